What follows belongs to an exercise in optimizing a design on an open flow for small area and a short achievable clock period; a production flow would make more cautious choices.
Where RTL was checked, it was by simulation tests only, not by an equivalence proof against the original.
Runs are listed by start time; runs that overlapped did not see each other's results, and the first one shown may already differ from the original design.
Some runs may be left out. An edit can pass the tests and still lose a function that they never use.
No functional check of the RTL was part of run 2.
In runs 4 to 16 the design's own scripts or RTL, not TritonCTS, make the clock network.
The flow treats the clock pin as an ideal source. Dropping or thinning the clock tree relies on that and would not hold on a real chip.
No activity file was given, so power comes from the tool's default toggle rates.

==> flow/design.v <==
`timescale 1ns / 1ps
module fifo_priority #(
    parameter DATA_WIDTH = 32,
    parameter DEPTH = 16,
    parameter ADDR_WIDTH = 4    
)(
    input wire clk,
    input wire rst,
    input wire hp_wr_en,
    input wire [DATA_WIDTH-1:0] hp_din,
    input wire lp_wr_en,
    input wire [DATA_WIDTH-1:0] lp_din,
    input wire rd_en,
    output reg [DATA_WIDTH-1:0] dout,
    output wire hp_empty,
    output wire lp_empty,
    output wire hp_full,
    output wire lp_full
);
reg [DATA_WIDTH-1:0] hp_mem [0:DEPTH-1];
reg [DATA_WIDTH-1:0] lp_mem [0:DEPTH-1];
reg [ADDR_WIDTH:0] hp_wr_ptr;
reg [ADDR_WIDTH:0] hp_rd_ptr;
reg [ADDR_WIDTH:0] lp_wr_ptr;
reg [ADDR_WIDTH:0] lp_rd_ptr;
always @(posedge clk) begin
    if (rst) begin
        hp_wr_ptr <= 0;
    end else if (hp_wr_en && !hp_full) begin
        hp_mem[hp_wr_ptr[ADDR_WIDTH-1:0]] <= hp_din;
        hp_wr_ptr <= hp_wr_ptr + 1;
    end
end
always @(posedge clk) begin
    if (rst) begin
        lp_wr_ptr <= 0;
    end else if (lp_wr_en && !lp_full) begin
        lp_mem[lp_wr_ptr[ADDR_WIDTH-1:0]] <= lp_din;
        lp_wr_ptr <= lp_wr_ptr + 1;
    end
end
always @(posedge clk) begin
    if (rst) begin
        dout <= 0;
        hp_rd_ptr <= 0;
        lp_rd_ptr <= 0;
    end else if (rd_en) begin
        if (!hp_empty) begin
            dout <= hp_mem[hp_rd_ptr[ADDR_WIDTH-1:0]];
            hp_rd_ptr <= hp_rd_ptr + 1;
        end else if (!lp_empty) begin
            dout <= lp_mem[lp_rd_ptr[ADDR_WIDTH-1:0]];
            lp_rd_ptr <= lp_rd_ptr + 1;
        end
    end
end
assign hp_empty = (hp_wr_ptr == hp_rd_ptr);
assign lp_empty = (lp_wr_ptr == lp_rd_ptr);
assign hp_full = (hp_wr_ptr[ADDR_WIDTH] != hp_rd_ptr[ADDR_WIDTH]) && 
                 (hp_wr_ptr[ADDR_WIDTH-1:0] == hp_rd_ptr[ADDR_WIDTH-1:0]);
assign lp_full = (lp_wr_ptr[ADDR_WIDTH] != lp_rd_ptr[ADDR_WIDTH]) && 
                 (lp_wr_ptr[ADDR_WIDTH-1:0] == lp_rd_ptr[ADDR_WIDTH-1:0]);
endmodule
==> flow/run.sh <==
#!/bin/bash
# synth_recipe.tcl (not shown) runs the flow's synth.tcl, then flattens the netlist and writes it again
# the make line also repeats each setting of config.mk as NAME=value (left out here)
make -C /OpenROAD-flow-scripts/flow DESIGN_CONFIG=/design/flow/config.mk WORK_HOME=/design/flow/orfs CLKGATE_MAP_FILE= SYNTH_SCRIPT=/design/flow/synth_recipe.tcl finish
==> flow/config.mk <==
export PLATFORM = sky130hd
export DESIGN_NAME = fifo_priority
export DESIGN_NICKNAME = fifo_priority
export VERILOG_FILES = /design/flow/design.v
export SDC_FILE = /design/flow/constraint.sdc
export NUM_CORES = 4
export LEC_CHECK = 0
export CAP_MARGIN = 20
export CORE_MARGIN = 2
export CORE_UTILIZATION = 40
export SETUP_SLACK_MARGIN = 0.5
export SLEW_MARGIN = 20
==> flow/constraint.sdc <==
create_clock -name core_clock -period 2.5 [get_ports {clk}]
set_input_delay 0.5000 -clock core_clock [delete_from_list [all_inputs] [get_ports {clk}]]
set_output_delay 0.5000 -clock core_clock [all_outputs]
set_load 0.01 [all_outputs]
==> results of run 1 <==
## placed cells by master (no fill, tap or decap), types with 6 or more instances in the layout
cell type                         count
sky130_fd_sc_hd__nand2_1              9
sky130_fd_sc_hd__nor2b_1              8
sky130_fd_sc_hd__a22oi_2             15
sky130_fd_sc_hd__dfxtp_1             32
sky130_fd_sc_hd__buf_16              25
sky130_fd_sc_hd__nor4_4               9
sky130_fd_sc_hd__inv_1               11
sky130_fd_sc_hd__mux2i_1             26
sky130_fd_sc_hd__nor2_1              23
sky130_fd_sc_hd__nand2b_1            10
sky130_fd_sc_hd__buf_12             109
sky130_fd_sc_hd__clkinv_1            16
sky130_fd_sc_hd__clkbuf_8            10
sky130_fd_sc_hd__clkbuf_16          159
sky130_fd_sc_hd__o211ai_1             6
sky130_fd_sc_hd__nor3_4               8
sky130_fd_sc_hd__bufinv_16           13
sky130_fd_sc_hd__a22oi_1             48
sky130_fd_sc_hd__dfxtp_4             14
sky130_fd_sc_hd__a21oi_1             33
sky130_fd_sc_hd__a221o_1             30
sky130_fd_sc_hd__buf_8                8
sky130_fd_sc_hd__buf_4              111
sky130_fd_sc_hd__ha_1                10
sky130_fd_sc_hd__nor2_4              20
sky130_fd_sc_hd__clkinv_2            22
sky130_fd_sc_hd__a21oi_2             12
sky130_fd_sc_hd__edfxtp_1          1024
sky130_fd_sc_hd__a221oi_1             8
sky130_fd_sc_hd__clkdlybuf4s50_1     68
sky130_fd_sc_hd__buf_6               51
sky130_fd_sc_hd__xnor2_2              9
sky130_fd_sc_hd__clkbuf_1            19
sky130_fd_sc_hd__mux4_2             264
sky130_fd_sc_hd__dlymetal6s2s_1      28
sky130_fd_sc_hd__dfxtp_2             14
## cell type report
class	instances	share of cell area [%]
Inverter	12	0.0842
Multi-Input combinational cell	635	17.6
Tap cell	1368	3.20
Clock buffer	140	5.58
Sequential cell	1084	59.9
Clock inverter	55	1.19
Timing Repair Buffer	452	12.5
## state kept, by name (all words and copies together) (netlist names), named ones only
| signal | cells |
|---|---|
| hp_rd_ptr | 5 |
| lp_wr_ptr | 5 |
| lp_rd_ptr | 5 |
| hp_wr_ptr | 5 |
| lp_mem | 512 |
| dout | 32 |
| hp_mem | 512 |
## worst register-to-register path, delay by kind of cell, from the launching register on
kind            cells  cell delay [ns]
compound gates      1             0.19
xor+xnor            1             0.20
buf+inv             8             1.13
flops               1             0.34
simple gates        2             0.19
## cells in the mapped netlist, types with 4 or more instances
library cell               number  area share (%)
sky130_fd_sc_hd__o211ai_1       6            0.11
sky130_fd_sc_hd__dfxtp_1       60             2.9
sky130_fd_sc_hd__nor3_1        10            0.12
sky130_fd_sc_hd__a211oi_1       6            0.11
sky130_fd_sc_hd__a21oi_1       47            0.57
sky130_fd_sc_hd__inv_1         11            0.10
sky130_fd_sc_hd__nand2_1       12            0.11
sky130_fd_sc_hd__buf_4         11            0.20
sky130_fd_sc_hd__nand2b_1      10            0.15
sky130_fd_sc_hd__xnor2_1       13            0.28
sky130_fd_sc_hd__buf_2         37            0.45
sky130_fd_sc_hd__a221o_1       30            0.73
sky130_fd_sc_hd__edfxtp_1    1024              75
sky130_fd_sc_hd__mux4_1         4            0.26
sky130_fd_sc_hd__o21ai_0        7           0.085
sky130_fd_sc_hd__buf_1          8           0.073
sky130_fd_sc_hd__nor2_1        46            0.42
sky130_fd_sc_hd__ha_1          10            0.30
sky130_fd_sc_hd__mux2i_1       32            0.78
sky130_fd_sc_hd__buf_6          4            0.11
sky130_fd_sc_hd__a22oi_1       63             1.2
sky130_fd_sc_hd__xor2_1         7            0.15
sky130_fd_sc_hd__or3_1          5           0.076
sky130_fd_sc_hd__a221oi_1      10            0.21
sky130_fd_sc_hd__clkbuf_1      38            0.35
sky130_fd_sc_hd__mux4_2       263              14
sky130_fd_sc_hd__nor4_1        10            0.15
sky130_fd_sc_hd__nor2b_1       11            0.17
## power by group through the flow
stage / logic, W / clock network, W / registers (W)
after CTS: 0.00525 / 0.0167 / 0.0204
after detailed placement: 0.00434 / 0 / 0.0208
final: 0.00551 / 0.0165 / 0.0204
after floorplan: 0.00253 / 0 / 0.0207
after global routing: 0.00580 / 0.0174 / 0.0204
after global placement: 0.00428 / 0 / 0.0208
## logic make-up after synthesis
kind of cell	share of synthesized area, %
AO/OA/AOI/OAI	3.33
XOR/XNOR	0.426
adder cells (fa/ha/maj)	0.305
buffers and inverters	1.29
flip-flops	77.8
multiplexers	15.5
AND/OR/NAND/NOR	1.44
## per-stage QoR
step / TNS (ns) / std cells
global placement: -3.04 / 3367
CTS: 0 / 3633
floorplan: -11.25 / 1829
global route: 0 / 3746
detailed placement: -2.40 / 3367
finish: 0 / 3746
## worst max-delay path by stage
stage / from / slack (ns) / endpoint / cells after the start
floorplan: lp_wr_ptr[2] / -0.09 / lp_mem[0][0] / 5
global placement: flop / -0.14 / dout[16] / 6
detailed placement: flop / -0.11 / dout[16] / 6
CTS: flop / 0.24 / dout[25] / 5
global route: hp_wr_ptr[3] / 0.13 / hp_mem[12][10] / 12
finish: hp_wr_ptr[3] / 0.20 / hp_mem[12][21] / 12
## layer usage
layer	part of all wire, %	routed length [um]
met1	40	45600
met2	51	58700
met3	6.6	7620
met4	2.6	3020
met5	0.081	93
## repair_timing
action / in CTS / in global routing
pin swaps: 25 / 40
cloned: 16 / 62
setup endpoints to repair: 683 / 1081
resized for setup: 166 / 152
setup buffers: 55 / 51
hold buffers: 0 / 0
endpoints found under the hold margin: 0 / 0
==> impl_table.tex, run 1 <==
\begin{tabular}{lr}
\hline
Metric & Value \\
\hline
\multicolumn{2}{l}{\textbf{Status}} \\
\quad Outcome & timing/DRC/antenna clean \\
\multicolumn{2}{l}{\textbf{Placement}} \\
\quad Setup WS pre-CTS & -0.112 ns \\
\quad Count of port buffers added during placement & approximately 100 \\
\quad HPWL reported at the end of detailed placement & a little over 60000 um \\
\quad Post-detailed-placement cell area & 0.0459 mm\^{}2 \\
\quad Routability-driven placement congestion ratio & around 0.77 \\
\multicolumn{2}{l}{\textbf{Setup path}} \\
\quad Number of cell instances on the worst register-to-register path & 12 \\
\quad Cell chain of the critical path & xnor2\_2, nand4\_1, buf\_6, buf\_6, buf\_6, buf\_6, o2111ai\_4, buf\_6, buf\_6, nor2\_4, buf\_12, clkbuf\_16 \\
\quad Kind of cell with the highest combined delay on the critical path & buffers and inverters \\
\quad Delay of the slowest cell on the worst path & between 0.3 and 0.4 ns \\
\quad Kind of end point of the critical path & flop \\
\quad Worst setup path class & flop to flop \\
\quad Crit path DAT & $\sim$2.7 ns \\
\quad Reg2reg setup slack & 0.20 ns \\
\quad Required time of the critical path & between 2 and 3 ns \\
\quad Beginning of the worst register-to-register path & hp\_wr\_ptr[3] \\
\quad Number of buffer and inverter instances along the worst setup path & 8 \\
\quad Crit-path slowest cell & sky130\_fd\_sc\_hd\_\_dfxtp\_2 \\
\quad Max FO, Critical Path & 8 \\
\quad Worst reg2reg endpoint & hp\_mem[12][21] \\
\quad Kind of start point of the critical path & flop \\
\quad Cell mode on critical path & sky130\_fd\_sc\_hd\_\_buf\_6 \\
\multicolumn{2}{l}{\textbf{Pwr}} \\
\quad Cell internal power dissipation & $\sim$0.033 W \\
\quad Reported leakage power & 17.3 nW \\
\quad Switching component of the power & 0.00953 W \\
\quad Power share of the sequential group & 48.2\% \\
\quad Maximum resistive drop on vdd & 0.000744 V \\
\quad Clock network power share & 38.8\% \\
\quad Fraction of power spent switching nets & between 20\% and 30\% \\
\quad PD cells & approximately 790 mW/mm\^{}2 \\
\quad Comb power frac & a little over an eighth \\
\quad Total power & about 0.042 W \\
\multicolumn{2}{l}{\textbf{Cells and area}} \\
\quad Post-route cell area & 0.0535 mm\^{}2 \\
\quad Area overhead of the layout relative to synthesis & 30.2\% \\
\quad Layout cells sized above 1 & about two fifths \\
\quad Area occupied by multi-input gates & 0.00943 mm\^{}2 \\
\quad FF/Latch Area & $\sim$0.032 mm\^{}2 \\
\quad Utilization after layout & $\sim$53\% \\
\quad Filler instances & just under 8000 \\
\quad Post-layout net count & about 2400 \\
\quad ANT cells & 0 \\
\multicolumn{2}{l}{\textbf{CTS}} \\
\quad Clock buffers created by TritonCTS & between 100 and 150 \\
\quad Clock Latency Late Sink & roughly 0.69 ns \\
\quad CTS tree & done \\
\quad Clock-pin slew on the worst setup and hold paths & 0.07 ns \\
\quad Number of clock sinks seen by CTS & around 1100 \\
\quad Max Buffers Root-to-Sink & 3 \\
\quad Root buffer cell & sky130\_fd\_sc\_hd\_\_clkbuf\_16 \\
\quad CTS HTree Levels & 3 \\
\multicolumn{2}{l}{\textbf{Logic synthesis}} \\
\quad Number of nets in the synthesized netlist & about 1900 \\
\quad Number of distinct standard cells referenced by the synthesized netlist & 46 \\
\quad Portion of the post-synthesis area used by sequential elements & between 70 and 80\% \\
\quad Async set-or-reset flop fraction in the synthesized netlist & 0\% \\
\quad Post-synthesis register bit count & roughly 1100 \\
\quad EDFF count, synth & 1024 \\
\quad Most used flip-flop cell after synthesis & sky130\_fd\_sc\_hd\_\_edfxtp\_1 \\
\quad Synth Cell Area & 0.0411 mm\^{}2 \\
\quad Post-synthesis average cell area & $\sim$22 um\^{}2 \\
\quad Count of warnings emitted by yosys & 1 \\
\quad Synthesized netlist cell count & approximately 1800 \\
\multicolumn{2}{l}{\textbf{Die}} \\
\quad Initial Utilization & $\sim$40\% \\
\quad I/O pin cnt & about 110 \\
\quad Floorplan die width & between 300 and 400 um \\
\quad Total Die Area & around 0.11 mm\^{}2 \\
\quad Total number of placement rows & approximately 120 \\
\quad Height of the die & around 320 um \\
\quad Placeable Area & 0.102 mm\^{}2 \\
\multicolumn{2}{l}{\textbf{Routing}} \\
\quad Final routed DRC violation total & 0 \\
\quad Wire length after detailed routing & about 120000 um \\
\quad Number of vias in the routed layout & between 20000 and 25000 \\
\quad Antenna-violating nets left & 0 \\
\quad Total iterations of the first detailed-routing run & 5 \\
\quad Via density per instance & around 5.7 \\
\quad 1st-iter DRT viols & about 2700 \\
\quad Per-cell routed wire length & 30.7 um \\
\multicolumn{2}{l}{\textbf{Global route}} \\
\quad GR Layer Usage met1 & 26.0\% \\
\quad Initial antenna violation count & 10 \\
\quad Met3 capacity usage during global routing & 3.19\% \\
\quad Maximum number of pins on one net before global-route repair & 45 \\
\quad Global route total overflow & 0 \\
\quad Met2 Track Usage GR & around a third \\
\quad First-pass GRT wire length & between 100000 and 150000 um \\
\quad Vias in the first global route & roughly 21000 \\
\quad Total GRT Usage & between 10\% and 20\% \\
\quad Highest-utilization routing layer at the global route stage & met2 \\
\multicolumn{2}{l}{\textbf{STA}} \\
\quad Share of the clock period used by the worst path after layout & between 90\% and 100\% \\
\quad Worst setup skew after layout & between 0.03 and 0.04 ns \\
\quad Slew at the pin with the worst max-slew slack & slightly below 0.7 ns \\
\quad Pins Over Slew Limit & 0 \\
\quad Post-route worst hold slack & 0.471 ns \\
\quad Count of final hold-check violations & 0 \\
\quad Final worst slack & between 0.15 and 0.2 ns \\
\quad Total of endpoints with negative setup slack in the final report & 0 \\
\quad Final Critical Period & around 2.3 ns \\
\quad FMAX & 434 MHz \\
\quad Max-slew headroom at the worst pin & between 50 and 60\% \\
\quad Unrepaired setup endpoints after global routing & true \\
\multicolumn{2}{l}{\textbf{Run}} \\
\quad Number of max-cap violations & 0 \\
\multicolumn{2}{l}{\textbf{Min path}} \\
\quad Class of the most critical hold timing path & flop to flop \\
\quad Depth of the worst hold-timing path & 2 \\
\quad Launch point of the worst hold path & dout[6] \\
\quad Worst hold endpoint & dout[6] \\
\hline
\end{tabular}
==> run 2, diff against run 1 <==
==> flow/design.v (replaced) <==
`timescale 1ns / 1ps
module fifo_queue16 (
    input  wire        clk,
    input  wire        rst,
    input  wire        wr_en,
    input  wire [31:0] din,
    input  wire        pop,
    output wire [31:0] head,
    output reg         empty,
    output reg         full
);
reg [31:0] mem [0:15];
reg [15:0] wsel;
reg [15:0] rsel;
reg [3:0]  cnt;
wire push = wr_en & ~full;
integer i;
always @(posedge clk) begin
    for (i = 0; i < 16; i = i + 1)
        if (wsel[i]) mem[i] <= din;
end
always @(posedge clk) begin
    if (rst) begin
        wsel  <= 16'h0001;
        rsel  <= 16'h0000;
        cnt   <= 4'd0;
        empty <= 1'b1;
        full  <= 1'b0;
    end else begin
        if (full)
            wsel <= pop ? rsel : 16'h0000;
        else if (push)
            wsel <= (cnt == 4'd15 && !pop) ? 16'h0000 : {wsel[14:0], wsel[15]};
        if (empty)
            rsel <= push ? wsel : 16'h0000;
        else if (pop)
            rsel <= (cnt == 4'd1 && !push) ? 16'h0000 : {rsel[14:0], rsel[15]};
        cnt   <= cnt + {3'd0, push} - {3'd0, pop};
        empty <= (empty & ~push) | (cnt == 4'd1 & pop & ~push);
        full  <= (full & ~pop) | (cnt == 4'd15 & push & ~pop);
    end
end
reg [31:0] h;
integer k;
always @(*) begin
    h = 32'd0;
    for (k = 0; k < 16; k = k + 1)
        h = h | ({32{rsel[k]}} & mem[k]);
end
assign head = h;
endmodule
module fifo_priority #(
    parameter DATA_WIDTH = 32,
    parameter DEPTH = 16,
    parameter ADDR_WIDTH = 4    
)(
    input wire clk,
    input wire rst,
    input wire hp_wr_en,
    input wire [DATA_WIDTH-1:0] hp_din,
    input wire lp_wr_en,
    input wire [DATA_WIDTH-1:0] lp_din,
    input wire rd_en,
    output reg [DATA_WIDTH-1:0] dout,
    output wire hp_empty,
    output wire lp_empty,
    output wire hp_full,
    output wire lp_full
);
wire [31:0] hp_head, lp_head;
wire hp_pop = rd_en & ~hp_empty;
wire lp_pop = rd_en & hp_empty & ~lp_empty;
fifo_queue16 hpq (
    .clk(clk), .rst(rst), .wr_en(hp_wr_en), .din(hp_din), .pop(hp_pop),
    .head(hp_head), .empty(hp_empty), .full(hp_full)
);
fifo_queue16 lpq (
    .clk(clk), .rst(rst), .wr_en(lp_wr_en), .din(lp_din), .pop(lp_pop),
    .head(lp_head), .empty(lp_empty), .full(lp_full)
);
always @(posedge clk) begin
    if (rst)
        dout <= 32'd0;
    else if (rd_en & ~(hp_empty & lp_empty))
        dout <= hp_head | (lp_head & {32{hp_empty}});
end
endmodule
==> run 2 against run 1 <==
Compared with the run above:
- still clean on timing, DRC and antenna
- clock power decreased by 3%
- global-route usage up 2.6 points
- routed wire length is 0.92% higher
- final area decreased by 9.9%
- sequential share of layout area increased by 8.7 points
- worst hold slack worse by 0.097 ns
- area after synthesis fell by 0.98%
- sequential power increased by 3%
- utilization down 4.5 points
- first-iteration DRC count increased by 16%
- die area is 0.97% lower
- clock skew is 0.012 ns lower
- largest cell class unchanged
==> impl_table.tex, run 2 <==
\begin{tabular}{lr}
\hline
Metric & Value \\
\hline
\multicolumn{2}{l}{\textbf{Status}} \\
\quad Outcome & timing/DRC/antenna clean (unchanged) \\
\multicolumn{2}{l}{\textbf{STA}} \\
\quad Final worst slack & 0.492 ns (was 0.198 ns) \\
\quad Unrepaired setup endpoints after global routing & true (unchanged) \\
\quad Slew at the pin with the worst max-slew slack & 0.954 ns (was 0.681 ns) \\
\quad Pins Over Slew Limit & 0 (unchanged) \\
\quad Total of endpoints with negative setup slack in the final report & 0 (unchanged) \\
\quad Max-slew headroom at the worst pin & 36.4\% (was 54.5\%) \\
\quad FMAX & 498 MHz (was 434 MHz) \\
\quad Count of final hold-check violations & 0 (unchanged) \\
\quad Worst setup skew after layout & 0.0232 ns (was 0.0356 ns) \\
\quad Final Critical Period & 2.01 ns (was 2.30 ns) \\
\quad Post-route worst hold slack & 0.373 ns (was 0.471 ns) \\
\quad Share of the clock period used by the worst path after layout & 80.3\% (was 92.1\%) \\
\multicolumn{2}{l}{\textbf{Logic synthesis}} \\
\quad Number of distinct standard cells referenced by the synthesized netlist & 35 (was 46) \\
\quad EDFF count, synth & 1024 (unchanged) \\
\quad Post-synthesis register bit count & 1132 (was 1084) \\
\quad Synth top cells by count & 1024 x sky130\_fd\_sc\_hd\_\_edfxtp\_1, 194 x sky130\_fd\_sc\_hd\_\_a221oi\_1, 192 x sky130\_fd\_sc\_hd\_\_a22o\_1 (was 1024 x sky130\_fd\_sc\_hd\_\_edfxtp\_1, 263 x sky130\_fd\_sc\_hd\_\_mux4\_2, 63 x sky130\_fd\_sc\_hd\_\_a22oi\_1) \\
\quad Most used flip-flop cell after synthesis & sky130\_fd\_sc\_hd\_\_edfxtp\_1 (unchanged) \\
\quad Number of nets in the synthesized netlist & 2294 (was 1908) \\
\quad Portion of the post-synthesis area used by sequential elements & 80.9\% (was 77.8\%) \\
\quad Post-synthesis average cell area & 18.4 um\^{}2 (was 22.5 um\^{}2) \\
\quad Most frequent cell after synthesis & sky130\_fd\_sc\_hd\_\_edfxtp\_1 (unchanged) \\
\quad Top area cells in the synthesized netlist & sky130\_fd\_sc\_hd\_\_edfxtp\_1 76\%, sky130\_fd\_sc\_hd\_\_dfxtp\_1 5.3\%, sky130\_fd\_sc\_hd\_\_a221oi\_1 4.2\% (was sky130\_fd\_sc\_hd\_\_edfxtp\_1 75\%, sky130\_fd\_sc\_hd\_\_mux4\_2 14\%, sky130\_fd\_sc\_hd\_\_dfxtp\_1 2.9\%) \\
\quad Synthesized netlist cell count & 2211 (was 1829) \\
\quad Async set-or-reset flop fraction in the synthesized netlist & 0\% (unchanged) \\
\quad Count of warnings emitted by yosys & 3 (was 1) \\
\quad Area share of the largest cell type after synthesis & 75.6\% (was 74.8\%) \\
\quad Synth Cell Area & 0.0407 mm\^{}2 (was 0.0411 mm\^{}2) \\
\quad Library cell occupying the most area in the post-synthesis netlist & sky130\_fd\_sc\_hd\_\_edfxtp\_1 (unchanged) \\
\multicolumn{2}{l}{\textbf{Cells and area}} \\
\quad Layout cells sized above 1 & 19.0\% (was 38.5\%) \\
\quad Most common cell after layout, fill and taps aside & sky130\_fd\_sc\_hd\_\_edfxtp\_1 (unchanged) \\
\quad Filler instances & 8317 (was 7844) \\
\quad Area overhead of the layout relative to synthesis & 18.5\% (was 30.2\%) \\
\quad Post-route insts no fill & 3880 (was 3746) \\
\quad FF/Latch Area & 0.0330 mm\^{}2 (was 0.0320 mm\^{}2) \\
\quad Most frequent cells in the layout & 1024 x sky130\_fd\_sc\_hd\_\_edfxtp\_1, 192 x sky130\_fd\_sc\_hd\_\_a22o\_1, 159 x sky130\_fd\_sc\_hd\_\_a221oi\_1 (was 1024 x sky130\_fd\_sc\_hd\_\_edfxtp\_1, 264 x sky130\_fd\_sc\_hd\_\_mux4\_2, 159 x sky130\_fd\_sc\_hd\_\_clkbuf\_16) \\
\quad Area occupied by multi-input gates & 0.00714 mm\^{}2 (was 0.00943 mm\^{}2) \\
\quad Post-layout net count & 2509 (was 2370) \\
\multicolumn{2}{l}{\textbf{Routing}} \\
\quad Wire length after detailed routing & 116000 um (was 115000 um) \\
\quad Total iterations of the first detailed-routing run & 9 (was 5) \\
\quad Via density per instance & 6.05 (was 5.71) \\
\quad 1st-iter DRT viols & 3186 (was 2741) \\
\quad Final routed DRC violation total & 0 (unchanged) \\
\quad Number of vias in the routed layout & 23500 (was 21400) \\
\quad Antenna-violating nets left & 0 (unchanged) \\
\quad Per-cell routed wire length & 29.9 um (was 30.7 um) \\
\multicolumn{2}{l}{\textbf{Setup path}} \\
\quad Max FO, Critical Path & 14 (was 8) \\
\quad Kind of end point of the critical path & flop (unchanged) \\
\quad Kind of start point of the critical path & flop (unchanged) \\
\quad Crit path DAT & 2.56 ns (was 2.73 ns) \\
\quad Reg2reg setup slack & 0.49 ns (was 0.20 ns) \\
\quad Required time of the critical path & 3.05 ns (was 2.93 ns) \\
\quad Worst setup path class & flop to flop (unchanged) \\
\multicolumn{2}{l}{\textbf{Die}} \\
\quad Total number of placement rows & 116 (was 117) \\
\quad Total Die Area & 0.104 mm\^{}2 (was 0.105 mm\^{}2) \\
\quad I/O pin cnt & 105 (unchanged) \\
\quad Height of the die & 323 um (was 325 um) \\
\quad Initial Utilization & 40.5\% (was 40.3\%) \\
\quad Placeable Area & 0.100 mm\^{}2 (was 0.102 mm\^{}2) \\
\quad Floorplan die width & 323 um (was 325 um) \\
\multicolumn{2}{l}{\textbf{Placement}} \\
\quad Placed insts & 3649 (was 3367) \\
\quad HPWL reported at the end of detailed placement & 66900 um (was 60300 um) \\
\quad Routability-driven placement congestion ratio & 0.800 (was 0.775) \\
\quad Setup WS pre-CTS & -0.175 ns (was -0.112 ns) \\
\quad Count of port buffers added during placement & 104 (unchanged) \\
\multicolumn{2}{l}{\textbf{Global route}} \\
\quad Maximum number of pins on one net before global-route repair & 61 (was 45) \\
\quad Initial antenna violation count & 8 (was 10) \\
\quad Vias in the first global route & 23300 (was 21300) \\
\quad Global route total overflow & 0 (unchanged) \\
\quad First-pass GRT wire length & 165000 um (was 149000 um) \\
\quad Total GRT Usage & 21.9\% (was 19.3\%) \\
\multicolumn{2}{l}{\textbf{CTS}} \\
\quad Max Buffers Root-to-Sink & 3 (unchanged) \\
\quad Root buffer cell & sky130\_fd\_sc\_hd\_\_clkbuf\_16 (unchanged) \\
\quad Clock Latency Late Sink & 0.69 ns (about the same) \\
\quad Clock buffers created by TritonCTS & 110 (was 106) \\
\quad Clock-pin slew on the worst setup and hold paths & 0.06 ns (was 0.07 ns) \\
\quad Post-cts hold buffer count & 0 (unchanged) \\
\quad Number of clock sinks seen by CTS & 1132 (was 1084) \\
\quad CTS tree & done (unchanged) \\
\quad CTS HTree Levels & 3 (unchanged) \\
\multicolumn{2}{l}{\textbf{Pwr}} \\
\quad Reported leakage power & 15.5 nW (was 17.3 nW) \\
\quad PD cells & 802 mW/mm\^{}2 (was 792 mW/mm\^{}2) \\
\quad Maximum resistive drop on vdd & 0.000572 V (was 0.000744 V) \\
\multicolumn{2}{l}{\textbf{Run}} \\
\quad Number of max-cap violations & 0 (unchanged) \\
\multicolumn{2}{l}{\textbf{Min path}} \\
\quad Class of the most critical hold timing path & input port to flop (was flop to flop) \\
\hline
\end{tabular}
## run 2: changes by cell type after synthesis, sizes merged, moves of 44 or more
cell and delta:
nand4 +62, a22o +192, mux4 -267, buf +44, a222oi +62, a221oi +184
nor2 +57, a22oi +65, dfxtp +48
## run 2: cells by family after synthesis
kind of cell	count (synthesis)	synth area share (%)
compound gates	624	13.0
buf+inv	185	2.51
xor+xnor	4	0.0861
flops	1132	80.9
simple gates	252	3.01
fa+ha+maj	14	0.467
## run 2: critical path: stages, from the launching register on
cell and delay, ns:
sky130_fd_sc_hd__dfxtp_4 0.39, sky130_fd_sc_hd__buf_6 0.17, sky130_fd_sc_hd__a22o_1 0.22, sky130_fd_sc_hd__a221oi_2 0.26
sky130_fd_sc_hd__nand4_1 0.37, sky130_fd_sc_hd__a211oi_2 0.36, sky130_fd_sc_hd__nor3_1 0.08
## run 2: per-stage QoR
| step | power [W] | setup TNS (ns) | utilization, % | instance area [um^2] |
|---|---|---|---|---|
| 5_1_grt | 0.0398 | 0 | 48.0 | 48200 |
| 4_1_cts | 0.0388 | 0 | 47.6 | 47800 |
| 3_5_place_dp | 0.0230 | -0.379 | 43.8 | 43900 |
| 3_3_place_gp | 0.0229 | -0.279 | 43.8 | 43900 |
| 2_1_floorplan | 0.0221 | 0 | - | 40700 |
| 6_report | 0.0387 | 0 | 48.0 | 48200 |
## run 2: path summary, 6_finish.rpt
check | from | cells after the start | endpoint
max reg2reg | lpq.rsel[0] | 6 | dout[23]
max | lpq.rsel[0] | 6 | dout[23]
min | rst | 2 | lpq.cnt[3]
min reg2reg | dout[27] | 2 | dout[27]
## run 2: metal layers
metal,wire (um),GRT usage [%]
met5,69,0
met4,2650,5.84
met3,9090,3.38
met2,57700,37.1
met1,46600,29.6
## run 2: cell type report
class | instances | share of cell area [%]
clock buffer | 148 | 6.30
multi-input combinational | 894 | 14.8
antenna | 1 | 0.00519
inverter | 18 | 0.140
sequential | 1132 | 68.6
tap | 1357 | 3.52
timing repair buffer | 270 | 5.65
clock inverter | 60 | 1.02
## run 2: timing repair
item	4_1_cts	5_1_grt
setup buffers	1	18
pin swaps	29	31
resized for setup	112	49
setup endpoints to repair	69	34
cloned	2	1
## run 2: power by group
part | internal [W] | leakage (nW) | switching (W)
registers | 0.0209 | 10.2 | 0.000196
logic | 0.000559 | 3.55 | 0.000968
clock network | 0.00906 | 1.73 | 0.00697
==> run 3, diff against run 2 <==
==> flow/design.v (replaced) <==
`timescale 1ns / 1ps
module fifo_queue16 (
    input  wire         clk,
    input  wire         rst,
    input  wire         wr_en,
    input  wire [31:0]  din,
    input  wire         pop,
    output reg  [15:0]  rsel,
    output wire [511:0] mem_q,    
    output reg          empty,
    output reg          full
);
reg [31:0] mem [0:15];
reg [15:0] wsel;
reg [7:0]  jc;      
wire one     = jc[0] & ~jc[1];    
wire fifteen = jc[7] & ~jc[6];    
wire push    = wr_en & ~full;
integer i;
always @(posedge clk) begin
    for (i = 0; i < 16; i = i + 1)
        if (wsel[i]) mem[i] <= din;
end
genvar g;
generate
    for (g = 0; g < 16; g = g + 1) begin : q
        assign mem_q[32*g +: 32] = mem[g];
    end
endgenerate
always @(posedge clk) begin
    if (rst) begin
        wsel  <= 16'h0001;
        rsel  <= 16'h0000;
        jc    <= 8'd0;
        empty <= 1'b1;
        full  <= 1'b0;
    end else begin
        if (full)
            wsel <= pop ? rsel : 16'h0000;
        else if (push)
            wsel <= (fifteen & ~pop) ? 16'h0000 : {wsel[14:0], wsel[15]};
        if (empty)
            rsel <= push ? wsel : 16'h0000;
        else if (pop)
            rsel <= (one & ~push) ? 16'h0000 : {rsel[14:0], rsel[15]};
        if (push & ~pop)
            jc <= {jc[6:0], ~jc[7]};
        else if (pop & ~push)
            jc <= {~jc[0], jc[7:1]};
        empty <= (empty & ~push) | (one & pop & ~push);
        full  <= (full & ~pop) | (fifteen & push & ~pop);
    end
end
endmodule
module fifo_aor8 (
    input  wire [7:0] s,
    input  wire [7:0] d,
    output wire       y
);
assign y = |(s & d);
endmodule
module fifo_dout_next (
    input  wire [3:0] p,
    input  wire       hload,
    input  wire       lload,
    input  wire       hold,
    input  wire       q,
    output wire       y
);
assign y = (hload & (p[0] | p[1])) | (lload & (p[2] | p[3])) | (hold & q);
endmodule
module fifo_priority #(
    parameter DATA_WIDTH = 32,
    parameter DEPTH = 16,
    parameter ADDR_WIDTH = 4    
)(
    input wire clk,
    input wire rst,
    input wire hp_wr_en,
    input wire [DATA_WIDTH-1:0] hp_din,
    input wire lp_wr_en,
    input wire [DATA_WIDTH-1:0] lp_din,
    input wire rd_en,
    output reg [DATA_WIDTH-1:0] dout,
    output wire hp_empty,
    output wire lp_empty,
    output wire hp_full,
    output wire lp_full
);
wire [15:0]  hp_rsel, lp_rsel;
wire [511:0] hp_mem, lp_mem;
wire hp_pop = rd_en & ~hp_empty;
wire lp_pop = rd_en & hp_empty & ~lp_empty;
fifo_queue16 hpq (
    .clk(clk), .rst(rst), .wr_en(hp_wr_en), .din(hp_din), .pop(hp_pop),
    .rsel(hp_rsel), .mem_q(hp_mem), .empty(hp_empty), .full(hp_full)
);
fifo_queue16 lpq (
    .clk(clk), .rst(rst), .wr_en(lp_wr_en), .din(lp_din), .pop(lp_pop),
    .rsel(lp_rsel), .mem_q(lp_mem), .empty(lp_empty), .full(lp_full)
);
wire fire  = rd_en & ~(hp_empty & lp_empty);
wire hload = rd_en & ~hp_empty & ~rst;
wire lload = rd_en & hp_empty & ~rst;
wire hold  = ~fire & ~rst;
wire [31:0] dout_d;
genvar b, e;
generate
    for (b = 0; b < 32; b = b + 1) begin : bit_
        wire [7:0] hd0, hd1, ld0, ld1;
        for (e = 0; e < 8; e = e + 1) begin : ent
            assign hd0[e] = hp_mem[32*e + b];
            assign hd1[e] = hp_mem[32*(e+8) + b];
            assign ld0[e] = lp_mem[32*e + b];
            assign ld1[e] = lp_mem[32*(e+8) + b];
        end
        wire [3:0] p;
        fifo_aor8 h0 (.s(hp_rsel[7:0]),  .d(hd0), .y(p[0]));
        fifo_aor8 h1 (.s(hp_rsel[15:8]), .d(hd1), .y(p[1]));
        fifo_aor8 l0 (.s(lp_rsel[7:0]),    .d(ld0), .y(p[2]));
        fifo_aor8 l1 (.s(lp_rsel[15:8]),  .d(ld1), .y(p[3]));
        fifo_dout_next n (.p(p), .hload(hload), .lload(lload), .hold(hold), .q(dout[b]), .y(dout_d[b]));
    end
endgenerate
always @(posedge clk)
    dout <= dout_d;
endmodule
--- a/flow/config.mk
+++ b/flow/config.mk
@@ -9,4 +9,8 @@
 export CORE_MARGIN = 2
-export CORE_UTILIZATION = 40
-export SETUP_SLACK_MARGIN = 0.5
+export CORE_UTILIZATION = 60
+export CTS_CLUSTER_DIAMETER = 100
+export CTS_CLUSTER_SIZE = 30
+export SETUP_SLACK_MARGIN = 0.8
 export SLEW_MARGIN = 20
+export SYNTH_HIERARCHICAL = 1
+export SYNTH_MINIMUM_KEEP_SIZE = 0
==> run 3 against run 2 <==
Compared with the run above:
- clock power down 45%
- final area down 5.3%
- combinational power down 36%
- routed wire length down 7.4%
- maximum frequency up 18%
- power down 20%
- sequential share of layout area up 4.4 points
- clock-buffer cell count down 71
- largest power group unchanged
==> impl_table.tex, run 3 <==
\begin{tabular}{lr}
\hline
Metric & Value \\
\hline
\multicolumn{2}{l}{\textbf{Cells and area}} \\
\quad Area overhead of the layout relative to synthesis & 11.4\% (was 18.5\%) \\
\quad Most common cell after layout, fill and taps aside & sky130\_fd\_sc\_hd\_\_edfxtp\_1 (unchanged) \\
\quad Post-layout net count & 2595 (was 2509) \\
\quad Layout cells sized above 1 & 15.2\% (was 19.0\%) \\
\quad Utilization after layout & 67.7\% (was 48.0\%) \\
\quad Filler instances & 4572 (was 8317) \\
\quad Most frequent cells in the layout & 1024 x sky130\_fd\_sc\_hd\_\_edfxtp\_1, 544 x sky130\_fd\_sc\_hd\_\_a22oi\_1, 128 x sky130\_fd\_sc\_hd\_\_nand4\_1 (was 1024 x sky130\_fd\_sc\_hd\_\_edfxtp\_1, 192 x sky130\_fd\_sc\_hd\_\_a22o\_1, 159 x sky130\_fd\_sc\_hd\_\_a221oi\_1) \\
\quad Post-route cell area & 0.0456 mm\^{}2 (was 0.0482 mm\^{}2) \\
\multicolumn{2}{l}{\textbf{Logic synthesis}} \\
\quad Post-synthesis average cell area & 17.7 um\^{}2 (was 18.4 um\^{}2) \\
\quad Synth Cell Area & 0.0409 mm\^{}2 (was 0.0407 mm\^{}2) \\
\quad Top area cells in the synthesized netlist & sky130\_fd\_sc\_hd\_\_edfxtp\_1 75\%, sky130\_fd\_sc\_hd\_\_a22oi\_1 10\%, sky130\_fd\_sc\_hd\_\_dfxtp\_1 5.7\% (was sky130\_fd\_sc\_hd\_\_edfxtp\_1 76\%, sky130\_fd\_sc\_hd\_\_dfxtp\_1 5.3\%, sky130\_fd\_sc\_hd\_\_a221oi\_1 4.2\%) \\
\quad Area share of the largest cell type after synthesis & 75.1\% (was 75.6\%) \\
\quad Post-synthesis register bit count & 1140 (was 1132) \\
\quad Async set-or-reset flop fraction in the synthesized netlist & 0\% (unchanged) \\
\quad Count of warnings emitted by yosys & 9 (was 3) \\
\quad Synth top cells by count & 1024 x sky130\_fd\_sc\_hd\_\_edfxtp\_1, 544 x sky130\_fd\_sc\_hd\_\_a22oi\_1, 128 x sky130\_fd\_sc\_hd\_\_nand4\_1 (was 1024 x sky130\_fd\_sc\_hd\_\_edfxtp\_1, 194 x sky130\_fd\_sc\_hd\_\_a221oi\_1, 192 x sky130\_fd\_sc\_hd\_\_a22o\_1) \\
\quad Portion of the post-synthesis area used by sequential elements & 80.8\% (was 80.9\%) \\
\quad Number of distinct standard cells referenced by the synthesized netlist & 34 (was 35) \\
\quad Most used flip-flop cell after synthesis & sky130\_fd\_sc\_hd\_\_edfxtp\_1 (unchanged) \\
\quad EDFF count, synth & 1024 (unchanged) \\
\quad Library cell occupying the most area in the post-synthesis netlist & sky130\_fd\_sc\_hd\_\_edfxtp\_1 (unchanged) \\
\quad Number of nets in the synthesized netlist & 2376 (was 2294) \\
\quad Most frequent cell after synthesis & sky130\_fd\_sc\_hd\_\_edfxtp\_1 (unchanged) \\
\quad Synthesized netlist cell count & 2307 (was 2211) \\
\multicolumn{2}{l}{\textbf{STA}} \\
\quad Final Critical Period & 1.69 ns (was 2.01 ns) \\
\quad Count of final hold-check violations & 0 (unchanged) \\
\quad Share of the clock period used by the worst path after layout & 67.8\% (was 80.3\%) \\
\quad Unrepaired setup endpoints after global routing & false (was true) \\
\quad Total of endpoints with negative setup slack in the final report & 0 (unchanged) \\
\quad Post-route worst hold slack & 0.234 ns (was 0.373 ns) \\
\quad FMAX & 590 MHz (was 498 MHz) \\
\quad Worst setup skew after layout & 0.0323 ns (was 0.0232 ns) \\
\quad Slew at the pin with the worst max-slew slack & 0.792 ns (was 0.954 ns) \\
\quad Pins Over Slew Limit & 0 (unchanged) \\
\quad Final-layout setup total negative slack & 0 ns (unchanged) \\
\quad Max-slew headroom at the worst pin & 47.2\% (was 36.4\%) \\
\multicolumn{2}{l}{\textbf{CTS}} \\
\quad Max Buffers Root-to-Sink & 3 (unchanged) \\
\quad CTS HTree Levels & 2 (was 3) \\
\quad Clock buffers created by TritonCTS & 43 (was 110) \\
\quad Root buffer cell & sky130\_fd\_sc\_hd\_\_clkbuf\_16 (unchanged) \\
\quad Post-cts hold buffer count & 0 (unchanged) \\
\quad Number of clock sinks seen by CTS & 1140 (was 1132) \\
\quad Clock Latency Late Sink & 0.64 ns (was 0.69 ns) \\
\quad CTS tree & done (unchanged) \\
\quad Clock-pin slew on the worst setup and hold paths & 0.12 ns (was 0.06 ns) \\
\multicolumn{2}{l}{\textbf{Die}} \\
\quad Height of the die & 265 um (was 323 um) \\
\quad Total Die Area & 0.0703 mm\^{}2 (was 0.104 mm\^{}2) \\
\quad Total number of placement rows & 95 (was 116) \\
\quad I/O pin cnt & 105 (unchanged) \\
\quad Initial Utilization & 60.8\% (was 40.5\%) \\
\quad Placeable Area & 0.0674 mm\^{}2 (was 0.100 mm\^{}2) \\
\quad Floorplan die width & 265 um (was 323 um) \\
\multicolumn{2}{l}{\textbf{Routing}} \\
\quad 1st-iter DRT viols & 2969 (was 3186) \\
\quad Number of vias in the routed layout & 23600 (was 23500) \\
\quad Per-cell routed wire length & 31.3 um (was 29.9 um) \\
\quad Wire length after detailed routing & 108000 um (was 116000 um) \\
\quad Via density per instance & 6.87 (was 6.05) \\
\quad Final routed DRC violation total & 0 (unchanged) \\
\quad Total iterations of the first detailed-routing run & 6 (was 9) \\
\quad Antenna-violating nets left & 0 (unchanged) \\
\multicolumn{2}{l}{\textbf{Placement}} \\
\quad HPWL reported at the end of detailed placement & 61000 um (was 66900 um) \\
\quad Count of port buffers added during placement & 104 (unchanged) \\
\quad Post-detailed-placement cell area & 0.0440 mm\^{}2 (was 0.0439 mm\^{}2) \\
\quad Routability-driven placement congestion ratio & 0.791 (was 0.800) \\
\multicolumn{2}{l}{\textbf{Global route}} \\
\quad Highest-utilization routing layer at the global route stage & met2 (unchanged) \\
\quad GR Layer Usage met1 & 42.0\% (was 29.6\%) \\
\quad Maximum number of pins on one net before global-route repair & 43 (was 61) \\
\quad Global route total overflow & 0 (unchanged) \\
\quad Total GRT Usage & 30.1\% (was 21.9\%) \\
\quad Met2 Track Usage GR & 50.5\% (was 37.1\%) \\
\quad Vias in the first global route & 23000 (was 23300) \\
\quad Initial antenna violation count & 7 (was 8) \\
\quad First-pass GRT wire length & 154000 um (was 165000 um) \\
\quad Met3 capacity usage during global routing & 4.40\% (was 3.38\%) \\
\multicolumn{2}{l}{\textbf{Pwr}} \\
\quad Reported leakage power & 13.8 nW (was 15.5 nW) \\
\quad PD cells & 676 mW/mm\^{}2 (was 802 mW/mm\^{}2) \\
\quad Total power & 0.0308 W (was 0.0387 W) \\
\quad Maximum resistive drop on vdd & 0.000694 V (was 0.000572 V) \\
\multicolumn{2}{l}{\textbf{Setup path}} \\
\quad Worst setup path class & flop to flop (unchanged) \\
\quad Max FO, Critical Path & 23 (was 14) \\
\quad Kind of end point of the critical path & flop (unchanged) \\
\quad Required time of the critical path & 3.00 ns (was 3.05 ns) \\
\quad Kind of start point of the critical path & flop (unchanged) \\
\quad Crit path DAT & 2.20 ns (was 2.56 ns) \\
\multicolumn{2}{l}{\textbf{Min path}} \\
\quad Class of the most critical hold timing path & input port to flop (unchanged) \\
\multicolumn{2}{l}{\textbf{Run}} \\
\quad Number of max-cap violations & 0 (unchanged) \\
\multicolumn{2}{l}{\textbf{Status}} \\
\quad Outcome & timing/DRC/antenna clean (unchanged) \\
\hline
\end{tabular}
[run 3: cell count changes after synthesis, sizes merged, moves of 33 or more]
cell / delta
nor3b: +33
o21ai: +96
nor2: -98
a22o: -192
a31oi: +33
nand4: +64
a21oi: +69
a222oi: -62
clkbuf: -43
buf: -66
a22oi: +416
a221oi: -194
[run 3: layout make-up]
type	instances	area (um^2)	share of cell area, %
multi-input combinational	1104	7700	16.9
antenna	3	7.51	0.0165
inverter	6	22.5	0.0494
clock buffer	77	1200	2.64
timing repair buffer	231	2290	5.03
clock inverter	3	26.3	0.0576
tap	873	1090	2.39
sequential	1140	33300	72.9
[run 3: worst paths after layout]
kind / startpoint / endpoint / slack (ns) / cells past startpoint
max: hpq.rsel[7] / dout[23] / 0.81 / 5
max reg2reg: hpq.rsel[7] / dout[23] / 0.81 / 5
min reg2reg: dout[0] / dout[0] / 0.47 / 2
min: rst / lpq.rsel[6] / 0.23 / 2
[run 3: metrics by stage]
stage                     std cells  setup slack (ns)
after floorplan                2307             0.808
after global placement         3330             0.151
final                          3437             0.805
after global routing           3435             0.801
after CTS                      3421             0.690
after detailed placement       3330             0.135
[run 3: cell families (layout without fill, tap and decap cells)]
family / Yosys count / after routing / share of synthesized area [%]
buffers and inverters: 64 / 317 / 0.892
AOI/OAI and AO/OA: 789 / 789 / 13.6
DFF: 1140 / 1140 / 80.8
other: 0 / 3 / 0
and+or+nand+nor: 314 / 315 / 4.77
[run 3: worst max-delay path: stages, from the launching register on]
cell                      delay [ns]
sky130_fd_sc_hd__dfxtp_2        0.45
sky130_fd_sc_hd__buf_12         0.23
sky130_fd_sc_hd__a22oi_1        0.19
sky130_fd_sc_hd__nand4_1        0.12
sky130_fd_sc_hd__o21ai_1        0.41
sky130_fd_sc_hd__nand3_1        0.13
[run 3: repair_timing]
action	in CTS	in global routing
resized for setup	222	38
buffers inserted	10	13
endpoints found under the setup margin	110	81
gates cloned	1	0
pin swaps	1	4
[run 3: per-layer routing]
| metal | vias up | share of wire [%] |
|---|---|---|
| met2 | 1058 | 50 |
| met5 | - | 0.064 |
| li1 | 10200 | - |
| met3 | 172 | 8.1 |
| met1 | 12100 | 40 |
| met4 | 10 | 2.5 |
[run 3: power breakdown]
group          leakage [nW]  internal (W)  switching [W]
sequential             10.3        0.0209       0.000166
clock                 0.584       0.00335        0.00541
combinational          2.95      0.000300       0.000672
[run 3: per-module statistics from Yosys (local to each module, per instance)]
module | cells inside | flops+latches | times used | area, um^2
fifo_queue16 | 750 | 554 | 2 | 17500
fifo_priority | 39 | 32 | 1 | 683
fifo_aor8 | 5 | 0 | 128 | 36.3
fifo_dout_next | 4 | 0 | 32 | 18.8
==> run 4, diff against run 3 <==
--- a/flow/design.v
+++ b/flow/design.v
@@ -9,5 +9,8 @@
     output wire [511:0] mem_q,    
-    output reg          empty,
-    output reg          full
+    output reg          empty,      
+    output reg          full,
+    output reg          ne,         
+    output wire         empty_n     
 );
+reg nf;                             
 reg [31:0] mem [0:15];
@@ -17,3 +20,3 @@
 wire fifteen = jc[7] & ~jc[6];    
-wire push    = wr_en & ~full;
+wire push    = wr_en & nf;
 integer i;
@@ -29,26 +32,59 @@
 endgenerate
+wire ns    = ~rst;
+wire w_r   = ns & ~nf & pop;
+wire w_s   = ns & nf & wr_en & ~(fifteen & ~pop);
+wire w_h   = ns & nf & ~wr_en;
+wire r_w   = ns & ~ne & wr_en;
+wire r_s   = ns & ne & pop & ~(one & ~push);
+wire r_h   = ns & ne & ~pop;
+wire inc   = push & ~pop;
+wire dec   = pop & ~push;
+wire j_u   = ns & inc;
+wire j_d   = ns & dec;
+wire j_h   = ns & ~inc & ~dec;
+assign empty_n = rst | (~ne & ~push) | (one & pop & ~push);
+wire   full_n  = ns & ((~nf & ~pop) | (fifteen & push & ~pop));
+wire [15:0] wsel_n, rsel_n;
+wire [7:0]  jc_n;
+wire [15:0] wsel_rot = {wsel[14:0], wsel[15]};
+wire [15:0] rsel_rot = {rsel[14:0], rsel[15]};
+wire [7:0]  jc_up    = {jc[6:0], ~jc[7]};
+wire [7:0]  jc_dn    = {~jc[0], jc[7:1]};
+genvar k;
+generate
+    for (k = 0; k < 16; k = k + 1) begin : ptr
+        fifo_sel3 ws (.a(rsel[k]), .sa(w_r), .b(wsel_rot[k]), .sb(w_s), .c(wsel[k]), .sc(w_h), .y(wsel_n[k]));
+        fifo_sel3 rs (.a(wsel[k]), .sa(r_w), .b(rsel_rot[k]), .sb(r_s), .c(rsel[k]), .sc(r_h), .y(rsel_n[k]));
+    end
+    for (k = 0; k < 8; k = k + 1) begin : cnt
+        fifo_sel3 js (.a(jc_up[k]), .sa(j_u), .b(jc_dn[k]), .sb(j_d), .c(jc[k]), .sc(j_h), .y(jc_n[k]));
+    end
+endgenerate
 always @(posedge clk) begin
-    if (rst) begin
-        wsel  <= 16'h0001;
-        rsel  <= 16'h0000;
-        jc    <= 8'd0;
-        empty <= 1'b1;
-        full  <= 1'b0;
-    end else begin
-        if (full)
-            wsel <= pop ? rsel : 16'h0000;
-        else if (push)
-            wsel <= (fifteen & ~pop) ? 16'h0000 : {wsel[14:0], wsel[15]};
-        if (empty)
-            rsel <= push ? wsel : 16'h0000;
-        else if (pop)
-            rsel <= (one & ~push) ? 16'h0000 : {rsel[14:0], rsel[15]};
-        if (push & ~pop)
-            jc <= {jc[6:0], ~jc[7]};
-        else if (pop & ~push)
-            jc <= {~jc[0], jc[7:1]};
-        empty <= (empty & ~push) | (one & pop & ~push);
-        full  <= (full & ~pop) | (fifteen & push & ~pop);
-    end
+    wsel  <= {wsel_n[15:1], wsel_n[0] | rst};
+    rsel  <= rsel_n;
+    jc    <= jc_n;
+    empty <= empty_n;
+    ne    <= ~empty_n;
+    full  <= full_n;
+    nf    <= ~full_n;
 end
+endmodule
+module fifo_sel3 (
+    input  wire a, sa,
+    input  wire b, sb,
+    input  wire c, sc,
+    output wire y
+);
+wire na, nb, nc;
+fifo_nand2 ga (.a(sa), .b(a), .y(na));
+fifo_nand2 gb (.a(sb), .b(b), .y(nb));
+fifo_nand2 gc (.a(sc), .b(c), .y(nc));
+fifo_nand3 gy (.a(na), .b(nb), .c(nc), .y(y));
+endmodule
+module fifo_nand2 (input wire a, b, output wire y);
+assign y = ~(a & b);
+endmodule
+module fifo_nand3 (input wire a, b, c, output wire y);
+assign y = ~(a & b & c);
 endmodule
@@ -91,7 +127,12 @@
 wire [511:0] hp_mem, lp_mem;
-wire hp_pop = rd_en & ~hp_empty;
-wire lp_pop = rd_en & hp_empty & ~lp_empty;
+wire hp_pop = rd_en & hp_ne;
+wire hp_empty_n, lp_empty_n;
+wire hp_ne, lp_ne;
+reg  lp_ok;
+always @(posedge clk)
+    lp_ok <= hp_empty_n & ~lp_empty_n;
+wire lp_pop = rd_en & lp_ok;
 fifo_queue16 hpq (
     .clk(clk), .rst(rst), .wr_en(hp_wr_en), .din(hp_din), .pop(hp_pop),
-    .rsel(hp_rsel), .mem_q(hp_mem), .empty(hp_empty), .full(hp_full)
+    .rsel(hp_rsel), .mem_q(hp_mem), .empty(hp_empty), .full(hp_full), .ne(hp_ne), .empty_n(hp_empty_n)
 );
@@ -99,7 +140,7 @@
     .clk(clk), .rst(rst), .wr_en(lp_wr_en), .din(lp_din), .pop(lp_pop),
-    .rsel(lp_rsel), .mem_q(lp_mem), .empty(lp_empty), .full(lp_full)
+    .rsel(lp_rsel), .mem_q(lp_mem), .empty(lp_empty), .full(lp_full), .ne(lp_ne), .empty_n(lp_empty_n)
 );
-wire fire  = rd_en & ~(hp_empty & lp_empty);
-wire hload = rd_en & ~hp_empty & ~rst;
-wire lload = rd_en & hp_empty & ~rst;
+wire fire  = rd_en & (hp_ne | lp_ok);
+wire hload = rd_en & hp_ne & ~rst;
+wire lload = rd_en & lp_ok & ~rst;
 wire hold  = ~fire & ~rst;
==> flow/flow/run.sh (new file) <==
#!/bin/bash
# Standard ORFS layout (standard.sh), except that the clock tree is
# built by flow/cts_tree.tcl (a PRE_CTS_TCL hook) instead of ORFS's CTS.
set -euo pipefail
work=$(pwd)
bash standard.sh PRE_CTS_TCL="$work/flow/cts_tree.tcl" finish > "$work/standard_flow.log" 2>&1
==> flow/flow/cts_tree.tcl (new file) <==
proc build_tree {leafsize nroot} {
  set block [ord::get_db_block]
  set db [ord::get_db]
  set master [$db findMaster sky130_fd_sc_hd__clkbuf_16]
  set clk [$block findNet clk]
  set sinks {}
  foreach it [$clk getITerms] {
    set inst [$it getInst]
    set b [$inst getBBox]
    lappend sinks [list $it [expr {([$b xMin]+[$b xMax])/2}] [expr {([$b yMin]+[$b yMax])/2}]]
  }
  set n [llength $sinks]
  set nleaf [expr {int(ceil(double($n)/$leafsize))}]
  # bands: nb bands by y, each split by x
  set nb [expr {int(round(sqrt($nleaf)))}]
  set sinks [lsort -real -index 2 $sinks]
  set per_band [expr {int(ceil(double($n)/$nb))}]
  set leaves {}
  set li 0
  for {set bi 0} {$bi < $nb} {incr bi} {
    set band [lrange $sinks [expr {$bi*$per_band}] [expr {($bi+1)*$per_band-1}]]
    if {[llength $band] == 0} continue
    set band [lsort -real -index 1 $band]
    set nc [expr {int(ceil(double([llength $band])/$leafsize))}]
    set per [expr {int(ceil(double([llength $band])/$nc))}]
    for {set ci 0} {$ci < $nc} {incr ci} {
      set cl [lrange $band [expr {$ci*$per}] [expr {($ci+1)*$per-1}]]
      if {[llength $cl] == 0} continue
      set sx 0; set sy 0
      foreach s $cl { set sx [expr {$sx+[lindex $s 1]}]; set sy [expr {$sy+[lindex $s 2]}] }
      set cx [expr {int($sx/[llength $cl])}]; set cy [expr {int($sy/[llength $cl])}]
      set inst [odb::dbInst_create $block $master "ckleaf_$li"]
      $inst setLocation $cx $cy
      $inst setPlacementStatus PLACED
      set net [odb::dbNet_create $block "cknet_leaf_$li"]
      $net setSigType CLOCK
      foreach s $cl { set it [lindex $s 0]; $it disconnect; $it connect $net }
      [$inst findITerm X] connect $net
      lappend leaves [list $inst $cx $cy]
      incr li
    }
  }
  # roots: split leaves by x into nroot groups
  set leaves [lsort -real -index 1 $leaves]
  set per [expr {int(ceil(double([llength $leaves])/$nroot))}]
  for {set r 0} {$r < $nroot} {incr r} {
    set gl [lrange $leaves [expr {$r*$per}] [expr {($r+1)*$per-1}]]
    if {[llength $gl] == 0} continue
    set sx 0; set sy 0
    foreach s $gl { set sx [expr {$sx+[lindex $s 1]}]; set sy [expr {$sy+[lindex $s 2]}] }
    set cx [expr {int($sx/[llength $gl])}]; set cy [expr {int($sy/[llength $gl])}]
    set inst [odb::dbInst_create $block $master "ckroot_$r"]
    $inst setLocation $cx $cy
    $inst setPlacementStatus PLACED
    set net [odb::dbNet_create $block "cknet_root_$r"]
    $net setSigType CLOCK
    foreach s $gl { [[lindex $s 0] findITerm A] connect $net }
    [$inst findITerm X] connect $net
    [$inst findITerm A] connect $clk
  }
  puts "tree: $n sinks, [llength $leaves] leaves, $nroot roots"
}

set leaf_size 28
set nroot 4
if {[info exists ::env(TREE_LEAF_SIZE)]} { set leaf_size $::env(TREE_LEAF_SIZE) }
if {[info exists ::env(TREE_NROOT)]} { set nroot $::env(TREE_NROOT) }
build_tree $leaf_size $nroot
set_propagated_clock [all_clocks]

rename clock_tree_synthesis orfs_clock_tree_synthesis
proc clock_tree_synthesis {args} {
  puts "clock_tree_synthesis skipped: clock tree built by the PRE_CTS_TCL hook"
}
==> flow/standard.sh (new file) <==
#!/bin/bash
# synth_recipe.tcl (not shown) runs the flow's synth.tcl, then flattens the netlist and writes it again
# the make line also repeats each setting of config.mk as NAME=value (left out here)
make -C /OpenROAD-flow-scripts/flow DESIGN_CONFIG=/design/flow/config.mk WORK_HOME=/design/flow/orfs CLKGATE_MAP_FILE= SYNTH_SCRIPT=/design/flow/synth_recipe.tcl "${@:-finish}"
--- a/flow/config.mk
+++ b/flow/config.mk
@@ -9,6 +9,4 @@
 export CORE_MARGIN = 2
-export CORE_UTILIZATION = 60
-export CTS_CLUSTER_DIAMETER = 100
-export CTS_CLUSTER_SIZE = 30
-export SETUP_SLACK_MARGIN = 0.8
+export CORE_UTILIZATION = 70
+export SETUP_SLACK_MARGIN = 0.95
 export SLEW_MARGIN = 20
removed: flow/run.sh
==> run 4 against run 3 <==
Compared with the run above:
- still clean on timing, DRC and antenna
- sequential share of layout area decreased by 0.38 points
- worst setup slack improved by 0.11 ns
- area after synthesis decreased by 1.8%
- register-to-register slack improved by 0.11 ns
- sequential cell count increased by 5
- final cell count decreased by 1.3%
- clock skew increased by 0.021 ns
- critical path type unchanged
- largest power group unchanged
==> impl_table.tex, run 4 <==
\begin{tabular}{lr}
\hline
Metric & Value \\
\hline
\multicolumn{2}{l}{\textbf{STA}} \\
\quad Slew at the pin with the worst max-slew slack & 0.795 ns (was 0.792 ns) \\
\quad Unrepaired setup endpoints after global routing & true (was false) \\
\quad Pins Over Slew Limit & 0 (unchanged) \\
\quad Total of endpoints with negative setup slack in the final report & 0 (unchanged) \\
\quad FMAX & 629 MHz (was 590 MHz) \\
\quad Max-slew headroom at the worst pin & 47.0\% (was 47.2\%) \\
\quad Worst setup skew after layout & 0.0537 ns (was 0.0323 ns) \\
\quad Count of final hold-check violations & 0 (unchanged) \\
\quad Final-layout setup total negative slack & 0 ns (unchanged) \\
\quad Share of the clock period used by the worst path after layout & 63.6\% (was 67.8\%) \\
\quad Final Critical Period & 1.59 ns (was 1.69 ns) \\
\multicolumn{2}{l}{\textbf{Logic synthesis}} \\
\quad Most used flip-flop cell after synthesis & sky130\_fd\_sc\_hd\_\_edfxtp\_1 (unchanged) \\
\quad Synth Cell Area & 0.0402 mm\^{}2 (was 0.0409 mm\^{}2) \\
\quad Fraction of synthesized cell area in xor and xnor cells & 0\% (unchanged) \\
\quad Number of distinct standard cells referenced by the synthesized netlist & 29 (was 34) \\
\quad Post-synthesis average cell area & 17.5 um\^{}2 (was 17.7 um\^{}2) \\
\quad Async set-or-reset flop fraction in the synthesized netlist & 0\% (unchanged) \\
\quad Compound-cell area share of the yosys netlist & 10.7\% (was 13.6\%) \\
\quad Synthesized netlist cell count & 2298 (was 2307) \\
\quad Adder and majority gate portion of the synthesized area & 0\% (unchanged) \\
\quad Post-synthesis register bit count & 1145 (was 1140) \\
\quad EDFF count, synth & 1024 (unchanged) \\
\quad Synth top cells by count & 1024 x sky130\_fd\_sc\_hd\_\_edfxtp\_1, 512 x sky130\_fd\_sc\_hd\_\_a22oi\_1, 272 x sky130\_fd\_sc\_hd\_\_nand2\_1 (was 1024 x sky130\_fd\_sc\_hd\_\_edfxtp\_1, 544 x sky130\_fd\_sc\_hd\_\_a22oi\_1, 128 x sky130\_fd\_sc\_hd\_\_nand4\_1) \\
\quad Area share of the largest cell type after synthesis & 76.5\% (was 75.1\%) \\
\quad Count of warnings emitted by yosys & 9 (unchanged) \\
\quad Most frequent cell after synthesis & sky130\_fd\_sc\_hd\_\_edfxtp\_1 (unchanged) \\
\quad Multiplexer fraction of the synthesized cell area & 0\% (unchanged) \\
\quad Number of nets in the synthesized netlist & 2367 (was 2376) \\
\quad Simple-gate area share of the yosys netlist & 6.54\% (was 4.77\%) \\
\quad Largest family of logic cells by synthesized area & compound AO/OA/AOI/OAI gates (unchanged) \\
\quad Top area cells in the synthesized netlist & sky130\_fd\_sc\_hd\_\_edfxtp\_1 76\%, sky130\_fd\_sc\_hd\_\_a22oi\_1 9.6\%, sky130\_fd\_sc\_hd\_\_dfxtp\_1 6.0\% (was sky130\_fd\_sc\_hd\_\_edfxtp\_1 75\%, sky130\_fd\_sc\_hd\_\_a22oi\_1 10\%, sky130\_fd\_sc\_hd\_\_dfxtp\_1 5.7\%) \\
\quad Library cell occupying the most area in the post-synthesis netlist & sky130\_fd\_sc\_hd\_\_edfxtp\_1 (unchanged) \\
\quad Portion of the post-synthesis area used by sequential elements & 82.5\% (was 80.8\%) \\
\multicolumn{2}{l}{\textbf{Die}} \\
\quad Height of the die & 244 um (was 265 um) \\
\quad Placeable Area & 0.0566 mm\^{}2 (was 0.0674 mm\^{}2) \\
\quad Total number of placement rows & 87 (was 95) \\
\quad Total Die Area & 0.0594 mm\^{}2 (was 0.0703 mm\^{}2) \\
\quad Initial Utilization & 71.0\% (was 60.8\%) \\
\quad Floorplan die width & 244 um (was 265 um) \\
\quad I/O pin cnt & 105 (unchanged) \\
\multicolumn{2}{l}{\textbf{Setup path}} \\
\quad Max FO, Critical Path & 10 (was 23) \\
\quad Crit path DAT & 1.92 ns (was 2.20 ns) \\
\quad Delay of the slowest cell on the worst path & 0.42 ns (was 0.45 ns) \\
\quad Worst reg2reg endpoint & dout[24] (was dout[23]) \\
\quad Reg2reg setup slack & 0.91 ns (was 0.81 ns) \\
\quad Crit-path slowest cell & sky130\_fd\_sc\_hd\_\_dfxtp\_4 (was sky130\_fd\_sc\_hd\_\_dfxtp\_2) \\
\quad Worst setup path class & flop to flop (unchanged) \\
\quad Required time of the critical path & 2.83 ns (was 3.00 ns) \\
\quad Beginning of the worst register-to-register path & lpq.rsel[0] (was hpq.rsel[7]) \\
\quad Number of cell instances on the worst register-to-register path & 5 (unchanged) \\
\quad Kind of start point of the critical path & flop (unchanged) \\
\quad Cell chain of the critical path & buf\_6, a22oi\_1, nand4\_1, o21ai\_2, nand3\_1 (was buf\_12, a22oi\_1, nand4\_1, o21ai\_1, nand3\_1) \\
\quad Kind of end point of the critical path & flop (unchanged) \\
\multicolumn{2}{l}{\textbf{Run}} \\
\quad Number of max-cap violations & 0 (unchanged) \\
\multicolumn{2}{l}{\textbf{Min path}} \\
\quad Launch point of the worst hold path & rst (unchanged) \\
\quad Class of the most critical hold timing path & input port to flop (unchanged) \\
\quad Worst hold endpoint & hpq.ne (was lpq.rsel[6]) \\
\quad Depth of the worst hold-timing path & 2 (unchanged) \\
\multicolumn{2}{l}{\textbf{Pwr}} \\
\quad Total power & 0.0306 W (was 0.0308 W) \\
\quad PD cells & 664 mW/mm\^{}2 (was 676 mW/mm\^{}2) \\
\quad Reported leakage power & 14.6 nW (was 13.8 nW) \\
\quad Maximum resistive drop on vdd & 0.000908 V (was 0.000694 V) \\
\multicolumn{2}{l}{\textbf{Routing}} \\
\quad Number of vias in the routed layout & 24500 (was 23600) \\
\quad 1st-iter DRT viols & 3606 (was 2969) \\
\quad Final routed DRC violation total & 0 (unchanged) \\
\quad Via density per instance & 7.23 (was 6.87) \\
\quad Wire length after detailed routing & 111000 um (was 108000 um) \\
\quad Per-cell routed wire length & 32.8 um (was 31.3 um) \\
\quad Total iterations of the first detailed-routing run & 7 (was 6) \\
\quad Antenna-violating nets left & 0 (unchanged) \\
\multicolumn{2}{l}{\textbf{Cells and area}} \\
\quad Area overhead of the layout relative to synthesis & 14.5\% (was 11.4\%) \\
\quad Layout cells sized above 1 & 16.9\% (was 15.2\%) \\
\quad Most common cell after layout, fill and taps aside & sky130\_fd\_sc\_hd\_\_edfxtp\_1 (unchanged) \\
\quad Utilization after layout & 81.3\% (was 67.7\%) \\
\quad Post-layout net count & 2706 (was 2595) \\
\quad Post-route cell area & 0.0460 mm\^{}2 (was 0.0456 mm\^{}2) \\
\quad Post-route insts no fill & 3392 (was 3437) \\
\quad Most frequent cells in the layout & 1024 x sky130\_fd\_sc\_hd\_\_edfxtp\_1, 499 x sky130\_fd\_sc\_hd\_\_a22oi\_1, 272 x sky130\_fd\_sc\_hd\_\_nand2\_1 (was 1024 x sky130\_fd\_sc\_hd\_\_edfxtp\_1, 544 x sky130\_fd\_sc\_hd\_\_a22oi\_1, 128 x sky130\_fd\_sc\_hd\_\_nand4\_1) \\
\multicolumn{2}{l}{\textbf{CTS}} \\
\quad Clock-pin slew on the worst setup and hold paths & 0.11 ns (was 0.12 ns) \\
\quad Clock Latency Late Sink & 0.44 ns (was 0.64 ns) \\
\multicolumn{2}{l}{\textbf{Placement}} \\
\quad Placed insts & 3254 (was 3330) \\
\quad Post-detailed-placement cell area & 0.0434 mm\^{}2 (was 0.0440 mm\^{}2) \\
\quad Count of port buffers added during placement & 104 (unchanged) \\
\quad Routability-driven placement congestion ratio & 0.822 (was 0.791) \\
\quad HPWL reported at the end of detailed placement & 60900 um (was 61000 um) \\
\multicolumn{2}{l}{\textbf{Global route}} \\
\quad Initial antenna violation count & 7 (unchanged) \\
\quad Global route total overflow & 0 (unchanged) \\
\quad First-pass GRT wire length & 156000 um (was 154000 um) \\
\quad Total GRT Usage & 36.1\% (was 30.1\%) \\
\quad Vias in the first global route & 23700 (was 23000) \\
\quad Maximum number of pins on one net before global-route repair & 36 (was 43) \\
\multicolumn{2}{l}{\textbf{Status}} \\
\quad Outcome & timing/DRC/antenna clean (unchanged) \\
\hline
\end{tabular}
run 4: changes by cell type after synthesis, sizes merged, moves of 14 or more:
cell / change
a31oi: -34
clkbuf: -20
buf: -30
o21ai: -32
a22oi: -32
a21oi: -73
nand3: +50
and2: -14
nor3b: -27
o2111ai: -32
nand2: +238
run 4: per-layer routing:
metal	global-route usage, %	vias up	share of wire [%]
met3	5.02	317	12
met4	13.2	14	4.4
met5	0	-	0.085
met2	59.9	1914	49
met1	50.0	12100	34
li1	-	10100	-
run 4: where the power goes:
group | switching, W | leakage (nW) | internal [W]
logic | 0.000644 | 3.71 | 0.000299
registers | 0.000139 | 10.3 | 0.0210
clock network | 0.00516 | 0.567 | 0.00331
total | 0.00595 | 14.6 | 0.0246
run 4: metrics by stage:
stage	hold WS, ns	worst slack [ns]
after floorplan	0.448	0.937
after global placement	0.447	0.336
after detailed placement	0.453	0.257
after CTS	0.476	0.859
after global routing	0.401	0.867
final	0.385	0.910
run 4: repair_timing:
item,4_1_cts,5_1_grt
gates cloned,4,1
hold buffers,0,0
setup endpoints to repair,149,70
pin swaps,17,42
setup buffers,31,55
resized for setup,204,55
run 4: how the worst max path moves through the flow:
| stage | from | to | slack [ns] | depth (start not counted) |
|---|---|---|---|---|
| 4_1_cts | dout[3] | dout[3] | 0.86 | 1 |
| 6_report | lpq.rsel[0] | dout[24] | 0.91 | 5 |
| 3_3_place_gp | rd_en | dout[3] | 0.34 | 6 |
| 5_1_grt | lpq.rsel[5] | dout[24] | 0.87 | 5 |
| 2_1_floorplan | rd_en | hpq.rsel[11] | 0.94 | 6 |
| 3_5_place_dp | hp_wr_en | hpq.jc[7] | 0.26 | 5 |
run 4: cells by family (layout without fill, tap and decap cells):
family                 Yosys count  count (layout)
buffers and inverters           14             350
and+or+nand+nor                544             545
other                            0               1
DFF                           1145            1145
AOI/OAI and AO/OA              595             595
run 4: per-module statistics from Yosys (local to each module, per instance), excerpt:
module	cell area (um^2)	flip-flops and latches	cells
fifo_aor8	36.3	0	5
fifo_dout_next	18.8	0	4
fifo_nand2	3.75	0	1
fifo_nand3	5.00	0	1
fifo_priority	723	33	40
fifo_queue16	16500	556	585
run 4: critical path: cells and delay by family, from the launching register on:
kind / cells / cell delay, ns
AOI/OAI and AO/OA: 2 / 0.47
and+or+nand+nor: 2 / 0.40
buffers and inverters: 1 / 0.19
DFF: 1 / 0.42
run 4: layout make-up:
class	instances	area, um^2
tap	756	946
antenna	1	2.50
sequential	1145	33400
inverter	6	22.5
timing repair buffer	298	3180
multi-input combinational	1140	7330
fill	2875	10600
buffer	46	1150
==> run 5, diff against run 4 <==
==> flow/flow/run.sh (replaced) <==
#!/bin/bash
# Standard ORFS layout (standard.sh), except that:
#  - the clock tree is built by flow/cts_tree.tcl (a PRE_CTS_TCL hook)
#    instead of ORFS's CTS;
#  - the port buffers are buf_2 cells (ORFS's default pick is a delay cell).
set -euo pipefail
work=$(pwd)
bash standard.sh PRE_CTS_TCL="$work/flow/cts_tree.tcl" \
    "BUFFER_PORTS_ARGS=-inputs -outputs -buffer_cell sky130_fd_sc_hd__buf_2" \
    finish > "$work/standard_flow.log" 2>&1
--- a/flow/config.mk
+++ b/flow/config.mk
@@ -9,3 +9,3 @@
 export CORE_MARGIN = 2
-export CORE_UTILIZATION = 70
+export CORE_UTILIZATION = 78
 export SETUP_SLACK_MARGIN = 0.95
==> run 5 against run 4 <==
Compared with the run above:
- still clean on timing, DRC and antenna
- combinational power is 3.9% lower
- die area fell by 10%
- final area shrank 1.4%
- global-route usage rose by 5.2 points
- area after synthesis is the same
- final cell count down 2.6%
- worst hold slack gained 0.021 ns
- routed wire length increased by 7.3%
- utilization up 7.5 points
- worst setup slack worse by 0.064 ns
==> impl_table.tex, run 5 <==
\begin{tabular}{lr}
\hline
Metric & Value \\
\hline
\multicolumn{2}{l}{\textbf{Setup path}} \\
\quad Crit-path slowest cell & sky130\_fd\_sc\_hd\_\_dfxtp\_4 (unchanged) \\
\quad Beginning of the worst register-to-register path & lpq.rsel[3] (was lpq.rsel[0]) \\
\quad Number of cell instances on the worst register-to-register path & 5 (unchanged) \\
\quad Kind of cell with the highest combined delay on the critical path & flip-flops (was compound AO/OA/AOI/OAI gates) \\
\quad Worst reg2reg endpoint & dout[1] (was dout[24]) \\
\quad Kind of end point of the critical path & flop (unchanged) \\
\quad Required time of the critical path & 2.86 ns (was 2.83 ns) \\
\quad Reg2reg setup slack & 0.85 ns (was 0.91 ns) \\
\quad Delay of the slowest cell on the worst path & 0.48 ns (was 0.42 ns) \\
\quad Crit path DAT & 2.01 ns (was 1.92 ns) \\
\quad Kind of start point of the critical path & flop (unchanged) \\
\quad Cell chain of the critical path & buf\_16, a22oi\_1, nand4\_1, o21ai\_1, nand3\_1 (was buf\_6, a22oi\_1, nand4\_1, o21ai\_2, nand3\_1) \\
\quad Worst setup path class & flop to flop (unchanged) \\
\quad Max FO, Critical Path & 19 (was 10) \\
\quad Number of buffer and inverter instances along the worst setup path & 1 (unchanged) \\
\multicolumn{2}{l}{\textbf{Logic synthesis}} \\
\quad Post-synthesis register bit count & 1145 (unchanged) \\
\quad Number of nets in the synthesized netlist & 2367 (unchanged) \\
\quad Most frequent cell after synthesis & sky130\_fd\_sc\_hd\_\_edfxtp\_1 (unchanged) \\
\quad Synth top cells by count & 1024 x sky130\_fd\_sc\_hd\_\_edfxtp\_1, 512 x sky130\_fd\_sc\_hd\_\_a22oi\_1, 272 x sky130\_fd\_sc\_hd\_\_nand2\_1 (unchanged) \\
\quad EDFF count, synth & 1024 (unchanged) \\
\quad Async set-or-reset flop fraction in the synthesized netlist & 0\% (unchanged) \\
\quad Top area cells in the synthesized netlist & sky130\_fd\_sc\_hd\_\_edfxtp\_1 76\%, sky130\_fd\_sc\_hd\_\_a22oi\_1 9.6\%, sky130\_fd\_sc\_hd\_\_dfxtp\_1 6.0\% (unchanged) \\
\quad Count of warnings emitted by yosys & 9 (unchanged) \\
\quad Library cell occupying the most area in the post-synthesis netlist & sky130\_fd\_sc\_hd\_\_edfxtp\_1 (unchanged) \\
\quad Post-synthesis average cell area & 17.5 um\^{}2 (unchanged) \\
\quad Portion of the post-synthesis area used by sequential elements & 82.5\% (unchanged) \\
\quad Most used flip-flop cell after synthesis & sky130\_fd\_sc\_hd\_\_edfxtp\_1 (unchanged) \\
\quad Synth Cell Area & 0.0402 mm\^{}2 (unchanged) \\
\quad Synthesized netlist cell count & 2298 (unchanged) \\
\quad Area share of the largest cell type after synthesis & 76.5\% (unchanged) \\
\quad Number of distinct standard cells referenced by the synthesized netlist & 29 (unchanged) \\
\multicolumn{2}{l}{\textbf{Routing}} \\
\quad Total iterations of the first detailed-routing run & 8 (was 7) \\
\quad Antenna-violating nets left & 0 (unchanged) \\
\quad Per-cell routed wire length & 36.1 um (was 32.8 um) \\
\quad Number of vias in the routed layout & 26100 (was 24500) \\
\quad 1st-iter DRT viols & 5034 (was 3606) \\
\quad Final routed DRC violation total & 0 (unchanged) \\
\quad Wire length after detailed routing & 119000 um (was 111000 um) \\
\quad Via density per instance & 7.90 (was 7.23) \\
\multicolumn{2}{l}{\textbf{Cells and area}} \\
\quad Most common cell after layout, fill and taps aside & sky130\_fd\_sc\_hd\_\_edfxtp\_1 (unchanged) \\
\quad Post-layout net count & 2691 (was 2706) \\
\quad Layout cells sized above 1 & 18.9\% (was 16.9\%) \\
\quad Most frequent cells in the layout & 1024 x sky130\_fd\_sc\_hd\_\_edfxtp\_1, 483 x sky130\_fd\_sc\_hd\_\_a22oi\_1, 272 x sky130\_fd\_sc\_hd\_\_nand2\_1 (was 1024 x sky130\_fd\_sc\_hd\_\_edfxtp\_1, 499 x sky130\_fd\_sc\_hd\_\_a22oi\_1, 272 x sky130\_fd\_sc\_hd\_\_nand2\_1) \\
\quad Post-route cell area & 0.0454 mm\^{}2 (was 0.0460 mm\^{}2) \\
\quad Area overhead of the layout relative to synthesis & 12.9\% (was 14.5\%) \\
\quad Post-route insts no fill & 3305 (was 3392) \\
\multicolumn{2}{l}{\textbf{STA}} \\
\quad Worst setup skew after layout & 0.0644 ns (was 0.0537 ns) \\
\quad Share of the clock period used by the worst path after layout & 66.1\% (was 63.6\%) \\
\quad Pins Over Slew Limit & 0 (unchanged) \\
\quad Max-slew headroom at the worst pin & 47.7\% (was 47.0\%) \\
\quad Final-layout setup total negative slack & 0 ns (unchanged) \\
\quad Count of final hold-check violations & 0 (unchanged) \\
\quad Post-route worst hold slack & 0.406 ns (was 0.385 ns) \\
\quad Unrepaired setup endpoints after global routing & true (unchanged) \\
\quad FMAX & 605 MHz (was 629 MHz) \\
\quad Total of endpoints with negative setup slack in the final report & 0 (unchanged) \\
\quad Slew at the pin with the worst max-slew slack & 0.783 ns (was 0.795 ns) \\
\quad Final Critical Period & 1.65 ns (was 1.59 ns) \\
\multicolumn{2}{l}{\textbf{Global route}} \\
\quad Vias in the first global route & 24400 (was 23700) \\
\quad Maximum number of pins on one net before global-route repair & 36 (unchanged) \\
\quad Total GRT Usage & 41.3\% (was 36.1\%) \\
\quad Global route total overflow & 0 (unchanged) \\
\quad First-pass GRT wire length & 158000 um (was 156000 um) \\
\quad Initial antenna violation count & 9 (was 7) \\
\multicolumn{2}{l}{\textbf{Die}} \\
\quad Total number of placement rows & 83 (was 87) \\
\quad Total Die Area & 0.0534 mm\^{}2 (was 0.0594 mm\^{}2) \\
\quad Floorplan die width & 231 um (was 244 um) \\
\quad Height of the die & 231 um (was 244 um) \\
\quad Placeable Area & 0.0511 mm\^{}2 (was 0.0566 mm\^{}2) \\
\quad I/O pin cnt & 105 (unchanged) \\
\quad Initial Utilization & 78.7\% (was 71.0\%) \\
\multicolumn{2}{l}{\textbf{Placement}} \\
\quad Routability-driven placement congestion ratio & 0.845 (was 0.822) \\
\quad Placed insts & 3160 (was 3254) \\
\quad Count of port buffers added during placement & 104 (unchanged) \\
\quad HPWL reported at the end of detailed placement & 61900 um (was 60900 um) \\
\quad Post-detailed-placement cell area & 0.0426 mm\^{}2 (was 0.0434 mm\^{}2) \\
\multicolumn{2}{l}{\textbf{CTS}} \\
\quad Post-cts hold buffer count & 0 (unchanged) \\
\quad Clock-pin slew on the worst setup and hold paths & 0.11 ns (about the same) \\
\quad Clock Latency Late Sink & 0.47 ns (was 0.44 ns) \\
\multicolumn{2}{l}{\textbf{Run}} \\
\quad Number of max-cap violations & 0 (unchanged) \\
\multicolumn{2}{l}{\textbf{Min path}} \\
\quad Depth of the worst hold-timing path & 1 (was 2) \\
\quad Launch point of the worst hold path & hp\_din[25] (was rst) \\
\quad Class of the most critical hold timing path & input port to flop (unchanged) \\
\quad Worst hold endpoint & hpq.mem[5][25] (was hpq.ne) \\
\multicolumn{2}{l}{\textbf{Pwr}} \\
\quad Total power & 0.0306 W (about the same) \\
\quad PD cells & 673 mW/mm\^{}2 (was 664 mW/mm\^{}2) \\
\quad Reported leakage power & 14.5 nW (was 14.6 nW) \\
\quad Maximum resistive drop on vdd & 0.000627 V (was 0.000908 V) \\
\multicolumn{2}{l}{\textbf{Status}} \\
\quad Outcome & timing/DRC/antenna clean (unchanged) \\
\hline
\end{tabular}
[run 5: cell counts after synthesis]
No cell type changed its count.
[run 5: repair_timing]
item | in CTS | in global routing
gates cloned | 3 | 1
setup buffers | 16 | 74
pin swaps | 13 | 55
setup endpoints to repair | 91 | 90
resized for setup | 70 | 64
[run 5: metal layers]
| metal | vias to the layer above | GRT usage, % | wire length, um |
|---|---|---|---|
| met3 | 644 | 7.22 | 16600 |
| met2 | 2751 | 68.2 | 57500 |
| li1 | 10100 | - | - |
| met5 | - | 0 | 57 |
| met1 | 12600 | 53.9 | 35900 |
| met4 | 10 | 21.3 | 9120 |
[run 5: per-module statistics from Yosys, one instance, submodules excluded, a selection]
| module | flops+latches | cell area, um^2 | times used | cells |
|---|---|---|---|---|
| fifo_aor8 | 0 | 36.3 | 128 | 5 |
| fifo_dout_next | 0 | 18.8 | 32 | 4 |
| fifo_nand2 | 0 | 3.75 | 240 | 1 |
| fifo_nand3 | 0 | 5.00 | 80 | 1 |
| fifo_priority | 33 | 723 | 1 | 40 |
| fifo_queue16 | 556 | 16500 | 2 | 585 |
[run 5: through the flow]
step                setup slack, ns  util (%)
global route                  0.847      88.8
floorplan                     0.937         -
detailed placement            0.403      83.4
CTS                           0.853      86.6
global placement              0.560      83.4
finish                        0.847      88.9
[run 5: how the worst max path moves through the flow]
stage / to / cells after the start / from
after detailed placement: lpq.rsel[12] / 5 / rst
final: dout[1] / 5 / lpq.rsel[3]
after floorplan: hpq.rsel[11] / 6 / rd_en
after CTS: dout[23] / 5 / lpq.rsel[10]
after global placement: hpq.rsel[13] / 5 / rst
after global routing: dout[1] / 5 / lpq.rsel[0]
[run 5: kinds of logic (layout without fill, tap and decap cells)]
kind of cell,count (synthesis),after routing,share of synthesized area [%]
buf+inv,14,334,0.230
other cells,0,5,0
flops,1145,1145,82.5
compound gates,595,595,10.7
simple gates,544,546,6.54
[run 5: layout make-up]
type,count,area [um^2]
timing repair buffer,282,2530
inverter,6,22.5
tap,680,851
buffer,46,1150
multi-input combinational,1141,7490
antenna,5,12.5
sequential,1145,33300
fill,1886,5690
[run 5: power by group]
part	switching, W	leakage (nW)	internal, W
logic	0.000666	3.65	0.000240
clock network	0.00520	0.567	0.00332
registers	0.000158	10.3	0.0210
total	0.00602	14.5	0.0245
==> run 6, diff against run 5 <==
==> flow/flow/run.sh (replaced) <==
#!/bin/bash
# Standard ORFS layout (standard.sh), except that:
#  - the clock tree is built by flow/cts_tree.tcl (a PRE_CTS_TCL hook)
#    instead of ORFS's CTS;
#  - the port buffers are buf_1 cells (ORFS's default pick is a delay cell).
set -euo pipefail
work=$(pwd)
bash standard.sh PRE_CTS_TCL="$work/flow/cts_tree.tcl" \
    "BUFFER_PORTS_ARGS=-inputs -outputs -buffer_cell sky130_fd_sc_hd__buf_1" \
    finish > "$work/standard_flow.log" 2>&1
--- a/flow/config.mk
+++ b/flow/config.mk
@@ -9,3 +9,3 @@
 export CORE_MARGIN = 2
-export CORE_UTILIZATION = 78
+export CORE_UTILIZATION = 74
 export SETUP_SLACK_MARGIN = 0.95
==> run 6 against run 5 <==
Compared with the run above:
- still clean on timing, DRC and antenna
- via count is 4.2% lower
- area after synthesis stayed put
- register-to-register slack hardly changed
- power is 0.24% lower
- final cell count is 0.70% higher
- final area hardly changed
- utilization is 4.5 points lower
- sequential power hardly changed
- die area is 5.3% higher
- critical path type unchanged
- critical endpoint is now dout[27]
- highest routed layer unchanged
==> impl_table.tex, run 6 <==
\begin{tabular}{lr}
\hline
Metric & Value \\
\hline
\multicolumn{2}{l}{\textbf{Cells and area}} \\
\quad Layout cells sized above 1 & 15.9\% (was 18.9\%) \\
\quad Most common cell after layout, fill and taps aside & sky130\_fd\_sc\_hd\_\_edfxtp\_1 (unchanged) \\
\quad Filler instances & 2470 (was 1886) \\
\quad Most frequent cells in the layout & 1024 x sky130\_fd\_sc\_hd\_\_edfxtp\_1, 459 x sky130\_fd\_sc\_hd\_\_a22oi\_1, 272 x sky130\_fd\_sc\_hd\_\_nand2\_1 (was 1024 x sky130\_fd\_sc\_hd\_\_edfxtp\_1, 483 x sky130\_fd\_sc\_hd\_\_a22oi\_1, 272 x sky130\_fd\_sc\_hd\_\_nand2\_1) \\
\quad Post-layout net count & 2698 (was 2691) \\
\quad Post-route insts no fill & 3328 (was 3305) \\
\quad Post-route cell area & 0.0454 mm\^{}2 (about the same) \\
\quad Area overhead of the layout relative to synthesis & 13.0\% (was 12.9\%) \\
\quad Utilization after layout & 84.4\% (was 88.9\%) \\
\multicolumn{2}{l}{\textbf{Die}} \\
\quad Floorplan die width & 237 um (was 231 um) \\
\quad Height of the die & 237 um (was 231 um) \\
\quad Initial Utilization & 74.7\% (was 78.7\%) \\
\quad I/O pin cnt & 105 (unchanged) \\
\quad Total number of placement rows & 85 (was 83) \\
\quad Placeable Area & 0.0538 mm\^{}2 (was 0.0511 mm\^{}2) \\
\quad Total Die Area & 0.0562 mm\^{}2 (was 0.0534 mm\^{}2) \\
\multicolumn{2}{l}{\textbf{Status}} \\
\quad Outcome & timing/DRC/antenna clean (unchanged) \\
\multicolumn{2}{l}{\textbf{Routing}} \\
\quad Per-cell routed wire length & 33.8 um (was 36.1 um) \\
\quad Antenna-violating nets left & 0 (unchanged) \\
\quad Wire length after detailed routing & 112000 um (was 119000 um) \\
\quad Total iterations of the first detailed-routing run & 6 (was 8) \\
\quad Via density per instance & 7.51 (was 7.90) \\
\quad Number of vias in the routed layout & 25000 (was 26100) \\
\quad Final routed DRC violation total & 0 (unchanged) \\
\quad 1st-iter DRT viols & 4260 (was 5034) \\
\multicolumn{2}{l}{\textbf{Placement}} \\
\quad Count of port buffers added during placement & 104 (unchanged) \\
\quad Placed insts & 3182 (was 3160) \\
\quad HPWL reported at the end of detailed placement & 61000 um (was 61900 um) \\
\quad Routability-driven placement congestion ratio & 0.846 (was 0.845) \\
\quad Setup WS pre-CTS & 0.447 ns (was 0.403 ns) \\
\quad Post-detailed-placement cell area & 0.0425 mm\^{}2 (was 0.0426 mm\^{}2) \\
\multicolumn{2}{l}{\textbf{Logic synthesis}} \\
\quad Number of nets in the synthesized netlist & 2367 (unchanged) \\
\quad Synth Cell Area & 0.0402 mm\^{}2 (unchanged) \\
\quad Portion of the post-synthesis area used by sequential elements & 82.5\% (unchanged) \\
\quad Count of warnings emitted by yosys & 9 (unchanged) \\
\quad Synthesized netlist cell count & 2298 (unchanged) \\
\quad Multiplexer fraction of the synthesized cell area & 0\% (unchanged) \\
\quad Most used flip-flop cell after synthesis & sky130\_fd\_sc\_hd\_\_edfxtp\_1 (unchanged) \\
\quad EDFF count, synth & 1024 (unchanged) \\
\quad Area share of the largest cell type after synthesis & 76.5\% (unchanged) \\
\quad Adder and majority gate portion of the synthesized area & 0\% (unchanged) \\
\quad Top area cells in the synthesized netlist & sky130\_fd\_sc\_hd\_\_edfxtp\_1 76\%, sky130\_fd\_sc\_hd\_\_a22oi\_1 9.6\%, sky130\_fd\_sc\_hd\_\_dfxtp\_1 6.0\% (unchanged) \\
\quad Synth top cells by count & 1024 x sky130\_fd\_sc\_hd\_\_edfxtp\_1, 512 x sky130\_fd\_sc\_hd\_\_a22oi\_1, 272 x sky130\_fd\_sc\_hd\_\_nand2\_1 (unchanged) \\
\quad Fraction of synthesized cell area in xor and xnor cells & 0\% (unchanged) \\
\quad Number of distinct standard cells referenced by the synthesized netlist & 29 (unchanged) \\
\quad Post-synthesis average cell area & 17.5 um\^{}2 (unchanged) \\
\quad Simple-gate area share of the yosys netlist & 6.54\% (unchanged) \\
\quad Most frequent cell after synthesis & sky130\_fd\_sc\_hd\_\_edfxtp\_1 (unchanged) \\
\quad Largest family of logic cells by synthesized area & compound AO/OA/AOI/OAI gates (unchanged) \\
\quad Async set-or-reset flop fraction in the synthesized netlist & 0\% (unchanged) \\
\quad Library cell occupying the most area in the post-synthesis netlist & sky130\_fd\_sc\_hd\_\_edfxtp\_1 (unchanged) \\
\quad Post-synthesis register bit count & 1145 (unchanged) \\
\quad Compound-cell area share of the yosys netlist & 10.7\% (unchanged) \\
\multicolumn{2}{l}{\textbf{Global route}} \\
\quad Total GRT Usage & 37.8\% (was 41.3\%) \\
\quad Vias in the first global route & 23500 (was 24400) \\
\quad Maximum number of pins on one net before global-route repair & 36 (unchanged) \\
\quad Global route total overflow & 0 (unchanged) \\
\quad First-pass GRT wire length & 154000 um (was 158000 um) \\
\quad Initial antenna violation count & 10 (was 9) \\
\multicolumn{2}{l}{\textbf{STA}} \\
\quad Worst setup skew after layout & 0.0579 ns (was 0.0644 ns) \\
\quad Final worst slack & 0.843 ns (was 0.847 ns) \\
\quad Final-layout setup total negative slack & 0 ns (unchanged) \\
\quad Pins Over Slew Limit & 0 (unchanged) \\
\quad FMAX & 603 MHz (was 605 MHz) \\
\quad Final Critical Period & 1.66 ns (was 1.65 ns) \\
\quad Share of the clock period used by the worst path after layout & 66.3\% (was 66.1\%) \\
\quad Slew at the pin with the worst max-slew slack & 0.796 ns (was 0.783 ns) \\
\quad Count of final hold-check violations & 0 (unchanged) \\
\quad Total of endpoints with negative setup slack in the final report & 0 (unchanged) \\
\quad Max-slew headroom at the worst pin & 47.0\% (was 47.7\%) \\
\quad Unrepaired setup endpoints after global routing & true (unchanged) \\
\multicolumn{2}{l}{\textbf{Setup path}} \\
\quad Kind of end point of the critical path & flop (unchanged) \\
\quad Worst setup path class & flop to flop (unchanged) \\
\quad Kind of start point of the critical path & flop (unchanged) \\
\quad Required time of the critical path & 2.81 ns (was 2.86 ns) \\
\quad Max FO, Critical Path & 11 (was 19) \\
\quad Crit path DAT & 1.97 ns (was 2.01 ns) \\
\quad Number of buffer and inverter instances along the worst setup path & 1 (unchanged) \\
\quad Kind of cell with the highest combined delay on the critical path & compound AO/OA/AOI/OAI gates (was flip-flops) \\
\quad Crit-path slowest cell & sky130\_fd\_sc\_hd\_\_dfxtp\_4 (unchanged) \\
\quad Delay of the slowest cell on the worst path & 0.41 ns (was 0.48 ns) \\
\quad Cell chain of the critical path & buf\_4, a22oi\_2, nand4\_1, o21ai\_2, nand3\_1 (was buf\_16, a22oi\_1, nand4\_1, o21ai\_1, nand3\_1) \\
\multicolumn{2}{l}{\textbf{CTS}} \\
\quad Clock-pin slew on the worst setup and hold paths & 0.11 ns (about the same) \\
\quad Clock Latency Late Sink & 0.45 ns (was 0.47 ns) \\
\quad Post-cts hold buffer count & 0 (unchanged) \\
\multicolumn{2}{l}{\textbf{Pwr}} \\
\quad PD cells & 671 mW/mm\^{}2 (was 673 mW/mm\^{}2) \\
\quad Maximum resistive drop on vdd & 0.000646 V (was 0.000627 V) \\
\quad Reported leakage power & 14.2 nW (was 14.5 nW) \\
\multicolumn{2}{l}{\textbf{Min path}} \\
\quad Class of the most critical hold timing path & flop to flop (was input port to flop) \\
\multicolumn{2}{l}{\textbf{Run}} \\
\quad Number of max-cap violations & 0 (unchanged) \\
\hline
\end{tabular}
[run 6: cell types whose count changed in the layout (fill, tap and decap cells not counted), sizes merged]
cell and change:
nor2b +1, clkbuf +5, and2 +1
[run 6: cells by family (layout without fill, tap and decap cells)]
| kind of cell | after synthesis | count (layout) |
|---|---|---|
| compound gates | 595 | 595 |
| buf+inv | 14 | 339 |
| flops | 1145 | 1145 |
| other cells | 0 | 5 |
| simple gates | 544 | 548 |
[run 6: repair_timing]
action | 4_1_cts | 5_1_grt
setup buffers | 39 | 49
endpoints found under the hold margin | 0 | 0
setup endpoints to repair | 108 | 95
gates resized for setup | 65 | 102
pin swaps | 26 | 82
gates cloned | 2 | 5
[run 6: metrics by stage]
step,total power [W],hold slack [ns]
finish,0.0305,0.481
global route,0.0310,0.499
CTS,0.0303,0.489
detailed placement,0.0223,0.460
global placement,0.0223,0.444
floorplan,0.0218,0.448
[run 6: report_power, final]
part | total (W) | leakage, nW | switching, W | internal [W]
clock network | 0.00847 | 0.567 | 0.00516 | 0.00331
logic | 0.000894 | 3.37 | 0.000669 | 0.000225
registers | 0.0211 | 10.3 | 0.000130 | 0.0210
[run 6: area by class of cell]
type	count	area, um^2	share of cell area, %
diodes	5	12.5	0.0275
plain buffers	46	1150	2.53
inverters	6	22.5	0.0496
multi-input cells	1143	7510	16.5
flip-flops and latches	1145	33300	73.4
well taps	696	871	1.92
repair buffers	287	2500	5.51
[run 6: per-layer routing]
layer	global-route usage, %	up-vias	wire, um
li1	-	10100	-
met1	52.3	12300	37400
met2	61.3	2208	53900
met3	6.26	397	15000
met4	16.1	6	6030
met5	0	-	34
[run 6: per-module statistics from Yosys, one instance, submodules excluded, excerpt]
module,cells,area (um^2),copies in the design,flops+latches
fifo_aor8,5,36.3,128,0
fifo_queue16,585,16500,2,556
fifo_nand2,1,3.75,240,0
fifo_dout_next,4,18.8,32,0
fifo_nand3,1,5.00,80,0
fifo_priority,40,723,1,33
[run 6: final timing paths]
path | from | end | slack (ns) | depth (start not counted)
worst min register to register | hpq.jc[3] | hpq.jc[2] | 0.48 | 2
worst max register to register | hpq.rsel[10] | dout[27] | 0.84 | 5
worst min-delay path | hpq.jc[3] | hpq.jc[2] | 0.48 | 2
worst max-delay path | hpq.rsel[10] | dout[27] | 0.84 | 5
[run 6: worst min-delay path, cell delays in order, from the launching register on]
cell,delay [ns]
sky130_fd_sc_hd__dfxtp_1,0.34
sky130_fd_sc_hd__nand2_1,0.06
sky130_fd_sc_hd__nand3_1,0.06
==> run 7, diff against run 6 <==
--- a/flow/config.mk
+++ b/flow/config.mk
@@ -14 +14,2 @@
 export SYNTH_MINIMUM_KEEP_SIZE = 0
+export TNS_END_PERCENT = 20
==> run 7 against run 6 <==
Compared with the run above:
- still clean
- register-to-register slack gained 0.03 ns
- combinational power shrank about 10%
- sequential cell count is the same
- critical path type unchanged
- largest cell class unchanged
- largest power group unchanged
==> impl_table.tex, run 7 <==
\begin{tabular}{lr}
\hline
Metric & Value \\
\hline
\multicolumn{2}{l}{\textbf{Logic synthesis}} \\
\quad Number of nets in the synthesized netlist & 2367 (unchanged) \\
\quad Synth top cells by count & 1024 x sky130\_fd\_sc\_hd\_\_edfxtp\_1, 512 x sky130\_fd\_sc\_hd\_\_a22oi\_1, 272 x sky130\_fd\_sc\_hd\_\_nand2\_1 (unchanged) \\
\quad Top area cells in the synthesized netlist & sky130\_fd\_sc\_hd\_\_edfxtp\_1 76\%, sky130\_fd\_sc\_hd\_\_a22oi\_1 9.6\%, sky130\_fd\_sc\_hd\_\_dfxtp\_1 6.0\% (unchanged) \\
\quad Post-synthesis register bit count & 1145 (unchanged) \\
\quad Number of distinct standard cells referenced by the synthesized netlist & 29 (unchanged) \\
\quad Most frequent cell after synthesis & sky130\_fd\_sc\_hd\_\_edfxtp\_1 (unchanged) \\
\quad EDFF count, synth & 1024 (unchanged) \\
\quad Most used flip-flop cell after synthesis & sky130\_fd\_sc\_hd\_\_edfxtp\_1 (unchanged) \\
\quad Largest family of logic cells by synthesized area & compound AO/OA/AOI/OAI gates (unchanged) \\
\quad Simple-gate area share of the yosys netlist & 6.54\% (unchanged) \\
\quad Library cell occupying the most area in the post-synthesis netlist & sky130\_fd\_sc\_hd\_\_edfxtp\_1 (unchanged) \\
\quad Synthesized netlist cell count & 2298 (unchanged) \\
\quad Count of warnings emitted by yosys & 9 (unchanged) \\
\quad Synth Cell Area & 0.0402 mm\^{}2 (unchanged) \\
\quad Multiplexer fraction of the synthesized cell area & 0\% (unchanged) \\
\quad Post-synthesis average cell area & 17.5 um\^{}2 (unchanged) \\
\quad Adder and majority gate portion of the synthesized area & 0\% (unchanged) \\
\quad Fraction of synthesized cell area in xor and xnor cells & 0\% (unchanged) \\
\quad Area share of the largest cell type after synthesis & 76.5\% (unchanged) \\
\quad Portion of the post-synthesis area used by sequential elements & 82.5\% (unchanged) \\
\quad Compound-cell area share of the yosys netlist & 10.7\% (unchanged) \\
\quad Async set-or-reset flop fraction in the synthesized netlist & 0\% (unchanged) \\
\multicolumn{2}{l}{\textbf{Setup path}} \\
\quad Cell chain of the critical path & buf\_4, buf\_6, a22oi\_2, nand4\_1, o21ai\_1, nand3\_1 (was buf\_4, a22oi\_2, nand4\_1, o21ai\_2, nand3\_1) \\
\quad Crit-path slowest cell & sky130\_fd\_sc\_hd\_\_dfxtp\_4 (unchanged) \\
\quad Worst setup path class & flop to flop (unchanged) \\
\quad Worst setup path start & lpq.rsel[4] (was hpq.rsel[10]) \\
\quad Max FO, Critical Path & 12 (was 11) \\
\quad Beginning of the worst register-to-register path & lpq.rsel[4] (was hpq.rsel[10]) \\
\quad Kind of cell with the highest combined delay on the critical path & flip-flops (was compound AO/OA/AOI/OAI gates) \\
\quad Crit path DAT & 1.96 ns (was 1.97 ns) \\
\quad Kind of start point of the critical path & flop (unchanged) \\
\quad Number of buffer and inverter instances along the worst setup path & 2 (was 1) \\
\quad Kind of end point of the critical path & flop (unchanged) \\
\quad Required time of the critical path & 2.84 ns (was 2.81 ns) \\
\quad Delay of the slowest cell on the worst path & 0.41 ns (about the same) \\
\multicolumn{2}{l}{\textbf{Pwr}} \\
\quad Total power & 0.0304 W (was 0.0305 W) \\
\quad Cell internal power dissipation & 0.0245 W (about the same) \\
\quad Comb power frac & 2.6\% (was 2.9\%) \\
\quad Fraction of power spent switching nets & 19.4\% (was 19.5\%) \\
\quad Maximum resistive drop on vdd & 0.000743 V (was 0.000646 V) \\
\quad Switching component of the power & 0.00590 W (was 0.00596 W) \\
\quad Clock network power share & 27.8\% (about the same) \\
\quad PD cells & 682 mW/mm\^{}2 (was 671 mW/mm\^{}2) \\
\quad Reported leakage power & 13.9 nW (was 14.2 nW) \\
\quad Power share of the sequential group & 69.6\% (was 69.3\%) \\
\multicolumn{2}{l}{\textbf{Placement}} \\
\quad Routability-driven placement congestion ratio & 0.847 (was 0.846) \\
\quad Count of port buffers added during placement & 104 (unchanged) \\
\quad HPWL reported at the end of detailed placement & 60800 um (was 61000 um) \\
\quad Post-detailed-placement cell area & 0.0426 mm\^{}2 (was 0.0425 mm\^{}2) \\
\multicolumn{2}{l}{\textbf{Global route}} \\
\quad Met2 Track Usage GR & 61.8\% (was 61.3\%) \\
\quad Highest-utilization routing layer at the global route stage & met2 (unchanged) \\
\quad Met3 capacity usage during global routing & 5.49\% (was 6.26\%) \\
\quad Initial antenna violation count & 8 (was 10) \\
\quad First-pass GRT wire length & 150000 um (was 154000 um) \\
\quad Maximum number of pins on one net before global-route repair & 36 (unchanged) \\
\quad Global route total overflow & 0 (unchanged) \\
\quad Vias in the first global route & 23300 (was 23500) \\
\quad GR Layer Usage met1 & 49.7\% (was 52.3\%) \\
\quad Total GRT Usage & 36.8\% (was 37.8\%) \\
\multicolumn{2}{l}{\textbf{Routing}} \\
\quad Total iterations of the first detailed-routing run & 9 (was 6) \\
\quad Wire length after detailed routing & 107000 um (was 112000 um) \\
\quad Antenna-violating nets left & 0 (unchanged) \\
\quad Via density per instance & 7.37 (was 7.51) \\
\quad Per-cell routed wire length & 32.6 um (was 33.8 um) \\
\quad Number of vias in the routed layout & 24200 (was 25000) \\
\quad 1st-iter DRT viols & 3851 (was 4260) \\
\quad Final routed DRC violation total & 0 (unchanged) \\
\multicolumn{2}{l}{\textbf{STA}} \\
\quad Final-layout setup total negative slack & 0 ns (unchanged) \\
\quad Post-route worst hold slack & 0.483 ns (was 0.481 ns) \\
\quad Max-slew headroom at the worst pin & 44.0\% (was 47.0\%) \\
\quad Worst setup skew after layout & 0.0602 ns (was 0.0579 ns) \\
\quad FMAX & 616 MHz (was 603 MHz) \\
\quad Share of the clock period used by the worst path after layout & 64.9\% (was 66.3\%) \\
\quad Slew at the pin with the worst max-slew slack & 0.840 ns (was 0.796 ns) \\
\quad Unrepaired setup endpoints after global routing & true (unchanged) \\
\quad Final Critical Period & 1.62 ns (was 1.66 ns) \\
\quad Total of endpoints with negative setup slack in the final report & 0 (unchanged) \\
\quad Pins Over Slew Limit & 0 (unchanged) \\
\quad Count of final hold-check violations & 0 (unchanged) \\
\multicolumn{2}{l}{\textbf{Min path}} \\
\quad Class of the most critical hold timing path & flop to flop (unchanged) \\
\quad Launch point of the worst hold path & lpq.wsel[2] (was hpq.jc[3]) \\
\multicolumn{2}{l}{\textbf{Cells and area}} \\
\quad Most common cell after layout, fill and taps aside & sky130\_fd\_sc\_hd\_\_edfxtp\_1 (unchanged) \\
\quad Layout cells sized above 1 & 12.4\% (was 15.9\%) \\
\quad FF/Latch Area & 0.0333 mm\^{}2 (about the same) \\
\quad Post-route cell area & 0.0446 mm\^{}2 (was 0.0454 mm\^{}2) \\
\quad Most frequent cells in the layout & 1024 x sky130\_fd\_sc\_hd\_\_edfxtp\_1, 508 x sky130\_fd\_sc\_hd\_\_a22oi\_1, 272 x sky130\_fd\_sc\_hd\_\_nand2\_1 (was 1024 x sky130\_fd\_sc\_hd\_\_edfxtp\_1, 459 x sky130\_fd\_sc\_hd\_\_a22oi\_1, 272 x sky130\_fd\_sc\_hd\_\_nand2\_1) \\
\quad Area overhead of the layout relative to synthesis & 11.0\% (was 13.0\%) \\
\quad Utilization after layout & 82.9\% (was 84.4\%) \\
\quad Filler instances & 2605 (was 2470) \\
\quad Post-layout net count & 2657 (was 2698) \\
\quad Area occupied by multi-input gates & 0.00721 mm\^{}2 (was 0.00751 mm\^{}2) \\
\multicolumn{2}{l}{\textbf{Die}} \\
\quad Floorplan die width & 237 um (unchanged) \\
\quad I/O pin cnt & 105 (unchanged) \\
\quad Placeable Area & 0.0538 mm\^{}2 (unchanged) \\
\quad Initial Utilization & 74.7\% (unchanged) \\
\quad Total Die Area & 0.0562 mm\^{}2 (unchanged) \\
\quad Total number of placement rows & 85 (unchanged) \\
\quad Height of the die & 237 um (unchanged) \\
\multicolumn{2}{l}{\textbf{Status}} \\
\quad Outcome & timing/DRC/antenna clean (unchanged) \\
\multicolumn{2}{l}{\textbf{Run}} \\
\quad Number of max-cap violations & 0 (unchanged) \\
\multicolumn{2}{l}{\textbf{CTS}} \\
\quad Clock-pin slew on the worst setup and hold paths & 0.11 ns (about the same) \\
\quad Post-cts hold buffer count & 0 (unchanged) \\
\quad Clock Latency Late Sink & 0.45 ns (about the same) \\
\hline
\end{tabular}
[run 7: cell counts after synthesis]
No cell type changed its count.
[run 7: final cells by class]
cell class / count / area share (%)
flip-flops and latches: 1145 / 74.7
multi-input cells: 1140 / 16.2
repair buffers: 249 / 4.51
plain buffers: 46 / 2.58
well taps: 696 / 1.95
inverters: 6 / 0.0505
diodes: 6 / 0.0337
[run 7: final timing paths]
check,end,slack [ns],cells after the start
hold reg to reg,lpq.wsel[3],0.48,2
setup reg to reg,dout[19],0.88,6
hold / removal,lpq.wsel[3],0.48,2
setup / recovery,dout[19],0.88,6
[run 7: per-layer routing]
| metal | share of wire [%] | wire length, um | up-vias |
|---|---|---|---|
| met5 | 0.025 | 27 | - |
| met4 | 5.0 | 5350 | 4 |
| met3 | 12 | 12400 | 353 |
| met2 | 49 | 52800 | 1832 |
| met1 | 34 | 36500 | 12000 |
| li1 | - | - | 10000 |
[run 7: per-module statistics from Yosys (local to each module, per instance), a selection]
module,cells,copies in the design
fifo_nand3,1,80
fifo_nand2,1,240
fifo_aor8,5,128
fifo_priority,40,1
fifo_queue16,585,2
fifo_dout_next,4,32
[run 7: repair_timing]
item                                    CTS  global route
endpoints found under the setup margin  100           101
setup buffers                            21            27
cloned                                    1             1
gates resized for setup                  50            33
pin swaps                                 8            15
[run 7: logic make-up (layout without fill, tap and decap cells)]
group | Yosys count | in the layout
DFF | 1145 | 1145
AOI/OAI and AO/OA | 595 | 595
buffers and inverters | 14 | 301
and+or+nand+nor | 544 | 545
other | 0 | 6
[run 7: metrics by stage]
stage                     std cells  worst slack [ns]
after floorplan                2298             0.767
after global placement         3186             0.520
final                          3288             0.877
after detailed placement       3186             0.472
after CTS                      3254             0.838
after global routing           3287             0.865
[run 7: worst register-to-register path, cell delays in order, from the launching register on]
cell and delay, ns:
sky130_fd_sc_hd__dfxtp_4 0.41, sky130_fd_sc_hd__buf_4 0.21, sky130_fd_sc_hd__buf_6 0.19, sky130_fd_sc_hd__a22oi_2 0.17
sky130_fd_sc_hd__nand4_1 0.23, sky130_fd_sc_hd__o21ai_1 0.23, sky130_fd_sc_hd__nand3_1 0.09
[run 7: power by group through the flow]
| stage | combinational [W] | clock, W | sequential (W) |
|---|---|---|---|
| after floorplan | 0.000218 | 0 | 0.0216 |
| after global placement | 0.000668 | 0 | 0.0216 |
| after detailed placement | 0.000701 | 0 | 0.0216 |
| after CTS | 0.000733 | 0.00842 | 0.0211 |
| after global routing | 0.000845 | 0.00891 | 0.0212 |
| final | 0.000805 | 0.00845 | 0.0211 |
==> run 8, diff against run 7 <==
==> flow/flow/run.sh (replaced) <==
#!/bin/bash
# Standard ORFS layout (standard.sh), except that:
#  - the clock tree is built by flow/cts_tree.tcl (a PRE_CTS_TCL hook)
#    instead of ORFS's CTS;
#  - the port buffers are buf_2 cells (ORFS's default pick is a delay cell).
set -euo pipefail
work=$(pwd)
bash standard.sh PRE_CTS_TCL="$work/flow/cts_tree.tcl" \
    "BUFFER_PORTS_ARGS=-inputs -outputs -buffer_cell sky130_fd_sc_hd__buf_2" \
    finish > "$work/standard_flow.log" 2>&1
--- a/flow/flow/cts_tree.tcl
+++ b/flow/flow/cts_tree.tcl
@@ -1,5 +1,7 @@
-proc build_tree {leafsize nroot} {
+
+proc build_tree {leafsize nroot {leafcell sky130_fd_sc_hd__clkbuf_16} {rootcell sky130_fd_sc_hd__clkbuf_16}} {
   set block [ord::get_db_block]
   set db [ord::get_db]
-  set master [$db findMaster sky130_fd_sc_hd__clkbuf_16]
+  set master [$db findMaster $rootcell]
+  set lmaster [$db findMaster $leafcell]
   set clk [$block findNet clk]
@@ -31,3 +33,3 @@
       set cx [expr {int($sx/[llength $cl])}]; set cy [expr {int($sy/[llength $cl])}]
-      set inst [odb::dbInst_create $block $master "ckleaf_$li"]
+      set inst [odb::dbInst_create $block $lmaster "ckleaf_$li"]
       $inst setLocation $cx $cy
@@ -37,3 +39,3 @@
       foreach s $cl { set it [lindex $s 0]; $it disconnect; $it connect $net }
-      [$inst findITerm X] connect $net
+      [$inst findITerm $::OUTPIN] connect $net
       lappend leaves [list $inst $cx $cy]
@@ -42,7 +44,18 @@
   }
-  # roots: split leaves by x into nroot groups
+  # roots: leaves split by x into two halves, each half by y into nroot/2
+  # groups (quadrants for 4 roots); one root buffer per group
   set leaves [lsort -real -index 1 $leaves]
-  set per [expr {int(ceil(double([llength $leaves])/$nroot))}]
-  for {set r 0} {$r < $nroot} {incr r} {
-    set gl [lrange $leaves [expr {$r*$per}] [expr {($r+1)*$per-1}]]
+  set nl [llength $leaves]
+  set half [expr {int(ceil($nl/2.0))}]
+  set groups {}
+  foreach hl [list [lrange $leaves 0 [expr {$half-1}]] [lrange $leaves $half end]] {
+    set hl [lsort -real -index 2 $hl]
+    set ng [expr {$nroot/2}]
+    set per [expr {int(ceil(double([llength $hl])/$ng))}]
+    for {set g 0} {$g < $ng} {incr g} {
+      lappend groups [lrange $hl [expr {$g*$per}] [expr {($g+1)*$per-1}]]
+    }
+  }
+  set r 0
+  foreach gl $groups {
     if {[llength $gl] == 0} continue
@@ -56,5 +69,6 @@
     $net setSigType CLOCK
-    foreach s $gl { [[lindex $s 0] findITerm A] connect $net }
-    [$inst findITerm X] connect $net
-    [$inst findITerm A] connect $clk
+    foreach s $gl { [[lindex $s 0] findITerm $::INPIN] connect $net }
+    [$inst findITerm $::OUTPIN] connect $net
+    [$inst findITerm $::INPIN] connect $clk
+    incr r
   }
@@ -63,9 +77,13 @@
 
-set leaf_size 28
+set ::OUTPIN Y
+set ::INPIN A
+set leaf_size 24
 set nroot 4
-if {[info exists ::env(TREE_LEAF_SIZE)]} { set leaf_size $::env(TREE_LEAF_SIZE) }
-if {[info exists ::env(TREE_NROOT)]} { set nroot $::env(TREE_NROOT) }
-build_tree $leaf_size $nroot
+build_tree $leaf_size $nroot sky130_fd_sc_hd__clkinv_8 sky130_fd_sc_hd__clkinv_16
 set_propagated_clock [all_clocks]
 
+rename repair_clock_inverters orfs_repair_clock_inverters
+proc repair_clock_inverters {args} {
+  puts "repair_clock_inverters skipped: clock tree built by the PRE_CTS_TCL hook"
+}
 rename clock_tree_synthesis orfs_clock_tree_synthesis
==> run 8 against run 7 <==
Compared with the run above:
- routed wire length decreased by 3.4%
- area after synthesis unchanged
- clock skew decreased by 0.022 ns
- power decreased by 5.1%
- largest cell class unchanged
- final area decreased by 1.0%
- critical path type unchanged
- die area unchanged
- sequential share of layout area increased by 0.75 points
==> impl_table.tex, run 8 <==
\begin{tabular}{lr}
\hline
Metric & Value \\
\hline
\multicolumn{2}{l}{\textbf{Status}} \\
\quad Outcome & timing/DRC/antenna clean (unchanged) \\
\multicolumn{2}{l}{\textbf{Setup path}} \\
\quad Kind of start point of the critical path & flop (unchanged) \\
\quad Kind of end point of the critical path & flop (unchanged) \\
\quad Number of cell instances on the worst register-to-register path & 5 (was 6) \\
\quad Beginning of the worst register-to-register path & hpq.rsel[13] (was lpq.rsel[4]) \\
\quad Kind of cell with the highest combined delay on the critical path & flip-flops (unchanged) \\
\quad Worst reg2reg endpoint & dout[1] (was dout[19]) \\
\quad Crit-path slowest cell & sky130\_fd\_sc\_hd\_\_dfxtp\_4 (unchanged) \\
\quad Worst setup path class & flop to flop (unchanged) \\
\quad Path length in cells of the critical path & 5 (was 6) \\
\quad Number of buffer and inverter instances along the worst setup path & 1 (was 2) \\
\quad Crit path DAT & 1.85 ns (was 1.96 ns) \\
\quad Cell chain of the critical path & buf\_16, a22oi\_1, nand4\_1, o21ai\_2, nand3\_1 (was buf\_4, buf\_6, a22oi\_2, nand4\_1, o21ai\_1, nand3\_1) \\
\quad Reg2reg setup slack & 0.86 ns (was 0.88 ns) \\
\quad Required time of the critical path & 2.70 ns (was 2.84 ns) \\
\quad Max FO, Critical Path & 15 (was 12) \\
\quad Delay of the slowest cell on the worst path & 0.47 ns (was 0.41 ns) \\
\multicolumn{2}{l}{\textbf{Placement}} \\
\quad Routability-driven placement congestion ratio & 0.849 (was 0.847) \\
\quad Count of port buffers added during placement & 104 (unchanged) \\
\quad Post-detailed-placement cell area & 0.0424 mm\^{}2 (was 0.0426 mm\^{}2) \\
\quad Placed insts & 3164 (was 3186) \\
\quad HPWL reported at the end of detailed placement & 57800 um (was 60800 um) \\
\multicolumn{2}{l}{\textbf{Global route}} \\
\quad Total GRT Usage & 36.5\% (was 36.8\%) \\
\quad Vias in the first global route & 23400 (was 23300) \\
\quad Initial antenna violation count & 4 (was 8) \\
\quad Maximum number of pins on one net before global-route repair & 36 (unchanged) \\
\quad Global route total overflow & 0 (unchanged) \\
\quad First-pass GRT wire length & 149000 um (was 150000 um) \\
\multicolumn{2}{l}{\textbf{STA}} \\
\quad Total of endpoints with negative setup slack in the final report & 0 (unchanged) \\
\quad Pins Over Slew Limit & 0 (unchanged) \\
\quad Worst setup skew after layout & 0.0382 ns (was 0.0602 ns) \\
\quad Post-route worst hold slack & 0.474 ns (was 0.483 ns) \\
\quad Max-slew headroom at the worst pin & 48.0\% (was 44.0\%) \\
\quad Final Critical Period & 1.64 ns (was 1.62 ns) \\
\quad FMAX & 608 MHz (was 616 MHz) \\
\quad Count of final hold-check violations & 0 (unchanged) \\
\quad Slew at the pin with the worst max-slew slack & 0.781 ns (was 0.840 ns) \\
\quad Share of the clock period used by the worst path after layout & 65.8\% (was 64.9\%) \\
\quad Unrepaired setup endpoints after global routing & true (unchanged) \\
\multicolumn{2}{l}{\textbf{Die}} \\
\quad Total number of placement rows & 85 (unchanged) \\
\quad Placeable Area & 0.0538 mm\^{}2 (unchanged) \\
\quad I/O pin cnt & 105 (unchanged) \\
\quad Height of the die & 237 um (unchanged) \\
\quad Floorplan die width & 237 um (unchanged) \\
\quad Initial Utilization & 74.7\% (unchanged) \\
\quad Total Die Area & 0.0562 mm\^{}2 (unchanged) \\
\multicolumn{2}{l}{\textbf{CTS}} \\
\quad Clock-pin slew on the worst setup and hold paths & 0.10 ns (was 0.11 ns) \\
\quad Clock Latency Late Sink & 0.34 ns (was 0.45 ns) \\
\multicolumn{2}{l}{\textbf{Cells and area}} \\
\quad Post-route insts no fill & 3260 (was 3288) \\
\quad Layout cells sized above 1 & 15.2\% (was 12.4\%) \\
\quad Post-route cell area & 0.0442 mm\^{}2 (was 0.0446 mm\^{}2) \\
\quad Utilization after layout & 82.1\% (was 82.9\%) \\
\quad Area overhead of the layout relative to synthesis & 9.85\% (was 11.0\%) \\
\quad Most frequent cells in the layout & 1024 x sky130\_fd\_sc\_hd\_\_edfxtp\_1, 511 x sky130\_fd\_sc\_hd\_\_a22oi\_1, 272 x sky130\_fd\_sc\_hd\_\_nand2\_1 (was 1024 x sky130\_fd\_sc\_hd\_\_edfxtp\_1, 508 x sky130\_fd\_sc\_hd\_\_a22oi\_1, 272 x sky130\_fd\_sc\_hd\_\_nand2\_1) \\
\quad Post-layout net count & 2633 (was 2657) \\
\quad Most common cell after layout, fill and taps aside & sky130\_fd\_sc\_hd\_\_edfxtp\_1 (unchanged) \\
\multicolumn{2}{l}{\textbf{Logic synthesis}} \\
\quad Async set-or-reset flop fraction in the synthesized netlist & 0\% (unchanged) \\
\quad Top area cells in the synthesized netlist & sky130\_fd\_sc\_hd\_\_edfxtp\_1 76\%, sky130\_fd\_sc\_hd\_\_a22oi\_1 9.6\%, sky130\_fd\_sc\_hd\_\_dfxtp\_1 6.0\% (unchanged) \\
\quad Number of distinct standard cells referenced by the synthesized netlist & 29 (unchanged) \\
\quad EDFF count, synth & 1024 (unchanged) \\
\quad Portion of the post-synthesis area used by sequential elements & 82.5\% (unchanged) \\
\quad Count of warnings emitted by yosys & 9 (unchanged) \\
\quad Most used flip-flop cell after synthesis & sky130\_fd\_sc\_hd\_\_edfxtp\_1 (unchanged) \\
\quad Synth Cell Area & 0.0402 mm\^{}2 (unchanged) \\
\quad Synth top cells by count & 1024 x sky130\_fd\_sc\_hd\_\_edfxtp\_1, 512 x sky130\_fd\_sc\_hd\_\_a22oi\_1, 272 x sky130\_fd\_sc\_hd\_\_nand2\_1 (unchanged) \\
\quad Post-synthesis register bit count & 1145 (unchanged) \\
\quad Area share of the largest cell type after synthesis & 76.5\% (unchanged) \\
\quad Most frequent cell after synthesis & sky130\_fd\_sc\_hd\_\_edfxtp\_1 (unchanged) \\
\quad Post-synthesis average cell area & 17.5 um\^{}2 (unchanged) \\
\quad Number of nets in the synthesized netlist & 2367 (unchanged) \\
\quad Library cell occupying the most area in the post-synthesis netlist & sky130\_fd\_sc\_hd\_\_edfxtp\_1 (unchanged) \\
\quad Synthesized netlist cell count & 2298 (unchanged) \\
\multicolumn{2}{l}{\textbf{Routing}} \\
\quad Number of vias in the routed layout & 24100 (was 24200) \\
\quad Per-cell routed wire length & 31.7 um (was 32.6 um) \\
\quad Antenna-violating nets left & 0 (unchanged) \\
\quad Total iterations of the first detailed-routing run & 8 (was 9) \\
\quad Via density per instance & 7.39 (was 7.37) \\
\quad Wire length after detailed routing & 103000 um (was 107000 um) \\
\quad 1st-iter DRT viols & 3760 (was 3851) \\
\quad Final routed DRC violation total & 0 (unchanged) \\
\multicolumn{2}{l}{\textbf{Pwr}} \\
\quad Reported leakage power & 13.9 nW (about the same) \\
\quad PD cells & 653 mW/mm\^{}2 (was 682 mW/mm\^{}2) \\
\quad Total power & 0.0289 W (was 0.0304 W) \\
\quad Maximum resistive drop on vdd & 0.000753 V (was 0.000743 V) \\
\multicolumn{2}{l}{\textbf{Run}} \\
\quad Number of max-cap violations & 0 (unchanged) \\
\multicolumn{2}{l}{\textbf{Min path}} \\
\quad Class of the most critical hold timing path & flop to flop (unchanged) \\
\quad Worst hold endpoint & dout[30] (was lpq.wsel[3]) \\
\quad Depth of the worst hold-timing path & 2 (unchanged) \\
\quad Launch point of the worst hold path & dout[30] (was lpq.wsel[2]) \\
\hline
\end{tabular}
[run 8: repair_timing]
action                                  CTS  global route
hold endpoints to repair                  0             0
gates resized for setup                  50            20
endpoints found under the setup margin  112           109
gates cloned                              3             0
hold buffers                              0             0
setup buffers                            23            15
pin swaps                                10             7
[run 8: logic make-up after synthesis]
logic type             count (synthesis)  share of synthesized area, %
flip-flops                          1145                          82.5
buffers and inverters                 14                         0.230
AO/OA/AOI/OAI                        595                          10.7
AND/OR/NAND/NOR                      544                          6.54
[run 8: cell type report]
cell class,instances,area (um^2)
Sequential cell,1145,33300
Fill cell,2700,9650
Multi-Input combinational cell,1142,7210
Timing Repair Buffer,216,1810
Inverter,59,940
Tap cell,696,871
Antenna cell,2,5.00
[run 8: worst min-delay path, delay by kind of cell (launching register included)]
kind             cells  cell delay (ns)
and+or+nand+nor      2             0.11
DFF                  1             0.32
[run 8: metal layers]
layer  GRT usage, %  wire [um]  up-vias
met3           6.07      12300      294
met1           48.6      35300    12000
met5              0         21        -
li1               -          -    10000
met4           14.1       4220        4
met2           61.6      51600     1837
[run 8: worst max path at each step]
| stage | startpoint | end | slack, ns |
|---|---|---|---|
| after floorplan | rd_en | lpq.wsel[0] | 0.77 |
| after global placement | rd_en | dout[4] | -0.03 |
| after detailed placement | rd_en | dout[4] | 0.005 |
| after CTS | hpq.ne | hpq.rsel[4] | 0.72 |
| after global routing | hpq.rsel[9] | dout[1] | 0.83 |
| final | hpq.rsel[13] | dout[1] | 0.86 |
[run 8: per-module statistics from Yosys, one instance, submodules excluded, a selection]
module	cell area (um^2)	cells	times used
fifo_queue16	16500	585	2
fifo_nand2	3.75	1	240
fifo_dout_next	18.8	4	32
fifo_nand3	5.00	1	80
fifo_aor8	36.3	5	128
fifo_priority	723	40	1
[run 8: where the power goes]
group / internal, W / total [W] / switching, W / leakage, nW
logic: 0.000207 / 0.000806 / 0.000599 / 3.20
registers: 0.0210 / 0.0211 / 0.000135 / 10.3
clock network: 0.000887 / 0.00692 / 0.00603 / 0.383
[run 8: per-stage QoR]
stage / setup TNS (ns) / setup WS, ns
6_report: 0 / 0.855
5_1_grt: 0 / 0.832
4_1_cts: 0 / 0.716
3_5_place_dp: 0 / 0.00518
3_3_place_gp: -0.0326 / -0.0253
2_1_floorplan: 0 / 0.767
==> run 9, diff against run 8 <==
--- a/flow/design.v
+++ b/flow/design.v
@@ -7,3 +7,4 @@
     input  wire         pop,
-    output reg  [15:0]  rsel,
+    output wire [15:0]  rsel,
+    output wire [15:0]  rsel_b,     
     output wire [511:0] mem_q,    
@@ -52,2 +53,4 @@
 wire [7:0]  jc_dn    = {~jc[0], jc[7:1]};
+fifo_reg16 ra (.clk(clk), .d(rsel_n), .q(rsel));
+fifo_reg16 rb (.clk(clk), .d(rsel_n), .q(rsel_b));
 genvar k;
@@ -64,3 +67,2 @@
     wsel  <= {wsel_n[15:1], wsel_n[0] | rst};
-    rsel  <= rsel_n;
     jc    <= jc_n;
@@ -71,2 +73,10 @@
 end
+endmodule
+module fifo_reg16 (
+    input  wire        clk,
+    input  wire [15:0] d,
+    output reg  [15:0] q
+);
+always @(posedge clk)
+    q <= d;
 endmodule
@@ -125,3 +135,3 @@
 );
-wire [15:0]  hp_rsel, lp_rsel;
+wire [15:0]  hp_rsel, lp_rsel, hp_rsel_b, lp_rsel_b;
 wire [511:0] hp_mem, lp_mem;
@@ -136,3 +146,3 @@
     .clk(clk), .rst(rst), .wr_en(hp_wr_en), .din(hp_din), .pop(hp_pop),
-    .rsel(hp_rsel), .mem_q(hp_mem), .empty(hp_empty), .full(hp_full), .ne(hp_ne), .empty_n(hp_empty_n)
+    .rsel(hp_rsel), .rsel_b(hp_rsel_b), .mem_q(hp_mem), .empty(hp_empty), .full(hp_full), .ne(hp_ne), .empty_n(hp_empty_n)
 );
@@ -140,3 +150,3 @@
     .clk(clk), .rst(rst), .wr_en(lp_wr_en), .din(lp_din), .pop(lp_pop),
-    .rsel(lp_rsel), .mem_q(lp_mem), .empty(lp_empty), .full(lp_full), .ne(lp_ne), .empty_n(lp_empty_n)
+    .rsel(lp_rsel), .rsel_b(lp_rsel_b), .mem_q(lp_mem), .empty(lp_empty), .full(lp_full), .ne(lp_ne), .empty_n(lp_empty_n)
 );
@@ -158,6 +168,8 @@
         wire [3:0] p;
-        fifo_aor8 h0 (.s(hp_rsel[7:0]),  .d(hd0), .y(p[0]));
-        fifo_aor8 h1 (.s(hp_rsel[15:8]), .d(hd1), .y(p[1]));
-        fifo_aor8 l0 (.s(lp_rsel[7:0]),    .d(ld0), .y(p[2]));
-        fifo_aor8 l1 (.s(lp_rsel[15:8]),  .d(ld1), .y(p[3]));
+        wire [15:0] hs = (b < 16) ? hp_rsel : hp_rsel_b;
+        wire [15:0] ls = (b < 16) ? lp_rsel : lp_rsel_b;
+        fifo_aor8 h0 (.s(hs[7:0]),  .d(hd0), .y(p[0]));
+        fifo_aor8 h1 (.s(hs[15:8]), .d(hd1), .y(p[1]));
+        fifo_aor8 l0 (.s(ls[7:0]),  .d(ld0), .y(p[2]));
+        fifo_aor8 l1 (.s(ls[15:8]), .d(ld1), .y(p[3]));
         fifo_dout_next n (.p(p), .hload(hload), .lload(lload), .hold(hold), .q(dout[b]), .y(dout_d[b]));
==> run 9 against run 8 <==
Compared with the run above:
- first-iteration DRC count is 7.3% lower
- sequential cell count increased by 32
- combinational power down 8.8%
- global-route usage is 2.1 points lower
- power increased by 3.1%
- area after synthesis grew 1.6%
- critical path type unchanged
==> impl_table.tex, run 9 <==
\begin{tabular}{lr}
\hline
Metric & Value \\
\hline
\multicolumn{2}{l}{\textbf{Routing}} \\
\quad M1 wire length & 35100 um (was 35300 um) \\
\quad 1st-iter DRT viols & 3484 (was 3760) \\
\quad Total iterations of the first detailed-routing run & 6 (was 8) \\
\quad Via density per instance & 7.19 (was 7.39) \\
\quad Length of routed met2 wiring & 49600 um (was 51600 um) \\
\quad Wire length after detailed routing & 98600 um (was 103000 um) \\
\quad Final routed DRC violation total & 0 (unchanged) \\
\quad Number of vias in the routed layout & 23500 (was 24100) \\
\quad Antenna-violating nets left & 0 (unchanged) \\
\quad DR WL met3 & 10100 um (was 12300 um) \\
\quad Per-cell routed wire length & 30.1 um (was 31.7 um) \\
\quad Highest routed metal layer & met5 (unchanged) \\
\multicolumn{2}{l}{\textbf{STA}} \\
\quad Final-layout setup total negative slack & 0 ns (unchanged) \\
\quad Count of final hold-check violations & 0 (unchanged) \\
\quad Total of endpoints with negative setup slack in the final report & 0 (unchanged) \\
\quad FMAX & 613 MHz (was 608 MHz) \\
\quad Pins Over Slew Limit & 0 (unchanged) \\
\quad Max-slew headroom at the worst pin & 39.1\% (was 48.0\%) \\
\quad Worst setup skew after layout & 0.0600 ns (was 0.0382 ns) \\
\quad Unrepaired setup endpoints after global routing & true (unchanged) \\
\quad Final worst slack & 0.870 ns (was 0.855 ns) \\
\quad Share of the clock period used by the worst path after layout & 65.2\% (was 65.8\%) \\
\quad Final Critical Period & 1.63 ns (was 1.64 ns) \\
\quad Slew at the pin with the worst max-slew slack & 0.913 ns (was 0.781 ns) \\
\multicolumn{2}{l}{\textbf{CTS}} \\
\quad Clock-pin slew on the worst setup and hold paths & 0.10 ns (about the same) \\
\quad Clock Latency Late Sink & 0.36 ns (was 0.34 ns) \\
\multicolumn{2}{l}{\textbf{Logic synthesis}} \\
\quad Top area cells in the synthesized netlist & sky130\_fd\_sc\_hd\_\_edfxtp\_1 75\%, sky130\_fd\_sc\_hd\_\_a22oi\_1 9.4\%, sky130\_fd\_sc\_hd\_\_dfxtp\_1 7.5\% (was sky130\_fd\_sc\_hd\_\_edfxtp\_1 76\%, sky130\_fd\_sc\_hd\_\_a22oi\_1 9.6\%, sky130\_fd\_sc\_hd\_\_dfxtp\_1 6.0\%) \\
\quad Post-synthesis average cell area & 17.5 um\^{}2 (about the same) \\
\quad Synth top cells by count & 1024 x sky130\_fd\_sc\_hd\_\_edfxtp\_1, 512 x sky130\_fd\_sc\_hd\_\_a22oi\_1, 272 x sky130\_fd\_sc\_hd\_\_nand2\_1 (unchanged) \\
\quad Library cell occupying the most area in the post-synthesis netlist & sky130\_fd\_sc\_hd\_\_edfxtp\_1 (unchanged) \\
\quad Synthesized netlist cell count & 2330 (was 2298) \\
\quad Synth Cell Area & 0.0408 mm\^{}2 (was 0.0402 mm\^{}2) \\
\quad Post-synthesis register bit count & 1177 (was 1145) \\
\quad Most frequent cell after synthesis & sky130\_fd\_sc\_hd\_\_edfxtp\_1 (unchanged) \\
\quad Async set-or-reset flop fraction in the synthesized netlist & 0\% (unchanged) \\
\quad Count of warnings emitted by yosys & 10 (was 9) \\
\quad Area share of the largest cell type after synthesis & 75.3\% (was 76.5\%) \\
\quad EDFF count, synth & 1024 (unchanged) \\
\quad Number of distinct standard cells referenced by the synthesized netlist & 29 (unchanged) \\
\quad Portion of the post-synthesis area used by sequential elements & 82.8\% (was 82.5\%) \\
\quad Number of nets in the synthesized netlist & 2399 (was 2367) \\
\quad Most used flip-flop cell after synthesis & sky130\_fd\_sc\_hd\_\_edfxtp\_1 (unchanged) \\
\multicolumn{2}{l}{\textbf{Global route}} \\
\quad Maximum number of pins on one net before global-route repair & 36 (unchanged) \\
\quad Vias in the first global route & 23300 (was 23400) \\
\quad First-pass GRT wire length & 143000 um (was 149000 um) \\
\quad Initial antenna violation count & 9 (was 4) \\
\quad Total GRT Usage & 34.4\% (was 36.5\%) \\
\quad Global route total overflow & 0 (unchanged) \\
\multicolumn{2}{l}{\textbf{Die}} \\
\quad I/O pin cnt & 105 (unchanged) \\
\quad Placeable Area & 0.0549 mm\^{}2 (was 0.0538 mm\^{}2) \\
\quad Initial Utilization & 74.4\% (was 74.7\%) \\
\quad Total Die Area & 0.0571 mm\^{}2 (was 0.0562 mm\^{}2) \\
\quad Floorplan die width & 239 um (was 237 um) \\
\quad Height of the die & 239 um (was 237 um) \\
\quad Total number of placement rows & 86 (was 85) \\
\multicolumn{2}{l}{\textbf{Placement}} \\
\quad Post-detailed-placement cell area & 0.0430 mm\^{}2 (was 0.0424 mm\^{}2) \\
\quad Setup WS pre-CTS & 0.365 ns (was 0.00518 ns) \\
\quad Count of port buffers added during placement & 104 (unchanged) \\
\quad Routability-driven placement congestion ratio & 0.837 (was 0.849) \\
\quad HPWL reported at the end of detailed placement & 58500 um (was 57800 um) \\
\multicolumn{2}{l}{\textbf{Run}} \\
\quad Number of max-cap violations & 0 (unchanged) \\
\multicolumn{2}{l}{\textbf{Cells and area}} \\
\quad Most common cell after layout, fill and taps aside & sky130\_fd\_sc\_hd\_\_edfxtp\_1 (unchanged) \\
\quad Most frequent cells in the layout & 1024 x sky130\_fd\_sc\_hd\_\_edfxtp\_1, 512 x sky130\_fd\_sc\_hd\_\_a22oi\_1, 272 x sky130\_fd\_sc\_hd\_\_nand2\_1 (was 1024 x sky130\_fd\_sc\_hd\_\_edfxtp\_1, 511 x sky130\_fd\_sc\_hd\_\_a22oi\_1, 272 x sky130\_fd\_sc\_hd\_\_nand2\_1) \\
\quad Post-layout net count & 2629 (was 2633) \\
\quad Filler instances & 2865 (was 2700) \\
\quad Layout cells sized above 1 & 14.3\% (was 15.2\%) \\
\quad Post-route cell area & 0.0443 mm\^{}2 (was 0.0442 mm\^{}2) \\
\quad Area overhead of the layout relative to synthesis & 8.54\% (was 9.85\%) \\
\multicolumn{2}{l}{\textbf{Setup path}} \\
\quad Max FO, Critical Path & 16 (was 15) \\
\quad Kind of start point of the critical path & flop (unchanged) \\
\quad Kind of end point of the critical path & flop (unchanged) \\
\quad Worst setup path class & flop to flop (unchanged) \\
\quad Number of cell instances on the worst register-to-register path & 5 (unchanged) \\
\quad Required time of the critical path & 2.73 ns (was 2.70 ns) \\
\quad Crit path DAT & 1.86 ns (was 1.85 ns) \\
\multicolumn{2}{l}{\textbf{Min path}} \\
\quad Depth of the worst hold-timing path & 2 (unchanged) \\
\quad Class of the most critical hold timing path & flop to flop (unchanged) \\
\multicolumn{2}{l}{\textbf{Pwr}} \\
\quad Maximum resistive drop on vdd & 0.000845 V (was 0.000753 V) \\
\quad Total power & 0.0297 W (was 0.0289 W) \\
\quad PD cells & 671 mW/mm\^{}2 (was 653 mW/mm\^{}2) \\
\quad Reported leakage power & 13.9 nW (about the same) \\
\multicolumn{2}{l}{\textbf{Status}} \\
\quad Outcome & timing/DRC/antenna clean (unchanged) \\
\hline
\end{tabular}
run 9: path summary, 6_finish.rpt:
| kind | to | slack (ns) | start |
|---|---|---|---|
| max | dout[0] | 0.87 | lpq.ra.q[0] |
| min | lpq.wsel[5] | 0.47 | lpq.wsel[4] |
| max reg2reg | dout[0] | 0.87 | lpq.ra.q[0] |
| min reg2reg | lpq.wsel[5] | 0.47 | lpq.wsel[4] |
run 9: routing by layer:
layer / vias up / track usage [%]
met5: - / 0
li1: 10000 / -
met1: 11800 / 46.2
met4: 4 / 13.2
met2: 1455 / 57.7
met3: 255 / 5.43
run 9: critical path, stage by stage (launching register included):
cell and delay [ns]:
sky130_fd_sc_hd__dfxtp_1 0.37, sky130_fd_sc_hd__buf_4 0.26, sky130_fd_sc_hd__a22oi_1 0.23, sky130_fd_sc_hd__nand4_1 0.14, sky130_fd_sc_hd__o21ai_1 0.39, sky130_fd_sc_hd__nand3_1 0.11
run 9: cell families (layout without fill, tap and decap cells):
logic type      count (synthesis)  after routing  synth area share [%]
buf+inv                        14            241                 0.227
simple gates                  544            545                  6.44
flops                        1177           1177                  82.8
compound gates                595            595                  10.6
other cells                     0              8                     0
run 9: Yosys stat by module, one instance, submodules excluded, excerpt:
module / copies in the design / cells / flops+latches
fifo_queue16: 2 / 569 / 540
fifo_priority: 1 / 40 / 33
fifo_reg16: 4 / 16 / 16
fifo_aor8: 128 / 5 / 0
fifo_dout_next: 32 / 4 / 0
fifo_nand3: 80 / 1 / 0
fifo_nand2: 240 / 1 / 0
run 9: cell type report:
class                      count  area [um^2]  share of cell area (%)
tap                          704          881                    1.99
inverter                      65         1040                    2.34
antenna                        8         20.0                  0.0452
sequential                  1177        33900                    76.5
multi-input combinational   1140         7120                    16.1
timing repair buffer         176         1350                    3.04
run 9: repair_timing:
action / in CTS / in global routing
endpoints found under the setup margin: 106 / 129
endpoints found under the hold margin: 0 / 0
pin swaps: 3 / 5
buffers inserted: 4 / 5
hold buffers: 0 / 0
gates resized for setup: 63 / 29
cloned: 0 / 2
run 9: power by group:
part	total, W	switching (W)	internal, W
Clock	0.00730	0.00634	0.000964
Sequential	0.0217	0.000166	0.0215
Combinational	0.000735	0.000538	0.000197
run 9: metrics by stage:
| step | instances | util, % | hold slack (ns) |
|---|---|---|---|
| 2_1_floorplan | 2330 | - | 0.448 |
| 3_3_place_gp | 3192 | 78.4 | 0.443 |
| 3_5_place_dp | 3192 | 78.4 | 0.448 |
| 4_1_cts | 3255 | 80.5 | 0.471 |
| 5_1_grt | 3267 | 80.8 | 0.486 |
| 6_report | 3270 | 80.8 | 0.474 |
==> run 10, diff against run 9 <==
--- a/flow/config.mk
+++ b/flow/config.mk
@@ -10,3 +10,3 @@
 export CORE_UTILIZATION = 74
-export SETUP_SLACK_MARGIN = 0.95
+export SETUP_SLACK_MARGIN = 1.05
 export SLEW_MARGIN = 20
==> run 10 against run 9 <==
Compared with the run above:
- synthesized cell count unchanged
- sequential power about the same
- register-to-register slack improved by 0.08 ns
- via count increased by 0.83%
- clock skew decreased by 0.014 ns
- worst setup slack improved by 0.077 ns
- clock power about the same
- utilization is 0.91 points higher
- final cell count rose by 0.21%
- worst hold slack worse by 0.00091 ns
==> impl_table.tex, run 10 <==
\begin{tabular}{lr}
\hline
Metric & Value \\
\hline
\multicolumn{2}{l}{\textbf{Logic synthesis}} \\
\quad Number of nets in the synthesized netlist & 2399 (unchanged) \\
\quad Most frequent cell after synthesis & sky130\_fd\_sc\_hd\_\_edfxtp\_1 (unchanged) \\
\quad Portion of the post-synthesis area used by sequential elements & 82.8\% (unchanged) \\
\quad Library cell occupying the most area in the post-synthesis netlist & sky130\_fd\_sc\_hd\_\_edfxtp\_1 (unchanged) \\
\quad Synthesized netlist cell count & 2330 (unchanged) \\
\quad Top area cells in the synthesized netlist & sky130\_fd\_sc\_hd\_\_edfxtp\_1 75\%, sky130\_fd\_sc\_hd\_\_a22oi\_1 9.4\%, sky130\_fd\_sc\_hd\_\_dfxtp\_1 7.5\% (unchanged) \\
\quad Async set-or-reset flop fraction in the synthesized netlist & 0\% (unchanged) \\
\quad Synth Cell Area & 0.0408 mm\^{}2 (unchanged) \\
\quad Number of distinct standard cells referenced by the synthesized netlist & 29 (unchanged) \\
\quad Area share of the largest cell type after synthesis & 75.3\% (unchanged) \\
\quad Post-synthesis register bit count & 1177 (unchanged) \\
\quad Most used flip-flop cell after synthesis & sky130\_fd\_sc\_hd\_\_edfxtp\_1 (unchanged) \\
\quad Count of warnings emitted by yosys & 10 (unchanged) \\
\quad EDFF count, synth & 1024 (unchanged) \\
\quad Synth top cells by count & 1024 x sky130\_fd\_sc\_hd\_\_edfxtp\_1, 512 x sky130\_fd\_sc\_hd\_\_a22oi\_1, 272 x sky130\_fd\_sc\_hd\_\_nand2\_1 (unchanged) \\
\quad Post-synthesis average cell area & 17.5 um\^{}2 (unchanged) \\
\multicolumn{2}{l}{\textbf{Setup path}} \\
\quad Worst setup path class & flop to flop (unchanged) \\
\quad Kind of end point of the critical path & flop (unchanged) \\
\quad Beginning of the worst register-to-register path & lp\_ok (was lpq.ra.q[0]) \\
\quad Reg2reg setup slack & 0.95 ns (was 0.87 ns) \\
\quad Delay of the slowest cell on the worst path & 0.37 ns (was 0.39 ns) \\
\quad Worst setup path start & lp\_ok (was lpq.ra.q[0]) \\
\quad Crit path DAT & 1.78 ns (was 1.86 ns) \\
\quad Crit-path slowest cell & sky130\_fd\_sc\_hd\_\_dfxtp\_4 (was sky130\_fd\_sc\_hd\_\_o21ai\_1) \\
\quad CP endpoint & lpq.wsel[0] (was dout[0]) \\
\quad Cell chain of the critical path & and2\_4, nor3b\_4, nor3\_4, buf\_4, nand2\_1, nand3\_1, or2\_1 (was buf\_4, a22oi\_1, nand4\_1, o21ai\_1, nand3\_1) \\
\quad Number of cell instances on the worst register-to-register path & 7 (was 5) \\
\quad Max FO, Critical Path & 5 (was 16) \\
\quad Worst reg2reg endpoint & lpq.wsel[0] (was dout[0]) \\
\quad Required time of the critical path & 2.72 ns (was 2.73 ns) \\
\quad Kind of start point of the critical path & flop (unchanged) \\
\multicolumn{2}{l}{\textbf{Global route}} \\
\quad Vias in the first global route & 23300 (about the same) \\
\quad Total GRT Usage & 35.3\% (was 34.4\%) \\
\quad First-pass GRT wire length & 146000 um (was 143000 um) \\
\quad Initial antenna violation count & 6 (was 9) \\
\quad Global route total overflow & 0 (unchanged) \\
\quad Maximum number of pins on one net before global-route repair & 35 (was 36) \\
\multicolumn{2}{l}{\textbf{Cells and area}} \\
\quad Post-layout net count & 2641 (was 2629) \\
\quad Layout cells sized above 1 & 15.9\% (was 14.3\%) \\
\quad Area overhead of the layout relative to synthesis & 9.77\% (was 8.54\%) \\
\quad FF/Latch Area & 0.0340 mm\^{}2 (was 0.0339 mm\^{}2) \\
\quad Area occupied by multi-input gates & 0.00733 mm\^{}2 (was 0.00712 mm\^{}2) \\
\quad Most common cell after layout, fill and taps aside & sky130\_fd\_sc\_hd\_\_edfxtp\_1 (unchanged) \\
\quad Filler instances & 2754 (was 2865) \\
\quad Utilization after layout & 81.7\% (was 80.8\%) \\
\quad Most frequent cells in the layout & 1024 x sky130\_fd\_sc\_hd\_\_edfxtp\_1, 508 x sky130\_fd\_sc\_hd\_\_a22oi\_1, 272 x sky130\_fd\_sc\_hd\_\_nand2\_1 (was 1024 x sky130\_fd\_sc\_hd\_\_edfxtp\_1, 512 x sky130\_fd\_sc\_hd\_\_a22oi\_1, 272 x sky130\_fd\_sc\_hd\_\_nand2\_1) \\
\multicolumn{2}{l}{\textbf{Pwr}} \\
\quad PD cells & 664 mW/mm\^{}2 (was 671 mW/mm\^{}2) \\
\quad Reported leakage power & 14.1 nW (was 13.9 nW) \\
\quad Maximum resistive drop on vdd & 0.000892 V (was 0.000845 V) \\
\quad Total power & 0.0298 W (was 0.0297 W) \\
\multicolumn{2}{l}{\textbf{Die}} \\
\quad I/O pin cnt & 105 (unchanged) \\
\quad Total Die Area & 0.0571 mm\^{}2 (unchanged) \\
\quad Placeable Area & 0.0549 mm\^{}2 (unchanged) \\
\quad Floorplan die width & 239 um (unchanged) \\
\quad Height of the die & 239 um (unchanged) \\
\quad Initial Utilization & 74.4\% (unchanged) \\
\quad Total number of placement rows & 86 (unchanged) \\
\multicolumn{2}{l}{\textbf{STA}} \\
\quad Share of the clock period used by the worst path after layout & 62.2\% (was 65.2\%) \\
\quad Pins Over Slew Limit & 0 (unchanged) \\
\quad Slew at the pin with the worst max-slew slack & 0.801 ns (was 0.913 ns) \\
\quad Worst setup skew after layout & 0.0461 ns (was 0.0600 ns) \\
\quad Max-slew headroom at the worst pin & 46.6\% (was 39.1\%) \\
\quad Unrepaired setup endpoints after global routing & true (unchanged) \\
\quad Total of endpoints with negative setup slack in the final report & 0 (unchanged) \\
\quad Final Critical Period & 1.55 ns (was 1.63 ns) \\
\quad Final-layout setup total negative slack & 0 ns (unchanged) \\
\quad FMAX & 644 MHz (was 613 MHz) \\
\quad Count of final hold-check violations & 0 (unchanged) \\
\multicolumn{2}{l}{\textbf{Routing}} \\
\quad Final routed DRC violation total & 0 (unchanged) \\
\quad Total iterations of the first detailed-routing run & 6 (unchanged) \\
\quad Antenna-violating nets left & 0 (unchanged) \\
\quad Per-cell routed wire length & 31.0 um (was 30.1 um) \\
\quad 1st-iter DRT viols & 3630 (was 3484) \\
\quad Via density per instance & 7.24 (was 7.19) \\
\quad Number of vias in the routed layout & 23700 (was 23500) \\
\quad Wire length after detailed routing & 101000 um (was 98600 um) \\
\multicolumn{2}{l}{\textbf{Status}} \\
\quad Outcome & timing/DRC/antenna clean (unchanged) \\
\multicolumn{2}{l}{\textbf{CTS}} \\
\quad Clock-pin slew on the worst setup and hold paths & 0.11 ns (was 0.10 ns) \\
\quad Post-cts hold buffer count & 0 (unchanged) \\
\quad Clock Latency Late Sink & 0.35 ns (was 0.36 ns) \\
\multicolumn{2}{l}{\textbf{Placement}} \\
\quad Count of port buffers added during placement & 104 (unchanged) \\
\quad Routability-driven placement congestion ratio & 0.869 (was 0.837) \\
\quad HPWL reported at the end of detailed placement & 58800 um (was 58500 um) \\
\multicolumn{2}{l}{\textbf{Min path}} \\
\quad Class of the most critical hold timing path & flop to flop (unchanged) \\
\multicolumn{2}{l}{\textbf{Run}} \\
\quad Number of max-cap violations & 0 (unchanged) \\
\hline
\end{tabular}
## run 10: cell count changes in the layout (fill, tap and decap cells not counted), moves of 5 or more
cell and change:
sky130_fd_sc_hd__buf_12 +7, sky130_fd_sc_hd__o21ai_1 -21, sky130_fd_sc_hd__dfxtp_4 +31, sky130_fd_sc_hd__dfxtp_2 -32, sky130_fd_sc_hd__diode_2 -5, sky130_fd_sc_hd__o21ai_2 +17
## run 10: per-module statistics from Yosys, one instance, submodules excluded, a selection
module          cells inside  cell area, um^2
fifo_aor8                  5             36.3
fifo_dout_next             4             18.8
fifo_nand2                 1             3.75
fifo_nand3                 1             5.00
fifo_priority             40              723
fifo_queue16             569            16100
fifo_reg16                16              320
## run 10: cell type report
type	count	share of cell area, %
sequential	1177	75.8
multi-input combinational	1141	16.3
timing repair buffer	187	3.51
inverter	65	2.31
tap	704	1.96
antenna	3	0.0167
## run 10: kinds of logic after synthesis
logic type / after synthesis / synth area share (%)
buffers and inverters: 14 / 0.227
AOI/OAI and AO/OA: 595 / 10.6
and+or+nand+nor: 544 / 6.44
DFF: 1177 / 82.8
## run 10: worst max-delay path, delay by kind of cell (launching register included)
family                 cells  cell delay (ns)
DFF                        1             0.37
and+or+nand+nor            6             0.89
buffers and inverters      1             0.16
## run 10: worst min-delay path by stage
| stage | from | to | slack (ns) | cells after the start |
|---|---|---|---|---|
| detailed placement | dout[28] | dout[28] | 0.46 | 2 |
| global route | dout[28] | dout[28] | 0.50 | 2 |
| CTS | dout[28] | dout[28] | 0.48 | 2 |
| finish | dout[28] | dout[28] | 0.47 | 2 |
| floorplan | hpq.jc[2] | hpq.jc[1] | 0.45 | 2 |
| global placement | dout[12] | dout[12] | 0.45 | 2 |
## run 10: what timing repair did
item,CTS,global route
buffers inserted,8,8
endpoints found under the setup margin,147,161
hold endpoints to repair,0,0
pin swaps,6,12
gates resized for setup,95,60
cloned,1,3
## run 10: layer usage
metal,track usage [%],part of all wire [%],vias up
li1,-,-,10100
met1,46.9,35,11800
met2,60.1,51,1571
met3,5.92,11,257
met4,12.7,3.9,6
met5,0,0.033,-
## run 10: report_power, final
group	internal, W	switching, W	total, W
sequential	0.0215	0.000162	0.0217
combinational	0.000230	0.000579	0.000808
clock	0.000964	0.00634	0.00730
## run 10: per-stage QoR
step	hold slack [ns]	cell area [um^2]	setup slack (ns)	std cells
detailed placement	0.457	43200	0.449	3195
CTS	0.476	44500	0.981	3263
finish	0.473	44800	0.946	3277
global placement	0.450	43200	0.510	3195
global route	0.497	44800	0.911	3276
floorplan	0.448	41000	0.972	2330
==> run 11, diff against run 10 <==
--- a/flow/config.mk
+++ b/flow/config.mk
@@ -9,4 +9,4 @@
 export CORE_MARGIN = 2
-export CORE_UTILIZATION = 74
-export SETUP_SLACK_MARGIN = 1.05
+export CORE_UTILIZATION = 68
+export SETUP_SLACK_MARGIN = 1.0
 export SLEW_MARGIN = 20
==> run 11 against run 10 <==
Compared with the run above:
- combinational power decreased by 2%
- maximum frequency decreased by 1.6%
- synthesized cell count unchanged
- clock power about the same
- sequential cell count unchanged
- routed wire length decreased by 1.0%
- register-to-register slack got worse by 0.03 ns
- power increased by 0.11%
- die area increased by 8.7%
- final area increased by 0.15%
- worst setup slack got worse by 0.025 ns
- critical endpoint is now dout[6]
- area after synthesis unchanged
- still clean on timing, DRC and antenna
==> impl_table.tex, run 11 <==
\begin{tabular}{lr}
\hline
Metric & Value \\
\hline
\multicolumn{2}{l}{\textbf{Placement}} \\
\quad HPWL reported at the end of detailed placement & 58600 um (was 58800 um) \\
\quad Routability-driven placement congestion ratio & 0.833 (was 0.869) \\
\quad Count of port buffers added during placement & 104 (unchanged) \\
\multicolumn{2}{l}{\textbf{Setup path}} \\
\quad Required time of the critical path & 2.73 ns (was 2.72 ns) \\
\quad Crit-path slowest cell & sky130\_fd\_sc\_hd\_\_dfxtp\_2 (was sky130\_fd\_sc\_hd\_\_dfxtp\_4) \\
\quad Delay of the slowest cell on the worst path & 0.44 ns (was 0.37 ns) \\
\quad Reg2reg setup slack & 0.92 ns (was 0.95 ns) \\
\quad Max FO, Critical Path & 11 (was 5) \\
\quad Crit path DAT & 1.81 ns (was 1.78 ns) \\
\quad Cell chain of the critical path & buf\_4, a22oi\_1, nand4\_1, o21ai\_2, nand3\_1 (was and2\_4, nor3b\_4, nor3\_4, buf\_4, nand2\_1, nand3\_1, or2\_1) \\
\quad Worst setup path class & flop to flop (unchanged) \\
\quad Kind of start point of the critical path & flop (unchanged) \\
\quad Kind of end point of the critical path & flop (unchanged) \\
\multicolumn{2}{l}{\textbf{STA}} \\
\quad Worst setup skew after layout & 0.0455 ns (was 0.0461 ns) \\
\quad Count of final hold-check violations & 0 (unchanged) \\
\quad Pins Over Slew Limit & 0 (unchanged) \\
\quad Share of the clock period used by the worst path after layout & 63.2\% (was 62.2\%) \\
\quad Final Critical Period & 1.58 ns (was 1.55 ns) \\
\quad FMAX & 633 MHz (was 644 MHz) \\
\quad Slew at the pin with the worst max-slew slack & 0.750 ns (was 0.801 ns) \\
\quad Final-layout setup total negative slack & 0 ns (unchanged) \\
\quad Total of endpoints with negative setup slack in the final report & 0 (unchanged) \\
\quad Unrepaired setup endpoints after global routing & true (unchanged) \\
\quad Max-slew headroom at the worst pin & 50.0\% (was 46.6\%) \\
\multicolumn{2}{l}{\textbf{Logic synthesis}} \\
\quad Most used flip-flop cell after synthesis & sky130\_fd\_sc\_hd\_\_edfxtp\_1 (unchanged) \\
\quad Post-synthesis register bit count & 1177 (unchanged) \\
\quad Synthesized netlist cell count & 2330 (unchanged) \\
\quad Number of nets in the synthesized netlist & 2399 (unchanged) \\
\quad Library cell occupying the most area in the post-synthesis netlist & sky130\_fd\_sc\_hd\_\_edfxtp\_1 (unchanged) \\
\quad Top area cells in the synthesized netlist & sky130\_fd\_sc\_hd\_\_edfxtp\_1 75\%, sky130\_fd\_sc\_hd\_\_a22oi\_1 9.4\%, sky130\_fd\_sc\_hd\_\_dfxtp\_1 7.5\% (unchanged) \\
\quad Count of warnings emitted by yosys & 10 (unchanged) \\
\quad Portion of the post-synthesis area used by sequential elements & 82.8\% (unchanged) \\
\quad Area share of the largest cell type after synthesis & 75.3\% (unchanged) \\
\quad Async set-or-reset flop fraction in the synthesized netlist & 0\% (unchanged) \\
\quad EDFF count, synth & 1024 (unchanged) \\
\quad Synth top cells by count & 1024 x sky130\_fd\_sc\_hd\_\_edfxtp\_1, 512 x sky130\_fd\_sc\_hd\_\_a22oi\_1, 272 x sky130\_fd\_sc\_hd\_\_nand2\_1 (unchanged) \\
\quad Post-synthesis average cell area & 17.5 um\^{}2 (unchanged) \\
\quad Most frequent cell after synthesis & sky130\_fd\_sc\_hd\_\_edfxtp\_1 (unchanged) \\
\quad Number of distinct standard cells referenced by the synthesized netlist & 29 (unchanged) \\
\quad Synth Cell Area & 0.0408 mm\^{}2 (unchanged) \\
\multicolumn{2}{l}{\textbf{Cells and area}} \\
\quad Filler instances & 3444 (was 2754) \\
\quad Most common cell after layout, fill and taps aside & sky130\_fd\_sc\_hd\_\_edfxtp\_1 (unchanged) \\
\quad Area overhead of the layout relative to synthesis & 9.93\% (was 9.77\%) \\
\quad Post-layout net count & 2677 (was 2641) \\
\quad Layout cells sized above 1 & 16.3\% (was 15.9\%) \\
\quad Most frequent cells in the layout & 1024 x sky130\_fd\_sc\_hd\_\_edfxtp\_1, 512 x sky130\_fd\_sc\_hd\_\_a22oi\_1, 268 x sky130\_fd\_sc\_hd\_\_nand2\_1 (was 1024 x sky130\_fd\_sc\_hd\_\_edfxtp\_1, 508 x sky130\_fd\_sc\_hd\_\_a22oi\_1, 272 x sky130\_fd\_sc\_hd\_\_nand2\_1) \\
\multicolumn{2}{l}{\textbf{Global route}} \\
\quad First-pass GRT wire length & 147000 um (was 146000 um) \\
\quad Vias in the first global route & 23100 (was 23300) \\
\quad Maximum number of pins on one net before global-route repair & 36 (was 35) \\
\quad Global route total overflow & 0 (unchanged) \\
\quad Total GRT Usage & 31.9\% (was 35.3\%) \\
\quad Initial antenna violation count & 3 (was 6) \\
\multicolumn{2}{l}{\textbf{Routing}} \\
\quad Per-cell routed wire length & 29.7 um (was 31.0 um) \\
\quad 1st-iter DRT viols & 3013 (was 3630) \\
\quad Number of vias in the routed layout & 23500 (was 23700) \\
\quad Wire length after detailed routing & 100000 um (was 101000 um) \\
\quad Antenna-violating nets left & 0 (unchanged) \\
\quad Via density per instance & 6.95 (was 7.24) \\
\quad Total iterations of the first detailed-routing run & 5 (was 6) \\
\quad Final routed DRC violation total & 0 (unchanged) \\
\multicolumn{2}{l}{\textbf{CTS}} \\
\quad Post-cts hold buffer count & 0 (unchanged) \\
\quad Clock Latency Late Sink & 0.35 ns (about the same) \\
\quad Clock-pin slew on the worst setup and hold paths & 0.11 ns (about the same) \\
\multicolumn{2}{l}{\textbf{Run}} \\
\quad Number of max-cap violations & 0 (unchanged) \\
\multicolumn{2}{l}{\textbf{Status}} \\
\quad Outcome & timing/DRC/antenna clean (unchanged) \\
\multicolumn{2}{l}{\textbf{Die}} \\
\quad I/O pin cnt & 105 (unchanged) \\
\quad Height of the die & 249 um (was 239 um) \\
\quad Total Die Area & 0.0620 mm\^{}2 (was 0.0571 mm\^{}2) \\
\quad Placeable Area & 0.0592 mm\^{}2 (was 0.0549 mm\^{}2) \\
\quad Total number of placement rows & 89 (was 86) \\
\quad Floorplan die width & 249 um (was 239 um) \\
\quad Initial Utilization & 68.9\% (was 74.4\%) \\
\multicolumn{2}{l}{\textbf{Pwr}} \\
\quad Reported leakage power & 14.2 nW (was 14.1 nW) \\
\quad Maximum resistive drop on vdd & 0.000913 V (was 0.000892 V) \\
\quad PD cells & 664 mW/mm\^{}2 (about the same) \\
\quad Total power & 0.0298 W (about the same) \\
\multicolumn{2}{l}{\textbf{Min path}} \\
\quad Class of the most critical hold timing path & flop to flop (unchanged) \\
\hline
\end{tabular}
[run 11: cell types whose count changed in the layout (fill, tap and decap cells not counted), moves of 4 or more]
cell	change
sky130_fd_sc_hd__buf_4	+47
sky130_fd_sc_hd__dfxtp_4	-26
sky130_fd_sc_hd__dfxtp_2	+19
sky130_fd_sc_hd__o21ai_1	+13
sky130_fd_sc_hd__o21ai_2	-10
sky130_fd_sc_hd__dfxtp_1	+7
sky130_fd_sc_hd__buf_12	-6
sky130_fd_sc_hd__a22oi_1	+4
sky130_fd_sc_hd__a22oi_2	-4
sky130_fd_sc_hd__nand2_1	-4
sky130_fd_sc_hd__nand2_2	+4
[run 11: logic make-up (layout without fill, tap and decap cells)]
kind of cell	after synthesis	in the layout	share of synthesized area, %
compound gates	595	595	10.6
buf+inv	14	286	0.227
flops	1177	1177	82.8
other cells	0	2	0
simple gates	544	548	6.44
[run 11: per-layer routing]
metal / vias to the layer above / track usage, % / part of all wire (%)
met5: - / 0 / 0.029
met4: 4 / 9.81 / 3.4
met3: 220 / 3.50 / 9.1
met2: 1347 / 55.0 / 51
met1: 11800 / 43.6 / 37
li1: 10100 / - / -
[run 11: power by group]
| group | total (W) | switching, W | internal [W] | leakage, nW |
|---|---|---|---|---|
| sequential | 0.0217 | 0.000153 | 0.0215 | 10.6 |
| combinational | 0.000794 | 0.000571 | 0.000223 | 3.25 |
| clock | 0.00733 | 0.00637 | 0.000964 | 0.425 |
| total | 0.0298 | 0.00709 | 0.0227 | 14.2 |
[run 11: timing repair]
| item | 4_1_cts | 5_1_grt |
|---|---|---|
| cloned | 4 | 1 |
| setup buffers | 19 | 8 |
| pin swaps | 9 | 6 |
| resized for setup | 81 | 30 |
| endpoints found under the setup margin | 138 | 142 |
[run 11: path summary, 6_finish.rpt]
check	end	startpoint	cells after the start
max	dout[6]	lpq.ra.q[12]	5
min	dout[25]	dout[25]	2
max reg2reg	dout[6]	lpq.ra.q[12]	5
min reg2reg	dout[25]	dout[25]	2
[run 11: area by class of cell]
type / count / area, um^2 / share of cell area (%)
diodes: 2 / 5.00 / 0.0111
inverters: 65 / 1040 / 2.31
multi-input cells: 1143 / 7250 / 16.2
flip-flops and latches: 1177 / 33900 / 75.6
well taps: 773 / 967 / 2.15
repair buffers: 221 / 1700 / 3.80
[run 11: through the flow]
stage / util [%] / hold slack (ns) / instances / cell area [um^2] / setup slack (ns)
global route: 75.8 / 0.506 / 3380 / 44900 / 0.870
CTS: 75.5 / 0.485 / 3370 / 44700 / 0.902
detailed placement: 73.0 / 0.465 / 3288 / 43200 / 0.0244
floorplan: - / 0.448 / 2330 / 40900 / 0.781
global placement: 73.0 / 0.454 / 3288 / 43200 / 0.0164
finish: 75.8 / 0.483 / 3381 / 44900 / 0.921
[run 11: critical path, delay by kind of cell, from the launching register on]
family | cells | cell delay, ns
simple gates | 2 | 0.28
compound gates | 2 | 0.51
buf+inv | 1 | 0.25
flops | 1 | 0.44
[run 11: Yosys stat by module, one instance, submodules excluded, excerpt]
| module | cells | copies in the design | flops+latches | area, um^2 |
|---|---|---|---|---|
| fifo_dout_next | 4 | 32 | 0 | 18.8 |
| fifo_queue16 | 569 | 2 | 540 | 16100 |
| fifo_reg16 | 16 | 4 | 16 | 320 |
| fifo_priority | 40 | 1 | 33 | 723 |
| fifo_nand2 | 1 | 240 | 0 | 3.75 |
| fifo_nand3 | 1 | 80 | 0 | 5.00 |
| fifo_aor8 | 5 | 128 | 0 | 36.3 |
==> run 12, diff against run 11 <==
--- a/flow/config.mk
+++ b/flow/config.mk
@@ -9,4 +9,4 @@
 export CORE_MARGIN = 2
-export CORE_UTILIZATION = 68
-export SETUP_SLACK_MARGIN = 1.0
+export CORE_UTILIZATION = 74
+export SETUP_SLACK_MARGIN = 1.15
 export SLEW_MARGIN = 20
==> run 12 against run 11 <==
Compared with the run above:
- clock power about the same
- sequential share of layout area decreased by 2.0 points
- combinational power grew 16%
- critical path depth unchanged
- final cell count down 1.4%
- via count grew 4.7%
- worst hold slack worse by 0.0085 ns
- utilization increased by 8.6 points
- maximum frequency is 6.1% higher
- still clean on timing, DRC and antenna
- register-to-register slack improved by 0.09 ns
- first-iteration DRC count is 31% higher
==> impl_table.tex, run 12 <==
\begin{tabular}{lr}
\hline
Metric & Value \\
\hline
\multicolumn{2}{l}{\textbf{Status}} \\
\quad Outcome & timing/DRC/antenna clean (unchanged) \\
\multicolumn{2}{l}{\textbf{Cells and area}} \\
\quad Post-route insts no fill & 3334 (was 3381) \\
\quad FF/Latch Area & 0.0341 mm\^{}2 (was 0.0339 mm\^{}2) \\
\quad Area occupied by multi-input gates & 0.00788 mm\^{}2 (was 0.00725 mm\^{}2) \\
\quad Most common cell after layout, fill and taps aside & sky130\_fd\_sc\_hd\_\_edfxtp\_1 (unchanged) \\
\quad Post-layout net count & 2695 (was 2677) \\
\quad Most frequent cells in the layout & 1024 x sky130\_fd\_sc\_hd\_\_edfxtp\_1, 459 x sky130\_fd\_sc\_hd\_\_a22oi\_1, 260 x sky130\_fd\_sc\_hd\_\_nand2\_1 (was 1024 x sky130\_fd\_sc\_hd\_\_edfxtp\_1, 512 x sky130\_fd\_sc\_hd\_\_a22oi\_1, 268 x sky130\_fd\_sc\_hd\_\_nand2\_1) \\
\quad Utilization after layout & 84.4\% (was 75.8\%) \\
\quad Layout cells sized above 1 & 21.5\% (was 16.3\%) \\
\quad Area overhead of the layout relative to synthesis & 13.3\% (was 9.93\%) \\
\quad Post-route cell area & 0.0463 mm\^{}2 (was 0.0449 mm\^{}2) \\
\quad Filler instances & 2494 (was 3444) \\
\multicolumn{2}{l}{\textbf{Placement}} \\
\quad HPWL reported at the end of detailed placement & 58700 um (was 58600 um) \\
\quad Routability-driven placement congestion ratio & 0.817 (was 0.833) \\
\quad Post-detailed-placement cell area & 0.0433 mm\^{}2 (was 0.0432 mm\^{}2) \\
\quad Placed insts & 3195 (was 3288) \\
\quad Count of port buffers added during placement & 104 (unchanged) \\
\multicolumn{2}{l}{\textbf{Die}} \\
\quad Placeable Area & 0.0549 mm\^{}2 (was 0.0592 mm\^{}2) \\
\quad Total number of placement rows & 86 (was 89) \\
\quad Height of the die & 239 um (was 249 um) \\
\quad I/O pin cnt & 105 (unchanged) \\
\quad Total Die Area & 0.0571 mm\^{}2 (was 0.0620 mm\^{}2) \\
\quad Floorplan die width & 239 um (was 249 um) \\
\quad Initial Utilization & 74.4\% (was 68.9\%) \\
\multicolumn{2}{l}{\textbf{Logic synthesis}} \\
\quad Most frequent cell after synthesis & sky130\_fd\_sc\_hd\_\_edfxtp\_1 (unchanged) \\
\quad Number of nets in the synthesized netlist & 2399 (unchanged) \\
\quad EDFF count, synth & 1024 (unchanged) \\
\quad Portion of the post-synthesis area used by sequential elements & 82.8\% (unchanged) \\
\quad Async set-or-reset flop fraction in the synthesized netlist & 0\% (unchanged) \\
\quad Top area cells in the synthesized netlist & sky130\_fd\_sc\_hd\_\_edfxtp\_1 75\%, sky130\_fd\_sc\_hd\_\_a22oi\_1 9.4\%, sky130\_fd\_sc\_hd\_\_dfxtp\_1 7.5\% (unchanged) \\
\quad Synthesized netlist cell count & 2330 (unchanged) \\
\quad Count of warnings emitted by yosys & 10 (unchanged) \\
\quad Most used flip-flop cell after synthesis & sky130\_fd\_sc\_hd\_\_edfxtp\_1 (unchanged) \\
\quad Library cell occupying the most area in the post-synthesis netlist & sky130\_fd\_sc\_hd\_\_edfxtp\_1 (unchanged) \\
\quad Synth Cell Area & 0.0408 mm\^{}2 (unchanged) \\
\quad Post-synthesis register bit count & 1177 (unchanged) \\
\quad Number of distinct standard cells referenced by the synthesized netlist & 29 (unchanged) \\
\quad Synth top cells by count & 1024 x sky130\_fd\_sc\_hd\_\_edfxtp\_1, 512 x sky130\_fd\_sc\_hd\_\_a22oi\_1, 272 x sky130\_fd\_sc\_hd\_\_nand2\_1 (unchanged) \\
\quad Post-synthesis average cell area & 17.5 um\^{}2 (unchanged) \\
\quad Area share of the largest cell type after synthesis & 75.3\% (unchanged) \\
\multicolumn{2}{l}{\textbf{Pwr}} \\
\quad Comb power frac & 3.1\% (was 2.7\%) \\
\quad Power share of the sequential group & 72.5\% (was 72.7\%) \\
\quad Clock network power share & 24.5\% (was 24.6\%) \\
\quad PD cells & 645 mW/mm\^{}2 (was 664 mW/mm\^{}2) \\
\quad Reported leakage power & 14.7 nW (was 14.2 nW) \\
\quad Cell internal power dissipation & 0.0227 W (about the same) \\
\quad Fraction of power spent switching nets & 23.9\% (was 23.8\%) \\
\quad Switching component of the power & 0.00714 W (was 0.00709 W) \\
\quad Maximum resistive drop on vdd & 0.000843 V (was 0.000913 V) \\
\multicolumn{2}{l}{\textbf{Routing}} \\
\quad Wire length after detailed routing & 106000 um (was 100000 um) \\
\quad Per-cell routed wire length & 31.9 um (was 29.7 um) \\
\quad Final routed DRC violation total & 0 (unchanged) \\
\quad Via density per instance & 7.38 (was 6.95) \\
\quad Number of vias in the routed layout & 24600 (was 23500) \\
\quad Antenna-violating nets left & 0 (unchanged) \\
\quad Total iterations of the first detailed-routing run & 6 (was 5) \\
\quad 1st-iter DRT viols & 3958 (was 3013) \\
\multicolumn{2}{l}{\textbf{Setup path}} \\
\quad Number of buffer and inverter instances along the worst setup path & 1 (unchanged) \\
\quad Worst setup path class & flop to flop (unchanged) \\
\quad Delay of the slowest cell on the worst path & 0.32 ns (was 0.44 ns) \\
\quad Kind of start point of the critical path & flop (unchanged) \\
\quad Kind of end point of the critical path & flop (unchanged) \\
\quad Crit-path slowest cell & sky130\_fd\_sc\_hd\_\_dfxtp\_1 (was sky130\_fd\_sc\_hd\_\_dfxtp\_2) \\
\quad Reg2reg setup slack & 1.01 ns (was 0.92 ns) \\
\quad Required time of the critical path & 2.75 ns (was 2.73 ns) \\
\quad Max FO, Critical Path & 19 (was 11) \\
\quad Cell chain of the critical path & buf\_6, a22oi\_2, nand4\_1, o21ai\_2, nand3\_1 (was buf\_4, a22oi\_1, nand4\_1, o21ai\_2, nand3\_1) \\
\quad Crit path DAT & 1.74 ns (was 1.81 ns) \\
\quad Kind of cell with the highest combined delay on the critical path & compound AO/OA/AOI/OAI gates (unchanged) \\
\multicolumn{2}{l}{\textbf{CTS}} \\
\quad Clock Latency Late Sink & 0.36 ns (was 0.35 ns) \\
\quad Clock-pin slew on the worst setup and hold paths & 0.11 ns (about the same) \\
\multicolumn{2}{l}{\textbf{STA}} \\
\quad Total of endpoints with negative setup slack in the final report & 0 (unchanged) \\
\quad Pins Over Slew Limit & 0 (unchanged) \\
\quad Share of the clock period used by the worst path after layout & 59.5\% (was 63.2\%) \\
\quad Final Critical Period & 1.49 ns (was 1.58 ns) \\
\quad Final-layout setup total negative slack & 0 ns (unchanged) \\
\quad Worst setup skew after layout & 0.0545 ns (was 0.0455 ns) \\
\quad Count of final hold-check violations & 0 (unchanged) \\
\quad Slew at the pin with the worst max-slew slack & 0.770 ns (was 0.750 ns) \\
\quad FMAX & 672 MHz (was 633 MHz) \\
\quad Unrepaired setup endpoints after global routing & true (unchanged) \\
\quad Max-slew headroom at the worst pin & 48.7\% (was 50.0\%) \\
\quad Post-route worst hold slack & 0.474 ns (was 0.483 ns) \\
\multicolumn{2}{l}{\textbf{Global route}} \\
\quad Total GRT Usage & 36.2\% (was 31.9\%) \\
\quad Vias in the first global route & 23600 (was 23100) \\
\quad Maximum number of pins on one net before global-route repair & 36 (unchanged) \\
\quad Initial antenna violation count & 10 (was 3) \\
\quad Global route total overflow & 0 (unchanged) \\
\quad First-pass GRT wire length & 149000 um (was 147000 um) \\
\multicolumn{2}{l}{\textbf{Run}} \\
\quad Number of max-cap violations & 0 (unchanged) \\
\multicolumn{2}{l}{\textbf{Min path}} \\
\quad Class of the most critical hold timing path & flop to flop (unchanged) \\
\hline
\end{tabular}
==> run 12: repair_timing <==
action	CTS	global route
endpoints found under the setup margin	198	254
gates resized for setup	208	116
buffers inserted	29	36
pin swaps	58	54
hold buffers	0	0
gates cloned	5	4
==> run 12: worst paths after layout <==
check | startpoint | endpoint | cells past startpoint
worst max register to register | lpq.ra.q[11] | dout[2] | 5
worst min-delay path | dout[4] | dout[4] | 2
worst max-delay path | lpq.ra.q[11] | dout[2] | 5
worst min register to register | dout[4] | dout[4] | 2
==> run 12: cells by family after synthesis <==
family | share of synthesized area, %
DFF | 82.8
AOI/OAI and AO/OA | 10.6
and+or+nand+nor | 6.44
buffers and inverters | 0.227
==> run 12: final cells by class <==
| type | instances | area share, % |
|---|---|---|
| antenna | 6 | 0.0324 |
| inverter | 65 | 2.24 |
| sequential | 1177 | 73.6 |
| tap | 704 | 1.90 |
| multi-input combinational | 1140 | 17.0 |
| timing repair buffer | 242 | 5.18 |
==> run 12: per-stage QoR <==
stage / power (W) / setup WS [ns]
final: 0.0299 / 1.01
after global routing: 0.0306 / 0.962
after CTS: 0.0298 / 1.08
after detailed placement: 0.0229 / 0.404
after global placement: 0.0228 / 0.451
after floorplan: 0.0224 / 0.972
==> run 12: per-layer routing <==
metal | track usage (%) | routed length (um) | share of wire, %
met3 | 6.35 | 11700 | 11
met5 | 0 | 57 | 0.054
met1 | 47.5 | 36600 | 34
met2 | 61.0 | 53400 | 50
met4 | 15.2 | 4510 | 4.2
==> run 12: tightest hold or removal path, cell delays in order, from the launching register on <==
cell,delay [ns]
sky130_fd_sc_hd__dfxtp_1,0.34
sky130_fd_sc_hd__nand2_1,0.05
sky130_fd_sc_hd__nand3_1,0.06
==> run 12: Yosys stat by module (local to each module, per instance), excerpt <==
module | flops+latches | cell area, um^2
fifo_aor8 | 0 | 36.3
fifo_priority | 33 | 723
fifo_nand3 | 0 | 5.00
fifo_reg16 | 16 | 320
fifo_nand2 | 0 | 3.75
fifo_dout_next | 0 | 18.8
fifo_queue16 | 540 | 16100
==> run 12: power by group through the flow <==
stage	logic, W	registers, W	clock network [W]
floorplan	0.000235	0.0221	0
global placement	0.000673	0.0221	0
detailed placement	0.000712	0.0221	0
CTS	0.000805	0.0217	0.00731
global route	0.000960	0.0217	0.00795
finish	0.000919	0.0216	0.00731
==> run 13, diff against run 12 <==
--- a/flow/config.mk
+++ b/flow/config.mk
@@ -10,3 +10,3 @@
 export CORE_UTILIZATION = 74
-export SETUP_SLACK_MARGIN = 1.15
+export SETUP_SLACK_MARGIN = 1.25
 export SLEW_MARGIN = 20
==> run 13 against run 12 <==
Compared with the run above:
- final area grew 4.2%
- first-iteration DRC count grew 8.5%
- area after synthesis is the same
- final cell count grew 2.6%
- clock skew shrank 0.0083 ns
- sequential cell count is the same
- worst setup slack lost 0.072 ns
- critical path type unchanged
- critical endpoint is now dout[4]
- largest power group unchanged
==> impl_table.tex, run 13 <==
\begin{tabular}{lr}
\hline
Metric & Value \\
\hline
\multicolumn{2}{l}{\textbf{STA}} \\
\quad Final Critical Period & 1.56 ns (was 1.49 ns) \\
\quad Total of endpoints with negative setup slack in the final report & 0 (unchanged) \\
\quad Count of final hold-check violations & 0 (unchanged) \\
\quad Worst setup skew after layout & 0.0462 ns (was 0.0545 ns) \\
\quad Pins Over Slew Limit & 0 (unchanged) \\
\quad Slew at the pin with the worst max-slew slack & 0.684 ns (was 0.770 ns) \\
\quad Final-layout setup total negative slack & 0 ns (unchanged) \\
\quad Unrepaired setup endpoints after global routing & true (unchanged) \\
\quad Share of the clock period used by the worst path after layout & 62.4\% (was 59.5\%) \\
\quad Post-route worst hold slack & 0.478 ns (was 0.474 ns) \\
\quad FMAX & 641 MHz (was 672 MHz) \\
\quad Max-slew headroom at the worst pin & 54.4\% (was 48.7\%) \\
\multicolumn{2}{l}{\textbf{Global route}} \\
\quad First-pass GRT wire length & 163000 um (was 149000 um) \\
\quad Vias in the first global route & 24800 (was 23600) \\
\quad Total GRT Usage & 39.9\% (was 36.2\%) \\
\quad Global route total overflow & 0 (unchanged) \\
\quad Initial antenna violation count & 8 (was 10) \\
\quad Maximum number of pins on one net before global-route repair & 36 (unchanged) \\
\multicolumn{2}{l}{\textbf{Pwr}} \\
\quad Cell internal power dissipation & 0.0228 W (was 0.0227 W) \\
\quad Power share of the sequential group & 71.7\% (was 72.5\%) \\
\quad Fraction of power spent switching nets & 24.6\% (was 23.9\%) \\
\quad PD cells & 625 mW/mm\^{}2 (was 645 mW/mm\^{}2) \\
\quad Reported leakage power & 15.8 nW (was 14.7 nW) \\
\quad Comb power frac & 3.3\% (was 3.1\%) \\
\quad Switching component of the power & 0.00742 W (was 0.00714 W) \\
\quad Maximum resistive drop on vdd & 0.000987 V (was 0.000843 V) \\
\quad Clock network power share & 25.0\% (was 24.5\%) \\
\multicolumn{2}{l}{\textbf{Cells and area}} \\
\quad Post-route insts no fill & 3420 (was 3334) \\
\quad Post-route cell area & 0.0482 mm\^{}2 (was 0.0463 mm\^{}2) \\
\quad Most common cell after layout, fill and taps aside & sky130\_fd\_sc\_hd\_\_edfxtp\_1 (unchanged) \\
\quad Post-layout net count & 2780 (was 2695) \\
\quad Utilization after layout & 87.9\% (was 84.4\%) \\
\quad Filler instances & 2110 (was 2494) \\
\quad Layout cells sized above 1 & 31.3\% (was 21.5\%) \\
\quad Most frequent cells in the layout & 1024 x sky130\_fd\_sc\_hd\_\_edfxtp\_1, 324 x sky130\_fd\_sc\_hd\_\_a22oi\_1, 226 x sky130\_fd\_sc\_hd\_\_nand2\_1 (was 1024 x sky130\_fd\_sc\_hd\_\_edfxtp\_1, 459 x sky130\_fd\_sc\_hd\_\_a22oi\_1, 260 x sky130\_fd\_sc\_hd\_\_nand2\_1) \\
\quad Area overhead of the layout relative to synthesis & 18.1\% (was 13.3\%) \\
\multicolumn{2}{l}{\textbf{Logic synthesis}} \\
\quad Synthesized netlist cell count & 2330 (unchanged) \\
\quad Post-synthesis register bit count & 1177 (unchanged) \\
\quad Synth Cell Area & 0.0408 mm\^{}2 (unchanged) \\
\quad Number of distinct standard cells referenced by the synthesized netlist & 29 (unchanged) \\
\quad Top area cells in the synthesized netlist & sky130\_fd\_sc\_hd\_\_edfxtp\_1 75\%, sky130\_fd\_sc\_hd\_\_a22oi\_1 9.4\%, sky130\_fd\_sc\_hd\_\_dfxtp\_1 7.5\% (unchanged) \\
\quad Number of nets in the synthesized netlist & 2399 (unchanged) \\
\quad EDFF count, synth & 1024 (unchanged) \\
\quad Synth top cells by count & 1024 x sky130\_fd\_sc\_hd\_\_edfxtp\_1, 512 x sky130\_fd\_sc\_hd\_\_a22oi\_1, 272 x sky130\_fd\_sc\_hd\_\_nand2\_1 (unchanged) \\
\quad Area share of the largest cell type after synthesis & 75.3\% (unchanged) \\
\quad Most used flip-flop cell after synthesis & sky130\_fd\_sc\_hd\_\_edfxtp\_1 (unchanged) \\
\quad Most frequent cell after synthesis & sky130\_fd\_sc\_hd\_\_edfxtp\_1 (unchanged) \\
\quad Portion of the post-synthesis area used by sequential elements & 82.8\% (unchanged) \\
\quad Post-synthesis average cell area & 17.5 um\^{}2 (unchanged) \\
\quad Async set-or-reset flop fraction in the synthesized netlist & 0\% (unchanged) \\
\quad Library cell occupying the most area in the post-synthesis netlist & sky130\_fd\_sc\_hd\_\_edfxtp\_1 (unchanged) \\
\quad Count of warnings emitted by yosys & 10 (unchanged) \\
\multicolumn{2}{l}{\textbf{Die}} \\
\quad Initial Utilization & 74.4\% (unchanged) \\
\quad Total number of placement rows & 86 (unchanged) \\
\quad Placeable Area & 0.0549 mm\^{}2 (unchanged) \\
\quad Total Die Area & 0.0571 mm\^{}2 (unchanged) \\
\quad I/O pin cnt & 105 (unchanged) \\
\quad Floorplan die width & 239 um (unchanged) \\
\quad Height of the die & 239 um (unchanged) \\
\multicolumn{2}{l}{\textbf{Min path}} \\
\quad Launch point of the worst hold path & dout[26] (was dout[4]) \\
\quad Worst hold endpoint & dout[26] (was dout[4]) \\
\quad Class of the most critical hold timing path & flop to flop (unchanged) \\
\quad Depth of the worst hold-timing path & 2 (unchanged) \\
\multicolumn{2}{l}{\textbf{Setup path}} \\
\quad Number of cell instances on the worst register-to-register path & 5 (unchanged) \\
\quad Delay of the slowest cell on the worst path & 0.34 ns (was 0.32 ns) \\
\quad Worst setup path class & flop to flop (unchanged) \\
\quad Max FO, Critical Path & 17 (was 19) \\
\quad Kind of start point of the critical path & flop (unchanged) \\
\quad Worst reg2reg endpoint & dout[4] (was dout[2]) \\
\quad Beginning of the worst register-to-register path & lpq.ra.q[5] (was lpq.ra.q[11]) \\
\quad Crit path DAT & 1.81 ns (was 1.74 ns) \\
\quad Crit-path slowest cell & sky130\_fd\_sc\_hd\_\_dfxtp\_2 (was sky130\_fd\_sc\_hd\_\_dfxtp\_1) \\
\quad Required time of the critical path & 2.75 ns (about the same) \\
\quad Kind of end point of the critical path & flop (unchanged) \\
\quad Cell chain of the critical path & buf\_12, a22oi\_1, nand4\_1, o21ai\_4, nand3\_2 (was buf\_6, a22oi\_2, nand4\_1, o21ai\_2, nand3\_1) \\
\quad Reg2reg setup slack & 0.94 ns (was 1.01 ns) \\
\multicolumn{2}{l}{\textbf{Placement}} \\
\quad HPWL reported at the end of detailed placement & 60200 um (was 58700 um) \\
\quad Routability-driven placement congestion ratio & 0.824 (was 0.817) \\
\quad Count of port buffers added during placement & 104 (unchanged) \\
\quad Post-detailed-placement cell area & 0.0432 mm\^{}2 (was 0.0433 mm\^{}2) \\
\quad Placed insts & 3202 (was 3195) \\
\multicolumn{2}{l}{\textbf{Routing}} \\
\quad Per-cell routed wire length & 34.4 um (was 31.9 um) \\
\quad Wire length after detailed routing & 118000 um (was 106000 um) \\
\quad Total iterations of the first detailed-routing run & 6 (unchanged) \\
\quad Via density per instance & 7.53 (was 7.38) \\
\quad Final routed DRC violation total & 0 (unchanged) \\
\quad 1st-iter DRT viols & 4293 (was 3958) \\
\quad Antenna-violating nets left & 0 (unchanged) \\
\quad Number of vias in the routed layout & 25800 (was 24600) \\
\multicolumn{2}{l}{\textbf{CTS}} \\
\quad Post-cts hold buffer count & 0 (unchanged) \\
\quad Clock Latency Late Sink & 0.36 ns (about the same) \\
\quad Clock-pin slew on the worst setup and hold paths & 0.11 ns (about the same) \\
\multicolumn{2}{l}{\textbf{Run}} \\
\quad Number of max-cap violations & 0 (unchanged) \\
\multicolumn{2}{l}{\textbf{Status}} \\
\quad Outcome & timing/DRC/antenna clean (unchanged) \\
\hline
\end{tabular}
[run 13: cell counts after synthesis]
No cell type changed its count.
[run 13: per-module statistics from Yosys (local to each module, per instance), excerpt]
module          cells  area [um^2]  times used
fifo_aor8           5         36.3         128
fifo_dout_next      4         18.8          32
fifo_nand2          1         3.75         240
fifo_nand3          1         5.00          80
fifo_priority      40          723           1
fifo_queue16      569        16100           2
fifo_reg16         16          320           4
[run 13: logic make-up after synthesis]
logic type | after synthesis | share of synthesized area, %
flops | 1177 | 82.8
compound gates | 595 | 10.6
simple gates | 544 | 6.44
buf+inv | 14 | 0.227
[run 13: final cells by class]
class	count	area [um^2]	area share, %
repair buffers	327	3370	6.99
multi-input cells	1140	8800	18.2
flip-flops and latches	1177	34100	70.8
diodes	7	17.5	0.0363
well taps	704	881	1.83
inverters	65	1040	2.15
[run 13: layer usage]
layer | share of wire [%] | track usage [%] | up-vias | routed length [um]
met5 | 0.023 | 0 | - | 27
li1 | - | - | 10300 | -
met3 | 13 | 7.26 | 497 | 15100
met2 | 49 | 66.1 | 2334 | 57500
met1 | 32 | 52.5 | 12600 | 38100
met4 | 5.8 | 18.4 | 4 | 6800
[run 13: worst max path at each step]
stage	cells past startpoint	from	endpoint
after floorplan	7	rd_en	lpq.wsel[0]
after global placement	5	rst	lpq.rb.q[10]
after detailed placement	5	rst	hpq.rb.q[10]
after CTS	1	dout[25]	dout[25]
after global routing	5	lpq.ra.q[2]	dout[6]
final	5	lpq.ra.q[5]	dout[4]
[run 13: critical path: cells and delay by family, from the launching register on]
family / cells / cell delay [ns]
buffers and inverters: 1 / 0.15
AND/OR/NAND/NOR: 2 / 0.39
AO/OA/AOI/OAI: 2 / 0.56
flip-flops: 1 / 0.34
[run 13: timing repair]
| action | CTS | global route |
|---|---|---|
| pin swaps | 229 | 157 |
| hold endpoints to repair | 0 | 0 |
| endpoints found under the setup margin | 530 | 597 |
| resized for setup | 442 | 204 |
| gates cloned | 6 | 3 |
| buffers inserted | 117 | 26 |
[run 13: stage by stage]
step	total power (W)	setup WS (ns)
floorplan	0.0224	0.972
global placement	0.0228	0.571
detailed placement	0.0229	0.460
CTS	0.0298	1.03
global route	0.0307	0.931
finish	0.0302	0.939
[run 13: power groups by stage]
stage	sequential, W	clock [W]	combinational [W]
6_report	0.0216	0.00753	0.00101
5_1_grt	0.0217	0.00803	0.00105
4_1_cts	0.0216	0.00732	0.000864
3_5_place_dp	0.0221	0	0.000729
3_3_place_gp	0.0221	0	0.000700
2_1_floorplan	0.0221	0	0.000236
==> run 14, diff against run 13 <==
--- a/flow/config.mk
+++ b/flow/config.mk
@@ -10,3 +10,3 @@
 export CORE_UTILIZATION = 74
-export SETUP_SLACK_MARGIN = 1.25
+export SETUP_SLACK_MARGIN = 1.1
 export SLEW_MARGIN = 20
==> run 14 against run 13 <==
Compared with the run above:
- worst setup slack improved by 0.015 ns
- global-route usage decreased by 4.9 points
- synthesized cell count is the same
- utilization down 4.9 points
==> impl_table.tex, run 14 <==
\begin{tabular}{lr}
\hline
Metric & Value \\
\hline
\multicolumn{2}{l}{\textbf{Die}} \\
\quad Placeable Area & 0.0549 mm\^{}2 (unchanged) \\
\quad I/O pin cnt & 105 (unchanged) \\
\quad Total Die Area & 0.0571 mm\^{}2 (unchanged) \\
\quad Total number of placement rows & 86 (unchanged) \\
\quad Initial Utilization & 74.4\% (unchanged) \\
\quad Height of the die & 239 um (unchanged) \\
\quad Floorplan die width & 239 um (unchanged) \\
\multicolumn{2}{l}{\textbf{STA}} \\
\quad Final-layout setup total negative slack & 0 ns (unchanged) \\
\quad Final Critical Period & 1.55 ns (was 1.56 ns) \\
\quad Total of endpoints with negative setup slack in the final report & 0 (unchanged) \\
\quad Slew at the pin with the worst max-slew slack & 0.763 ns (was 0.684 ns) \\
\quad FMAX & 647 MHz (was 641 MHz) \\
\quad Worst setup skew after layout & 0.0484 ns (was 0.0462 ns) \\
\quad Max-slew headroom at the worst pin & 49.1\% (was 54.4\%) \\
\quad Count of final hold-check violations & 0 (unchanged) \\
\quad Share of the clock period used by the worst path after layout & 61.8\% (was 62.4\%) \\
\quad Pins Over Slew Limit & 0 (unchanged) \\
\quad Unrepaired setup endpoints after global routing & true (unchanged) \\
\multicolumn{2}{l}{\textbf{Routing}} \\
\quad Wire length after detailed routing & 104000 um (was 118000 um) \\
\quad Length of routed met2 wiring & 52300 um (was 57500 um) \\
\quad DR WL met3 & 11300 um (was 15100 um) \\
\quad Via density per instance & 7.28 (was 7.53) \\
\quad Final routed DRC violation total & 0 (unchanged) \\
\quad Per-cell routed wire length & 31.3 um (was 34.4 um) \\
\quad Total iterations of the first detailed-routing run & 6 (unchanged) \\
\quad Number of vias in the routed layout & 24200 (was 25800) \\
\quad Antenna-violating nets left & 0 (unchanged) \\
\quad 1st-iter DRT viols & 3718 (was 4293) \\
\quad M1 wire length & 36100 um (was 38100 um) \\
\quad Highest routed metal layer & met5 (unchanged) \\
\multicolumn{2}{l}{\textbf{Min path}} \\
\quad Launch point of the worst hold path & dout[31] (was dout[26]) \\
\quad Class of the most critical hold timing path & flop to flop (unchanged) \\
\multicolumn{2}{l}{\textbf{Setup path}} \\
\quad Kind of cell with the highest combined delay on the critical path & compound AO/OA/AOI/OAI gates (unchanged) \\
\quad Number of buffer and inverter instances along the worst setup path & 1 (unchanged) \\
\quad Worst setup path class & flop to flop (unchanged) \\
\quad Delay of the slowest cell on the worst path & 0.44 ns (was 0.34 ns) \\
\quad Beginning of the worst register-to-register path & hpq.ra.q[13] (was lpq.ra.q[5]) \\
\quad Max FO, Critical Path & 8 (was 17) \\
\quad Crit path DAT & 1.79 ns (was 1.81 ns) \\
\quad Worst setup path start & hpq.ra.q[13] (was lpq.ra.q[5]) \\
\quad Kind of end point of the critical path & flop (unchanged) \\
\quad Cell chain of the critical path & buf\_4, a22oi\_1, nand4\_1, o21ai\_2, nand3\_1 (was buf\_12, a22oi\_1, nand4\_1, o21ai\_4, nand3\_2) \\
\quad Crit-path slowest cell & sky130\_fd\_sc\_hd\_\_dfxtp\_4 (was sky130\_fd\_sc\_hd\_\_dfxtp\_2) \\
\quad Reg2reg setup slack & 0.95 ns (was 0.94 ns) \\
\quad Required time of the critical path & 2.75 ns (about the same) \\
\quad Kind of start point of the critical path & flop (unchanged) \\
\multicolumn{2}{l}{\textbf{Logic synthesis}} \\
\quad Most frequent cell after synthesis & sky130\_fd\_sc\_hd\_\_edfxtp\_1 (unchanged) \\
\quad Simple-gate area share of the yosys netlist & 6.44\% (unchanged) \\
\quad EDFF count, synth & 1024 (unchanged) \\
\quad Adder and majority gate portion of the synthesized area & 0\% (unchanged) \\
\quad Largest family of logic cells by synthesized area & compound AO/OA/AOI/OAI gates (unchanged) \\
\quad Most used flip-flop cell after synthesis & sky130\_fd\_sc\_hd\_\_edfxtp\_1 (unchanged) \\
\quad Number of distinct standard cells referenced by the synthesized netlist & 29 (unchanged) \\
\quad Portion of the post-synthesis area used by sequential elements & 82.8\% (unchanged) \\
\quad Compound-cell area share of the yosys netlist & 10.6\% (unchanged) \\
\quad Number of nets in the synthesized netlist & 2399 (unchanged) \\
\quad Fraction of synthesized cell area in xor and xnor cells & 0\% (unchanged) \\
\quad Area share of the largest cell type after synthesis & 75.3\% (unchanged) \\
\quad Synth top cells by count & 1024 x sky130\_fd\_sc\_hd\_\_edfxtp\_1, 512 x sky130\_fd\_sc\_hd\_\_a22oi\_1, 272 x sky130\_fd\_sc\_hd\_\_nand2\_1 (unchanged) \\
\quad Multiplexer fraction of the synthesized cell area & 0\% (unchanged) \\
\quad Post-synthesis average cell area & 17.5 um\^{}2 (unchanged) \\
\quad Synth Cell Area & 0.0408 mm\^{}2 (unchanged) \\
\quad Top area cells in the synthesized netlist & sky130\_fd\_sc\_hd\_\_edfxtp\_1 75\%, sky130\_fd\_sc\_hd\_\_a22oi\_1 9.4\%, sky130\_fd\_sc\_hd\_\_dfxtp\_1 7.5\% (unchanged) \\
\quad Library cell occupying the most area in the post-synthesis netlist & sky130\_fd\_sc\_hd\_\_edfxtp\_1 (unchanged) \\
\quad Synthesized netlist cell count & 2330 (unchanged) \\
\quad Post-synthesis register bit count & 1177 (unchanged) \\
\quad Async set-or-reset flop fraction in the synthesized netlist & 0\% (unchanged) \\
\quad Count of warnings emitted by yosys & 10 (unchanged) \\
\multicolumn{2}{l}{\textbf{Pwr}} \\
\quad Cell internal power dissipation & 0.0227 W (was 0.0228 W) \\
\quad Maximum resistive drop on vdd & 0.000854 V (was 0.000987 V) \\
\quad Switching component of the power & 0.00713 W (was 0.00742 W) \\
\quad Comb power frac & 2.8\% (was 3.3\%) \\
\quad Total power & 0.0298 W (was 0.0302 W) \\
\quad Fraction of power spent switching nets & 23.9\% (was 24.6\%) \\
\quad Power share of the sequential group & 72.6\% (was 71.7\%) \\
\quad PD cells & 654 mW/mm\^{}2 (was 625 mW/mm\^{}2) \\
\quad Reported leakage power & 14.4 nW (was 15.8 nW) \\
\quad Clock network power share & 24.6\% (was 25.0\%) \\
\multicolumn{2}{l}{\textbf{Global route}} \\
\quad Initial antenna violation count & 8 (unchanged) \\
\quad Maximum number of pins on one net before global-route repair & 34 (was 36) \\
\quad Total GRT Usage & 35.0\% (was 39.9\%) \\
\quad Vias in the first global route & 23200 (was 24800) \\
\quad First-pass GRT wire length & 146000 um (was 163000 um) \\
\quad Global route total overflow & 0 (unchanged) \\
\multicolumn{2}{l}{\textbf{Placement}} \\
\quad Routability-driven placement congestion ratio & 0.839 (was 0.824) \\
\quad HPWL reported at the end of detailed placement & 59400 um (was 60200 um) \\
\quad Placed insts & 3197 (was 3202) \\
\quad Count of port buffers added during placement & 104 (unchanged) \\
\quad Post-detailed-placement cell area & 0.0431 mm\^{}2 (was 0.0432 mm\^{}2) \\
\multicolumn{2}{l}{\textbf{Cells and area}} \\
\quad Post-route insts no fill & 3328 (was 3420) \\
\quad Most frequent cells in the layout & 1024 x sky130\_fd\_sc\_hd\_\_edfxtp\_1, 483 x sky130\_fd\_sc\_hd\_\_a22oi\_1, 272 x sky130\_fd\_sc\_hd\_\_nand2\_1 (was 1024 x sky130\_fd\_sc\_hd\_\_edfxtp\_1, 324 x sky130\_fd\_sc\_hd\_\_a22oi\_1, 226 x sky130\_fd\_sc\_hd\_\_nand2\_1) \\
\quad Most common cell after layout, fill and taps aside & sky130\_fd\_sc\_hd\_\_edfxtp\_1 (unchanged) \\
\quad Post-route cell area & 0.0456 mm\^{}2 (was 0.0482 mm\^{}2) \\
\quad Area overhead of the layout relative to synthesis & 11.6\% (was 18.1\%) \\
\quad Filler instances & 2628 (was 2110) \\
\quad Layout cells sized above 1 & 19.1\% (was 31.3\%) \\
\quad Post-layout net count & 2689 (was 2780) \\
\multicolumn{2}{l}{\textbf{Run}} \\
\quad Number of max-cap violations & 0 (unchanged) \\
\multicolumn{2}{l}{\textbf{CTS}} \\
\quad Clock-pin slew on the worst setup and hold paths & 0.11 ns (about the same) \\
\quad Clock Latency Late Sink & 0.35 ns (was 0.36 ns) \\
\multicolumn{2}{l}{\textbf{Status}} \\
\quad Outcome & timing/DRC/antenna clean (unchanged) \\
\hline
\end{tabular}
run 14: worst paths after layout:
check / end / depth (start not counted)
setup reg to reg: dout[8] / 5
hold reg to reg: dout[31] / 2
setup / recovery: dout[8] / 5
hold / removal: dout[31] / 2
run 14: worst min-delay path, cell delays in order, from the launching register on:
cell and delay [ns]:
sky130_fd_sc_hd__dfxtp_1 0.32, sky130_fd_sc_hd__nand2_1 0.05, sky130_fd_sc_hd__nand3_1 0.06
run 14: power by group through the flow:
stage / clock [W] / combinational [W] / sequential (W)
2_1_floorplan: 0 / 0.000233 / 0.0221
3_3_place_gp: 0 / 0.000679 / 0.0221
3_5_place_dp: 0 / 0.000716 / 0.0222
4_1_cts: 0.00731 / 0.000764 / 0.0217
5_1_grt: 0.00794 / 0.000890 / 0.0217
6_report: 0.00733 / 0.000845 / 0.0217
run 14: per-layer routing:
layer	global-route usage, %	vias up
met1	46.7	12000
li1	-	10200
met3	4.86	295
met2	59.7	1717
met4	13.6	6
met5	0	-
run 14: layout make-up:
cell class | instances | area (um^2) | share of cell area, %
repair buffers | 234 | 2090 | 4.59
diodes | 6 | 15.0 | 0.0329
multi-input cells | 1142 | 7480 | 16.4
inverters | 65 | 1040 | 2.28
well taps | 704 | 881 | 1.93
flip-flops and latches | 1177 | 34100 | 74.8
run 14: timing repair:
action,4_1_cts,5_1_grt
setup endpoints to repair,200,222
hold buffers,0,0
cloned,1,4
pin swaps,14,60
gates resized for setup,96,126
setup buffers,16,45
run 14: per-stage QoR:
| stage | hold slack (ns) | setup WS (ns) | utilization, % |
|---|---|---|---|
| 2_1_floorplan | 0.448 | 0.972 | - |
| 4_1_cts | 0.477 | 0.962 | 81.2 |
| 3_3_place_gp | 0.459 | 0.540 | 78.6 |
| 3_5_place_dp | 0.456 | 0.463 | 78.6 |
| 5_1_grt | 0.491 | 0.927 | 83.0 |
| 6_report | 0.474 | 0.955 | 83.1 |
run 14: logic make-up (layout without fill, tap and decap cells):
kind of cell / count (synthesis) / in the layout
AO/OA/AOI/OAI: 595 / 595
buffers and inverters: 14 / 299
flip-flops: 1177 / 1177
other: 0 / 6
AND/OR/NAND/NOR: 544 / 547
run 14: modules after synthesis (local to each module, per instance), a selection:
module          cell area, um^2  flops+latches
fifo_aor8                  36.3              0
fifo_dout_next             18.8              0
fifo_nand2                 3.75              0
fifo_nand3                 5.00              0
fifo_priority               723             33
fifo_reg16                  320             16
==> run 15, diff against run 14 <==
--- a/flow/config.mk
+++ b/flow/config.mk
@@ -10,3 +10,3 @@
 export CORE_UTILIZATION = 74
-export SETUP_SLACK_MARGIN = 1.1
+export SETUP_SLACK_MARGIN = 1.2
 export SLEW_MARGIN = 20
==> run 15 against run 14 <==
Compared with the run above:
- sequential share of layout area is 2.2 points lower
- worst hold slack got worse by 0.00085 ns
- routed wire length rose by 7.0%
- first-iteration DRC count increased by 15%
- power grew 0.65%
- clock power increased by 1%
- via count is 3.8% higher
- area after synthesis did not move
- combinational power increased by 15%
==> impl_table.tex, run 15 <==
\begin{tabular}{lr}
\hline
Metric & Value \\
\hline
\multicolumn{2}{l}{\textbf{Logic synthesis}} \\
\quad Post-synthesis average cell area & 17.5 um\^{}2 (unchanged) \\
\quad Library cell occupying the most area in the post-synthesis netlist & sky130\_fd\_sc\_hd\_\_edfxtp\_1 (unchanged) \\
\quad EDFF count, synth & 1024 (unchanged) \\
\quad Post-synthesis register bit count & 1177 (unchanged) \\
\quad Synth Cell Area & 0.0408 mm\^{}2 (unchanged) \\
\quad Number of nets in the synthesized netlist & 2399 (unchanged) \\
\quad Portion of the post-synthesis area used by sequential elements & 82.8\% (unchanged) \\
\quad Number of distinct standard cells referenced by the synthesized netlist & 29 (unchanged) \\
\quad Synth top cells by count & 1024 x sky130\_fd\_sc\_hd\_\_edfxtp\_1, 512 x sky130\_fd\_sc\_hd\_\_a22oi\_1, 272 x sky130\_fd\_sc\_hd\_\_nand2\_1 (unchanged) \\
\quad Count of warnings emitted by yosys & 10 (unchanged) \\
\quad Most used flip-flop cell after synthesis & sky130\_fd\_sc\_hd\_\_edfxtp\_1 (unchanged) \\
\quad Top area cells in the synthesized netlist & sky130\_fd\_sc\_hd\_\_edfxtp\_1 75\%, sky130\_fd\_sc\_hd\_\_a22oi\_1 9.4\%, sky130\_fd\_sc\_hd\_\_dfxtp\_1 7.5\% (unchanged) \\
\quad Area share of the largest cell type after synthesis & 75.3\% (unchanged) \\
\quad Async set-or-reset flop fraction in the synthesized netlist & 0\% (unchanged) \\
\quad Synthesized netlist cell count & 2330 (unchanged) \\
\quad Most frequent cell after synthesis & sky130\_fd\_sc\_hd\_\_edfxtp\_1 (unchanged) \\
\multicolumn{2}{l}{\textbf{Pwr}} \\
\quad Total power & 0.0300 W (was 0.0298 W) \\
\quad Maximum resistive drop on vdd & 0.000835 V (was 0.000854 V) \\
\quad PD cells & 638 mW/mm\^{}2 (was 654 mW/mm\^{}2) \\
\quad Reported leakage power & 15.6 nW (was 14.4 nW) \\
\multicolumn{2}{l}{\textbf{Min path}} \\
\quad Launch point of the worst hold path & dout[18] (was dout[31]) \\
\quad Depth of the worst hold-timing path & 2 (unchanged) \\
\quad Class of the most critical hold timing path & flop to flop (unchanged) \\
\quad Worst hold endpoint & dout[18] (was dout[31]) \\
\multicolumn{2}{l}{\textbf{Setup path}} \\
\quad Delay of the slowest cell on the worst path & 0.41 ns (was 0.44 ns) \\
\quad Kind of cell with the highest combined delay on the critical path & compound AO/OA/AOI/OAI gates (unchanged) \\
\quad Number of buffer and inverter instances along the worst setup path & 1 (unchanged) \\
\quad Crit-path slowest cell & sky130\_fd\_sc\_hd\_\_dfxtp\_4 (unchanged) \\
\quad Crit path DAT & 1.89 ns (was 1.79 ns) \\
\quad Kind of end point of the critical path & flop (unchanged) \\
\quad Required time of the critical path & 2.76 ns (was 2.75 ns) \\
\quad Reg2reg setup slack & 0.88 ns (was 0.95 ns) \\
\quad Kind of start point of the critical path & flop (unchanged) \\
\quad Worst setup path class & flop to flop (unchanged) \\
\quad Worst reg2reg endpoint & dout[10] (was dout[8]) \\
\quad Cell chain of the critical path & clkbuf\_4, a22oi\_1, nand4\_1, o21ai\_2, nand3\_1 (was buf\_4, a22oi\_1, nand4\_1, o21ai\_2, nand3\_1) \\
\quad Beginning of the worst register-to-register path & hpq.ra.q[13] (unchanged) \\
\quad Max FO, Critical Path & 6 (was 8) \\
\quad Number of cell instances on the worst register-to-register path & 5 (unchanged) \\
\multicolumn{2}{l}{\textbf{Cells and area}} \\
\quad Post-route insts no fill & 3376 (was 3328) \\
\quad Area overhead of the layout relative to synthesis & 15.2\% (was 11.6\%) \\
\quad Post-route cell area & 0.0471 mm\^{}2 (was 0.0456 mm\^{}2) \\
\quad Layout cells sized above 1 & 25.9\% (was 19.1\%) \\
\quad Most frequent cells in the layout & 1024 x sky130\_fd\_sc\_hd\_\_edfxtp\_1, 445 x sky130\_fd\_sc\_hd\_\_a22oi\_1, 217 x sky130\_fd\_sc\_hd\_\_nand2\_1 (was 1024 x sky130\_fd\_sc\_hd\_\_edfxtp\_1, 483 x sky130\_fd\_sc\_hd\_\_a22oi\_1, 272 x sky130\_fd\_sc\_hd\_\_nand2\_1) \\
\quad Post-layout net count & 2739 (was 2689) \\
\quad Most common cell after layout, fill and taps aside & sky130\_fd\_sc\_hd\_\_edfxtp\_1 (unchanged) \\
\multicolumn{2}{l}{\textbf{Die}} \\
\quad Floorplan die width & 239 um (unchanged) \\
\quad Total Die Area & 0.0571 mm\^{}2 (unchanged) \\
\quad Placeable Area & 0.0549 mm\^{}2 (unchanged) \\
\quad I/O pin cnt & 105 (unchanged) \\
\quad Initial Utilization & 74.4\% (unchanged) \\
\quad Total number of placement rows & 86 (unchanged) \\
\quad Height of the die & 239 um (unchanged) \\
\multicolumn{2}{l}{\textbf{Placement}} \\
\quad HPWL reported at the end of detailed placement & 61800 um (was 59400 um) \\
\quad Count of port buffers added during placement & 104 (unchanged) \\
\quad Routability-driven placement congestion ratio & 0.873 (was 0.839) \\
\quad Post-detailed-placement cell area & 0.0432 mm\^{}2 (was 0.0431 mm\^{}2) \\
\quad Placed insts & 3199 (was 3197) \\
\multicolumn{2}{l}{\textbf{STA}} \\
\quad Share of the clock period used by the worst path after layout & 64.9\% (was 61.8\%) \\
\quad Final Critical Period & 1.62 ns (was 1.55 ns) \\
\quad Max-slew headroom at the worst pin & 54.1\% (was 49.1\%) \\
\quad Count of final hold-check violations & 0 (unchanged) \\
\quad Unrepaired setup endpoints after global routing & true (unchanged) \\
\quad Worst setup skew after layout & 0.0551 ns (was 0.0484 ns) \\
\quad Final-layout setup total negative slack & 0 ns (unchanged) \\
\quad Pins Over Slew Limit & 0 (unchanged) \\
\quad Slew at the pin with the worst max-slew slack & 0.689 ns (was 0.763 ns) \\
\quad Total of endpoints with negative setup slack in the final report & 0 (unchanged) \\
\quad FMAX & 616 MHz (was 647 MHz) \\
\multicolumn{2}{l}{\textbf{CTS}} \\
\quad Post-cts hold buffer count & 0 (unchanged) \\
\quad Clock-pin slew on the worst setup and hold paths & 0.11 ns (about the same) \\
\quad Clock Latency Late Sink & 0.37 ns (was 0.35 ns) \\
\multicolumn{2}{l}{\textbf{Run}} \\
\quad Number of max-cap violations & 0 (unchanged) \\
\multicolumn{2}{l}{\textbf{Routing}} \\
\quad Via density per instance & 7.45 (was 7.28) \\
\quad Final routed DRC violation total & 0 (unchanged) \\
\quad Per-cell routed wire length & 33.0 um (was 31.3 um) \\
\quad Wire length after detailed routing & 111000 um (was 104000 um) \\
\quad Antenna-violating nets left & 0 (unchanged) \\
\quad 1st-iter DRT viols & 4268 (was 3718) \\
\quad Number of vias in the routed layout & 25100 (was 24200) \\
\quad Total iterations of the first detailed-routing run & 6 (unchanged) \\
\multicolumn{2}{l}{\textbf{Global route}} \\
\quad Global route total overflow & 0 (unchanged) \\
\quad Total GRT Usage & 37.6\% (was 35.0\%) \\
\quad Vias in the first global route & 24200 (was 23200) \\
\quad First-pass GRT wire length & 154000 um (was 146000 um) \\
\quad Initial antenna violation count & 5 (was 8) \\
\quad Maximum number of pins on one net before global-route repair & 32 (was 34) \\
\multicolumn{2}{l}{\textbf{Status}} \\
\quad Outcome & timing/DRC/antenna clean (unchanged) \\
\hline
\end{tabular}
==> run 15: cell types whose count changed in the layout (fill, tap and decap cells not counted), moves of 22 or more <==
cell	delta
sky130_fd_sc_hd__nand2_4	+33
sky130_fd_sc_hd__a22oi_1	-38
sky130_fd_sc_hd__nand2_2	+22
sky130_fd_sc_hd__nand2_1	-55
sky130_fd_sc_hd__nand3_1	-44
sky130_fd_sc_hd__buf_6	+39
sky130_fd_sc_hd__a22oi_2	+38
sky130_fd_sc_hd__nand3_2	+42
==> run 15: cell families (layout without fill, tap and decap cells) <==
group / after synthesis / in the layout / synth area share [%]
DFF: 1177 / 1177 / 82.8
AOI/OAI and AO/OA: 595 / 595 / 10.6
and+or+nand+nor: 544 / 546 / 6.44
buffers and inverters: 14 / 350 / 0.227
other: 0 / 4 / 0
==> run 15: through the flow <==
stage,setup slack (ns),hold WS [ns],util [%]
floorplan,0.972,0.448,-
global placement,0.509,0.446,78.6
detailed placement,0.486,0.452,78.6
CTS,1.04,0.470,83.9
global route,0.878,0.489,85.7
finish,0.877,0.473,85.7
==> run 15: worst reg2reg max path: cells and delay by family (launching register included) <==
kind | cells | cell delay [ns]
compound gates | 2 | 0.53
buf+inv | 1 | 0.21
flops | 1 | 0.41
simple gates | 2 | 0.37
==> run 15: metal layers <==
metal	track usage, %	share of wire [%]	vias up
met5	0	0.013	-
met3	7.71	13	388
met2	61.4	49	2064
met1	50.6	34	12400
li1	-	-	10300
met4	15.2	4.6	2
==> run 15: cell type report <==
class	count	area (um^2)
diodes	4	10.0
fillers	2315	7820
inverters	65	1040
multi-input cells	1141	8220
flip-flops and latches	1177	34100
well taps	704	881
repair buffers	285	2780
==> run 15: power by group <==
group	total (W)	internal, W	switching, W
clock	0.00740	0.000960	0.00644
sequential	0.0216	0.0215	0.000171
combinational	0.000975	0.000300	0.000675
total	0.0300	0.0227	0.00728
==> run 15: worst max-delay path by stage <==
stage                      start     endpoint  slack (ns)  cells past startpoint
CTS                      dout[5]      dout[5]        1.04                      1
floorplan                  rd_en  lpq.wsel[0]        0.97                      7
global placement             rst  lpq.ra.q[1]        0.51                      5
global route        hpq.ra.q[13]     dout[10]        0.88                      5
finish              hpq.ra.q[13]     dout[10]        0.88                      5
detailed placement           rst  lpq.ra.q[8]        0.49                      5
==> run 15: Yosys stat by module, one instance, submodules excluded, excerpt <==
| module | flip-flops and latches | copies in the design |
|---|---|---|
| fifo_aor8 | 0 | 128 |
| fifo_queue16 | 540 | 2 |
| fifo_reg16 | 16 | 4 |
| fifo_nand3 | 0 | 80 |
| fifo_priority | 33 | 1 |
| fifo_nand2 | 0 | 240 |
| fifo_dout_next | 0 | 32 |
==> run 15: what timing repair did <==
item / 4_1_cts / 5_1_grt
setup endpoints to repair: 611 / 603
gates resized for setup: 310 / 174
buffers inserted: 81 / 25
pin swaps: 103 / 84
cloned: 5 / 3
==> run 16, diff against run 15 <==
--- a/flow/config.mk
+++ b/flow/config.mk
@@ -9,4 +9,4 @@
 export CORE_MARGIN = 2
-export CORE_UTILIZATION = 74
-export SETUP_SLACK_MARGIN = 1.2
+export CORE_UTILIZATION = 71
+export SETUP_SLACK_MARGIN = 1.15
 export SLEW_MARGIN = 20
==> run 16 against run 15 <==
Compared with the run above:
- final area down 0.84%
- critical path depth unchanged
- highest routed layer unchanged
- sequential cell count is the same
- clock power shrank 0.9%
- register-to-register slack improved by 0.10 ns
- final cell count rose by 1.4%
- power fell by 0.58%
==> impl_table.tex, run 16 <==
\begin{tabular}{lr}
\hline
Metric & Value \\
\hline
\multicolumn{2}{l}{\textbf{Status}} \\
\quad Outcome & timing/DRC/antenna clean (unchanged) \\
\multicolumn{2}{l}{\textbf{Cells and area}} \\
\quad FF/Latch Area & 0.0341 mm\^{}2 (about the same) \\
\quad Area overhead of the layout relative to synthesis & 14.2\% (was 15.2\%) \\
\quad Most common cell after layout, fill and taps aside & sky130\_fd\_sc\_hd\_\_edfxtp\_1 (unchanged) \\
\quad Post-route cell area & 0.0467 mm\^{}2 (was 0.0471 mm\^{}2) \\
\quad Post-layout net count & 2733 (was 2739) \\
\quad Filler instances & 2752 (was 2315) \\
\quad Layout cells sized above 1 & 23.6\% (was 25.9\%) \\
\quad Area occupied by multi-input gates & 0.00791 mm\^{}2 (was 0.00822 mm\^{}2) \\
\quad Most frequent cells in the layout & 1024 x sky130\_fd\_sc\_hd\_\_edfxtp\_1, 429 x sky130\_fd\_sc\_hd\_\_a22oi\_1, 269 x sky130\_fd\_sc\_hd\_\_nand2\_1 (was 1024 x sky130\_fd\_sc\_hd\_\_edfxtp\_1, 445 x sky130\_fd\_sc\_hd\_\_a22oi\_1, 217 x sky130\_fd\_sc\_hd\_\_nand2\_1) \\
\multicolumn{2}{l}{\textbf{Setup path}} \\
\quad Cell chain of the critical path & buf\_4, a22oi\_2, nand4\_1, o21ai\_4, nand3\_1 (was clkbuf\_4, a22oi\_1, nand4\_1, o21ai\_2, nand3\_1) \\
\quad Delay of the slowest cell on the worst path & 0.40 ns (was 0.41 ns) \\
\quad Max FO, Critical Path & 7 (was 6) \\
\quad Kind of start point of the critical path & flop (unchanged) \\
\quad Required time of the critical path & 2.72 ns (was 2.76 ns) \\
\quad Worst setup path class & flop to flop (unchanged) \\
\quad Reg2reg setup slack & 0.98 ns (was 0.88 ns) \\
\quad Kind of end point of the critical path & flop (unchanged) \\
\quad Crit path DAT & 1.74 ns (was 1.89 ns) \\
\quad Crit-path slowest cell & sky130\_fd\_sc\_hd\_\_dfxtp\_4 (unchanged) \\
\multicolumn{2}{l}{\textbf{Die}} \\
\quad Placeable Area & 0.0566 mm\^{}2 (was 0.0549 mm\^{}2) \\
\quad Total Die Area & 0.0595 mm\^{}2 (was 0.0571 mm\^{}2) \\
\quad I/O pin cnt & 105 (unchanged) \\
\quad Height of the die & 244 um (was 239 um) \\
\quad Total number of placement rows & 87 (was 86) \\
\quad Floorplan die width & 244 um (was 239 um) \\
\quad Initial Utilization & 72.2\% (was 74.4\%) \\
\multicolumn{2}{l}{\textbf{CTS}} \\
\quad Clock Latency Late Sink & 0.35 ns (was 0.37 ns) \\
\quad Post-cts hold buffer count & 0 (unchanged) \\
\quad Clock-pin slew on the worst setup and hold paths & 0.10 ns (was 0.11 ns) \\
\multicolumn{2}{l}{\textbf{Global route}} \\
\quad Initial antenna violation count & 7 (was 5) \\
\quad First-pass GRT wire length & 153000 um (was 154000 um) \\
\quad Vias in the first global route & 23700 (was 24200) \\
\quad Global route total overflow & 0 (unchanged) \\
\quad Maximum number of pins on one net before global-route repair & 34 (was 32) \\
\quad Total GRT Usage & 35.4\% (was 37.6\%) \\
\multicolumn{2}{l}{\textbf{Logic synthesis}} \\
\quad Synthesized netlist cell count & 2330 (unchanged) \\
\quad Synth Cell Area & 0.0408 mm\^{}2 (unchanged) \\
\quad Post-synthesis average cell area & 17.5 um\^{}2 (unchanged) \\
\quad Async set-or-reset flop fraction in the synthesized netlist & 0\% (unchanged) \\
\quad Library cell occupying the most area in the post-synthesis netlist & sky130\_fd\_sc\_hd\_\_edfxtp\_1 (unchanged) \\
\quad Synth top cells by count & 1024 x sky130\_fd\_sc\_hd\_\_edfxtp\_1, 512 x sky130\_fd\_sc\_hd\_\_a22oi\_1, 272 x sky130\_fd\_sc\_hd\_\_nand2\_1 (unchanged) \\
\quad Most frequent cell after synthesis & sky130\_fd\_sc\_hd\_\_edfxtp\_1 (unchanged) \\
\quad Count of warnings emitted by yosys & 10 (unchanged) \\
\quad Area share of the largest cell type after synthesis & 75.3\% (unchanged) \\
\quad Most used flip-flop cell after synthesis & sky130\_fd\_sc\_hd\_\_edfxtp\_1 (unchanged) \\
\quad Number of distinct standard cells referenced by the synthesized netlist & 29 (unchanged) \\
\quad EDFF count, synth & 1024 (unchanged) \\
\quad Post-synthesis register bit count & 1177 (unchanged) \\
\quad Number of nets in the synthesized netlist & 2399 (unchanged) \\
\quad Top area cells in the synthesized netlist & sky130\_fd\_sc\_hd\_\_edfxtp\_1 75\%, sky130\_fd\_sc\_hd\_\_a22oi\_1 9.4\%, sky130\_fd\_sc\_hd\_\_dfxtp\_1 7.5\% (unchanged) \\
\quad Portion of the post-synthesis area used by sequential elements & 82.8\% (unchanged) \\
\multicolumn{2}{l}{\textbf{STA}} \\
\quad Final Critical Period & 1.52 ns (was 1.62 ns) \\
\quad Slew at the pin with the worst max-slew slack & 0.692 ns (was 0.689 ns) \\
\quad Final worst slack & 0.980 ns (was 0.877 ns) \\
\quad Count of final hold-check violations & 0 (unchanged) \\
\quad Max-slew headroom at the worst pin & 53.8\% (was 54.1\%) \\
\quad Unrepaired setup endpoints after global routing & true (unchanged) \\
\quad Worst setup skew after layout & 0.0524 ns (was 0.0551 ns) \\
\quad Total of endpoints with negative setup slack in the final report & 0 (unchanged) \\
\quad Final-layout setup total negative slack & 0 ns (unchanged) \\
\quad FMAX & 658 MHz (was 616 MHz) \\
\quad Share of the clock period used by the worst path after layout & 60.8\% (was 64.9\%) \\
\quad Pins Over Slew Limit & 0 (unchanged) \\
\multicolumn{2}{l}{\textbf{Routing}} \\
\quad Wire length after detailed routing & 107000 um (was 111000 um) \\
\quad Per-cell routed wire length & 31.3 um (was 33.0 um) \\
\quad 1st-iter DRT viols & 3593 (was 4268) \\
\quad Final routed DRC violation total & 0 (unchanged) \\
\quad Antenna-violating nets left & 0 (unchanged) \\
\quad Number of vias in the routed layout & 24400 (was 25100) \\
\quad Via density per instance & 7.13 (was 7.45) \\
\quad Total iterations of the first detailed-routing run & 6 (unchanged) \\
\multicolumn{2}{l}{\textbf{Placement}} \\
\quad Count of port buffers added during placement & 104 (unchanged) \\
\quad HPWL reported at the end of detailed placement & 59400 um (was 61800 um) \\
\quad Post-detailed-placement cell area & 0.0433 mm\^{}2 (was 0.0432 mm\^{}2) \\
\quad Setup WS pre-CTS & 0.561 ns (was 0.486 ns) \\
\quad Routability-driven placement congestion ratio & 0.836 (was 0.873) \\
\multicolumn{2}{l}{\textbf{Pwr}} \\
\quad Total power & 0.0298 W (was 0.0300 W) \\
\quad Power share of the sequential group & 72.5\% (was 72.1\%) \\
\quad Maximum resistive drop on vdd & 0.000920 V (was 0.000835 V) \\
\quad Clock network power share & 24.6\% (about the same) \\
\quad Switching component of the power & 0.00713 W (was 0.00728 W) \\
\quad Fraction of power spent switching nets & 23.9\% (was 24.3\%) \\
\quad PD cells & 640 mW/mm\^{}2 (was 638 mW/mm\^{}2) \\
\quad Reported leakage power & 14.7 nW (was 15.6 nW) \\
\quad Comb power frac & 2.9\% (was 3.2\%) \\
\quad Cell internal power dissipation & 0.0227 W (about the same) \\
\multicolumn{2}{l}{\textbf{Run}} \\
\quad Number of max-cap violations & 0 (unchanged) \\
\multicolumn{2}{l}{\textbf{Min path}} \\
\quad Class of the most critical hold timing path & flop to flop (unchanged) \\
\hline
\end{tabular}
## run 16: cells by family after synthesis
group | after synthesis | synth area share, %
DFF | 1177 | 82.8
AOI/OAI and AO/OA | 595 | 10.6
and+or+nand+nor | 544 | 6.44
buffers and inverters | 14 | 0.227
## run 16: what timing repair did
action / in CTS / in global routing
gates resized for setup: 221 / 137
setup buffers: 63 / 29
gates cloned: 4 / 2
endpoints found under the setup margin: 296 / 343
pin swaps: 74 / 86
## run 16: final cells by class
class / instances / share of cell area [%]
flip-flops and latches: 1177 / 73.1
well taps: 756 / 2.03
multi-input cells: 1140 / 17.0
diodes: 4 / 0.0215
repair buffers: 280 / 5.71
inverters: 65 / 2.22
## run 16: through the flow
stage / hold slack [ns] / instances / utilization, %
floorplan: 0.448 / 2330 / -
global placement: 0.438 / 3261 / 76.5
detailed placement: 0.458 / 3261 / 76.5
CTS: 0.479 / 3387 / 80.7
global route: 0.496 / 3420 / 82.4
finish: 0.476 / 3422 / 82.4
## run 16: per-module statistics from Yosys (local to each module, per instance), excerpt
| module | area, um^2 | cells | flops+latches |
|---|---|---|---|
| fifo_nand3 | 5.00 | 1 | 0 |
| fifo_nand2 | 3.75 | 1 | 0 |
| fifo_dout_next | 18.8 | 4 | 0 |
| fifo_reg16 | 320 | 16 | 16 |
| fifo_aor8 | 36.3 | 5 | 0 |
| fifo_queue16 | 16100 | 569 | 540 |
| fifo_priority | 723 | 40 | 33 |
## run 16: worst paths after layout
path	from	endpoint	depth (start not counted)
worst max register to register	lpq.ra.q[10]	dout[4]	5
worst min-delay path	dout[24]	dout[24]	2
worst min register to register	dout[24]	dout[24]	2
worst max-delay path	lpq.ra.q[10]	dout[4]	5
## run 16: layer usage
| layer | share of wire (%) | track usage (%) | up-vias |
|---|---|---|---|
| li1 | - | - | 10300 |
| met1 | 35 | 48.0 | 12200 |
| met2 | 50 | 58.8 | 1607 |
| met3 | 11 | 5.68 | 289 |
| met4 | 4.4 | 13.6 | 8 |
| met5 | 0.055 | 0 | - |
## run 16: power by group through the flow
stage | logic [W] | clock network (W) | registers (W)
2_1_floorplan | 0.000235 | 0 | 0.0221
3_3_place_gp | 0.000678 | 0 | 0.0221
4_1_cts | 0.000815 | 0.00734 | 0.0216
3_5_place_dp | 0.000714 | 0 | 0.0221
6_report | 0.000871 | 0.00733 | 0.0216
5_1_grt | 0.000923 | 0.00802 | 0.0217
## run 16: critical path, delay by kind of cell, from the launching register on
family | cells | cell delay (ns)
buffers and inverters | 1 | 0.17
AOI/OAI and AO/OA | 2 | 0.47
and+or+nand+nor | 2 | 0.34
DFF | 1 | 0.40

## static timing again, ports no longer ideal
In the flow no input, the clock included, has a driving cell. The finished layouts below were timed again as built, in two steps. Step 1 assumes that a clkbuf_16 drives the clock port and a buf_2 every other input. Step 2 adds t to the input delays and takes it off the output delays; t is the mean of the earliest and latest rising clock arrival at the registers after step 1. Input paths then give back, and output paths get back, about the clock's delay inside the block. Three values: ideal, step 1, step 2; two values: the first two.
| run | t (ns) | slack for setup (ns) | latest minus earliest clock arrival (ns) |
|---|---|---|---|
| run 1 | 0.737 | 0.198 / 0.180 / -0.061 | 0.038 / 0.038 |
| run 2 | 0.748 | 0.492 / 0.492 / -0.106 | 0.025 / 0.025 |
| run 3 | 0.691 | 0.805 / 0.776 / 0.250 | 0.033 / 0.033 |
| run 4 | 0.537 | 0.910 / 0.824 / 0.552 | 0.059 / 0.060 |
| run 5 | 0.543 | 0.847 / 0.833 / 0.455 | 0.065 / 0.065 |
| run 6 | 0.537 | 0.843 / 0.842 / 0.493 | 0.063 / 0.064 |
| run 7 | 0.538 | 0.877 / 0.785 / 0.543 | 0.061 / 0.061 |
| run 8 | 0.589 | 0.855 / 0.769 / 0.585 | 0.047 / 0.047 |
| run 9 | 0.598 | 0.870 / 0.687 / 0.560 | 0.062 / 0.064 |
| run 10 | 0.591 | 0.946 / 0.779 / 0.641 | 0.054 / 0.055 |
| run 11 | 0.601 | 0.921 / 0.740 / 0.610 | 0.051 / 0.053 |
| run 12 | 0.601 | 1.012 / 0.814 / 0.652 | 0.055 / 0.056 |
| run 13 | 0.608 | 0.939 / 0.814 / 0.694 | 0.049 / 0.050 |
| run 14 | 0.601 | 0.955 / 0.747 / 0.710 | 0.056 / 0.057 |
| run 15 | 0.611 | 0.877 / 0.798 / 0.598 | 0.064 / 0.065 |
| run 16 | 0.591 | 0.980 / 0.818 / 0.765 | 0.058 / 0.059 |
With both steps, setup timing fails in run 1 and run 2, where it was met with ideal ports. The setup slack of run 2, which loses most, moves by 0.000 ns with the drivers and by -0.598 ns with both steps.
